Context: an optimization exercise on an open-source flow, tuned for a short achievable clock period and few clock cycles. The choices shown serve that exercise and are no tape-out recipe.
RTL that was checked went through simulation tests only; none was proved equivalent to the original.
Runs are listed by start time; runs that overlapped did not see each other's results, and the first one shown may already differ from the original design.
Some runs may be left out. An edit can pass the tests and still lose a function that they never use.
The RTL of runs 3, 4, 6, 7 and 9 was laid out without a check of its function.
Power is estimated from default activity; no workload was simulated.

--- design/flow/config.mk ---
export PLATFORM = sky130hd
export DESIGN_NAME = mp3_core
export DESIGN_NICKNAME = mp3_core
export VERILOG_FILES = /design/flow/design.v
export SDC_FILE = /design/flow/constraint.sdc
export NUM_CORES = 4
export LEC_CHECK = 0
export CAP_MARGIN = 20
export CORE_MARGIN = 2
export CORE_UTILIZATION = 40
export SLEW_MARGIN = 20
--- design/flow/constraint.sdc ---
create_clock -name core_clock -period 12.0 [get_ports {clk}]
set_input_delay 2.4000 -clock core_clock [delete_from_list [all_inputs] [get_ports {clk}]]
set_output_delay 2.4000 -clock core_clock [all_outputs]
set_load 0.01 [all_outputs]
--- design/flow/design.v ---
package rv32i_types;
typedef enum bit [6:0] {
    op_lui   = 7'b0110111,  
    op_auipc = 7'b0010111,  
    op_jal   = 7'b1101111,  
    op_jalr  = 7'b1100111,  
    op_br    = 7'b1100011,  
    op_load  = 7'b0000011,  
    op_store = 7'b0100011,  
    op_imm   = 7'b0010011,  
    op_reg   = 7'b0110011,  
    op_csr   = 7'b1110011   
} rv32i_opcode;
typedef enum bit [2:0] {
    beq  = 3'b000,
    bne  = 3'b001,
    blt  = 3'b100,
    bge  = 3'b101,
    bltu = 3'b110,
    bgeu = 3'b111
} branch_funct3_t;
typedef enum bit [2:0] {
    lb  = 3'b000,
    lh  = 3'b001,
    lw  = 3'b010,
    lbu = 3'b100,
    lhu = 3'b101
} load_funct3_t;
typedef enum bit [2:0] {
    sb = 3'b000,
    sh = 3'b001,
    sw = 3'b010
} store_funct3_t;
typedef enum bit [2:0] {
    add  = 3'b000,  
    sll  = 3'b001,
    slt  = 3'b010,
    sltu = 3'b011,
    axor = 3'b100,
    sr   = 3'b101,  
    aor  = 3'b110,
    aand = 3'b111
} arith_funct3_t;
typedef enum bit [2:0] {
    alu_add = 3'b000,
    alu_sll = 3'b001,
    alu_sra = 3'b010,
    alu_sub = 3'b011,
    alu_xor = 3'b100,
    alu_srl = 3'b101,
    alu_or  = 3'b110,
    alu_and = 3'b111
} alu_ops;
typedef logic [31:0] rv32i_word;
typedef logic [4:0] rv32i_reg;
typedef logic [3:0] rv32i_mem_wmask;
 typedef struct packed {
	rv32i_opcode opcode;
	logic [1:0] pcadd_sel;
	logic [2:0] alumux_sel;
	logic alumux_sel_a;
	logic cmpmux_sel;
	logic pc_adder_arg;
	alu_ops aluop;
	branch_funct3_t cmpop;
} EX_struct;
typedef struct packed {
	rv32i_opcode opcode;
	logic [1:0] pcmux_if_sel;
	logic mem_read;
	logic mem_write;
	logic [3:0] mem_byte_enable;
	logic [2:0] mask_sel;
	logic load_predictor;
} MEM_struct;
typedef struct packed {
	rv32i_opcode opcode;
	logic [2:0] wbmux_sel;
	logic load_regfile;
} WB_struct;
endpackage : rv32i_types
module mux2 #(parameter width = 32)
(
	input sel,
	input [width-1:0] a, b,
	output logic [width-1:0] f
);
always_comb
begin
	if (sel == 0)
		f = a;
	else
		f = b;
end
endmodule : mux2
module mux4 #(parameter width = 32)
(
	input logic[1:0]sel,
	input [width-1:0] a, b, c, d,
	output logic [width-1:0] f
);
always_comb
begin
	if (sel == 2'b00)
		f = a;
	else if (sel == 2'b01)
		f = b;
	else if (sel == 2'b10)
		f = c;
	else 
		f = d;
end
endmodule : mux4
module mux8 #(parameter width = 32)
(
	input logic[2:0]sel,
	input [width-1:0] a, b, c, d, e, f, g, h,
	output logic [width-1:0] out
);
always_comb
begin
	case(sel)
		3'b000: out = a;
		3'b001: out = b;
		3'b010: out = c;
		3'b011: out = d;
		3'b100: out = e;
		3'b101: out = f;
		3'b110: out = g;
		3'b111: out = h;
	endcase
end
endmodule : mux8
module adder
(
	input logic [31:0] a, b,
	output logic [31:0] f
);
always_comb 
begin
	f = a + b;
end
endmodule
module register #(parameter width = 32)
(
    input clk,
    input rst,
    input load,
    input [width-1:0] in,
    output logic [width-1:0] out
);
logic [width-1:0] data;
always_ff @(posedge clk)
begin
    if (rst)
    begin
        data <= 1'b0;
    end
    else if (load)
    begin
        data <= in;
    end
end
always_comb
begin
    out = data;
end
endmodule : register
module pc_register #(parameter width = 32)
(
    input clk,
    input rst,
    input load,
    input [width-1:0] in,
    output logic [width-1:0] out
);
logic [width-1:0] data;
always_ff @(posedge clk)
begin
    if (rst)
    begin
        data <= 32'h00000060;
    end
    else if (load)
    begin
        data <= in;
    end
end
always_comb
begin
    out = data;
end
endmodule : pc_register
import rv32i_types::*;
module ir
(
    input clk,
    input rst,
    input load,
    input [31:0] in,
    output [2:0] funct3,
    output [6:0] funct7,
    output rv32i_types::rv32i_opcode opcode,
    output [31:0] i_imm,
    output [31:0] s_imm,
    output [31:0] b_imm,
    output [31:0] u_imm,
    output [31:0] j_imm,
    output [4:0] rs1,
    output [4:0] rs2,
    output [4:0] rd
);
logic [31:0] data;
assign funct3 = data[14:12];
assign funct7 = data[31:25];
assign opcode = rv32i_types::rv32i_opcode'(data[6:0]);
assign i_imm = {{21{data[31]}}, data[30:20]};
assign s_imm = {{21{data[31]}}, data[30:25], data[11:7]};
assign b_imm = {{20{data[31]}}, data[7], data[30:25], data[11:8], 1'b0};
assign u_imm = {data[31:12], 12'h000};
assign j_imm = {{12{data[31]}}, data[19:12], data[20], data[30:21], 1'b0};
assign rs1 = data[19:15];
assign rs2 = data[24:20];
assign rd = data[11:7];
always_ff @(posedge clk)
begin
    if (rst)
    begin
        data <= 32'h00000000;
    end
    else if (load == 1)
    begin
        data <= in;
    end
end
endmodule : ir
module regfile
(
    input clk,
    input load,
    input [31:0] in,
    input [4:0] src_a, src_b, dest,
    output logic [31:0] reg_a, reg_b
);
logic [31:0] data [32]  ;
always_ff @(posedge clk)
begin
    if (load && dest)
    begin
        data[dest] <= in;
    end
end
always_comb
begin
    reg_a = src_a ? data[src_a] : 0;
    reg_b = src_b ? data[src_b] : 0;
end
endmodule : regfile
import rv32i_types::*;
module control_memory
(
	input rv32i_types::rv32i_opcode opcode,
	input logic [2:0] funct3,
	input logic [6:0] funct7,
	output rv32i_types::EX_struct EX_struct_out,
	output rv32i_types::MEM_struct MEM_struct_out,
	output rv32i_types::WB_struct WB_struct_out
);
always_comb
begin
	EX_struct_out.opcode = opcode;
	EX_struct_out.pcadd_sel = 0;
	EX_struct_out.alumux_sel = 0;
	EX_struct_out.alumux_sel_a = 0;
	EX_struct_out.pc_adder_arg = 0;
	EX_struct_out.cmpmux_sel = 0;
	EX_struct_out.aluop = rv32i_types::alu_ops'(funct3);
	EX_struct_out.cmpop = rv32i_types::branch_funct3_t'(funct3);
	MEM_struct_out.opcode = opcode;
	MEM_struct_out.pcmux_if_sel = 0;
	MEM_struct_out.mem_read = 0;
	MEM_struct_out.mem_write = 0;
	MEM_struct_out.mem_byte_enable = 4'b1111;
	MEM_struct_out.mask_sel = 0;
	MEM_struct_out.load_predictor = 0;
	WB_struct_out.opcode = opcode;
	WB_struct_out.wbmux_sel = 0;
	WB_struct_out.load_regfile = 0;
	case (opcode)
		op_auipc: begin
			WB_struct_out.load_regfile=1;
			EX_struct_out.alumux_sel=1;
			EX_struct_out.aluop=alu_add;
			EX_struct_out.alumux_sel_a = 1;
		end
		op_lui: begin
			WB_struct_out.load_regfile=1;
			WB_struct_out.wbmux_sel=2;
		end
		op_store: begin
			case (funct3)
				sw: begin
					EX_struct_out.alumux_sel = 3;
					EX_struct_out.aluop = alu_add;
					MEM_struct_out.mem_write = 1;
					MEM_struct_out.mem_byte_enable = 4'b1111;
				end
				sh: begin
					EX_struct_out.alumux_sel = 3;
					EX_struct_out.aluop = alu_add;
					MEM_struct_out.mem_write = 1;
					MEM_struct_out.mem_byte_enable = 4'b0011;
				end
				sb: begin
					EX_struct_out.alumux_sel = 3;
					EX_struct_out.aluop = alu_add;
					MEM_struct_out.mem_write = 1;
					MEM_struct_out.mem_byte_enable = 4'b0001;
				end
				default :;
			endcase
		end
		op_load: begin
			case (funct3) 
				lw: begin
					EX_struct_out.aluop = alu_add;
					MEM_struct_out.mem_read = 1;
					MEM_struct_out.mask_sel = 0;
					WB_struct_out.wbmux_sel = 3;
					WB_struct_out.load_regfile = 1;
				end
				lh: begin
					EX_struct_out.aluop = alu_add;
					MEM_struct_out.mem_read = 1;
					MEM_struct_out.mask_sel = 1;
					WB_struct_out.wbmux_sel = 3;
					WB_struct_out.load_regfile = 1;
				end
				lhu: begin
					EX_struct_out.aluop = alu_add;
					MEM_struct_out.mem_read = 1;
					MEM_struct_out.mask_sel = 2;
					WB_struct_out.wbmux_sel = 3;
					WB_struct_out.load_regfile = 1;
				end
				lb: begin
					EX_struct_out.aluop = alu_add;
					MEM_struct_out.mem_read = 1;
					MEM_struct_out.mask_sel = 3;
					WB_struct_out.wbmux_sel = 3;
					WB_struct_out.load_regfile = 1;
				end
				lbu: begin
					EX_struct_out.aluop = alu_add;
					MEM_struct_out.mem_read = 1;
					MEM_struct_out.mask_sel = 4;
					WB_struct_out.wbmux_sel = 3;
					WB_struct_out.load_regfile = 1;
				end
				default :;
			endcase
		end
		op_br: begin
			MEM_struct_out.pcmux_if_sel = 1;
			MEM_struct_out.load_predictor = 1;
		end
		op_imm: begin
			case (funct3)
				slt: begin
					WB_struct_out.load_regfile = 1;
					EX_struct_out.cmpop = blt;
					WB_struct_out.wbmux_sel = 1;
					EX_struct_out.cmpmux_sel = 1;
				end
				sltu: begin
					WB_struct_out.load_regfile = 1;
					EX_struct_out.cmpop = bltu;
					WB_struct_out.wbmux_sel = 1;
					EX_struct_out.cmpmux_sel = 1;
				end
				sr: begin
					if (funct7 == 7'b0100000) begin
						WB_struct_out.load_regfile = 1;
						EX_struct_out.aluop = alu_sra;
					end
					else begin
						WB_struct_out.load_regfile = 1;
						EX_struct_out.aluop = rv32i_types::alu_ops'(funct3);
					end
				end
				default: begin
					WB_struct_out.load_regfile = 1;
					EX_struct_out.aluop = rv32i_types::alu_ops'(funct3);
				end
			endcase
		end
		op_reg: begin
			case (funct3)
				add: begin
					if (funct7 == 7'b0000000) begin
						WB_struct_out.load_regfile = 1;
						EX_struct_out.alumux_sel = 5;
						EX_struct_out.aluop = alu_add;
					end
					else begin
						WB_struct_out.load_regfile = 1;
						EX_struct_out.alumux_sel = 5;
						EX_struct_out.aluop = alu_sub;
					end
				end
				sll: begin
					WB_struct_out.load_regfile = 1;
					EX_struct_out.alumux_sel = 5;
					EX_struct_out.aluop = alu_sll;
				end
				axor: begin
					WB_struct_out.load_regfile = 1;
					EX_struct_out.alumux_sel = 5;
					EX_struct_out.aluop = alu_xor;
				end
				sr: begin
					if (funct7 == 7'b0000000) begin
						WB_struct_out.load_regfile = 1;
						EX_struct_out.alumux_sel = 5;
						EX_struct_out.aluop = alu_srl;
					end
					else begin
						WB_struct_out.load_regfile = 1;
						EX_struct_out.alumux_sel = 5;
						EX_struct_out.aluop = alu_sra;
					end
				end
				aor: begin
					WB_struct_out.load_regfile = 1;
					EX_struct_out.alumux_sel = 5;
					EX_struct_out.aluop = alu_or;
				end
				aand: begin
					WB_struct_out.load_regfile = 1;
					EX_struct_out.alumux_sel = 5;
					EX_struct_out.aluop = alu_and;
				end
				slt: begin
					WB_struct_out.load_regfile = 1;
					WB_struct_out.wbmux_sel = 1;
					EX_struct_out.cmpop = blt;
				end
				sltu: begin
					WB_struct_out.load_regfile = 1;
					WB_struct_out.wbmux_sel = 1;
					EX_struct_out.cmpop = bltu;
				end
				default: ;
			endcase
		end
		op_jal: begin
			EX_struct_out.pcadd_sel = 1;   
			WB_struct_out.wbmux_sel = 4;
			WB_struct_out.load_regfile = 1;
			MEM_struct_out.pcmux_if_sel = 2;
			MEM_struct_out.load_predictor = 1;
		end
		op_jalr: begin
			EX_struct_out.pcadd_sel = 2;   
			EX_struct_out.pc_adder_arg = 1;
			WB_struct_out.wbmux_sel = 4;
			WB_struct_out.load_regfile = 1;
			MEM_struct_out.pcmux_if_sel = 2;
			MEM_struct_out.load_predictor = 1;
		end
		default:;
	endcase
end 
endmodule : control_memory
import rv32i_types::*;
module alu
(
    input rv32i_types::alu_ops aluop,
    input [31:0] a, b,
    output logic [31:0] f
);
always_comb
begin
    case (aluop)
        alu_add:  f = a + b;
        alu_sll:  f = a << b[4:0];
        alu_sra:  f = $signed(a) >>> b[4:0];
        alu_sub:  f = a - b;
        alu_xor:  f = a ^ b;
        alu_srl:  f = a >> b[4:0];
        alu_or:   f = a | b;
        alu_and:  f = a & b;
    endcase
end
endmodule : alu
import rv32i_types::*;
module cmp
(
	input [31:0] a, b, 
	input rv32i_types::branch_funct3_t cmpop,
	output logic br_en
);
always_comb
begin
	br_en = 0;
	case(cmpop)
		beq: begin
			if (a==b)
				br_en = 1;
			else 
				br_en = 0;
		end
		bne: begin
			if (a!=b)
				br_en = 1;
			else 
				br_en = 0;
		end
		blt: begin
			if ($signed(a)<$signed(b))
				br_en = 1;
			else
				br_en = 0;
		end
		bge: begin
			if ($signed(a)>=$signed(b))
				br_en = 1;
			else 
				br_en = 0;
		end
		bltu: begin
			if (a<b)
				br_en = 1;
			else 
				br_en = 0;
		end
		bgeu: begin
			if (a>=b)
				br_en = 1;
			else 
				br_en = 0;
		end
	endcase	
end
endmodule : cmp
module forward
(
	input MEM_write,
	input WB_write,
	input EX_write,
	input [4:0] reg_MEM,
	input [4:0] reg_WB,
	input [4:0] reg_EX,
	input [4:0] curr_a,
	input [4:0] curr_b,
	output logic [1:0] sel_a,
	output logic [1:0] sel_b
);
always_comb
begin
	if((curr_a == reg_EX)&&(EX_write == 1)&&(curr_a!=0))
		sel_a = 1;
	else if((curr_a == reg_MEM)&&(MEM_write == 1)&&(curr_a!=0))
		sel_a = 2;
	else if((curr_a == reg_WB)&&(WB_write == 1)&&(curr_a!=0))
		sel_a = 3;
	else
		sel_a = 0;
	if((curr_b == reg_EX)&&(EX_write == 1)&&(curr_b!=0))
		sel_b = 1;
	else if((curr_b == reg_MEM)&&(MEM_write == 1)&&(curr_b!=0))
		sel_b = 2;
	else if((curr_b == reg_WB)&&(WB_write == 1)&&(curr_b!=0))
		sel_b = 3;
	else
		sel_b = 0;
end
endmodule : forward
module ex_forward_mod #(parameter width = 32)
(
	input logic[2:0]sel,
	input [width-1:0] a, b, c, d,
	output logic [width-1:0] f
);
always_comb
begin
	if (sel == 3'b00)
		f = a;
	else if (sel == 3'b01)
		f = b;
	else if (sel == 3'b10)
		f = c;
	else 
		f = d;
end
endmodule : ex_forward_mod
module mem_forward_mod #(parameter width = 32)
(
	input logic[2:0]sel,
	input [width-1:0] mem,old,
	output logic [width-1:0] out
);
always_comb
begin
	if (sel == 3)
		out = mem;
	else 
		out = old;
end
endmodule : mem_forward_mod
module mem_data_mask 
(
	input logic [31:0] in,
	input logic [2:0] sel,
	output logic [31:0] out
);
always_comb 
begin
	case (sel)
		3'b000: out = in;   
		3'b001: out = {{16{in[15]}}, in[15:0]};  
		3'b010: out = {16'd0, in[15:0]};  
		3'b011: out = {{24{in[7]}}, in[7:0]};  
		3'b100: out = {24'd0, in[7:0]};  
		default: out = in;
	endcase 
end
endmodule 
module new_pc_mod
(
    input [1:0] sel,
    input br,
	 input pc,
	 input cmp,
	 input BTB_found,
	 input predict_result,
	 output logic flush,
	 output logic[1:0] out
);
always_comb
begin
	flush = 0;
	out = 0;
	if (predict_result && BTB_found)
	begin
		out = 3;
	end
	if((!br)&&(((sel==1) && cmp)||(sel==2)))
	begin
		flush = 1;
		out = 2;
	end
	else if((sel==1) && (!pc) && (!cmp))
	begin
		flush = 1;
		out = 1;
	end
end
endmodule : new_pc_mod
import rv32i_types::*;
module datapath
(
	 input clk,
	 input rst,
    input logic resp_a,
    input logic [31:0] rdata_a,
    output read_a,
    output write_a,
    output [3:0] wmask_a,
    output [31:0] address_a,
    output [31:0] wdata_a,
    input logic resp_b,
    input logic [31:0] rdata_b,
    output read_b,
    output write_b,
    output [3:0] wmask_b,
    output [31:0] address_b,
    output [31:0] wdata_b
);
logic cmpmux_sel;
logic [1:0] pcadd_sel;
logic [2:0] alumux_sel,  wbmux_sel;
logic [31:0] pcmux_if_out;
logic [31:0] b_imm, j_imm, i_imm, u_imm, s_imm, b_imm_out, j_imm_out, i_imm_out, u_imm_out, s_imm_out,u_imm_mem;
logic [31:0] pcmux_ex_out, alumux_out, alumux_out_a, cmpmux_out;
logic [31:0] alu_out_mem,alu_out_wb, br_en_wb, br_en_mem, br_en_ex, u_imm_wb, mem_data_mask_wb,mem_data_mask_wb_pseudo; 
logic [31:0] instruction_raw;
logic [31:0] pc_reg_out_if, pcadder_out_if, pcadder_mux_out, pc_reg_out_id, pc_reg_out_ex,pc_reg_out_mem,pc_reg_out_wb,pc_new;
logic [31:0] mem_rdata_wb;
logic pc_reg_load;
logic [2:0] mask_sel;
rv32i_types::rv32i_opcode opcode;
logic [2:0] funct3;
logic [6:0] funct7;
rv32i_types::EX_struct EX_struct_ID,EX_struct_EX;
rv32i_types::MEM_struct MEM_struct_ID,MEM_struct_EX,MEM_struct_MEM;
rv32i_types::WB_struct WB_struct_ID,WB_struct_EX,WB_struct_MEM,WB_struct_WB;
logic load_regfile;
logic [31:0] reg_datain,alu_out,rs1_out, rs2_out, rs1_out_EX, rs2_out_EX, rs1_out_old, rs2_out_old, mem_forward,ex_forward,ex_forward_out;
logic [4:0] rs1, rs2, rd, rd_EX, rd_MEM, rd_WB;
logic alumux_sel_a;
logic [1:0] forward_sel_a;
logic [1:0] forward_sel_b;
rv32i_types::alu_ops aluop;
logic cmp_out;
rv32i_types::branch_funct3_t cmpop;
logic flush_IF_ID, flush_IF_ID_EX,flush_counter,flush_counter_EX,predictor_a_hit,predictor_b_hit;
logic br_counter_ld,br_ms_counter_ld,I_cache_hit_ld,D_cache_hit_ld,l2_cache_hit_ld,I_cache_miss_ld,D_cache_miss_ld,l2_cache_miss_ld,stall_counter_ld,predictor_a_ld,predictor_b_ld;
logic br_counter_sel, br_ms_counter_sel,I_cache_hit_sel,D_cache_hit_sel,l2_cache_hit_sel,I_cache_miss_sel,D_cache_miss_sel,l2_cache_miss_sel,stall_counter_sel,predictor_a_sel,predictor_b_sel;
logic [31:0] rdata;
logic [31:0] br_counter;
logic [31:0] br_ms_counter;
logic [31:0] I_cache_hit;
logic [31:0] D_cache_hit;
logic [31:0] l2_cache_hit;
logic [31:0] I_cache_miss;
logic [31:0] D_cache_miss;
logic [31:0] l2_cache_miss;
logic [31:0] stall_counter;
logic [31:0] predictor_a;
logic [31:0] predictor_b;
logic IF_ID_load;
logic ID_EX_load;
logic EX_MEM_load;
logic MEM_WB_load;
logic [9:0] PHT_idx;
logic [1:0] PHT_wdata_a, PHT_wdata_b, PHT_rdata,PHT_rdata_a,PHT_rdata_b,PHT_rdata_a_temp,PHT_rdata_b_temp,PHT_rdata_temp,tournament_sel_prev,tournament_sel,tournament_write;
logic BTB_load,BTB_found,BTB_found_ID,BTB_counter_ID;
logic [31:0] BTB_data;
logic [31:0] BTB_input;
logic [31:0] pc_input;
logic [1:0] ID_PC_sel;
logic flush;
logic [2:0] funct3_temp;
logic[6:0] funct7_temp;
logic[6:0] opcode_temp,opcode_out;
logic [31:0] i_imm_out_temp;
logic [31:0] s_imm_out_temp;
logic [31:0] b_imm_out_temp;
logic [31:0] u_imm_out_temp;
logic [31:0] j_imm_out_temp;
logic [4:0] rs1_temp;
logic [4:0] rs2_temp;
logic [4:0] rd_temp;
assign opcode = rv32i_types::rv32i_opcode' (opcode_out);
assign BTB_found = 1'b0;
assign BTB_data = 32'b0;
assign PHT_rdata = 2'b0;
assign instruction_raw = rdata_a;
assign address_a = pc_reg_out_if;
assign write_a = 1'b0;
assign wmask_a = 4'b0;
assign wdata_a = 32'b0;
assign read_a = 1;
assign pc_reg_load = (!(read_a||write_a)||resp_a)&&(!(read_b||write_b)||resp_b) &&(!((opcode == op_load)&& ((rd == instruction_raw[19:15])||(rd == instruction_raw[24:20]))));
assign IF_ID_load = (!(read_a||write_a)||resp_a)&&(!(read_b||write_b)||resp_b);
assign ID_EX_load = (!(read_a||write_a)||resp_a)&&(!(read_b||write_b)||resp_b);
assign EX_MEM_load = (!(read_a||write_a)||resp_a)&&(!(read_b||write_b)||resp_b);
assign MEM_WB_load = (!(read_a||write_a)||resp_a)&&(!(read_b||write_b)||resp_b);
assign flush_IF_ID = ((opcode == op_load)&& ((rd == instruction_raw[19:15])||(rd == instruction_raw[24:20]))) || flush;
assign read_b = MEM_struct_MEM.mem_read;
assign write_b = MEM_struct_MEM.mem_write;
assign wmask_b = MEM_struct_MEM.mem_byte_enable;
assign address_b = alu_out_mem;
assign pcadd_sel = EX_struct_ID.pcadd_sel;
assign alumux_sel = EX_struct_EX.alumux_sel;
assign alumux_sel_a = EX_struct_EX.alumux_sel_a;
assign aluop = EX_struct_EX.aluop;
assign cmpop = EX_struct_ID.cmpop;
assign cmpmux_sel = EX_struct_ID.cmpmux_sel;
assign load_regfile = WB_struct_WB.load_regfile;
assign mask_sel = MEM_struct_MEM.mask_sel;
assign wbmux_sel = WB_struct_WB.wbmux_sel; 
mux4 pcmux_if
(
	.sel(ID_PC_sel),
   .a(pcadder_out_if),
   .b(pc_reg_out_id+4),
	.c(pc_new),
	.d(BTB_data),
   .f(pc_input)
);
adder add_if
(
	.a(pc_reg_out_if),
	.b(32'd4),
	.f(pcadder_out_if)
);
pc_register pc_reg
(
	.clk(clk),
    .rst(rst),
   .load(pc_reg_load),
   .in(pc_input),
   .out(pc_reg_out_if)
);
register #(.width(1)) flush_ID_EX
(
    .clk,
    .rst(rst),
    .load(IF_ID_load),
    .in(flush_IF_ID),
    .out(flush_IF_ID_EX)
);
register #(.width(32)) pc_latch_IF_ID
(
    .clk,
    .rst(rst),
    .load(IF_ID_load),
    .in(pc_reg_out_if),
    .out(pc_reg_out_id)
);
ir ir
(
    .clk,
    .rst(rst),
    .load(IF_ID_load),
    .in(instruction_raw),
    .funct3(funct3_temp),
	 .funct7(funct7_temp),
    .opcode(opcode_temp),
    .i_imm(i_imm_out_temp),
	 .s_imm(s_imm_out_temp),
	 .b_imm(b_imm_out_temp),
	 .u_imm(u_imm_out_temp),
	 .j_imm(j_imm_out_temp),
	 .rs1(rs1_temp),
	 .rs2(rs2_temp),
	 .rd(rd_temp)
);
mux2 #(.width(5)) rs1_flush
(
	.sel(flush_IF_ID_EX),
	.a(rs1_temp),
	.b(5'b0),
	.f(rs1)
);
mux2 #(.width(5)) rs2_flush
(
	.sel(flush_IF_ID_EX),
	.a(rs2_temp),
	.b(5'b0),
	.f(rs2)
);
mux2 #(.width(5)) rd_flush
(
	.sel(flush_IF_ID_EX),
	.a(rd_temp),
	.b(5'b0),
	.f(rd)
);
mux2 s_imm_flush
(
	.sel(flush_IF_ID_EX),
	.a(s_imm_out_temp),
	.b(32'b0),
	.f(s_imm_out)
);
mux2 b_imm_flush
(
	.sel(flush_IF_ID_EX),
	.a(b_imm_out_temp),
	.b(32'b0),
	.f(b_imm_out)
);
mux2 u_imm_flush
(
	.sel(flush_IF_ID_EX),
	.a(u_imm_out_temp),
	.b(32'b0),
	.f(u_imm_out)
);
mux2 j_imm_flush
(
	.sel(flush_IF_ID_EX),
	.a(j_imm_out_temp),
	.b(32'b0),
	.f(j_imm_out)
);
mux2 i_imm_flush
(
	.sel(flush_IF_ID_EX),
	.a(i_imm_out_temp),
	.b(32'b0),
	.f(i_imm_out)
);
mux2 #(.width(3)) funct3_flush
(
	.sel(flush_IF_ID_EX),
	.a(funct3_temp),
	.b(3'b0),
	.f(funct3)
);
mux2 #(.width(7)) funct7_flush
(
	.sel(flush_IF_ID_EX),
	.a(funct7_temp),
	.b(7'b0),
	.f(funct7)
);
mux2 #(.width(7)) opcode_flush
(
	.sel(flush_IF_ID_EX),
	.a(opcode_temp),
	.b(7'b0110011),
	.f(opcode_out)
);
control_memory control_memory
(
	.opcode(opcode),
	.funct3(funct3),
	.funct7(funct7),
	.EX_struct_out(EX_struct_ID),
	.MEM_struct_out(MEM_struct_ID),
	.WB_struct_out(WB_struct_ID)
);
regfile regfile
(
	.clk(clk),
   .load(load_regfile),
   .in(reg_datain),
   .src_a(rs1),
	.src_b(rs2), 
	.dest(rd_WB),
   .reg_a(rs1_out), 
	.reg_b(rs2_out)
);
mux4 pcmux_ex
(
	.sel(pcadd_sel),
	.a(b_imm_out),
	.b(j_imm_out),
	.c(i_imm_out),
	.d(i_imm_out),
	.f(pcmux_ex_out)
);
mux2 pcadder_sel_mux
(
	.sel(EX_struct_ID.pc_adder_arg),
	.a(pc_reg_out_id+pcmux_ex_out),
	.b(rs1_out_old+pcmux_ex_out),
	.f(pc_new)
);
mux4 forward_mux_a
(
	.sel(forward_sel_a),
	.a(rs1_out),
	.b(ex_forward),
	.c(mem_forward),
	.d(reg_datain),
	.f(rs1_out_old)
);
mux4 forward_mux_b
(
	.sel(forward_sel_b),
	.a(rs2_out),
	.b(ex_forward),
	.c(mem_forward),
	.d(reg_datain),
	.f(rs2_out_old)
);
forward foward
(
	.MEM_write(WB_struct_MEM.load_regfile),
	.WB_write(WB_struct_WB.load_regfile),
	.EX_write(WB_struct_EX.load_regfile),
	.reg_MEM(rd_MEM),
	.reg_WB(rd_WB),
	.reg_EX(rd_EX),
	.sel_a(forward_sel_a),
	.sel_b(forward_sel_b),
	.curr_a(rs1),
	.curr_b(rs2)
);
mux2 cmpmux
(
	.sel(cmpmux_sel),
	.a(rs2_out_old),
	.b(i_imm_out),
	.f(cmpmux_out)
);
cmp cmp
(
	.a(rs1_out_old), 
	.b(cmpmux_out), 
	.cmpop(cmpop),
	.br_en(cmp_out)
);
new_pc_mod new_pc_mod
(
	.sel(MEM_struct_ID.pcmux_if_sel),
	.br(pc_new==pc_reg_out_if),
	.cmp(cmp_out),
	.pc((pc_reg_out_id+4)==pc_reg_out_if),
	.predict_result(PHT_rdata[1]),
	.BTB_found(BTB_found),
	.flush(flush),
	.out(ID_PC_sel)
);
register #(.width(32)) pc_latch_ID_EX
(
    .clk,
    .rst(rst),
    .load(ID_EX_load),
    .in(pc_reg_out_id),
    .out(pc_reg_out_ex)
);
register #(.width(21)) EX_struct_ID_EX
(
    .clk,
    .rst(rst),
    .load(ID_EX_load),
    .in(EX_struct_ID),
    .out(EX_struct_EX)
);
register #(.width(19)) MEM_struct_ID_EX
(
    .clk,
    .rst(rst),
    .load(ID_EX_load),
    .in(MEM_struct_ID),
    .out(MEM_struct_EX)
);
register #(.width(11)) WB_struct_ID_EX
(
    .clk,
    .rst(rst),
    .load(ID_EX_load),
    .in(WB_struct_ID),
    .out(WB_struct_EX)
);
register #(.width(32)) rs1_ID_EX
(
    .clk,
    .rst(rst),
    .load(ID_EX_load),
    .in(rs1_out_old),
    .out(rs1_out_EX)
);
register #(.width(32)) rs2_ID_EX
(
    .clk,
    .rst(rst),
    .load(ID_EX_load),
    .in(rs2_out_old),
    .out(rs2_out_EX)
);
register #(.width(5)) rd_ID_EX
(
    .clk,
    .rst(rst),
    .load(ID_EX_load),
    .in(rd),
    .out(rd_EX)
);
register #(.width(32)) br_en_ID_EX
(
    .clk,
    .rst(rst),
    .load(ID_EX_load),
    .in({31'b0,cmp_out}),
    .out(br_en_ex)
);
register #(.width(32)) b_imm_out_ID_EX
(
    .clk,
    .rst(rst),
    .load(ID_EX_load),
    .in(b_imm_out),
    .out(b_imm)
);
register #(.width(32)) j_imm_out_ID_EX
(
    .clk,
    .rst(rst),
    .load(ID_EX_load),
    .in(j_imm_out),
    .out(j_imm)
);
register #(.width(32)) i_imm_out_ID_EX
(
    .clk,
    .rst(rst),
    .load(ID_EX_load),
    .in(i_imm_out),
    .out(i_imm)
);
register #(.width(32)) u_imm_out_ID_EX
(
    .clk,
    .rst(rst),
    .load(ID_EX_load),
    .in(u_imm_out),
    .out(u_imm)
);
register #(.width(32)) s_imm_out_ID_EX
(
    .clk,
    .rst(rst),
    .load(ID_EX_load),
    .in(s_imm_out),
    .out(s_imm)
);
mux8 alumux
(
	.sel(alumux_sel),
	.a(i_imm),
	.b(u_imm),
	.c(b_imm),
	.d(s_imm),
	.e(j_imm),
	.f(rs2_out_EX),
	.g(32'd0),
	.h(32'd0),
	.out(alumux_out)
);
mux2 alumux_a
(
	.sel(alumux_sel_a),
	.a(rs1_out_EX),
	.b(pc_reg_out_ex),
	.f(alumux_out_a)
);
ex_forward_mod ex_forward_mod
(
	.sel(WB_struct_EX.wbmux_sel),
	.a(alu_out),
	.b(br_en_ex),
	.c(u_imm),
	.d(pc_reg_out_ex+4),
	.f(ex_forward)
);
alu alu
(
	.aluop(aluop),
   .a(alumux_out_a), 
	.b(alumux_out),
   .f(alu_out)
);
register #(.width(32)) pc_latch_EX_MEM
(
    .clk,
    .rst(rst),
    .load(EX_MEM_load),
    .in(pc_reg_out_ex),
    .out(pc_reg_out_mem)
);
register #(.width(19)) MEM_struct_EX_MEM
(
    .clk,
    .rst(rst),
    .load(EX_MEM_load),
    .in(MEM_struct_EX),
    .out(MEM_struct_MEM)
);
register #(.width(11)) WB_struct_EX_MEM
(
    .clk,
    .rst(rst),
    .load(EX_MEM_load),
    .in(WB_struct_EX),
    .out(WB_struct_MEM)
);
register #(.width(32)) alu_out_EX_MEM
(
    .clk,
    .rst(rst),
    .load(EX_MEM_load),
    .in(alu_out),
    .out(alu_out_mem)
);
register #(.width(32)) mem_data_out_EX_MEM
(
    .clk,
    .rst(rst),
    .load(EX_MEM_load),
    .in(rs2_out_EX),
    .out(wdata_b)
);
register #(.width(32)) br_en_EX_MEM
(
    .clk,
    .rst(rst),
    .load(EX_MEM_load),
    .in(br_en_ex),
    .out(br_en_mem)
);
register #(.width(5)) rd_EX_MEM
(
    .clk,
    .rst(rst),
    .load(EX_MEM_load),
    .in(rd_EX),
    .out(rd_MEM)
);
register #(.width(32)) u_imm_out_EX_MEM
(
    .clk,
    .rst(rst),
    .load(EX_MEM_load),
    .in(u_imm),
    .out(u_imm_mem)
);
register #(.width(32)) EX_MEM_forwarding
(
    .clk,
    .rst(rst),
    .load(EX_MEM_load),
    .in(ex_forward),
    .out(ex_forward_out)
);
mem_forward_mod mem_forward_mod
(
	.sel(WB_struct_MEM.wbmux_sel),
	.old(ex_forward_out),
	.mem(mem_data_mask_wb_pseudo),
	.out(mem_forward)
);
assign rdata = rdata_b;
mem_data_mask mem_data_mask_pse
(
	.in(rdata_b),
	.sel(mask_sel),
	.out(mem_data_mask_wb_pseudo)
);
mem_data_mask mem_data_mask
(
	.in(rdata),
	.sel(mask_sel),
	.out(mem_data_mask_wb)
);
register #(.width(32)) pc_latch_MEM_WB
(
    .clk,
    .rst(rst),
    .load(MEM_WB_load),
    .in(pc_reg_out_mem),
    .out(pc_reg_out_wb)
);
register #(.width(11)) WB_struct_MEM_WB
(
    .clk,
    .rst(rst),
    .load(MEM_WB_load),
    .in(WB_struct_MEM),
    .out(WB_struct_WB)
);
register #(.width(32)) alu_out_MEM_WB
(
    .clk,
    .rst(rst),
    .load(MEM_WB_load),
    .in(alu_out_mem),
    .out(alu_out_wb)
);
register #(.width(32)) mem_data_out_MEM_WB
(
    .clk,
    .rst(rst),
    .load(MEM_WB_load),
    .in(mem_data_mask_wb),
    .out(mem_rdata_wb)
);
register #(.width(32)) br_en_MEM_WB
(
    .clk,
    .rst(rst),
    .load(MEM_WB_load),
    .in(br_en_mem),
    .out(br_en_wb)
);
register #(.width(5)) rd_MEM_WB
(
    .clk,
    .rst(rst),
    .load(MEM_WB_load),
    .in(rd_MEM),
    .out(rd_WB)
);
register #(.width(32)) u_imm_out_MEM_WB
(
    .clk,
    .rst(rst),
    .load(MEM_WB_load),
    .in(u_imm_mem),
    .out(u_imm_wb)
);
mux8 wbmux
(
	.sel(wbmux_sel),
	.a(alu_out_wb),
	.b(br_en_wb),
	.c(u_imm_wb),
	.d(mem_rdata_wb),
	.e(pc_reg_out_wb+4),
	.f(32'd0),
	.g(32'd0),
	.h(32'd0),
	.out(reg_datain)
);
endmodule
module mp3_core
(
    input  logic        clk,
    input  logic        rst,
    output logic [31:0] imem_addr,
    input  logic        imem_resp,
    input  logic [31:0] imem_rdata,
    output logic        dmem_read,
    output logic        dmem_write,
    output logic [3:0]  dmem_wmask,
    output logic [31:0] dmem_addr,
    output logic [31:0] dmem_wdata,
    input  logic        dmem_resp,
    input  logic [31:0] dmem_rdata
);
logic        read_a, write_a;
logic [3:0]  wmask_a;
logic [31:0] wdata_a;
datapath datapath
(
    .clk(clk),
    .rst(rst),
    .resp_a(imem_resp),
    .rdata_a(imem_rdata),
    .read_a(read_a),
    .write_a(write_a),
    .wmask_a(wmask_a),
    .address_a(imem_addr),
    .wdata_a(wdata_a),
    .resp_b(dmem_resp),
    .rdata_b(dmem_rdata),
    .read_b(dmem_read),
    .write_b(dmem_write),
    .wmask_b(dmem_wmask),
    .address_b(dmem_addr),
    .wdata_b(dmem_wdata)
);
endmodule
--- design/flow/run.sh ---
#!/bin/bash
# synth_recipe.tcl (not shown) runs the flow's synth.tcl, then flattens the netlist and writes it again
# the make line also repeats each setting of config.mk as NAME=value (left out here)
make -C /OpenROAD-flow-scripts/flow DESIGN_CONFIG=/design/flow/config.mk WORK_HOME=/design/flow/orfs CLKGATE_MAP_FILE= SYNTH_SCRIPT=/design/flow/synth_recipe.tcl finish
==> results of run 1 <==
## cell usage after synthesis (all sizes together), types with 52 or more instances
cell and count:
o22ai 172, a21o 68, a221oi 181, a21oi 807, o21ai 350, buf 183
nor2b 73, dfxtp 530, nand2 1296, a221o 93, a31oi 159, a22oi 52
mux2i 750, xor2 88, nor2 839, nor3 168, nand3 196, clkbuf 635
o211ai 70, xnor2 157, a311oi 62, a2111oi 103, ha 162, inv 152
edfxtp 1024, a211oi 254
## critical path, delay by kind of cell (launching register included)
kind	cells	cell delay [ns]
AOI/OAI and AO/OA	18	4.19
muxes	2	0.53
buffers and inverters	4	0.86
DFF	1	0.48
and+or+nand+nor	11	4.08
xor gates and xnor gates	2	0.29
adders and majority gates	2	0.87
## through the flow
stage	total power, uW	utilization [%]	hold slack [ns]
after floorplan	7470	-	0.432
after global placement	8760	43.0	0.438
after detailed placement	8750	43.0	0.443
after CTS	14200	45.6	0.433
after global routing	14600	45.7	0.453
final	14300	45.7	0.424
## area by class of cell
type,instances,share of cell area [%]
diodes,12,0.0299
clock buffers,229,4.71
clock inverters,82,1.01
inverters,157,0.588
multi-input cells,6799,43.8
flip-flops and latches,1554,41.3
well taps,2871,3.58
repair buffers,570,5.01
## report_power, final
group	total [uW]	internal, uW	switching, uW
clock	5500	3140	2350
sequential	5930	5810	121
combinational	2850	862	1990
## cells by family (layout without fill, tap and decap cells)
group	Yosys count	after routing	synth area share, %
mux	803	803	9.43
fa+ha+maj	165	165	2.35
compound gates	2684	2684	20.5
buf+inv	975	1038	4.26
xor+xnor	247	247	2.52
other cells	1	44	0.00425
flops	1554	1554	46.9
simple gates	2868	2868	14.1
## per-layer routing
metal | wire (um) | global-route usage, %
met5 | 212 | 0
met4 | 28000 | 20.8
met3 | 49600 | 9.34
met2 | 180000 | 53.6
met1 | 169000 | 49.1
## layout by cell type, fill, tap and decap left out, drive strengths merged, types with 70 or more instances in the layout
master,n
xnor2,157
a221oi,181
nor2,839
nand3,196
xor2,88
ha,162
clkdlybuf4s50,168
a221o,93
o211ai,70
mux2i,750
clkbuf,229
a2111oi,103
o22ai,172
a211oi,254
inv,156
nand2,1296
dfxtp,530
nor3,168
a21oi,807
nor2b,73
a31oi,159
o21ai,350
buf,402
edfxtp,1024
## worst max path at each step
stage | start | to | depth (start not counted)
floorplan | datapath.s_imm_out_ID_EX.data[0] | datapath.pc_reg.data[17] | 45
finish | datapath.EX_struct_ID_EX.data[10] | datapath.pc_reg.data[19] | 39
global placement | datapath.EX_struct_ID_EX.data[9] | datapath.pc_reg.data[0] | 38
detailed placement | datapath.EX_struct_ID_EX.data[9] | datapath.pc_reg.data[20] | 39
global route | datapath.EX_struct_ID_EX.data[10] | datapath.pc_reg.data[20] | 40
CTS | datapath.EX_struct_ID_EX.data[10] | datapath.pc_reg.data[1] | 39
## timing repair
action | 4_1_cts | 5_1_grt
endpoints found under the setup margin | 0 | 32
buffers inserted | 0 | 1
resized for setup | 0 | 3
hold buffers | 0 | 0
==> summary.txt, run 1 <==
Reg clk slew, reported paths=0.06 ns; # clock sinks=1554; worst reg2reg setup slack=0.60 ns; Layout area overhead=13.7%; worst skew pair latency=0.87 ns; DRC viols=0; status=complete, no violations; largest area contributor in the netlist=edfxtp_1; non-filler cells, final=12.3k; first-pass GRT wire length=589 mm; Yosys reg bits=1554; Post-DP HPWL=286 mm; post-DR wirelength/cell=34.8 um; max-slew violations=0; gr usage total=36.7%; peak supply drop=0.154 mV; Pre-antenna DRT Iters=6; Critical Path Max Stage Delay=0.58 ns; worst slew pin tran=1.24 ns; cells after synthesis=9297; R2R depth=39; layout cells sized above 1=9.53%; TritonCTS clock tree=done; clock skew=0.0684 ns; WHS Path Cells=2; Placer Congestion=1.04; worst hold path startpoint=datapath.alu_out_EX_MEM.data[18]; Reg area=41400 sq um; Post-synth EDFFs=1024; setup TNS=0 ns; Final #Nets=9488; final setup violation count=0; Setup WS post-layout=0.601 ns; die height=474 um; Critical Path Start Type=flip-flop; Fin. Hold Viols=0; Rel. slew slack=16.5%; CP endpoint kind=flip-flop; chip width=474 um; P_leak=0.0348 uW; worst slack, placed=0.729 ns; Synth top area share=34.9%; Vias per Instance=6.68; Top FF cell, synth=edfxtp_1; min Tclk post-route=11.40 ns; slowest cell on the critical path=or4_1; top post-synthesis cells by area=edfxtp_1 35%, dfxtp_1 12%, mux2i_1 8.5%; critical-path maximum fanout=18; row cnt=172; power per cell area=142 nW/um^2; post-synth cell types=115; yosys warns=24; cts bufs inserted=174; post-synthesis sequential area ratio=46.9%; Worst R2R End=datapath.pc_reg.data[19]; max reg flops=1024; buffer depth of the longest clock path=3; Max Freq=87.7 MHz; filler cell count=20.8k; Max Cap Viol=0; Port-buffer cells=169; Async S/R FF share, synth=0%; origin of the critical flop-to-flop path=datapath.EX_struct_ID_EX.data[10]; # H-tree levels=4; dpl cell area=94400 sq um; Detailed Route WL=427 mm; ANT nets after route=0; Design Area, Final=100000 sq um; Worst Path Required=12.73 ns; I/O Pins=170; initial antenna violation count=32; grt ovf=0; area of the multi-input gates=43900 sq um; die area=224000 sq um; Placed Instances=11.9k; fin crit share=95.0%; Worst Hold Class=reg -> reg; RSZ-0062 raised after global routing=no; Initial Util=40.2%; Post-Syn Area=88200 sq um; First DRT Iteration DRCs=12.0k; critical path type=reg -> reg; root buffer cell=clkbuf_16; detailed-route via count=82.0k; WHS Endpoint=datapath.alu_out_MEM_WB.data[18]; CP arrival=12.13 ns; largest net degree at the start of global routing=167; number of global-route vias before repair=75.3k; largest reg by FF count=datapath.regfile.data; core area=220000 sq um; Synth Area per Inst=9.49 sq um
Testbench counts, summed over its fixed seeds: cycles 83,340.
==> run 2: changes to the inputs <==
==> design/flow/design.v (replaced) <==
module mp3_core
(
    input  logic        clk,
    input  logic        rst,
    output logic [31:0] imem_addr,
    input  logic        imem_resp,
    input  logic [31:0] imem_rdata,
    output logic        dmem_read,
    output logic        dmem_write,
    output logic [3:0]  dmem_wmask,
    output logic [31:0] dmem_addr,
    output logic [31:0] dmem_wdata,
    input  logic        dmem_resp,
    input  logic [31:0] dmem_rdata
);
logic [29:0] pc_f;
logic [31:0] bt_v;
logic [5:0]  bt_tag [32];
logic [29:0] bt_tgt [32];
logic [1:0]  bt_ctr [32];
logic        d_valid, d_miss;
logic [31:0] d_ir;
logic [29:0] d_pc, d_pnpc;
logic        d_hit;
logic [1:0]  d_ctr;
logic        e_valid;
logic [29:0] e_pc1, e_target, e_pnpc;
logic [10:0] e_pcl;
logic [31:0] e_a, e_b, e_sd, e_pass;
logic        e_mt, e_mnt;
logic        e_fam, e_fawa, e_fawl;
logic        e_fbm, e_fbwa, e_fbwl;
logic        e_fsm, e_fswa, e_fswl;
logic        e_sub;
logic        e_r_add, e_r_sll, e_r_srl, e_r_sra, e_r_xor, e_r_or, e_r_and, e_r_slt, e_r_sltu, e_r_pass;
logic        e_c_eq, e_c_ne, e_c_lt, e_c_ge, e_c_ltu, e_c_geu;
logic        e_br, e_jal, e_jalr, e_smis;
logic        e_we, e_ld, e_rdq, e_st;
logic [4:0]  e_rd;
logic        e_lw, e_lh, e_lhs, e_lbs;
logic [3:0]  e_mask;
logic        e_hit;
logic [1:0]  e_ctr;
logic        m_valid;
logic [29:0] m_pc1, m_pnpc;
logic [10:0] m_pcl;
logic [31:0] m_res, m_sd;
logic        m_we, m_ld, m_rdq, m_wrq;
logic [4:0]  m_rd;
logic        m_lw, m_lh, m_lhs, m_lbs;
logic [3:0]  m_mask;
logic        m_ctrl, m_jal, m_jalr, m_taken;
logic        m_hit;
logic [1:0]  m_ctr;
logic        replay_q;
logic        w_we, w_isld;
logic [4:0]  w_rd;
logic [31:0] w_alu, w_ld;
logic [31:0] rf [32];
assign imem_addr = {pc_f, 2'b00};
wire [4:0]  f_idx = pc_f[4:0];
wire        f_hit = bt_v[f_idx] && (bt_tag[f_idx] == pc_f[10:5]);
wire [1:0]  f_ctr = bt_ctr[f_idx];
wire [29:0] f_pc1 = pc_f + 30'd1;
wire [29:0] f_npc = (f_hit && f_ctr[1]) ? bt_tgt[f_idx] : f_pc1;
wire [6:0] d_op  = d_ir[6:0];
wire [4:0] d_rd  = d_ir[11:7];
wire [2:0] d_f3  = d_ir[14:12];
wire [4:0] d_rs1 = d_ir[19:15];
wire [4:0] d_rs2 = d_ir[24:20];
wire       d_b30 = d_ir[30];
wire d_is_lui   = (d_op == 7'b0110111);
wire d_is_auipc = (d_op == 7'b0010111);
wire d_is_jal   = (d_op == 7'b1101111);
wire d_is_jalr  = (d_op == 7'b1100111);
wire d_is_br    = (d_op == 7'b1100011);
wire d_is_ld    = (d_op == 7'b0000011);
wire d_is_st    = (d_op == 7'b0100011);
wire d_is_opi   = (d_op == 7'b0010011);
wire d_is_op    = (d_op == 7'b0110011);
wire d_ld_ok = d_is_ld && (d_f3 == 3'd0 || d_f3 == 3'd1 || d_f3 == 3'd2 || d_f3 == 3'd4 || d_f3 == 3'd5);
wire d_st_ok = d_is_st && (d_f3 == 3'd0 || d_f3 == 3'd1 || d_f3 == 3'd2);
wire d_use1 = d_is_jalr || d_is_br || d_is_ld || d_is_st || d_is_opi || d_is_op;
wire d_use2 = d_is_br || d_is_st || d_is_op;
wire d_wr   = d_is_lui || d_is_auipc || d_is_jal || d_is_jalr || d_ld_ok || d_is_opi || d_is_op;
wire d_we   = d_wr && (d_rd != 5'd0);
wire [31:0] d_i_imm = {{20{d_ir[31]}}, d_ir[31:20]};
wire [31:0] d_s_imm = {{20{d_ir[31]}}, d_ir[31:25], d_ir[11:7]};
wire [31:0] d_b_imm = {{19{d_ir[31]}}, d_ir[31], d_ir[7], d_ir[30:25], d_ir[11:8], 1'b0};
wire [31:0] d_u_imm = {d_ir[31:12], 12'h000};
wire [31:0] d_j_imm = {{11{d_ir[31]}}, d_ir[31], d_ir[19:12], d_ir[20], d_ir[30:21], 1'b0};
wire [31:0] d_t_imm = d_is_jal ? d_j_imm : (d_is_br ? d_b_imm : d_u_imm);
wire [31:0] d_tsum  = {d_pc, 2'b00} + d_t_imm;
wire [29:0] d_pc1   = d_pc + 30'd1;
wire        d_mt    = (d_tsum[31:2] == d_pnpc);
wire        d_mnt   = (d_pc1 == d_pnpc);
wire [31:0] w_wdata = w_isld ? w_ld : w_alu;
wire [31:0] d_rf1 = (d_rs1 == 5'd0) ? 32'd0 : ((w_we && w_rd == d_rs1) ? w_wdata : rf[d_rs1]);
wire [31:0] d_rf2 = (d_rs2 == 5'd0) ? 32'd0 : ((w_we && w_rd == d_rs2) ? w_wdata : rf[d_rs2]);
wire d_a_e = e_we && (e_rd == d_rs1);
wire d_b_e = e_we && (e_rd == d_rs2);
wire d_a_m = m_we && (m_rd == d_rs1);
wire d_b_m = m_we && (m_rd == d_rs2);
wire d_use_imm = d_is_opi || d_is_ld || d_is_st || d_is_jalr;
wire [31:0] d_b_imm_val = d_is_st ? d_s_imm : d_i_imm;
wire d_haz = e_ld && ((d_use1 && d_a_e) || (d_use2 && d_b_e));
wire d_alu_op  = d_is_op || d_is_opi;
wire d_f_add   = d_alu_op && d_f3 == 3'd0;
wire d_f_sub   = d_is_op && d_f3 == 3'd0 && d_b30;
wire d_f_slt   = d_alu_op && d_f3 == 3'd2;
wire d_f_sltu  = d_alu_op && d_f3 == 3'd3;
wire d_r_pass  = d_is_lui || d_is_auipc || d_is_jal || d_is_jalr;
wire [31:0] opA = ({32{e_fam}}  & m_res) | ({32{e_fawa}} & w_alu) | ({32{e_fawl}} & w_ld) |
                  ({32{!(e_fam | e_fawa | e_fawl)}} & e_a);
wire [31:0] opB = ({32{e_fbm}}  & m_res) | ({32{e_fbwa}} & w_alu) | ({32{e_fbwl}} & w_ld) |
                  ({32{!(e_fbm | e_fbwa | e_fbwl)}} & e_b);
wire [31:0] sdv = ({32{e_fsm}}  & m_res) | ({32{e_fswa}} & w_alu) | ({32{e_fswl}} & w_ld) |
                  ({32{!(e_fsm | e_fswa | e_fswl)}} & e_sd);
wire [31:0] opBx = opB ^ {32{e_sub}};
wire [33:0] addw = {opA, 1'b1} + {opBx, e_sub};
wire [31:0] sum  = addw[32:1];
wire        cout = addw[33];
wire        lt_u = !cout;
wire        lt_s = (opA[31] ^ opB[31]) ? opA[31] : sum[31];
wire        eq   = (opA == opB);
wire [31:0] sh_l  = opA << opB[4:0];
wire [31:0] sh_r  = opA >> opB[4:0];
wire [31:0] sh_ra = $signed(opA) >>> opB[4:0];
wire [31:0] e_res = ({32{e_r_add}}  & sum) |
                    ({32{e_r_sll}}  & sh_l) |
                    ({32{e_r_srl}}  & sh_r) |
                    ({32{e_r_sra}}  & sh_ra) |
                    ({32{e_r_xor}}  & (opA ^ opB)) |
                    ({32{e_r_or}}   & (opA | opB)) |
                    ({32{e_r_and}}  & (opA & opB)) |
                    {31'd0, (e_r_slt & lt_s) | (e_r_sltu & lt_u)} |
                    ({32{e_r_pass}} & e_pass);
wire cond = (e_c_eq & eq) | (e_c_ne & !eq) | (e_c_lt & lt_s) | (e_c_ge & !lt_s) |
            (e_c_ltu & lt_u) | (e_c_geu & !lt_u);
wire take_t = e_jal | (e_br & cond);
wire e_mis  = e_smis | (e_br & (cond ? !e_mt : !e_mnt));
wire [29:0] t_e = take_t ? e_target : e_pc1;
wire hold   = (m_rdq | m_wrq) & !dmem_resp;
wire r_jalr = m_valid & m_jalr & (m_sd[31:2] != m_pnpc);
wire r_m    = replay_q | r_jalr;
wire [29:0] t_m = replay_q ? m_pc1 : m_sd[31:2];
wire r_e    = e_valid & !r_m & e_mis;
wire r_d    = d_miss & !r_m & !r_e;
wire stall_d = d_valid & d_haz & !r_m & !r_e;
wire d_go   = d_valid & !stall_d & !r_m & !r_e;
wire e_go   = e_valid & !r_m;
always_ff @(posedge clk) begin
    if (rst)
        pc_f <= 30'h18;
    else if (r_m)
        pc_f <= t_m;
    else if (r_e)
        pc_f <= t_e;
    else if (r_d)
        pc_f <= d_pc;
    else if (!stall_d)
        pc_f <= f_npc;
end
always_ff @(posedge clk) begin
    if (rst || r_m || r_e || r_d) begin
        d_valid <= 1'b0;
        d_miss  <= 1'b0;
    end else if (!stall_d) begin
        d_valid <= imem_resp;
        d_miss  <= !imem_resp;
    end
    if (!stall_d) begin
        d_ir   <= imem_rdata;
        d_pc   <= pc_f;
        d_pnpc <= f_npc;
        d_hit  <= f_hit;
        d_ctr  <= f_ctr;
    end
end
always_ff @(posedge clk) begin
    if (rst) begin
        e_valid <= 1'b0;
        e_we <= 1'b0; e_ld <= 1'b0; e_rdq <= 1'b0; e_st <= 1'b0;
        e_br <= 1'b0; e_jal <= 1'b0; e_jalr <= 1'b0; e_smis <= 1'b0;
    end else begin
        e_valid <= d_go;
        e_we    <= d_go & d_we;
        e_ld    <= d_go & d_ld_ok & d_we;
        e_rdq   <= d_go & d_ld_ok;
        e_st    <= d_go & d_st_ok;
        e_br    <= d_go & d_is_br;
        e_jal   <= d_go & d_is_jal;
        e_jalr  <= d_go & d_is_jalr;
        e_smis  <= d_go & !d_is_br & !d_is_jalr & (d_is_jal ? !d_mt : !d_mnt);
    end
    e_pc1    <= d_pc1;
    e_pcl    <= d_pc[10:0];
    e_target <= d_tsum[31:2];
    e_pnpc   <= d_pnpc;
    e_mt     <= d_mt;
    e_mnt    <= d_mnt;
    e_a      <= d_rf1;
    e_b      <= d_use_imm ? d_b_imm_val : d_rf2;
    e_sd     <= d_rf2;
    e_pass   <= d_is_lui ? d_u_imm : (d_is_auipc ? d_tsum : {d_pc1, 2'b00});
    e_fam    <= d_use1 & d_a_e;
    e_fawa   <= d_use1 & !d_a_e & d_a_m & !m_ld;
    e_fawl   <= d_use1 & !d_a_e & d_a_m & m_ld;
    e_fbm    <= !d_use_imm & d_b_e;
    e_fbwa   <= !d_use_imm & !d_b_e & d_b_m & !m_ld;
    e_fbwl   <= !d_use_imm & !d_b_e & d_b_m & m_ld;
    e_fsm    <= d_b_e;
    e_fswa   <= !d_b_e & d_b_m & !m_ld;
    e_fswl   <= !d_b_e & d_b_m & m_ld;
    e_sub    <= d_f_sub | d_f_slt | d_f_sltu | d_is_br;
    e_r_add  <= d_f_add || d_is_ld || d_is_st;
    e_r_sll  <= d_alu_op && d_f3 == 3'd1;
    e_r_srl  <= d_alu_op && d_f3 == 3'd5 && !d_b30;
    e_r_sra  <= d_alu_op && d_f3 == 3'd5 && d_b30;
    e_r_xor  <= d_alu_op && d_f3 == 3'd4;
    e_r_or   <= d_alu_op && d_f3 == 3'd6;
    e_r_and  <= d_alu_op && d_f3 == 3'd7;
    e_r_slt  <= d_f_slt;
    e_r_sltu <= d_f_sltu;
    e_r_pass <= d_r_pass;
    e_c_eq   <= d_f3 == 3'd0;
    e_c_ne   <= d_f3 == 3'd1;
    e_c_lt   <= d_f3 == 3'd4;
    e_c_ge   <= d_f3 == 3'd5;
    e_c_ltu  <= d_f3 == 3'd6;
    e_c_geu  <= d_f3 == 3'd7;
    e_rd     <= d_rd;
    e_lw     <= d_f3 == 3'd2;
    e_lh     <= d_f3[0];
    e_lhs    <= d_f3 == 3'd1;
    e_lbs    <= d_f3 == 3'd0;
    e_mask   <= (d_f3 == 3'd0) ? 4'b0001 : ((d_f3 == 3'd1) ? 4'b0011 : 4'b1111);
    e_hit    <= d_hit;
    e_ctr    <= d_ctr;
end
always_ff @(posedge clk) begin
    if (rst) begin
        m_valid <= 1'b0;
        m_we <= 1'b0; m_ld <= 1'b0; m_rdq <= 1'b0; m_wrq <= 1'b0;
        m_ctrl <= 1'b0; m_jal <= 1'b0; m_jalr <= 1'b0;
    end else if (!hold) begin
        m_valid <= e_go;
        m_we    <= e_go & e_we;
        m_ld    <= e_go & e_ld;
        m_rdq   <= e_go & e_rdq;
        m_wrq   <= e_go & e_st;
        m_ctrl  <= e_go & (e_br | e_jal | e_jalr);
        m_jal   <= e_go & e_jal;
        m_jalr  <= e_go & e_jalr;
    end
    if (!hold) begin
        m_pc1   <= e_pc1;
        m_pcl   <= e_pcl;
        m_pnpc  <= e_pnpc;
        m_res   <= e_res;
        m_sd    <= e_jalr ? sum : ((e_br | e_jal) ? {e_target, 2'b00} : sdv);
        m_rd    <= e_rd;
        m_lw    <= e_lw;
        m_lh    <= e_lh;
        m_lhs   <= e_lhs;
        m_lbs   <= e_lbs;
        m_mask  <= e_mask;
        m_taken <= take_t | e_jalr;
        m_hit   <= e_hit;
        m_ctr   <= e_ctr;
    end
    replay_q <= !rst & hold;
end
assign dmem_read  = m_rdq;
assign dmem_write = m_wrq;
assign dmem_wmask = m_mask;
assign dmem_addr  = m_res;
assign dmem_wdata = m_sd;
wire [31:0] ld_ext;
assign ld_ext[7:0]   = dmem_rdata[7:0];
assign ld_ext[15:8]  = (m_lw | m_lh) ? dmem_rdata[15:8] : {8{m_lbs & dmem_rdata[7]}};
assign ld_ext[31:16] = m_lw ? dmem_rdata[31:16] :
                       {16{(m_lhs & dmem_rdata[15]) | (m_lbs & dmem_rdata[7])}};
always_ff @(posedge clk) begin
    w_we  <= !rst & m_we & !hold;
    w_rd  <= m_rd;
    w_isld <= m_ld;
    w_alu <= m_res;
    w_ld  <= ld_ext;
end
always_ff @(posedge clk) begin
    if (w_we)
        rf[w_rd] <= w_wdata;
end
wire [4:0] u_idx = m_pcl[4:0];
always_ff @(posedge clk) begin
    if (rst) begin
        bt_v <= 32'd0;
    end else if (m_valid) begin
        if (m_ctrl) begin
            if (m_taken) begin
                bt_v[u_idx]   <= 1'b1;
                bt_tag[u_idx] <= m_pcl[10:5];
                bt_tgt[u_idx] <= m_sd[31:2];
                bt_ctr[u_idx] <= (m_jal | m_jalr) ? 2'b11 :
                                 (m_hit ? ((m_ctr == 2'b11) ? 2'b11 : m_ctr + 2'b01) : 2'b10);
            end else if (m_hit) begin
                bt_ctr[u_idx] <= (m_ctr == 2'b00) ? 2'b00 : m_ctr - 2'b01;
            end
        end else if (m_hit && m_ctr[1]) begin
            bt_v[u_idx] <= 1'b0;
        end
    end
end
endmodule
==> run 2 against run 1 <==
Still clean on timing, DRC and antenna. Global-route usage decreased by 10 points. Non-clock buffer count is 184 lower. Sequential power is 91% higher. Clock skew grew 0.031 ns. Clock power grew 79%. Hold slack worse by 0.056 ns. Final cell count rose by 3.4%. Design area rose by 48%. Largest cell class is now registers. Largest power group unchanged.
==> summary.txt, run 2 <==
chip width=575 um (was 474 um); Final #Nets=8280 (was 9488); register share of total power=47.8% (was 41.5%); Yosys reg bits=2916 (was 1554); switch share=24.9% (was 31.3%); critical-path maximum fanout=51 (was 18); worst reg2reg setup slack=3.76 ns (was 0.60 ns); Detailed Route WL=447 mm (was 427 mm); most common cell in the synthesized netlist=edfxtp_1 (was nand2_1); top post-synthesis cells by area=edfxtp_1 57%, mux4_2 17%, dfxtp_1 6.6% (was edfxtp_1 35%, dfxtp_1 12%, mux2i_1 8.5%); non-filler cells, final=12.7k (was 12.3k); WHS Endpoint=e_ctr[0] (was datapath.alu_out_MEM_WB.data[18]); RSZ-0062 raised after global routing=no (unchanged); post-DR wirelength/cell=35.2 um (was 34.8 um); row cnt=209 (was 172); Synth top area share=57.2% (was 34.9%); CP arrival=8.98 ns (was 12.13 ns); P_leak=0.0497 uW (was 0.0348 uW); Max Cap Viol=0 (unchanged); Post-Syn Area=130000 sq um (was 88200 sq um); Port-buffer cells=166 (was 169); Fin. Hold Viols=0 (unchanged); Top FF cell, synth=edfxtp_1 (unchanged); Clock power frac=41.5% (was 38.5%); final setup violation count=0 (unchanged); Placed Instances=12.1k (was 11.9k); Worst Path Required=12.74 ns (was 12.73 ns); setup TNS=0 ns (unchanged); Max Freq=121 MHz (was 87.7 MHz); buffer depth of the longest clock path=4 (was 3); Async S/R FF share, synth=0% (unchanged); min Tclk post-route=8.24 ns (was 11.40 ns); max reg flops=1024 (unchanged); R2R depth=23 (was 39); die height=575 um (was 474 um); detailed-route via count=79.4k (was 82.0k); root buffer cell=clkbuf_16 (unchanged); Placer Congestion=0.973 (was 1.04); initial antenna violation count=30 (was 32); first-pass GRT wire length=615 mm (was 589 mm); origin of the critical flop-to-flop path=e_fbm (was datapath.EX_struct_ID_EX.data[10]); Reg clk slew, reported paths=0.06 ns (about the same); Vias per Instance=6.26 (was 6.68); yosys warns=1 (was 24); worst slew pin tran=1.25 ns (was 1.24 ns); Tot Pwr=23700 uW (was 14300 uW); commonest non-fill, non-tap cells in the layout=2485 x edfxtp_1, 973 x mux4_2, 512 x nand2_1, 416 x dfxtp_1, 330 x clkbuf_16 (was 1287 x nand2_1, 1024 x edfxtp_1, 801 x nor2_1, 801 x a21oi_1, 746 x mux2i_1); post-CTS sizing=0 (unchanged); largest area contributor in the netlist=edfxtp_1 (unchanged); simple-gate share of the synthesized area=5.01% (was 14.1%); die area=331000 sq um (was 224000 sq um); Post-DP HPWL=282 mm (was 286 mm); First DRT Iteration DRCs=11.4k (was 12.0k); power per cell area=160 nW/um^2 (was 142 nW/um^2); status=complete, no violations (unchanged); Synth Area per Inst=16.5 sq um (was 9.49 sq um); hold_buf cts=0 (unchanged); fin crit share=68.7% (was 95.0%); CP endpoint kind=flip-flop (unchanged); Synth Area in XOR/XNOR=1.85% (was 2.52%); post-synth cell types=95 (was 115); biggest regs=rf x1024, bt_tgt x960, bt_tag x192; Compound-Gate Fraction of Synth Area=6.40% (was 20.5%); Layout area overhead=13.7% (about the same); largest reg by FF count=rf (was datapath.regfile.data); ANT nets after route=0 (unchanged); Post-synth top cells=2485 x edfxtp_1, 973 x mux4_2, 516 x nand2_1, 431 x dfxtp_1, 383 x nor2_1 (was 1296 x nand2_1, 1024 x edfxtp_1, 837 x nor2_1, 806 x a21oi_1, 749 x mux2i_1); core area=324000 sq um (was 220000 sq um); layout cells sized above 1=22.2% (was 9.53%); critical path type=reg -> reg (unchanged); Rel. slew slack=16.4% (was 16.5%); # H-tree levels=5 (was 4); number of global-route vias before repair=77.5k (was 75.3k); TritonCTS clock tree=done (unchanged); Worst Hold Class=reg -> reg (unchanged); clock skew=0.0995 ns (was 0.0684 ns); commonest non-fill, non-tap cell in the layout=edfxtp_1 (was nand2_1); max-slew violations=0 (unchanged); largest family of logic cells by synthesized area=multiplexers (was compound AO/OA/AOI/OAI gates); P_int=17800 uW (was 9810 uW); Post-CTS Setup Inserts=0 (unchanged); grt ovf=0 (unchanged); largest net degree at the start of global routing=124 (was 167); Gate power share=10.7% (was 20.0%); DRC viols=0 (unchanged); I/O Pins=170 (unchanged); cts bufs inserted=320 (was 174); cells after synthesis=7903 (was 9297); post-synthesis sequential area ratio=63.8% (was 46.9%); worst hold path startpoint=d_ctr[0] (was datapath.alu_out_EX_MEM.data[18]); NetSw=5900 uW (was 4460 uW); # clock sinks=2916 (was 1554); post-synthesis mux area share=19.4% (was 9.43%); Pre-antenna DRT Iters=11 (was 6); filler cell count=27.8k (was 20.8k); worst skew pair latency=0.94 ns (was 0.87 ns); Adder-Cell Fraction of Synth Area=1.30% (was 2.35%); Post-synth EDFFs=2485 (was 1024); WHS Path Cells=0 (was 2); Initial Util=40.2% (about the same); peak supply drop=0.110 mV (was 0.154 mV); Critical Path Start Type=flip-flop (unchanged); gr usage total=26.4% (was 36.7%)
==> run 2: area by class of cell <==
class / count / area, sq um / share of cell area, %
inverters: 174 / 658 / 0.444
diodes: 15 / 37.5 / 0.0253
clock buffers: 412 / 8710 / 5.88
repair buffers: 386 / 3470 / 2.34
multi-input cells: 4279 / 45000 / 30.3
flip-flops and latches: 2916 / 83300 / 56.2
well taps: 4325 / 5410 / 3.65
clock inverters: 179 / 1680 / 1.13
==> run 2: layer usage <==
metal | wire length, um | track usage (%)
met5 | 60 | 0
met2 | 212000 | 42.7
met1 | 177000 | 35.9
met4 | 18500 | 9.27
met3 | 38400 | 4.81
==> run 2: kinds of logic after synthesis <==
| group | after synthesis |
|---|---|
| XOR/XNOR | 268 |
| buffers and inverters | 710 |
| flip-flops | 2916 |
| adder cells (fa/ha/maj) | 135 |
| AO/OA/AOI/OAI | 1184 |
| multiplexers | 1273 |
| other | 2 |
| AND/OR/NAND/NOR | 1415 |
==> run 2: how the worst max path moves through the flow <==
stage | start | endpoint | slack [ns] | cells past startpoint
after global routing | e_fbm | flip-flop | 3.51 | 23
final | e_fbm | flip-flop | 3.76 | 23
after CTS | e_fbm | flip-flop | 3.87 | 23
after global placement | e_fbm | flip-flop | 3.94 | 23
after detailed placement | e_fbm | flip-flop | 3.90 | 23
after floorplan | m_res[0] | flip-flop | 4.46 | 21
==> run 2: critical path: stages, from the launching register on <==
cell	delay (ns)
dfxtp_1	0.30
buf_4	0.27
nor3_4	0.64
buf_4	0.37
nand2_1	0.10
nand2_1	0.12
buf_4	0.45
inv_1	0.08
buf_4	0.30
xnor2_1	0.19
ha_1	0.40
a21oi_1	0.13
nor2b_1	0.19
a2111o_1	0.45
a21oi_1	0.32
a2111oi_2	0.15
o41a_1	0.47
a311oi_1	0.44
mux2_2	0.48
and2_1	0.19
buf_4	0.26
nand2_4	0.55
buf_4	0.65
mux2_2	0.40
==> run 2: power groups by stage <==
stage	Combinational (uW)	Sequential, uW	Clock, uW
final	2540	11300	9820
after global routing	2660	11300	10300
after CTS	2520	11300	9930
after detailed placement	2510	11500	0
after global placement	2500	11500	0
after floorplan	1510	11500	0
==> run 2: through the flow <==
stage | area [sq um] | hold slack, ns | worst slack (ns) | util, %
after global placement | 138000 | 0.344 | 3.94 | 42.5
after detailed placement | 138000 | 0.353 | 3.90 | 42.5
after global routing | 148000 | 0.380 | 3.51 | 45.7
after floorplan | 130000 | 0.323 | 4.46 | -
after CTS | 148000 | 0.367 | 3.87 | 45.7
final | 148000 | 0.368 | 3.76 | 45.7
Testbench counts for the RTL of run 2, summed over its fixed seeds: cycles 78,026.
==> run 3: changes to the inputs <==
--- a/design/flow/design.v
+++ b/design/flow/design.v
@@ -28,9 +28,9 @@
 logic [10:0] e_pcl;
 logic [31:0] e_a, e_b, e_sd, e_pass;
 logic        e_mt, e_mnt;
-logic        e_fam, e_fawa, e_fawl;
-logic        e_fbm, e_fbwa, e_fbwl;
-logic        e_fsm, e_fswa, e_fswl;
+logic        e_fam, e_fawa, e_fawl, e_far;
+logic        e_fbm, e_fbwa, e_fbwl, e_fbr;
+logic        e_fsm, e_fswa, e_fswl, e_fsr;
 logic        e_sub;
 logic        e_r_add, e_r_sll, e_r_srl, e_r_sra, e_r_xor, e_r_or, e_r_and, e_r_slt, e_r_sltu, e_r_pass;
 logic        e_c_eq, e_c_ne, e_c_lt, e_c_ge, e_c_ltu, e_c_geu;
@@ -42,14 +42,14 @@
 logic        e_hit;
 logic [1:0]  e_ctr;
 logic        m_valid;
-logic [29:0] m_pc1, m_pnpc;
+logic [29:0] m_tgt, m_pnpc, rp_pc;
 logic [10:0] m_pcl;
 logic [31:0] m_res, m_sd;
 logic        m_we, m_ld, m_rdq, m_wrq;
 logic [4:0]  m_rd;
 logic        m_lw, m_lh, m_lhs, m_lbs;
 logic [3:0]  m_mask;
-logic        m_ctrl, m_jal, m_jalr, m_taken;
+logic        m_ctrl, m_jal, m_jalr, m_taken, m_mis;
 logic        m_hit;
 logic [1:0]  m_ctr;
 logic        replay_q;
@@ -111,11 +111,11 @@
 wire d_f_sltu  = d_alu_op && d_f3 == 3'd3;
 wire d_r_pass  = d_is_lui || d_is_auipc || d_is_jal || d_is_jalr;
 wire [31:0] opA = ({32{e_fam}}  & m_res) | ({32{e_fawa}} & w_alu) | ({32{e_fawl}} & w_ld) |
-                  ({32{!(e_fam | e_fawa | e_fawl)}} & e_a);
+                  ({32{e_far}} & e_a);
 wire [31:0] opB = ({32{e_fbm}}  & m_res) | ({32{e_fbwa}} & w_alu) | ({32{e_fbwl}} & w_ld) |
-                  ({32{!(e_fbm | e_fbwa | e_fbwl)}} & e_b);
+                  ({32{e_fbr}} & e_b);
 wire [31:0] sdv = ({32{e_fsm}}  & m_res) | ({32{e_fswa}} & w_alu) | ({32{e_fswl}} & w_ld) |
-                  ({32{!(e_fsm | e_fswa | e_fswl)}} & e_sd);
+                  ({32{e_fsr}} & e_sd);
 wire [31:0] opBx = opB ^ {32{e_sub}};
 wire [33:0] addw = {opA, 1'b1} + {opBx, e_sub};
 wire [31:0] sum  = addw[32:1];
@@ -141,28 +141,26 @@
 wire e_mis  = e_smis | (e_br & (cond ? !e_mt : !e_mnt));
 wire [29:0] t_e = take_t ? e_target : e_pc1;
 wire hold   = (m_rdq | m_wrq) & !dmem_resp;
-wire r_jalr = m_valid & m_jalr & (m_sd[31:2] != m_pnpc);
-wire r_m    = replay_q | r_jalr;
-wire [29:0] t_m = replay_q ? m_pc1 : m_sd[31:2];
-wire r_e    = e_valid & !r_m & e_mis;
-wire r_d    = d_miss & !r_m & !r_e;
-wire stall_d = d_valid & d_haz & !r_m & !r_e;
-wire d_go   = d_valid & !stall_d & !r_m & !r_e;
+wire m_act  = m_valid & !replay_q;
+wire r_mis  = m_act & (m_mis | (m_jalr & (m_tgt != m_pnpc)));
+wire r_m    = replay_q | r_mis;
+wire [29:0] t_m = replay_q ? rp_pc : m_tgt;
+wire r_d    = d_miss & !r_m;
+wire stall_d = d_valid & d_haz;             
+wire d_go   = d_valid & !d_haz & !r_m;
 wire e_go   = e_valid & !r_m;
 always_ff @(posedge clk) begin
     if (rst)
         pc_f <= 30'h18;
     else if (r_m)
         pc_f <= t_m;
-    else if (r_e)
-        pc_f <= t_e;
     else if (r_d)
         pc_f <= d_pc;
     else if (!stall_d)
         pc_f <= f_npc;
 end
 always_ff @(posedge clk) begin
-    if (rst || r_m || r_e || r_d) begin
+    if (rst || r_m || r_d) begin
         d_valid <= 1'b0;
         d_miss  <= 1'b0;
     end else if (!stall_d) begin
@@ -206,12 +204,15 @@
     e_fam    <= d_use1 & d_a_e;
     e_fawa   <= d_use1 & !d_a_e & d_a_m & !m_ld;
     e_fawl   <= d_use1 & !d_a_e & d_a_m & m_ld;
+    e_far    <= !(d_use1 & (d_a_e | d_a_m));
     e_fbm    <= !d_use_imm & d_b_e;
     e_fbwa   <= !d_use_imm & !d_b_e & d_b_m & !m_ld;
     e_fbwl   <= !d_use_imm & !d_b_e & d_b_m & m_ld;
+    e_fbr    <= !(!d_use_imm & (d_b_e | d_b_m));
     e_fsm    <= d_b_e;
     e_fswa   <= !d_b_e & d_b_m & !m_ld;
     e_fswl   <= !d_b_e & d_b_m & m_ld;
+    e_fsr    <= !(d_b_e | d_b_m);
     e_sub    <= d_f_sub | d_f_slt | d_f_sltu | d_is_br;
     e_r_add  <= d_f_add || d_is_ld || d_is_st;
     e_r_sll  <= d_alu_op && d_f3 == 3'd1;
@@ -243,32 +244,37 @@
         m_valid <= 1'b0;
         m_we <= 1'b0; m_ld <= 1'b0; m_rdq <= 1'b0; m_wrq <= 1'b0;
         m_ctrl <= 1'b0; m_jal <= 1'b0; m_jalr <= 1'b0;
-    end else if (!hold) begin
-        m_valid <= e_go;
-        m_we    <= e_go & e_we;
-        m_ld    <= e_go & e_ld;
-        m_rdq   <= e_go & e_rdq;
-        m_wrq   <= e_go & e_st;
+    end else begin
+        if (!hold) begin
+            m_valid <= e_go;
+            m_we    <= e_go & e_we;
+            m_ld    <= e_go & e_ld;
+            m_rdq   <= e_go & e_rdq;
+            m_wrq   <= e_go & e_st;
+        end
         m_ctrl  <= e_go & (e_br | e_jal | e_jalr);
         m_jal   <= e_go & e_jal;
         m_jalr  <= e_go & e_jalr;
+        m_mis   <= e_go & e_mis;
     end
     if (!hold) begin
-        m_pc1   <= e_pc1;
-        m_pcl   <= e_pcl;
-        m_pnpc  <= e_pnpc;
         m_res   <= e_res;
-        m_sd    <= e_jalr ? sum : ((e_br | e_jal) ? {e_target, 2'b00} : sdv);
+        m_sd    <= sdv;
         m_rd    <= e_rd;
         m_lw    <= e_lw;
         m_lh    <= e_lh;
         m_lhs   <= e_lhs;
         m_lbs   <= e_lbs;
         m_mask  <= e_mask;
-        m_taken <= take_t | e_jalr;
-        m_hit   <= e_hit;
-        m_ctr   <= e_ctr;
     end
+    m_tgt   <= e_jalr ? sum[31:2] : t_e;
+    m_pcl   <= e_pcl;
+    m_pnpc  <= e_pnpc;
+    m_taken <= take_t | e_jalr;
+    m_hit   <= e_hit;
+    m_ctr   <= e_ctr;
+    if (!replay_q)
+        rp_pc <= m_tgt;              
     replay_q <= !rst & hold;
 end
 assign dmem_read  = m_rdq;
@@ -296,12 +302,12 @@
 always_ff @(posedge clk) begin
     if (rst) begin
         bt_v <= 32'd0;
-    end else if (m_valid) begin
+    end else if (m_act) begin
         if (m_ctrl) begin
             if (m_taken) begin
                 bt_v[u_idx]   <= 1'b1;
                 bt_tag[u_idx] <= m_pcl[10:5];
-                bt_tgt[u_idx] <= m_sd[31:2];
+                bt_tgt[u_idx] <= m_tgt;
                 bt_ctr[u_idx] <= (m_jal | m_jalr) ? 2'b11 :
                                  (m_hit ? ((m_ctr == 2'b11) ? 2'b11 : m_ctr + 2'b01) : 2'b10);
             end else if (m_hit) begin
==> design/flow/flow/run.sh (new file) <==
#!/bin/bash
set -euo pipefail
cd "$(dirname "$0")/.."
bash standard.sh SETUP_SLACK_MARGIN=9.0 finish > standard_flow.log 2>&1
==> design/flow/standard.sh (new file) <==
#!/bin/bash
# synth_recipe.tcl (not shown) runs the flow's synth.tcl, then flattens the netlist and writes it again
# the make line also repeats each setting of config.mk as NAME=value (left out here)
make -C /OpenROAD-flow-scripts/flow DESIGN_CONFIG=/design/flow/config.mk WORK_HOME=/design/flow/orfs CLKGATE_MAP_FILE= SYNTH_SCRIPT=/design/flow/synth_recipe.tcl "${@:-finish}"
removed: design/flow/run.sh
==> run 3 against run 2 <==
Now fails the layout checks on capacitance limit, slew limit. Final cell count increased by 8.7%. Sequential power about the same. Maximum frequency increased by 86%. Area after synthesis decreased by 0.18%. Setup slack improved by 3.8 ns. Design area increased by 18%. Largest cell class unchanged. Largest power group unchanged.
==> summary.txt, run 3 <==
die height=574 um (was 575 um); Design Area, Final=175000 sq um (was 148000 sq um); P_leak=0.0624 uW (was 0.0497 uW); Rel. slew slack=-4.42% (was 16.4%); commonest non-fill, non-tap cells in the layout=2411 x edfxtp_1, 1030 x mux4_2, 557 x buf_4, 481 x dfxtp_1, 365 x clkbuf_16 (was 2485 x edfxtp_1, 973 x mux4_2, 512 x nand2_1, 416 x dfxtp_1, 330 x clkbuf_16); yosys warns=1 (unchanged); fin crit share=36.9% (was 68.7%); R2R depth=18 (was 23); worst slack, placed=6.23 ns (was 3.90 ns); # H-tree levels=5 (unchanged); Worst Hold Class=reg -> reg (unchanged); Post-synth EDFFs=2411 (was 2485); Layout area overhead=34.7% (was 13.7%); number of global-route vias before repair=84.9k (was 77.5k); critical path type=reg -> reg (unchanged); biggest regs=rf x1024, bt_tgt x960, bt_tag x192 (unchanged); Synth Area per Inst=16.8 sq um (was 16.5 sq um); Initial Util=40.2% (about the same); Detailed Route WL=534 mm (was 447 mm); grt ovf=0 (unchanged); RSZ-0062 raised after global routing=yes (was no); worst skew pair latency=0.95 ns (was 0.94 ns); Post-synth top cells=2411 x edfxtp_1, 1030 x mux4_2, 539 x dfxtp_1, 444 x nand2_1, 371 x clkbuf_1 (was 2485 x edfxtp_1, 973 x mux4_2, 516 x nand2_1, 431 x dfxtp_1, 383 x nor2_1); most common cell in the synthesized netlist=edfxtp_1 (unchanged); buffer depth of the longest clock path=4 (unchanged); Setup WS post-layout=7.57 ns (was 3.76 ns); Max Cap Viol=1 (was 0); peak supply drop=0.116 mV (was 0.110 mV); Post-DP HPWL=266 mm (was 282 mm); largest net degree at the start of global routing=70 (was 124); Post-Syn Area=130000 sq um (about the same); layout cells sized above 1=44.2% (was 22.2%); final core utilization=54.1% (was 45.7%); CP arrival=4.96 ns (was 8.98 ns); Vias per Instance=6.41 (was 6.26); cts bufs inserted=316 (was 320); Final #Nets=9390 (was 8280); DRC viols=0 (unchanged); largest reg by FF count=rf (unchanged); top post-synthesis cells by area=edfxtp_1 56%, mux4_2 18%, dfxtp_1 8.3% (was edfxtp_1 57%, mux4_2 17%, dfxtp_1 6.6%); filler cell count=24.7k (was 27.8k); Yosys reg bits=2950 (was 2916); largest area contributor in the netlist=edfxtp_1 (unchanged); Reg clk slew, reported paths=0.07 ns (was 0.06 ns); Placer Congestion=0.951 (was 0.973); min Tclk post-route=4.43 ns (was 8.24 ns); Synth top area share=55.6% (was 57.2%); TritonCTS clock tree=done (unchanged); max-slew violations=5 (was 0); CP endpoint kind=flip-flop (unchanged); I/O Pins=170 (unchanged); dpl cell area=138000 sq um (about the same); Port-buffer cells=166 (unchanged); row cnt=209 (unchanged); hold_buf cts=0 (unchanged); commonest non-fill, non-tap cell in the layout=edfxtp_1 (unchanged); status=failed layout checks (was complete, no violations); die area=330000 sq um (was 331000 sq um); Layout Check Fails=capacitance limit, slew limit; clock skew=0.0944 ns (was 0.0995 ns); first-pass GRT wire length=707 mm (was 615 mm); Async S/R FF share, synth=0% (unchanged); setup TNS=0 ns (unchanged); critical-path maximum fanout=6 (was 51); detailed-route via count=88.4k (was 79.4k); cells after synthesis=7744 (was 7903); final setup violation count=0 (unchanged); max reg flops=1024 (unchanged); Worst Path Required=12.52 ns (was 12.74 ns); core area=324000 sq um (about the same); Placed Instances=11.9k (was 12.1k); ANT nets after route=0 (unchanged); # clock sinks=2950 (was 2916); post-DR wirelength/cell=38.7 um (was 35.2 um); post-synthesis sequential area ratio=63.9% (was 63.8%); non-filler cells, final=13.8k (was 12.7k); power per cell area=140 nW/um^2 (was 160 nW/um^2); worst slew pin tran=1.55 ns (was 1.25 ns); Pre-antenna DRT Iters=6 (was 11); Max Freq=226 MHz (was 121 MHz); Top FF cell, synth=edfxtp_1 (unchanged); root buffer cell=clkbuf_16 (unchanged); chip width=574 um (was 575 um); First DRT Iteration DRCs=12.8k (was 11.4k); Fin. Hold Viols=0 (unchanged); post-synth cell types=83 (was 95); WHS Path Cells=0 (unchanged); gr usage total=30.9% (was 26.4%); Critical Path Start Type=flip-flop (unchanged); initial antenna violation count=31 (was 30)
## run 3: cell count changes after synthesis, sizes merged, moves of 36 or more
cell,previous run,this run
a211oi,168,86
a221o,50,14
a222oi,111,0
a22oi,55,208
dfxtp,431,539
edfxtp,2485,2411
mux2,36,103
mux2i,255,337
mux4,982,1030
nand2,516,444
nor2b,89,39
o21ai,249,176
## run 3: stage by stage
stage | hold slack, ns | total power [uW]
after floorplan | 0.310 | 12900
after CTS | 0.291 | 24100
after global placement | 0.310 | 13800
after global routing | 0.296 | 25100
after detailed placement | 0.312 | 13800
final | 0.274 | 24600
## run 3: cell families (layout without fill, tap and decap cells)
kind of cell | after synthesis | after routing | synth area share, %
flops | 2950 | 2950 | 63.9
other cells | 2 | 33 | 0.00577
xor+xnor | 271 | 271 | 1.93
simple gates | 1238 | 1241 | 4.33
mux | 1470 | 1470 | 21.3
compound gates | 1013 | 1019 | 5.25
buf+inv | 665 | 2352 | 1.97
fa+ha+maj | 135 | 135 | 1.30
## run 3: layout make-up
class	instances	area, sq um	area share (%)
Antenna cell	29	72.6	0.0414
Clock buffer	404	8600	4.90
Clock inverter	169	1600	0.912
Inverter	157	689	0.393
Multi-Input combinational cell	4140	52100	29.7
Sequential cell	2950	83400	47.5
Tap cell	4325	5410	3.09
Timing Repair Buffer	1612	23500	13.4
Timing Repair inverter	10	50.0	0.0285
## run 3: worst paths after layout
kind	startpoint	end	slack (ns)
worst min register to register	e_pnpc[3]	m_pnpc[3]	0.27
worst min-delay path	e_pnpc[3]	m_pnpc[3]	0.27
worst max register to register	e_fbwl	m_res[25]	7.57
worst max-delay path	e_fbwl	m_res[25]	7.57
## run 3: routing by layer
metal	track usage, %	routed length, um	up-vias
met5	0	145	-
met3	7.64	61400	1540
met2	48.4	246000	6406
met4	17.0	37600	22
li1	-	-	34300
met1	39.5	189000	46100
## run 3: critical path, stage by stage (launching register included)
cell      delay (ns)
dfxtp_4         0.38
buf_16          0.15
buf_6           0.12
a22oi_2         0.17
nand2_2         0.14
xor2_2          0.19
ha_4            0.33
buf_4           0.11
buf_6           0.09
nand2_4         0.07
nor3_4          0.32
buf_6           0.15
a21oi_4         0.06
o31ai_4         0.34
o41a_1          0.23
a21oi_2         0.09
a21oi_2         0.17
xnor2_2         0.10
o211ai_1        0.85
## run 3: what timing repair did
item | CTS | global route
setup endpoints to repair | 2047 | 1966
buffers inserted | 666 | 268
cloned | 274 | 49
pin swaps | 302 | 272
gates resized for setup | 2187 | 544
## run 3: power breakdown
part | switching [uW] | internal (uW)
Combinational | 1970 | 1560
Sequential | 130 | 11100
Clock | 4270 | 5530
Total | 6370 | 18200
==> run 4: changes to the inputs <==
--- a/design/flow/design.v
+++ b/design/flow/design.v
@@ -14,10 +14,13 @@
     input  logic [31:0] dmem_rdata
 );
 logic [29:0] pc_f;
-logic [31:0] bt_v;
-logic [5:0]  bt_tag [32];
-logic [29:0] bt_tgt [32];
-logic [1:0]  bt_ctr [32];
+logic [31:0] f_oh;           
+localparam int IB = 5;            
+localparam int NB = 1 << IB;
+logic [NB-1:0] bt_v;
+logic [10-IB:0] bt_tag [NB];
+logic [29:0]   bt_tgt [NB];
+logic [1:0]    bt_ctr [NB];
 logic        d_valid, d_miss;
 logic [31:0] d_ir;
 logic [29:0] d_pc, d_pnpc;
@@ -42,9 +45,9 @@
 logic        e_hit;
 logic [1:0]  e_ctr;
 logic        m_valid;
-logic [29:0] m_tgt, m_pnpc, rp_pc;
+logic [29:0] m_tt, m_pc1, m_pnpc, rp_pc;
 logic [10:0] m_pcl;
-logic [31:0] m_res, m_sd;
+logic [31:0] m_res, m_addr, m_sd;      
 logic        m_we, m_ld, m_rdq, m_wrq;
 logic [4:0]  m_rd;
 logic        m_lw, m_lh, m_lhs, m_lbs;
@@ -58,11 +61,22 @@
 logic [31:0] w_alu, w_ld;
 logic [31:0] rf [32];
 assign imem_addr = {pc_f, 2'b00};
-wire [4:0]  f_idx = pc_f[4:0];
-wire        f_hit = bt_v[f_idx] && (bt_tag[f_idx] == pc_f[10:5]);
-wire [1:0]  f_ctr = bt_ctr[f_idx];
+logic          f_v;
+logic [10-IB:0] f_tag;
+logic [29:0]   f_tgt;
+logic [1:0]    f_ctr;
+always_comb begin
+    f_v = 1'b0; f_tag = '0; f_tgt = '0; f_ctr = '0;
+    for (int i = 0; i < NB; i++) begin
+        f_v   = f_v   | (f_oh[i] & bt_v[i]);
+        f_tag = f_tag | ({(11-IB){f_oh[i]}} & bt_tag[i]);
+        f_tgt = f_tgt | ({30{f_oh[i]}} & bt_tgt[i]);
+        f_ctr = f_ctr | ({2{f_oh[i]}} & bt_ctr[i]);
+    end
+end
+wire        f_hit = f_v && (f_tag == pc_f[10:IB]);
 wire [29:0] f_pc1 = pc_f + 30'd1;
-wire [29:0] f_npc = (f_hit && f_ctr[1]) ? bt_tgt[f_idx] : f_pc1;
+wire [29:0] f_npc = (f_hit && f_ctr[1]) ? f_tgt : f_pc1;
 wire [6:0] d_op  = d_ir[6:0];
 wire [4:0] d_rd  = d_ir[11:7];
 wire [2:0] d_f3  = d_ir[14:12];
@@ -92,8 +106,14 @@
 wire [31:0] d_t_imm = d_is_jal ? d_j_imm : (d_is_br ? d_b_imm : d_u_imm);
 wire [31:0] d_tsum  = {d_pc, 2'b00} + d_t_imm;
 wire [29:0] d_pc1   = d_pc + 30'd1;
-wire        d_mt    = (d_tsum[31:2] == d_pnpc);
-wire        d_mnt   = (d_pc1 == d_pnpc);
+wire [29:0] mt_x = d_pc;
+wire [29:0] mt_y = d_t_imm[31:2];    
+wire [29:0] mt_c = mt_x ^ mt_y ^ d_pnpc;
+wire [29:0] mt_o = (mt_x & mt_y) | (mt_c & (mt_x | mt_y));
+wire        d_mt  = !mt_c[0] && (mt_o[28:0] == mt_c[29:1]);
+wire [29:0] mn_c = d_pc ^ d_pnpc ^ 30'd1;
+wire [29:0] mn_o = (d_pc & 30'd1) | (mn_c & (d_pc | 30'd1));
+wire        d_mnt = !mn_c[0] && (mn_o[28:0] == mn_c[29:1]);
 wire [31:0] w_wdata = w_isld ? w_ld : w_alu;
 wire [31:0] d_rf1 = (d_rs1 == 5'd0) ? 32'd0 : ((w_we && w_rd == d_rs1) ? w_wdata : rf[d_rs1]);
 wire [31:0] d_rf2 = (d_rs2 == 5'd0) ? 32'd0 : ((w_we && w_rd == d_rs2) ? w_wdata : rf[d_rs2]);
@@ -139,28 +159,42 @@
             (e_c_ltu & lt_u) | (e_c_geu & !lt_u);
 wire take_t = e_jal | (e_br & cond);
 wire e_mis  = e_smis | (e_br & (cond ? !e_mt : !e_mnt));
-wire [29:0] t_e = take_t ? e_target : e_pc1;
 wire hold   = (m_rdq | m_wrq) & !dmem_resp;
 wire m_act  = m_valid & !replay_q;
-wire r_mis  = m_act & (m_mis | (m_jalr & (m_tgt != m_pnpc)));
+wire r_mis  = m_act & (m_mis | (m_jalr & (m_tt != m_pnpc)));
 wire r_m    = replay_q | r_mis;
-wire [29:0] t_m = replay_q ? rp_pc : m_tgt;
+wire [29:0] t_m = replay_q ? rp_pc : (m_taken ? m_tt : m_pc1);
 wire r_d    = d_miss & !r_m;
 wire stall_d = d_valid & d_haz;             
 wire d_go   = d_valid & !d_haz & !r_m;
+wire d_sjmp = d_is_jal | (d_is_br & d_ir[31]);
+wire r_dj   = d_go & d_sjmp & !d_mt;
 wire e_go   = e_valid & !r_m;
-always_ff @(posedge clk) begin
-    if (rst)
-        pc_f <= 30'h18;
-    else if (r_m)
-        pc_f <= t_m;
+logic [29:0] pc_alt;
+always_comb begin
+    if (r_m)
+        pc_alt = t_m;
     else if (r_d)
-        pc_f <= d_pc;
+        pc_alt = d_pc;
+    else if (r_dj)
+        pc_alt = d_tsum[31:2];
     else if (!stall_d)
-        pc_f <= f_npc;
+        pc_alt = f_pc1;
+    else
+        pc_alt = pc_f;
 end
+wire f_take = !r_m & !r_d & !r_dj & !stall_d & f_hit & f_ctr[1];
 always_ff @(posedge clk) begin
-    if (rst || r_m || r_d) begin
+    if (rst) begin
+        pc_f <= 30'h18;
+        f_oh <= 32'd1 << 5'h18;
+    end else begin
+        pc_f <= f_take ? f_tgt : pc_alt;
+        f_oh <= f_take ? (32'd1 << f_tgt[IB-1:0]) : (32'd1 << pc_alt[IB-1:0]);
+    end
+end
+always_ff @(posedge clk) begin
+    if (rst || r_m || r_d || r_dj) begin
         d_valid <= 1'b0;
         d_miss  <= 1'b0;
     end else if (!stall_d) begin
@@ -189,14 +223,14 @@
         e_br    <= d_go & d_is_br;
         e_jal   <= d_go & d_is_jal;
         e_jalr  <= d_go & d_is_jalr;
-        e_smis  <= d_go & !d_is_br & !d_is_jalr & (d_is_jal ? !d_mt : !d_mnt);
+        e_smis  <= d_go & !d_is_br & !d_is_jalr & (d_is_jal ? (!d_mt & !r_dj) : !d_mnt);
     end
     e_pc1    <= d_pc1;
     e_pcl    <= d_pc[10:0];
     e_target <= d_tsum[31:2];
-    e_pnpc   <= d_pnpc;
-    e_mt     <= d_mt;
-    e_mnt    <= d_mnt;
+    e_pnpc   <= r_dj ? d_tsum[31:2] : d_pnpc;
+    e_mt     <= d_mt | r_dj;
+    e_mnt    <= d_mnt & !r_dj;
     e_a      <= d_rf1;
     e_b      <= d_use_imm ? d_b_imm_val : d_rf2;
     e_sd     <= d_rf2;
@@ -258,7 +292,7 @@
         m_mis   <= e_go & e_mis;
     end
     if (!hold) begin
-        m_res   <= e_res;
+        m_addr  <= e_res;
         m_sd    <= sdv;
         m_rd    <= e_rd;
         m_lw    <= e_lw;
@@ -267,20 +301,22 @@
         m_lbs   <= e_lbs;
         m_mask  <= e_mask;
     end
-    m_tgt   <= e_jalr ? sum[31:2] : t_e;
+    m_res   <= e_res;
+    m_tt    <= e_jalr ? sum[31:2] : e_target;
+    m_pc1   <= e_pc1;
     m_pcl   <= e_pcl;
     m_pnpc  <= e_pnpc;
     m_taken <= take_t | e_jalr;
     m_hit   <= e_hit;
     m_ctr   <= e_ctr;
     if (!replay_q)
-        rp_pc <= m_tgt;              
+        rp_pc <= m_pc1;
     replay_q <= !rst & hold;
 end
 assign dmem_read  = m_rdq;
 assign dmem_write = m_wrq;
 assign dmem_wmask = m_mask;
-assign dmem_addr  = m_res;
+assign dmem_addr  = m_addr;
 assign dmem_wdata = m_sd;
 wire [31:0] ld_ext;
 assign ld_ext[7:0]   = dmem_rdata[7:0];
@@ -298,23 +334,24 @@
     if (w_we)
         rf[w_rd] <= w_wdata;
 end
-wire [4:0] u_idx = m_pcl[4:0];
+wire [IB-1:0] u_idx = m_pcl[IB-1:0];
 always_ff @(posedge clk) begin
-    if (rst) begin
-        bt_v <= 32'd0;
-    end else if (m_act) begin
-        if (m_ctrl) begin
-            if (m_taken) begin
-                bt_v[u_idx]   <= 1'b1;
-                bt_tag[u_idx] <= m_pcl[10:5];
-                bt_tgt[u_idx] <= m_tgt;
-                bt_ctr[u_idx] <= (m_jal | m_jalr) ? 2'b11 :
-                                 (m_hit ? ((m_ctr == 2'b11) ? 2'b11 : m_ctr + 2'b01) : 2'b10);
-            end else if (m_hit) begin
-                bt_ctr[u_idx] <= (m_ctr == 2'b00) ? 2'b00 : m_ctr - 2'b01;
-            end
-        end else if (m_hit && m_ctr[1]) begin
-            bt_v[u_idx] <= 1'b0;
+    if (rst)
+        bt_v <= '0;
+    else if (m_act && m_ctrl && m_taken)
+        bt_v[u_idx] <= 1'b1;
+    else if (m_act && !m_ctrl && m_hit && m_ctr[1])
+        bt_v[u_idx] <= 1'b0;
+end
+always_ff @(posedge clk) begin
+    if (m_act && m_ctrl) begin
+        if (m_taken) begin
+            bt_tag[u_idx] <= m_pcl[10:IB];
+            bt_tgt[u_idx] <= m_tt;
+            bt_ctr[u_idx] <= (m_jal | m_jalr) ? 2'b11 :
+                             (m_hit ? ((m_ctr == 2'b11) ? 2'b11 : m_ctr + 2'b01) : 2'b10);
+        end else if (m_hit) begin
+            bt_ctr[u_idx] <= (m_ctr == 2'b00) ? 2'b00 : m_ctr - 2'b01;
         end
     end
 end
==> design/flow/flow/run.sh (replaced) <==
#!/bin/bash
set -euo pipefail
cd "$(dirname "$0")/.."
bash standard.sh SETUP_SLACK_MARGIN=9.0 PRE_DETAIL_ROUTE_TCL="$PWD/flow/pre_drt.tcl" finish > standard_flow.log 2>&1
==> design/flow/flow/pre_drt.tcl (new file) <==
# Run before detailed routing (ORFS PRE_DETAIL_ROUTE_TCL hook): repair max slew and
# max capacitance with global-route parasitics, then legalize and re-route the
# changed nets incrementally.
if { [info exists ::env(DONT_USE_CELLS)] && $::env(DONT_USE_CELLS) ne "" } {
  set_dont_use $::env(DONT_USE_CELLS)
}
set_placement_padding -global \
  -left $::env(CELL_PAD_IN_SITES_DETAIL_PLACEMENT) \
  -right $::env(CELL_PAD_IN_SITES_DETAIL_PLACEMENT)
estimate_parasitics -global_routing
repair_design -slew_margin 30 -cap_margin 30 -verbose
global_route -start_incremental
detailed_placement
global_route -end_incremental
check_placement -verbose
==> run 4 against run 3 <==
Now clean on timing, DRC and antenna. Global-route usage is 0.71 points lower. Sequential power is 5% higher. Synthesized cell count is 12% higher. Wire length is 2.5% lower. Sequential share of layout area is 5.2 points higher. Clock-buffer cell count is 46 higher. Critical path depth is 1 higher. Total power is 2.8% higher. First-iteration DRC count is 16% higher. Setup slack worse by 0.54 ns. Design area is 7.5% lower. Via count is 3.5% higher.
==> summary.txt, run 4 <==
Tot Pwr=25200 uW (was 24600 uW); row cnt=210 (was 209); RSZ-0062 raised after global routing=yes (unchanged); Final #Nets=9790 (was 9390); Worst Path Required=12.82 ns (was 12.52 ns); Reg clk slew, reported paths=0.06 ns (was 0.07 ns); worst reg2reg setup slack=7.03 ns (was 7.57 ns); setup TNS=0 ns (unchanged); layout cells sized above 1=31.3% (was 44.2%); commonest non-fill, non-tap cell in the layout=edfxtp_1 (unchanged); Layout area overhead=23.8% (was 34.7%); post-DR wirelength/cell=36.8 um (was 38.7 um); fin crit share=41.4% (was 36.9%); worst skew pair latency=0.97 ns (was 0.95 ns); Synth Area per Inst=15.1 sq um (was 16.8 sq um); CP endpoint kind=flip-flop (unchanged); largest net degree at the start of global routing=71 (was 70); post-synthesis sequential area ratio=65.1% (was 63.9%); slowest cell on the critical path=fa_1 (was o211ai_1); initial antenna violation count=22 (was 31); most common cell in the synthesized netlist=edfxtp_1 (unchanged); worst slew pin tran=1.04 ns (was 1.55 ns); cts bufs inserted=325 (was 316); biggest regs=rf x1024, bt_tgt x960, bt_tag x192 (unchanged); largest area contributor in the netlist=edfxtp_1 (unchanged); First DRT Iteration DRCs=14.8k (was 12.8k); Post-DP HPWL=301 mm (was 266 mm); post-synth cell types=104 (was 83); Post-Syn Area=131000 sq um (was 130000 sq um); Worst Hold Class=reg -> reg (unchanged); final setup violation count=0 (unchanged); Post-synth top cells=2441 x edfxtp_1, 702 x a22oi_1, 598 x dfxtp_1, 566 x mux4_2, 490 x nand2_1 (was 2411 x edfxtp_1, 1030 x mux4_2, 539 x dfxtp_1, 444 x nand2_1, 371 x clkbuf_1); # H-tree levels=5 (unchanged); Max Cap Viol=0 (was 1); TritonCTS clock tree=done (unchanged); Detailed Route WL=520 mm (was 534 mm); commonest non-fill, non-tap cells in the layout=2441 x edfxtp_1, 654 x a22oi_1, 566 x mux4_2, 525 x buf_4, 506 x dfxtp_1 (was 2411 x edfxtp_1, 1030 x mux4_2, 557 x buf_4, 481 x dfxtp_1, 365 x clkbuf_16); Vias per Instance=6.48 (was 6.41); Async S/R FF share, synth=0% (unchanged); min Tclk post-route=4.97 ns (was 4.43 ns); first-pass GRT wire length=702 mm (was 707 mm); critical-path maximum fanout=8 (was 6); root buffer cell=clkbuf_16 (unchanged); Post-synth EDFFs=2441 (was 2411); Critical Path Start Type=flip-flop (unchanged); peak supply drop=0.115 mV (was 0.116 mV); Placer Congestion=0.949 (was 0.951); critical path type=reg -> reg (unchanged); DRC viols=0 (unchanged); power per cell area=156 nW/um^2 (was 140 nW/um^2); Critical Path Max Stage Delay=0.53 ns (was 0.85 ns); gr usage total=30.2% (was 30.9%); max reg flops=1024 (unchanged); Yosys reg bits=3039 (was 2950); CP arrival=5.79 ns (was 4.96 ns); die height=576 um (was 574 um); hold_buf cts=0 (unchanged); final core utilization=49.7% (was 54.1%); chip width=576 um (was 574 um); cells after synthesis=8666 (was 7744); P_leak=0.0560 uW (was 0.0624 uW); Initial Util=40.1% (was 40.2%); max-slew violations=0 (was 5); Synth top area share=56.0% (was 55.6%); Pre-antenna DRT Iters=7 (was 6); number of global-route vias before repair=87.2k (was 84.9k); Fin. Hold Viols=0 (unchanged); ANT nets after route=0 (unchanged); Max Freq=201 MHz (was 226 MHz); clock skew=0.119 ns (was 0.0944 ns); Rel. slew slack=30.8% (was -4.42%); Top FF cell, synth=edfxtp_1 (unchanged); cell-by-cell trace of the critical path=nand3b_4, or3_4, nand2_4, and2_4, a21o_1, inv_2, fa_1, xor2_2, nand2_1, or4_4, nor4_4, buf_6, buf_4, nor2_4, a211oi_4, a211oi_4, o31ai_4, nand2_1, nor3_2 (was buf_16, buf_6, a22oi_2, nand2_2, xor2_2, ha_4, buf_4, buf_6, nand2_4, nor3_4, buf_6, a21oi_4, o31ai_4, o41a_1, a21oi_2, a21oi_2, xnor2_2, o211ai_1); status=complete, no violations (was failed layout checks); detailed-route via count=91.5k (was 88.4k); largest reg by FF count=rf (unchanged); top post-synthesis cells by area=edfxtp_1 56%, mux4_2 9.7%, dfxtp_1 9.1% (was edfxtp_1 56%, mux4_2 18%, dfxtp_1 8.3%); I/O Pins=170 (unchanged); Port-buffer cells=166 (unchanged); core area=327000 sq um (was 324000 sq um); yosys warns=1 (unchanged); die area=332000 sq um (was 330000 sq um); grt ovf=0 (unchanged); # clock sinks=3039 (was 2950); buffer depth of the longest clock path=4 (unchanged)
-- run 4: cell count changes in the layout (fill, tap and decap cells not counted), sizes merged, moves of 77 or more --
cell and delta:
mux4 -464, nand4 +113, mux2i -77, a22oi +496, a221oi +96, buf -528
-- run 4: layout make-up --
type | count | area (sq um)
diodes | 11 | 27.5
clock buffers | 450 | 9090
clock inverters | 142 | 1340
fillers | 27100 | 164000
inverters | 217 | 886
multi-input cells | 4858 | 48200
flip-flops and latches | 3039 | 85500
well taps | 4346 | 5440
repair buffers | 1052 | 11700
repair inverters | 7 | 78.8
-- run 4: cell families after synthesis --
kind of cell,share of synthesized area (%)
compound gates,9.83
buf+inv,2.32
fa+ha+maj,2.29
simple gates,5.80
flops,65.1
xor+xnor,1.81
other cells,0.00573
mux,12.9
-- run 4: worst max-delay path: cells and delay by family (launching register included) --
kind	cells	cell delay [ns]
buf+inv	3	0.34
simple gates	10	2.36
compound gates	4	0.99
xor+xnor	1	0.21
fa+ha+maj	1	0.53
flops	1	0.42
-- run 4: path summary, 6_finish.rpt --
path,start,end,depth (start not counted)
hold reg to reg,e_pcl[0],m_pcl[0],0
hold / removal,e_pcl[0],m_pcl[0],0
setup reg to reg,d_ir[3],f_oh[19],19
setup / recovery,d_ir[3],f_oh[19],19
-- run 4: layer usage --
layer  up-vias  global-route usage, %  share of wire (%)
li1      36200                      -                  -
met4        10                   14.2                6.0
met5         -                      0              0.011
met2      6544                   46.6                 45
met3      1357                   6.20                 12
met1     47400                   40.9                 37
-- run 4: what timing repair did --
action                                  4_1_cts  5_1_grt
setup buffers                               418      154
resized for setup                          1553      410
endpoints found under the setup margin     2163     1738
pin swaps                                   272      188
gates cloned                                 52       14
-- run 4: metrics by stage --
step | hold WS, ns | cell area [sq um] | setup WS (ns) | cells
after floorplan | 0.310 | 132000 | 7.56 | 8668
after global placement | 0.311 | 139000 | 5.80 | 12900
after detailed placement | 0.312 | 139000 | 5.82 | 12900
after CTS | 0.317 | 159000 | 7.21 | 13900
after global routing | 0.326 | 162000 | 6.94 | 14100
final | 0.316 | 162000 | 7.03 | 14100
-- run 4: where the power goes --
| part | leakage (uW) | switching [uW] | internal [uW] |
|---|---|---|---|
| clock network | 0.00512 | 4250 | 5720 |
| logic | 0.0235 | 2030 | 1440 |
| registers | 0.0274 | 210 | 11600 |
==> run 5: changes to the inputs <==
--- a/design/flow/design.v
+++ b/design/flow/design.v
@@ -167,8 +167,6 @@
 wire r_d    = d_miss & !r_m;
 wire stall_d = d_valid & d_haz;             
 wire d_go   = d_valid & !d_haz & !r_m;
-wire d_sjmp = d_is_jal | (d_is_br & d_ir[31]);
-wire r_dj   = d_go & d_sjmp & !d_mt;
 wire e_go   = e_valid & !r_m;
 logic [29:0] pc_alt;
 always_comb begin
@@ -176,14 +174,12 @@
         pc_alt = t_m;
     else if (r_d)
         pc_alt = d_pc;
-    else if (r_dj)
-        pc_alt = d_tsum[31:2];
     else if (!stall_d)
         pc_alt = f_pc1;
     else
         pc_alt = pc_f;
 end
-wire f_take = !r_m & !r_d & !r_dj & !stall_d & f_hit & f_ctr[1];
+wire f_take = !r_m & !r_d & !stall_d & f_hit & f_ctr[1];
 always_ff @(posedge clk) begin
     if (rst) begin
         pc_f <= 30'h18;
@@ -194,7 +190,7 @@
     end
 end
 always_ff @(posedge clk) begin
-    if (rst || r_m || r_d || r_dj) begin
+    if (rst || r_m || r_d) begin
         d_valid <= 1'b0;
         d_miss  <= 1'b0;
     end else if (!stall_d) begin
@@ -223,14 +219,14 @@
         e_br    <= d_go & d_is_br;
         e_jal   <= d_go & d_is_jal;
         e_jalr  <= d_go & d_is_jalr;
-        e_smis  <= d_go & !d_is_br & !d_is_jalr & (d_is_jal ? (!d_mt & !r_dj) : !d_mnt);
+        e_smis  <= d_go & !d_is_br & !d_is_jalr & (d_is_jal ? !d_mt : !d_mnt);
     end
     e_pc1    <= d_pc1;
     e_pcl    <= d_pc[10:0];
     e_target <= d_tsum[31:2];
-    e_pnpc   <= r_dj ? d_tsum[31:2] : d_pnpc;
-    e_mt     <= d_mt | r_dj;
-    e_mnt    <= d_mnt & !r_dj;
+    e_pnpc   <= d_pnpc;
+    e_mt     <= d_mt;
+    e_mnt    <= d_mnt;
     e_a      <= d_rf1;
     e_b      <= d_use_imm ? d_b_imm_val : d_rf2;
     e_sd     <= d_rf2;
==> design/flow/flow/run.sh (replaced) <==
#!/bin/bash
set -euo pipefail
cd "$(dirname "$0")/.."
bash standard.sh SETUP_SLACK_MARGIN=9.0 finish > standard_flow.log 2>&1
removed: design/flow/flow/pre_drt.tcl
==> run 5 against run 4 <==
Flip-flop and latch count stayed put. Design area shrank 0.31%. Critical path type is now reg -> out. Die area is 0.59% lower. First-iteration DRC count shrank 3.2%. Largest cell class unchanged.
==> summary.txt, run 5 <==
status=complete, no violations (unchanged); # H-tree levels=5 (unchanged); biggest regs=rf x1024, bt_tgt x960, bt_tag x192 (unchanged); # clock sinks=3039 (unchanged); yosys warns=1 (unchanged); core area=324000 sq um (was 327000 sq um); row cnt=209 (was 210); Detailed Route WL=527 mm (was 520 mm); power per cell area=152 nW/um^2 (was 156 nW/um^2); cts bufs inserted=324 (was 325); Yosys reg bits=3039 (unchanged); min Tclk post-route=4.09 ns (was 4.97 ns); Synth Area per Inst=15.3 sq um (was 15.1 sq um); initial antenna violation count=28 (was 22); Post-synth top cells=2441 x edfxtp_1, 673 x a22oi_1, 598 x dfxtp_1, 560 x mux4_2, 483 x nand2_1 (was 2441 x edfxtp_1, 702 x a22oi_1, 598 x dfxtp_1, 566 x mux4_2, 490 x nand2_1); Reg area=85600 sq um (was 85500 sq um); largest area contributor in the netlist=edfxtp_1 (unchanged); Worst Hold Class=reg -> reg (unchanged); post-synth cell types=88 (was 104); Initial Util=40.2% (was 40.1%); most common cell in the synthesized netlist=edfxtp_1 (unchanged); critical-path maximum fanout=1 (was 8); instance count on the critical path=1 (was 19); number of global-route vias before repair=87.3k (was 87.2k); Compound-Gate Fraction of Synth Area=9.43% (was 9.83%); Post-DP HPWL=292 mm (was 301 mm); First DRT Iteration DRCs=14.3k (was 14.8k); Fin. Hold Viols=0 (unchanged); simple-gate share of the synthesized area=5.54% (was 5.80%); Post-synth EDFFs=2441 (unchanged); WHS Path Cells=0 (unchanged); top post-synthesis cells by area=edfxtp_1 56%, mux4_2 9.7%, dfxtp_1 9.2% (was edfxtp_1 56%, mux4_2 9.7%, dfxtp_1 9.1%); die height=575 um (was 576 um); Pre-antenna DRT Iters=8 (was 7); first-pass GRT wire length=709 mm (was 702 mm); root buffer cell=clkbuf_16 (unchanged); slowest cell on the critical path=edfxtp_1 (was fa_1); worst hold path startpoint=e_pnpc[18] (was e_pcl[0]); Placer Congestion=0.979 (was 0.949); largest family of logic cells by synthesized area=multiplexers (unchanged); DRC viols=0 (unchanged); Port-buffer cells=166 (unchanged); area of the multi-input gates=47600 sq um (was 48200 sq um); Async S/R FF share, synth=0% (unchanged); fin crit share=34.1% (was 41.4%); layout cells sized above 1=31.3% (about the same); worst reg2reg setup slack=7.94 ns (was 7.03 ns); grt ovf=0 (unchanged); Rel. slew slack=24.8% (was 30.8%); post-DR wirelength/cell=37.8 um (was 36.8 um); max reg flops=1024 (unchanged); CP arrival=1.69 ns (was 5.79 ns); Critical Path Start Type=flip-flop (unchanged); filler cell count=26.6k (was 27.1k); worst slew pin tran=1.13 ns (was 1.04 ns); largest reg by FF count=rf (unchanged); post-synthesis mux area share=13.2% (was 12.9%); chip width=575 um (was 576 um); Max Cap Viol=0 (unchanged); cell-by-cell trace of the critical path=buf_2 (was nand3b_4, or3_4, nand2_4, and2_4, a21o_1, inv_2, fa_1, xor2_2, nand2_1, or4_4, nor4_4, buf_6, buf_4, nor2_4, a211oi_4, a211oi_4, o31ai_4, nand2_1, nor3_2); RSZ-0062 raised after global routing=yes (unchanged); Reg clk slew, reported paths=0.06 ns (about the same); max-slew violations=0 (unchanged); worst skew pair latency=0.95 ns (was 0.97 ns); I/O Pins=170 (unchanged); Critical Path Max Stage Delay=0.57 ns (was 0.53 ns); Final #Nets=9637 (was 9790); CP endpoint kind=output pin (was flip-flop); cells after synthesis=8520 (was 8666); Top FF cell, synth=edfxtp_1 (unchanged); die area=330000 sq um (was 332000 sq um); Worst Path Required=9.60 ns (was 12.82 ns); P_leak=0.0557 uW (was 0.0560 uW); Post-Syn Area=130000 sq um (was 131000 sq um); Layout area overhead=24.2% (was 23.8%); Adder-Cell Fraction of Synth Area=2.31% (was 2.29%); ANT nets after route=0 (unchanged); origin of the critical flop-to-flop path=d_ir[4] (was d_ir[3]); hold_buf cts=0 (unchanged); Vias per Instance=6.48 (about the same); commonest non-fill, non-tap cells in the layout=2441 x edfxtp_1, 614 x a22oi_1, 560 x mux4_2, 519 x buf_4, 501 x dfxtp_1 (was 2441 x edfxtp_1, 654 x a22oi_1, 566 x mux4_2, 525 x buf_4, 506 x dfxtp_1); Worst R2R End=e_pass[29] (was f_oh[19]); TritonCTS clock tree=done (unchanged); final setup violation count=0 (unchanged); critical path type=reg -> out (was reg -> reg); Max Freq=244 MHz (was 201 MHz); peak supply drop=0.114 mV (was 0.115 mV); Tot Pwr=24700 uW (was 25200 uW); buffer depth of the longest clock path=4 (unchanged); Synth Area in XOR/XNOR=1.85% (was 1.81%); CP bufs+invs=1 (was 3); largest net degree at the start of global routing=67 (was 71); Synth top area share=56.3% (was 56.0%); detailed-route via count=90.5k (was 91.5k); post-synthesis sequential area ratio=65.5% (was 65.1%); kind of cell adding the most delay to the critical path=flip-flops (was simple AND/OR/NAND/NOR gates); R2R depth=17 (was 19); gr usage total=30.7% (was 30.2%); commonest non-fill, non-tap cell in the layout=edfxtp_1 (unchanged); clock skew=0.0585 ns (was 0.119 ns); WHS=0.321 ns (was 0.316 ns); setup TNS=0 ns (unchanged); WHS Endpoint=m_pnpc[18] (was m_pcl[0])
run 5: cell types whose count changed after synthesis, sizes merged, moves of 17 or more:
cell	delta
mux2i	+55
o21ai	-34
a21o	-17
nand3	-33
xor2	+21
nor4	+19
a22oi	-29
run 5: cells by family after synthesis:
logic type / Yosys count
muxes: 998
adders and majority gates: 222
DFF: 3039
buffers and inverters: 743
and+or+nand+nor: 1533
AOI/OAI and AO/OA: 1708
other: 2
xor gates and xnor gates: 275
run 5: metrics by stage:
stage	area (sq um)	setup WS (ns)	utilization (%)	instances
final	162000	7.91	49.9	14000
after global routing	162000	7.85	49.9	13900
after CTS	159000	7.90	48.9	13800
after detailed placement	138000	6.29	42.7	12700
after global placement	138000	6.39	42.7	12700
after floorplan	131000	7.97	-	8522
run 5: routing by layer:
| layer | vias up | wire [um] | track usage (%) |
|---|---|---|---|
| met5 | - | 46 | 0 |
| met4 | 8 | 40500 | 19.0 |
| met3 | 1498 | 61900 | 6.98 |
| met2 | 6780 | 237000 | 47.6 |
| met1 | 46500 | 188000 | 39.4 |
| li1 | 35700 | - | - |
run 5: timing repair:
action	in CTS	in global routing
buffers inserted	403	150
setup endpoints to repair	1808	805
gates resized for setup	1566	359
gates cloned	61	10
pin swaps	268	187
run 5: worst max-delay path by stage:
stage               startpoint      endpoint  slack (ns)
detailed placement      e_fbwl     m_addr[0]        6.29
floorplan            dmem_resp          w_we        7.97
CTS                    d_ir[4]    e_pass[31]        7.90
global placement        e_fbwl         m_mis        6.39
finish               m_addr[9]  dmem_addr[9]        7.91
global route           d_ir[5]    e_pass[29]        7.85
run 5: final cells by class:
class	instances	share of cell area (%)
Clock buffer	444	5.59
Timing Repair Buffer	1027	7.27
Sequential cell	3039	52.9
Multi-Input combinational cell	4742	29.4
Antenna cell	17	0.0263
Tap cell	4325	3.35
Timing Repair inverter	4	0.0302
Inverter	209	0.544
Clock inverter	150	0.888
run 5: power by group:
group	switching, uW	total [uW]	internal [uW]	leakage [uW]
logic	1770	3000	1230	0.0232
clock network	4280	10000	5750	0.00514
registers	169	11600	11500	0.0274
Testbench counts for the RTL of run 5, summed over its fixed seeds: cycles 81,070.
==> run 6: changes to the inputs <==
--- a/design/flow/design.v
+++ b/design/flow/design.v
@@ -15,6 +15,7 @@
 );
 logic [29:0] pc_f;
 logic [31:0] f_oh;           
+logic        rst_q;          
 localparam int IB = 5;            
 localparam int NB = 1 << IB;
 logic [NB-1:0] bt_v;
@@ -31,11 +32,12 @@
 logic [10:0] e_pcl;
 logic [31:0] e_a, e_b, e_sd, e_pass;
 logic        e_mt, e_mnt;
-logic        e_fam, e_fawa, e_fawl, e_far;
-logic        e_fbm, e_fbwa, e_fbwl, e_fbr;
-logic        e_fsm, e_fswa, e_fswl, e_fsr;
+logic        e_fas, e_fao, e_fal, e_far;    
+logic        e_fbs, e_fbo, e_fbl, e_fbr;
+logic        e_fss, e_fso, e_fsl, e_fsr;
+logic        e_ussum;                       
 logic        e_sub;
-logic        e_r_add, e_r_sll, e_r_srl, e_r_sra, e_r_xor, e_r_or, e_r_and, e_r_slt, e_r_sltu, e_r_pass;
+logic        e_r_sll, e_r_srl, e_r_sra, e_r_xor, e_r_or, e_r_and, e_r_slt, e_r_sltu, e_r_pass;
 logic        e_c_eq, e_c_ne, e_c_lt, e_c_ge, e_c_ltu, e_c_geu;
 logic        e_br, e_jal, e_jalr, e_smis;
 logic        e_we, e_ld, e_rdq, e_st;
@@ -47,12 +49,15 @@
 logic        m_valid;
 logic [29:0] m_tt, m_pc1, m_pnpc, rp_pc;
 logic [10:0] m_pcl;
-logic [31:0] m_res, m_addr, m_sd;      
+logic [31:0] m_sum, m_oth, m_addr, m_sd;  
+logic        m_ussum, m_eq, m_lts, m_ltu;
+logic        m_br, m_smis, m_mt, m_mnt;
+logic        m_c_eq, m_c_ne, m_c_lt, m_c_ge, m_c_ltu, m_c_geu;
 logic        m_we, m_ld, m_rdq, m_wrq;
 logic [4:0]  m_rd;
 logic        m_lw, m_lh, m_lhs, m_lbs;
 logic [3:0]  m_mask;
-logic        m_ctrl, m_jal, m_jalr, m_taken, m_mis;
+logic        m_ctrl, m_jal, m_jalr;
 logic        m_hit;
 logic [1:0]  m_ctr;
 logic        replay_q;
@@ -74,7 +79,7 @@
         f_ctr = f_ctr | ({2{f_oh[i]}} & bt_ctr[i]);
     end
 end
-wire        f_hit = f_v && (f_tag == pc_f[10:IB]);
+wire        f_hit = f_v && (f_tag == pc_f[10:IB]) && !rst_q;
 wire [29:0] f_pc1 = pc_f + 30'd1;
 wire [29:0] f_npc = (f_hit && f_ctr[1]) ? f_tgt : f_pc1;
 wire [6:0] d_op  = d_ir[6:0];
@@ -103,7 +108,7 @@
 wire [31:0] d_b_imm = {{19{d_ir[31]}}, d_ir[31], d_ir[7], d_ir[30:25], d_ir[11:8], 1'b0};
 wire [31:0] d_u_imm = {d_ir[31:12], 12'h000};
 wire [31:0] d_j_imm = {{11{d_ir[31]}}, d_ir[31], d_ir[19:12], d_ir[20], d_ir[30:21], 1'b0};
-wire [31:0] d_t_imm = d_is_jal ? d_j_imm : (d_is_br ? d_b_imm : d_u_imm);
+wire [31:0] d_t_imm = d_op[3] ? d_j_imm : (d_op[6] ? d_b_imm : d_u_imm);
 wire [31:0] d_tsum  = {d_pc, 2'b00} + d_t_imm;
 wire [29:0] d_pc1   = d_pc + 30'd1;
 wire [29:0] mt_x = d_pc;
@@ -114,13 +119,16 @@
 wire [29:0] mn_c = d_pc ^ d_pnpc ^ 30'd1;
 wire [29:0] mn_o = (d_pc & 30'd1) | (mn_c & (d_pc | 30'd1));
 wire        d_mnt = !mn_c[0] && (mn_o[28:0] == mn_c[29:1]);
-wire [31:0] w_wdata = w_isld ? w_ld : w_alu;
-wire [31:0] d_rf1 = (d_rs1 == 5'd0) ? 32'd0 : ((w_we && w_rd == d_rs1) ? w_wdata : rf[d_rs1]);
-wire [31:0] d_rf2 = (d_rs2 == 5'd0) ? 32'd0 : ((w_we && w_rd == d_rs2) ? w_wdata : rf[d_rs2]);
 wire d_a_e = e_we && (e_rd == d_rs1);
 wire d_b_e = e_we && (e_rd == d_rs2);
 wire d_a_m = m_we && (m_rd == d_rs1);
 wire d_b_m = m_we && (m_rd == d_rs2);
+wire [31:0] w_wdata = w_isld ? w_ld : w_alu;
+wire [31:0] m_val   = m_ussum ? m_sum : m_oth;
+wire [31:0] d_rf1 = (d_rs1 == 5'd0) ? 32'd0 :
+                    ((d_a_m && !m_ld) ? m_val : ((w_we && w_rd == d_rs1) ? w_wdata : rf[d_rs1]));
+wire [31:0] d_rf2 = (d_rs2 == 5'd0) ? 32'd0 :
+                    ((d_b_m && !m_ld) ? m_val : ((w_we && w_rd == d_rs2) ? w_wdata : rf[d_rs2]));
 wire d_use_imm = d_is_opi || d_is_ld || d_is_st || d_is_jalr;
 wire [31:0] d_b_imm_val = d_is_st ? d_s_imm : d_i_imm;
 wire d_haz = e_ld && ((d_use1 && d_a_e) || (d_use2 && d_b_e));
@@ -130,11 +138,12 @@
 wire d_f_slt   = d_alu_op && d_f3 == 3'd2;
 wire d_f_sltu  = d_alu_op && d_f3 == 3'd3;
 wire d_r_pass  = d_is_lui || d_is_auipc || d_is_jal || d_is_jalr;
-wire [31:0] opA = ({32{e_fam}}  & m_res) | ({32{e_fawa}} & w_alu) | ({32{e_fawl}} & w_ld) |
+wire d_ussum   = d_f_add;
+wire [31:0] opA = ({32{e_fas}} & m_sum) | ({32{e_fao}} & m_oth) | ({32{e_fal}} & w_ld) |
                   ({32{e_far}} & e_a);
-wire [31:0] opB = ({32{e_fbm}}  & m_res) | ({32{e_fbwa}} & w_alu) | ({32{e_fbwl}} & w_ld) |
+wire [31:0] opB = ({32{e_fbs}} & m_sum) | ({32{e_fbo}} & m_oth) | ({32{e_fbl}} & w_ld) |
                   ({32{e_fbr}} & e_b);
-wire [31:0] sdv = ({32{e_fsm}}  & m_res) | ({32{e_fswa}} & w_alu) | ({32{e_fswl}} & w_ld) |
+wire [31:0] sdv = ({32{e_fss}} & m_sum) | ({32{e_fso}} & m_oth) | ({32{e_fsl}} & w_ld) |
                   ({32{e_fsr}} & e_sd);
 wire [31:0] opBx = opB ^ {32{e_sub}};
 wire [33:0] addw = {opA, 1'b1} + {opBx, e_sub};
@@ -146,8 +155,7 @@
 wire [31:0] sh_l  = opA << opB[4:0];
 wire [31:0] sh_r  = opA >> opB[4:0];
 wire [31:0] sh_ra = $signed(opA) >>> opB[4:0];
-wire [31:0] e_res = ({32{e_r_add}}  & sum) |
-                    ({32{e_r_sll}}  & sh_l) |
+wire [31:0] e_oth = ({32{e_r_sll}}  & sh_l) |
                     ({32{e_r_srl}}  & sh_r) |
                     ({32{e_r_sra}}  & sh_ra) |
                     ({32{e_r_xor}}  & (opA ^ opB)) |
@@ -155,42 +163,51 @@
                     ({32{e_r_and}}  & (opA & opB)) |
                     {31'd0, (e_r_slt & lt_s) | (e_r_sltu & lt_u)} |
                     ({32{e_r_pass}} & e_pass);
-wire cond = (e_c_eq & eq) | (e_c_ne & !eq) | (e_c_lt & lt_s) | (e_c_ge & !lt_s) |
-            (e_c_ltu & lt_u) | (e_c_geu & !lt_u);
-wire take_t = e_jal | (e_br & cond);
-wire e_mis  = e_smis | (e_br & (cond ? !e_mt : !e_mnt));
 wire hold   = (m_rdq | m_wrq) & !dmem_resp;
 wire m_act  = m_valid & !replay_q;
-wire r_mis  = m_act & (m_mis | (m_jalr & (m_tt != m_pnpc)));
+wire m_cond = (m_c_eq & m_eq) | (m_c_ne & !m_eq) | (m_c_lt & m_lts) | (m_c_ge & !m_lts) |
+              (m_c_ltu & m_ltu) | (m_c_geu & !m_ltu);
+wire m_taken = m_jal | m_jalr | (m_br & m_cond);
+wire [29:0] m_tgt = m_jalr ? m_sum[31:2] : m_tt;
+wire r_mis  = m_act & (m_smis | (m_br & (m_cond ? !m_mt : !m_mnt)) |
+                       (m_jalr & (m_sum[31:2] != m_pnpc)));
 wire r_m    = replay_q | r_mis;
-wire [29:0] t_m = replay_q ? rp_pc : (m_taken ? m_tt : m_pc1);
+wire [29:0] t_m = replay_q ? rp_pc : (m_taken ? m_tgt : m_pc1);
 wire r_d    = d_miss & !r_m;
 wire stall_d = d_valid & d_haz;             
 wire d_go   = d_valid & !d_haz & !r_m;
+wire d_sjmp = d_is_jal | (d_is_br & d_ir[31]);
+wire r_dj   = d_go & d_sjmp & !d_mt;
 wire e_go   = e_valid & !r_m;
-logic [29:0] pc_alt;
-always_comb begin
-    if (r_m)
-        pc_alt = t_m;
-    else if (r_d)
-        pc_alt = d_pc;
-    else if (!stall_d)
-        pc_alt = f_pc1;
-    else
-        pc_alt = pc_f;
-end
-wire f_take = !r_m & !r_d & !stall_d & f_hit & f_ctr[1];
+wire s_m    = r_m;
+wire s_d    = !r_m & r_d;
+wire s_dj   = !r_m & !r_d & r_dj;
+wire s_hold = !r_m & !r_d & !r_dj & stall_d;
+wire s_f    = !r_m & !r_d & !r_dj & !stall_d;
+wire f_take = s_f & f_hit & f_ctr[1];
+wire s_inc  = s_f & !(f_hit & f_ctr[1]);
+wire [29:0] pc_nx = ({30{s_m}}    & t_m) |
+                    ({30{s_d}}    & d_pc) |
+                    ({30{s_dj}}   & d_tsum[31:2]) |
+                    ({30{s_hold}} & pc_f) |
+                    ({30{s_inc}}  & f_pc1) |
+                    ({30{f_take}} & f_tgt);
+wire [31:0] oh_nx = ({32{s_m}}    & (32'd1 << t_m[4:0])) |
+                    ({32{s_d}}    & (32'd1 << d_pc[4:0])) |
+                    ({32{s_dj}}   & (32'd1 << d_tsum[6:2])) |
+                    ({32{s_hold}} & f_oh) |
+                    ({32{s_inc}}  & {f_oh[30:0], f_oh[31]}) |
+                    ({32{f_take}} & (32'd1 << f_tgt[4:0]));
 always_ff @(posedge clk) begin
-    if (rst) begin
+    if (rst)
         pc_f <= 30'h18;
-        f_oh <= 32'd1 << 5'h18;
-    end else begin
-        pc_f <= f_take ? f_tgt : pc_alt;
-        f_oh <= f_take ? (32'd1 << f_tgt[IB-1:0]) : (32'd1 << pc_alt[IB-1:0]);
-    end
+    else
+        pc_f <= pc_nx;
+    f_oh <= rst_q ? (32'd1 << 25) : oh_nx;
+    rst_q <= rst;
 end
 always_ff @(posedge clk) begin
-    if (rst || r_m || r_d) begin
+    if (rst || r_m || r_d || r_dj) begin
         d_valid <= 1'b0;
         d_miss  <= 1'b0;
     end else if (!stall_d) begin
@@ -219,32 +236,32 @@
         e_br    <= d_go & d_is_br;
         e_jal   <= d_go & d_is_jal;
         e_jalr  <= d_go & d_is_jalr;
-        e_smis  <= d_go & !d_is_br & !d_is_jalr & (d_is_jal ? !d_mt : !d_mnt);
+        e_smis  <= d_go & !d_is_br & !d_is_jalr & (d_is_jal ? (!d_mt & !r_dj) : !d_mnt);
     end
     e_pc1    <= d_pc1;
     e_pcl    <= d_pc[10:0];
     e_target <= d_tsum[31:2];
-    e_pnpc   <= d_pnpc;
-    e_mt     <= d_mt;
-    e_mnt    <= d_mnt;
+    e_pnpc   <= r_dj ? d_tsum[31:2] : d_pnpc;
+    e_mt     <= d_mt | r_dj;
+    e_mnt    <= d_mnt & !r_dj;
     e_a      <= d_rf1;
     e_b      <= d_use_imm ? d_b_imm_val : d_rf2;
     e_sd     <= d_rf2;
-    e_pass   <= d_is_lui ? d_u_imm : (d_is_auipc ? d_tsum : {d_pc1, 2'b00});
-    e_fam    <= d_use1 & d_a_e;
-    e_fawa   <= d_use1 & !d_a_e & d_a_m & !m_ld;
-    e_fawl   <= d_use1 & !d_a_e & d_a_m & m_ld;
-    e_far    <= !(d_use1 & (d_a_e | d_a_m));
-    e_fbm    <= !d_use_imm & d_b_e;
-    e_fbwa   <= !d_use_imm & !d_b_e & d_b_m & !m_ld;
-    e_fbwl   <= !d_use_imm & !d_b_e & d_b_m & m_ld;
-    e_fbr    <= !(!d_use_imm & (d_b_e | d_b_m));
-    e_fsm    <= d_b_e;
-    e_fswa   <= !d_b_e & d_b_m & !m_ld;
-    e_fswl   <= !d_b_e & d_b_m & m_ld;
-    e_fsr    <= !(d_b_e | d_b_m);
+    e_pass   <= d_op[6] ? {d_pc1, 2'b00} : (d_op[5] ? d_u_imm : d_tsum);
+    e_fas    <= d_use1 & d_a_e & e_ussum;
+    e_fao    <= d_use1 & d_a_e & !e_ussum;
+    e_fal    <= d_use1 & !d_a_e & d_a_m & m_ld;
+    e_far    <= !(d_use1 & (d_a_e | (d_a_m & m_ld)));
+    e_fbs    <= !d_use_imm & d_b_e & e_ussum;
+    e_fbo    <= !d_use_imm & d_b_e & !e_ussum;
+    e_fbl    <= !d_use_imm & !d_b_e & d_b_m & m_ld;
+    e_fbr    <= !(!d_use_imm & (d_b_e | (d_b_m & m_ld)));
+    e_fss    <= d_b_e & e_ussum;
+    e_fso    <= d_b_e & !e_ussum;
+    e_fsl    <= !d_b_e & d_b_m & m_ld;
+    e_fsr    <= !(d_b_e | (d_b_m & m_ld));
+    e_ussum  <= d_ussum;
     e_sub    <= d_f_sub | d_f_slt | d_f_sltu | d_is_br;
-    e_r_add  <= d_f_add || d_is_ld || d_is_st;
     e_r_sll  <= d_alu_op && d_f3 == 3'd1;
     e_r_srl  <= d_alu_op && d_f3 == 3'd5 && !d_b30;
     e_r_sra  <= d_alu_op && d_f3 == 3'd5 && d_b30;
@@ -273,7 +290,7 @@
     if (rst) begin
         m_valid <= 1'b0;
         m_we <= 1'b0; m_ld <= 1'b0; m_rdq <= 1'b0; m_wrq <= 1'b0;
-        m_ctrl <= 1'b0; m_jal <= 1'b0; m_jalr <= 1'b0;
+        m_ctrl <= 1'b0; m_jal <= 1'b0; m_jalr <= 1'b0; m_br <= 1'b0; m_smis <= 1'b0;
     end else begin
         if (!hold) begin
             m_valid <= e_go;
@@ -285,10 +302,11 @@
         m_ctrl  <= e_go & (e_br | e_jal | e_jalr);
         m_jal   <= e_go & e_jal;
         m_jalr  <= e_go & e_jalr;
-        m_mis   <= e_go & e_mis;
+        m_br    <= e_go & e_br;
+        m_smis  <= e_go & e_smis;
     end
     if (!hold) begin
-        m_addr  <= e_res;
+        m_addr  <= sum;
         m_sd    <= sdv;
         m_rd    <= e_rd;
         m_lw    <= e_lw;
@@ -297,12 +315,24 @@
         m_lbs   <= e_lbs;
         m_mask  <= e_mask;
     end
-    m_res   <= e_res;
-    m_tt    <= e_jalr ? sum[31:2] : e_target;
+    m_sum   <= sum;
+    m_oth   <= e_oth;
+    m_ussum <= e_ussum;
+    m_eq    <= eq;
+    m_lts   <= lt_s;
+    m_ltu   <= lt_u;
+    m_mt    <= e_mt;
+    m_mnt   <= e_mnt;
+    m_c_eq  <= e_c_eq;
+    m_c_ne  <= e_c_ne;
+    m_c_lt  <= e_c_lt;
+    m_c_ge  <= e_c_ge;
+    m_c_ltu <= e_c_ltu;
+    m_c_geu <= e_c_geu;
+    m_tt    <= e_target;
     m_pc1   <= e_pc1;
     m_pcl   <= e_pcl;
     m_pnpc  <= e_pnpc;
-    m_taken <= take_t | e_jalr;
     m_hit   <= e_hit;
     m_ctr   <= e_ctr;
     if (!replay_q)
@@ -323,7 +353,7 @@
     w_we  <= !rst & m_we & !hold;
     w_rd  <= m_rd;
     w_isld <= m_ld;
-    w_alu <= m_res;
+    w_alu <= m_val;
     w_ld  <= ld_ext;
 end
 always_ff @(posedge clk) begin
@@ -332,7 +362,7 @@
 end
 wire [IB-1:0] u_idx = m_pcl[IB-1:0];
 always_ff @(posedge clk) begin
-    if (rst)
+    if (rst_q)
         bt_v <= '0;
     else if (m_act && m_ctrl && m_taken)
         bt_v[u_idx] <= 1'b1;
@@ -343,7 +373,7 @@
     if (m_act && m_ctrl) begin
         if (m_taken) begin
             bt_tag[u_idx] <= m_pcl[10:IB];
-            bt_tgt[u_idx] <= m_tt;
+            bt_tgt[u_idx] <= m_tgt;
             bt_ctr[u_idx] <= (m_jal | m_jalr) ? 2'b11 :
                              (m_hit ? ((m_ctr == 2'b11) ? 2'b11 : m_ctr + 2'b01) : 2'b10);
         end else if (m_hit) begin
==> design/flow/flow/run.sh (replaced) <==
#!/bin/bash
set -euo pipefail
cd "$(dirname "$0")/.."
bash standard.sh SETUP_SLACK_MARGIN=9.0 PRE_DETAIL_ROUTE_TCL="$PWD/flow/pre_drt.tcl" \
  "BUFFER_PORTS_ARGS=-buffer_cell sky130_fd_sc_hd__buf_4" finish > standard_flow.log 2>&1
==> design/flow/flow/pre_drt.tcl (new file) <==
# Run before detailed routing (ORFS PRE_DETAIL_ROUTE_TCL hook): repair max slew and
# max capacitance with global-route parasitics, then legalize and re-route the
# changed nets incrementally.
if { [info exists ::env(DONT_USE_CELLS)] && $::env(DONT_USE_CELLS) ne "" } {
  set_dont_use $::env(DONT_USE_CELLS)
}
set_placement_padding -global \
  -left $::env(CELL_PAD_IN_SITES_DETAIL_PLACEMENT) \
  -right $::env(CELL_PAD_IN_SITES_DETAIL_PLACEMENT)
estimate_parasitics -global_routing
repair_design -slew_margin 30 -cap_margin 30 -verbose
global_route -start_incremental
detailed_placement
global_route -end_incremental
check_placement -verbose
==> run 6 against run 5 <==
Area after synthesis is 2.6% higher. Hold slack got worse by 0.019 ns. Flip-flop and latch count up 50. Setup slack lost 0.36 ns. Utilization grew 0.71 points. Total power increased by 3.0%. Maximum frequency shrank 8.0%. Design area rose by 4.2%. Largest power group unchanged.
==> summary.txt, run 6 <==
yosys warns=1 (unchanged); top post-synthesis cells by area=edfxtp_1 55%, mux4_2 11%, dfxtp_1 9.7% (was edfxtp_1 56%, mux4_2 9.7%, dfxtp_1 9.2%); post-synthesis sequential area ratio=64.6% (was 65.5%); Layout area overhead=26.1% (was 24.2%); origin of the critical flop-to-flop path=d_ir[31] (was d_ir[4]); min Tclk post-route=4.45 ns (was 4.09 ns); Post-synth EDFFs=2440 (was 2441); Critical Path Max Stage Delay=0.84 ns (was 0.57 ns); WHS Path Cells=0 (unchanged); Vias per Instance=6.57 (was 6.48); cells after synthesis=8773 (was 8520); Top FF cell, synth=edfxtp_1 (unchanged); chip width=582 um (was 575 um); first-pass GRT wire length=726 mm (was 709 mm); R2R depth=15 (was 17); commonest non-fill, non-tap cell in the layout=edfxtp_1 (unchanged); First DRT Iteration DRCs=14.8k (was 14.3k); Worst R2R End=f_oh[18] (was e_pass[29]); row cnt=212 (was 209); WHS Endpoint=m_tt[6] (was m_pnpc[18]); ANT nets after route=0 (unchanged); most used cell, CP=nor4_4; final core utilization=50.6% (was 49.9%); grt ovf=0 (unchanged); largest area contributor in the netlist=edfxtp_1 (unchanged); Max Freq=225 MHz (was 244 MHz); Yosys reg bits=3089 (was 3039); cell-by-cell trace of the critical path=and2_4, a21oi_4, inv_2, fa_1, xnor2_2, nor4_4, nand4_1, or4_4, nand4_4, nor4_4, buf_6, nor3b_4, a221o_1, a31oi_1, o22ai_1 (was buf_2); Detailed Route WL=538 mm (was 527 mm); critical path type=reg -> reg (was reg -> out); Synth top area share=54.8% (was 56.3%); largest reg by FF count=rf (unchanged); CP arrival=5.26 ns (was 1.69 ns); power per cell area=151 nW/um^2 (was 152 nW/um^2); # clock sinks=3089 (was 3039); peak supply drop=0.122 mV (was 0.114 mV); worst reg2reg setup slack=7.55 ns (was 7.94 ns); root buffer cell=clkbuf_16 (unchanged); Final #Nets=9990 (was 9637); core area=333000 sq um (was 324000 sq um); status=complete, no violations (unchanged); Worst Path Required=12.81 ns (was 9.60 ns); Post-Syn Area=134000 sq um (was 130000 sq um); Critical Path Start Type=flip-flop (unchanged); setup TNS=0 ns (unchanged); Max Cap Viol=0 (unchanged); post-DR wirelength/cell=37.4 um (was 37.8 um); layout cells sized above 1=35.1% (was 31.3%); P_leak=0.0575 uW (was 0.0557 uW); Synth Area per Inst=15.2 sq um (was 15.3 sq um); worst slew pin tran=1.10 ns (was 1.13 ns); fin crit share=37.1% (was 34.1%); max reg flops=1024 (unchanged); gr usage total=30.5% (was 30.7%); Post-synth top cells=2440 x edfxtp_1, 649 x dfxtp_1, 640 x mux4_2, 618 x a22oi_1, 574 x nand2_1 (was 2441 x edfxtp_1, 673 x a22oi_1, 598 x dfxtp_1, 560 x mux4_2, 483 x nand2_1); clock skew=0.111 ns (was 0.0585 ns); CP endpoint kind=flip-flop (was output pin); DRC viols=0 (unchanged); Worst Hold Class=reg -> reg (unchanged); initial antenna violation count=35 (was 28); RSZ-0062 raised after global routing=yes (unchanged); TritonCTS clock tree=done (unchanged); buffer depth of the longest clock path=4 (unchanged); post-synth cell types=105 (was 88); Rel. slew slack=26.6% (was 24.8%); Port-buffer cells=166 (unchanged); max-slew violations=0 (unchanged); commonest non-fill, non-tap cells in the layout=2440 x edfxtp_1, 640 x mux4_2, 596 x buf_4, 573 x a22oi_1, 531 x dfxtp_1 (was 2441 x edfxtp_1, 614 x a22oi_1, 560 x mux4_2, 519 x buf_4, 501 x dfxtp_1); Reg clk slew, reported paths=0.06 ns (about the same); Pre-antenna DRT Iters=8 (unchanged); critical-path maximum fanout=8 (was 1); worst skew pair latency=0.98 ns (was 0.95 ns); largest net degree at the start of global routing=67 (unchanged); die area=339000 sq um (was 330000 sq um); Initial Util=40.1% (was 40.2%); Fin. Hold Viols=0 (unchanged); biggest regs=rf x1024, bt_tgt x960, bt_tag x192 (unchanged); final setup violation count=0 (unchanged); number of global-route vias before repair=90.3k (was 87.3k); Async S/R FF share, synth=0% (unchanged); worst hold path startpoint=e_target[6] (was e_pnpc[18]); slowest cell on the critical path=edfxtp_1 (unchanged); Post-DP HPWL=301 mm (was 292 mm); I/O Pins=170 (unchanged); detailed-route via count=94.3k (was 90.5k); # H-tree levels=5 (unchanged); cts bufs inserted=325 (was 324); most common cell in the synthesized netlist=edfxtp_1 (unchanged); die height=582 um (was 575 um); Placer Congestion=0.965 (was 0.979); hold_buf cts=0 (unchanged)
[run 6: changes by cell type after synthesis, sizes merged, moves of 56 or more]
cell / delta
a221oi: +61
nand2: +90
nor2: -68
mux4: +80
nor2b: +56
a22oi: -57
a211oi: +60
mux2i: -98
[run 6: what timing repair did]
action                                  CTS  global route
setup buffers                           424           215
endpoints found under the hold margin     0             0
resized for setup                      1354           565
pin swaps                               301           283
cloned                                   89            24
setup endpoints to repair              2109           815
[run 6: how the worst max path moves through the flow]
stage / start / endpoint / slack (ns) / depth (start not counted)
after floorplan: dmem_resp / m_addr[0] / 8.01 / 2
after global placement: e_fbl / m_addr[29] / 6.76 / 17
after detailed placement: e_fbl / m_addr[29] / 6.64 / 17
after CTS: d_ir[6] / f_oh[12] / 7.72 / 18
after global routing: d_ir[6] / f_oh[22] / 7.49 / 17
final: d_ir[31] / f_oh[18] / 7.55 / 15
[run 6: where the power goes]
group | total [uW] | leakage, uW | switching (uW) | internal [uW]
clock network | 10200 | 0.00516 | 4380 | 5790
logic | 3120 | 0.0249 | 1830 | 1290
registers | 12100 | 0.0275 | 328 | 11800
total | 25400 | 0.0575 | 6540 | 18900
[run 6: cells by family after synthesis]
group	share of synthesized area (%)
compound gates	10.1
xor+xnor	1.79
fa+ha+maj	2.29
buf+inv	2.41
flops	64.6
mux	13.0
other cells	0.00562
simple gates	5.80
[run 6: final cells by class]
cell class | count | area [sq um]
well taps | 4387 | 5490
inverters | 229 | 906
multi-input cells | 4874 | 50300
diodes | 15 | 37.5
fillers | 27000 | 164000
clock inverters | 159 | 1570
clock buffers | 434 | 9030
repair buffers | 1176 | 14700
flip-flops and latches | 3089 | 86600
[run 6: metrics by stage]
step | instance area, sq um | cells | power [uW] | setup slack, ns | hold slack [ns]
after CTS | 164000 | 14100 | 25000 | 7.72 | 0.304
final | 169000 | 14400 | 25400 | 7.55 | 0.301
after floorplan | 135000 | 8774 | 13400 | 8.01 | 0.310
after global placement | 141000 | 13000 | 14500 | 6.76 | 0.310
after detailed placement | 141000 | 13000 | 14500 | 6.64 | 0.312
after global routing | 168000 | 14400 | 25900 | 7.49 | 0.317
[run 6: critical path, delay by kind of cell (launching register included)]
family                   cells  cell delay (ns)
AO/OA/AOI/OAI                4             0.64
XOR/XNOR                     1             0.18
adder cells (fa/ha/maj)      1             0.45
buffers and inverters        2             0.26
flip-flops                   1             0.84
AND/OR/NAND/NOR              7             1.95
[run 6: per-layer routing]
metal / share of wire, % / wire length [um] / track usage, % / up-vias
li1: - / - / - / 36900
met1: 37 / 198000 / 41.4 / 48700
met2: 44 / 235000 / 45.0 / 7148
met3: 13 / 68700 / 7.15 / 1498
met4: 6.7 / 35900 / 17.2 / 12
met5: 0.014 / 77 / 0 / -
==> run 7: changes to the inputs <==
--- a/design/flow/design.v
+++ b/design/flow/design.v
@@ -39,7 +39,7 @@
 logic        e_sub;
 logic        e_r_sll, e_r_srl, e_r_sra, e_r_xor, e_r_or, e_r_and, e_r_slt, e_r_sltu, e_r_pass;
 logic        e_c_eq, e_c_ne, e_c_lt, e_c_ge, e_c_ltu, e_c_geu;
-logic        e_br, e_jal, e_jalr, e_smis;
+logic        e_br, e_jal, e_jalr, e_rt, e_rp, e_beqne;
 logic        e_we, e_ld, e_rdq, e_st;
 logic [4:0]  e_rd;
 logic        e_lw, e_lh, e_lhs, e_lbs;
@@ -51,7 +51,7 @@
 logic [10:0] m_pcl;
 logic [31:0] m_sum, m_oth, m_addr, m_sd;  
 logic        m_ussum, m_eq, m_lts, m_ltu;
-logic        m_br, m_smis, m_mt, m_mnt;
+logic        m_br, m_mt, m_mnt, m_jrok, m_redone;
 logic        m_c_eq, m_c_ne, m_c_lt, m_c_ge, m_c_ltu, m_c_geu;
 logic        m_we, m_ld, m_rdq, m_wrq;
 logic [4:0]  m_rd;
@@ -108,14 +108,27 @@
 wire [31:0] d_b_imm = {{19{d_ir[31]}}, d_ir[31], d_ir[7], d_ir[30:25], d_ir[11:8], 1'b0};
 wire [31:0] d_u_imm = {d_ir[31:12], 12'h000};
 wire [31:0] d_j_imm = {{11{d_ir[31]}}, d_ir[31], d_ir[19:12], d_ir[20], d_ir[30:21], 1'b0};
-wire [31:0] d_t_imm = d_op[3] ? d_j_imm : (d_op[6] ? d_b_imm : d_u_imm);
-wire [31:0] d_tsum  = {d_pc, 2'b00} + d_t_imm;
+wire [31:0] d_pcx   = {d_pc, 2'b00};
+wire [31:0] d_tsu   = d_pcx + d_u_imm;
+wire [11:0] tb_lo = {1'b0, d_pc[10:0]} + {1'b0, d_b_imm[12:2]};
+wire [18:0] tb_p1 = d_pc[29:11] + 19'd1;
+wire [18:0] tb_m1 = d_pc[29:11] - 19'd1;
+wire [18:0] tb_hi = (tb_lo[11] == d_ir[31]) ? d_pc[29:11] : (tb_lo[11] ? tb_p1 : tb_m1);
+wire [19:0] tj_lo = {1'b0, d_pc[18:0]} + {1'b0, d_j_imm[20:2]};
+wire [10:0] tj_p1 = d_pc[29:19] + 11'd1;
+wire [10:0] tj_m1 = d_pc[29:19] - 11'd1;
+wire [10:0] tj_hi = (tj_lo[19] == d_ir[31]) ? d_pc[29:19] : (tj_lo[19] ? tj_p1 : tj_m1);
+wire [29:0] d_tsb = {tb_hi, tb_lo[10:0]};
+wire [29:0] d_tsj = {tj_hi, tj_lo[18:0]};
+wire [29:0] d_tgt = ({30{d_op[3]}} & d_tsj) | ({30{!d_op[3]}} & d_tsb);    
 wire [29:0] d_pc1   = d_pc + 30'd1;
-wire [29:0] mt_x = d_pc;
-wire [29:0] mt_y = d_t_imm[31:2];    
-wire [29:0] mt_c = mt_x ^ mt_y ^ d_pnpc;
-wire [29:0] mt_o = (mt_x & mt_y) | (mt_c & (mt_x | mt_y));
-wire        d_mt  = !mt_c[0] && (mt_o[28:0] == mt_c[29:1]);
+wire [29:0] mj_c = d_pc ^ d_j_imm[31:2] ^ d_pnpc;
+wire [29:0] mj_o = (d_pc & d_j_imm[31:2]) | (mj_c & (d_pc | d_j_imm[31:2]));
+wire [29:0] mb_c = d_pc ^ d_b_imm[31:2] ^ d_pnpc;
+wire [29:0] mb_o = (d_pc & d_b_imm[31:2]) | (mb_c & (d_pc | d_b_imm[31:2]));
+wire        d_mtj = !mj_c[0] && (mj_o[28:0] == mj_c[29:1]);
+wire        d_mtb = !mb_c[0] && (mb_o[28:0] == mb_c[29:1]);
+wire        d_mt  = d_op[3] ? d_mtj : d_mtb;
 wire [29:0] mn_c = d_pc ^ d_pnpc ^ 30'd1;
 wire [29:0] mn_o = (d_pc & 30'd1) | (mn_c & (d_pc | 30'd1));
 wire        d_mnt = !mn_c[0] && (mn_o[28:0] == mn_c[29:1]);
@@ -145,13 +158,19 @@
                   ({32{e_fbr}} & e_b);
 wire [31:0] sdv = ({32{e_fss}} & m_sum) | ({32{e_fso}} & m_oth) | ({32{e_fsl}} & w_ld) |
                   ({32{e_fsr}} & e_sd);
-wire [31:0] opBx = opB ^ {32{e_sub}};
+wire [31:0] subm = {32{e_sub}};
+wire [31:0] opBx = ({32{e_fbs}} & (m_sum ^ subm)) | ({32{e_fbo}} & (m_oth ^ subm)) |
+                   ({32{e_fbl}} & (w_ld ^ subm)) | ({32{e_fbr}} & (e_b ^ subm));
 wire [33:0] addw = {opA, 1'b1} + {opBx, e_sub};
 wire [31:0] sum  = addw[32:1];
 wire        cout = addw[33];
 wire        lt_u = !cout;
 wire        lt_s = (opA[31] ^ opB[31]) ? opA[31] : sum[31];
 wire        eq   = (opA == opB);
+wire [29:0] jr_c  = opA[31:2] ^ e_b[31:2] ^ e_pnpc;
+wire [29:0] jr_o  = (opA[31:2] & e_b[31:2]) | (jr_c & (opA[31:2] | e_b[31:2]));
+wire        jr_ci = (opA[1] & e_b[1]) | ((opA[1] | e_b[1]) & opA[0] & e_b[0]);
+wire        e_jrok = (jr_c[0] == jr_ci) && (jr_o[28:0] == jr_c[29:1]);
 wire [31:0] sh_l  = opA << opB[4:0];
 wire [31:0] sh_r  = opA >> opB[4:0];
 wire [31:0] sh_ra = $signed(opA) >>> opB[4:0];
@@ -169,35 +188,41 @@
               (m_c_ltu & m_ltu) | (m_c_geu & !m_ltu);
 wire m_taken = m_jal | m_jalr | (m_br & m_cond);
 wire [29:0] m_tgt = m_jalr ? m_sum[31:2] : m_tt;
-wire r_mis  = m_act & (m_smis | (m_br & (m_cond ? !m_mt : !m_mnt)) |
-                       (m_jalr & (m_sum[31:2] != m_pnpc)));
+wire r_mis  = m_act & !m_redone & ((m_br & (m_cond ? !m_mt : !m_mnt)) | (m_jalr & !m_jrok));
 wire r_m    = replay_q | r_mis;
 wire [29:0] t_m = replay_q ? rp_pc : (m_taken ? m_tgt : m_pc1);
+wire e_eqt  = e_c_eq ? eq : !eq;            
+wire e_tt   = e_rt | (e_beqne & e_eqt);     
+wire r_e    = !r_m & (e_rt | e_rp | (e_beqne & (e_eqt ? !e_mt : !e_mnt)));
+wire [29:0] t_e = e_tt ? e_target : e_pc1;
 wire r_d    = d_miss & !r_m;
 wire stall_d = d_valid & d_haz;             
-wire d_go   = d_valid & !d_haz & !r_m;
+wire d_adv  = d_valid & !d_haz & !r_m;      
+wire d_go   = d_adv & !r_e;
 wire d_sjmp = d_is_jal | (d_is_br & d_ir[31]);
-wire r_dj   = d_go & d_sjmp & !d_mt;
+wire d_pt   = d_hit & d_ctr[1];            
+wire d_beqne = d_is_br & (d_f3 == 3'd0 || d_f3 == 3'd1);
+wire d_rt   = (d_is_jal | (d_is_br & d_ir[31] & !d_beqne)) & !d_mt;
+wire d_rp   = !d_is_br & !d_is_jal & !d_is_jalr & !d_mnt;   
 wire e_go   = e_valid & !r_m;
 wire s_m    = r_m;
 wire s_d    = !r_m & r_d;
-wire s_dj   = !r_m & !r_d & r_dj;
-wire s_hold = !r_m & !r_d & !r_dj & stall_d;
-wire s_f    = !r_m & !r_d & !r_dj & !stall_d;
+wire s_hold = !r_m & !r_d & stall_d;
+wire s_f    = !r_m & !r_d & !stall_d;
 wire f_take = s_f & f_hit & f_ctr[1];
 wire s_inc  = s_f & !(f_hit & f_ctr[1]);
-wire [29:0] pc_nx = ({30{s_m}}    & t_m) |
+wire [29:0] pc_rs = ({30{s_m}}    & t_m) |
                     ({30{s_d}}    & d_pc) |
-                    ({30{s_dj}}   & d_tsum[31:2]) |
                     ({30{s_hold}} & pc_f) |
                     ({30{s_inc}}  & f_pc1) |
                     ({30{f_take}} & f_tgt);
-wire [31:0] oh_nx = ({32{s_m}}    & (32'd1 << t_m[4:0])) |
+wire [31:0] oh_rs = ({32{s_m}}    & (32'd1 << t_m[4:0])) |
                     ({32{s_d}}    & (32'd1 << d_pc[4:0])) |
-                    ({32{s_dj}}   & (32'd1 << d_tsum[6:2])) |
                     ({32{s_hold}} & f_oh) |
                     ({32{s_inc}}  & {f_oh[30:0], f_oh[31]}) |
                     ({32{f_take}} & (32'd1 << f_tgt[4:0]));
+wire [29:0] pc_nx = r_e ? t_e : pc_rs;
+wire [31:0] oh_nx = r_e ? (e_tt ? (32'd1 << e_target[4:0]) : (32'd1 << e_pc1[4:0])) : oh_rs;
 always_ff @(posedge clk) begin
     if (rst)
         pc_f <= 30'h18;
@@ -207,7 +232,7 @@
     rst_q <= rst;
 end
 always_ff @(posedge clk) begin
-    if (rst || r_m || r_d || r_dj) begin
+    if (rst || r_m || r_e || r_d) begin
         d_valid <= 1'b0;
         d_miss  <= 1'b0;
     end else if (!stall_d) begin
@@ -226,7 +251,7 @@
     if (rst) begin
         e_valid <= 1'b0;
         e_we <= 1'b0; e_ld <= 1'b0; e_rdq <= 1'b0; e_st <= 1'b0;
-        e_br <= 1'b0; e_jal <= 1'b0; e_jalr <= 1'b0; e_smis <= 1'b0;
+        e_br <= 1'b0; e_jal <= 1'b0; e_jalr <= 1'b0; e_rt <= 1'b0; e_rp <= 1'b0; e_beqne <= 1'b0;
     end else begin
         e_valid <= d_go;
         e_we    <= d_go & d_we;
@@ -234,20 +259,22 @@
         e_rdq   <= d_go & d_ld_ok;
         e_st    <= d_go & d_st_ok;
         e_br    <= d_go & d_is_br;
+        e_beqne <= d_go & d_beqne;
         e_jal   <= d_go & d_is_jal;
         e_jalr  <= d_go & d_is_jalr;
-        e_smis  <= d_go & !d_is_br & !d_is_jalr & (d_is_jal ? (!d_mt & !r_dj) : !d_mnt);
+        e_rt    <= d_go & d_rt;
+        e_rp    <= d_go & d_rp;
     end
     e_pc1    <= d_pc1;
     e_pcl    <= d_pc[10:0];
-    e_target <= d_tsum[31:2];
-    e_pnpc   <= r_dj ? d_tsum[31:2] : d_pnpc;
-    e_mt     <= d_mt | r_dj;
-    e_mnt    <= d_mnt & !r_dj;
+    e_target <= d_tgt;
+    e_pnpc   <= d_pnpc;
+    e_mt     <= d_mt;
+    e_mnt    <= d_mnt;
     e_a      <= d_rf1;
     e_b      <= d_use_imm ? d_b_imm_val : d_rf2;
     e_sd     <= d_rf2;
-    e_pass   <= d_op[6] ? {d_pc1, 2'b00} : (d_op[5] ? d_u_imm : d_tsum);
+    e_pass   <= d_op[6] ? {d_pc1, 2'b00} : (d_op[5] ? d_u_imm : d_tsu);
     e_fas    <= d_use1 & d_a_e & e_ussum;
     e_fao    <= d_use1 & d_a_e & !e_ussum;
     e_fal    <= d_use1 & !d_a_e & d_a_m & m_ld;
@@ -290,7 +317,8 @@
     if (rst) begin
         m_valid <= 1'b0;
         m_we <= 1'b0; m_ld <= 1'b0; m_rdq <= 1'b0; m_wrq <= 1'b0;
-        m_ctrl <= 1'b0; m_jal <= 1'b0; m_jalr <= 1'b0; m_br <= 1'b0; m_smis <= 1'b0;
+        m_ctrl <= 1'b0; m_jal <= 1'b0; m_jalr <= 1'b0; m_br <= 1'b0;
+        m_redone <= 1'b0;
     end else begin
         if (!hold) begin
             m_valid <= e_go;
@@ -303,7 +331,7 @@
         m_jal   <= e_go & e_jal;
         m_jalr  <= e_go & e_jalr;
         m_br    <= e_go & e_br;
-        m_smis  <= e_go & e_smis;
+        m_redone <= e_go & e_beqne;        
     end
     if (!hold) begin
         m_addr  <= sum;
@@ -321,8 +349,9 @@
     m_eq    <= eq;
     m_lts   <= lt_s;
     m_ltu   <= lt_u;
-    m_mt    <= e_mt;
-    m_mnt   <= e_mnt;
+    m_mt    <= e_mt | e_rt;                
+    m_jrok  <= e_jrok;
+    m_mnt   <= e_mnt & !e_rt;
     m_c_eq  <= e_c_eq;
     m_c_ne  <= e_c_ne;
     m_c_lt  <= e_c_lt;
--- a/design/flow/config.mk
+++ b/design/flow/config.mk
@@ -7,5 +7,8 @@
 export LEC_CHECK = 0
 export CAP_MARGIN = 20
 export CORE_MARGIN = 2
-export CORE_UTILIZATION = 40
+export CORE_UTILIZATION = 60
+export CTS_CLUSTER_DIAMETER = 100
+export CTS_CLUSTER_SIZE = 20
+export PLACE_DENSITY = 0.75
 export SLEW_MARGIN = 20
==> run 7 against run 6 <==
Total power is 9.1% lower. Via count is 11% higher. Sequential share of layout area is 0.30 points lower. Design area hardly changed. Clock skew is 0.018 ns lower. Sequential power hardly changed. Flip-flop and latch count is 28 lower. Critical path depth is 6 higher. Wire length is 10% higher. Global-route usage is 18 points higher. Critical endpoint is now e_target[23]. First-iteration DRC count is 45% higher. Non-clock buffer count is 131 higher.
==> summary.txt, run 7 <==
Fin. Hold Viols=0 (unchanged); number of global-route vias before repair=97.0k (was 90.3k); Compound-Gate Fraction of Synth Area=10.6% (was 10.1%); root buffer cell=clkbuf_16 (unchanged); Rel. slew slack=24.9% (was 26.6%); buffer depth of the longest clock path=3 (was 4); Initial Util=60.2% (was 40.1%); First DRT Iteration DRCs=21.4k (was 14.8k); max reg flops=1024 (unchanged); first-pass GRT wire length=772 mm (was 726 mm); post-DR wirelength/cell=44.9 um (was 37.4 um); Post-synth EDFFs=2440 (unchanged); Synth Area in XOR/XNOR=1.81% (was 1.79%); Final #Nets=10.4k (was 9990); Design Area, Final=168000 sq um (was 169000 sq um); Vias per Instance=7.93 (was 6.57); worst slack, placed=5.55 ns (was 6.64 ns); P_leak=0.0572 uW (was 0.0575 uW); clock skew=0.0931 ns (was 0.111 ns); Pre-antenna DRT Iters=7 (was 8); Post-DP HPWL=314 mm (was 301 mm); cells after synthesis=9179 (was 8773); largest net degree at the start of global routing=66 (was 67); min Tclk post-route=4.26 ns (was 4.45 ns); DRC viols=0 (unchanged); power per cell area=137 nW/um^2 (was 151 nW/um^2); Worst Path Required=12.82 ns (was 12.81 ns); simple-gate share of the synthesized area=5.69% (was 5.80%); largest family of logic cells by synthesized area=multiplexers (unchanged); critical-path maximum fanout=8 (unchanged); largest reg by FF count=rf (unchanged); ANT nets after route=0 (unchanged); Worst Hold Class=reg -> reg (unchanged); yosys warns=1 (unchanged); largest area contributor in the netlist=edfxtp_1 (unchanged); fin crit share=35.5% (was 37.1%); initial antenna violation count=35 (unchanged); hold_buf cts=0 (unchanged); commonest non-fill, non-tap cells in the layout=2440 x edfxtp_1, 662 x buf_4, 641 x mux4_2, 552 x a22oi_1, 507 x dfxtp_1 (was 2440 x edfxtp_1, 640 x mux4_2, 596 x buf_4, 573 x a22oi_1, 531 x dfxtp_1); Top FF cell, synth=edfxtp_1 (unchanged); worst slew pin tran=1.10 ns (about the same); Critical Path Start Type=flip-flop (unchanged); cell-by-cell trace of the critical path=inv_2, ha_4, a21oi_2, o211ai_1, buf_4, o21bai_4, a21oi_4, o21ai_4, buf_12, inv_16, buf_6, ha_4, o21a_1, o31a_1, o2111a_1, or3_1, a21o_1, a21o_1, a21oi_2, xor2_1, a221oi_2 (was and2_4, a21oi_4, inv_2, fa_1, xnor2_2, nor4_4, nand4_1, or4_4, nand4_4, nor4_4, buf_6, nor3b_4, a221o_1, a31oi_1, o22ai_1); # clock sinks=3061 (was 3089); post-synth cell types=93 (was 105); Layout area overhead=23.3% (was 26.1%); dpl cell area=143000 sq um (was 141000 sq um); biggest regs=rf x1024, bt_tgt x960, bt_tag x192 (unchanged); die height=481 um (was 582 um); post-synthesis mux area share=13.5% (was 13.0%); Synth Area per Inst=14.9 sq um (was 15.2 sq um); CP arrival=5.08 ns (was 5.26 ns); RSZ-0062 raised after global routing=yes (unchanged); post-synthesis sequential area ratio=62.8% (was 64.6%); gr usage total=48.4% (was 30.5%); Synth top area share=53.6% (was 54.8%); CP endpoint kind=flip-flop (unchanged); top post-synthesis cells by area=edfxtp_1 54%, mux4_2 11%, dfxtp_1 9.1% (was edfxtp_1 55%, mux4_2 11%, dfxtp_1 9.7%); setup TNS=0 ns (unchanged); Adder-Cell Fraction of Synth Area=3.17% (was 2.29%); cts bufs inserted=174 (was 325); most common cell in the synthesized netlist=edfxtp_1 (unchanged); die area=231000 sq um (was 339000 sq um); commonest non-fill, non-tap cell in the layout=edfxtp_1 (unchanged); Yosys reg bits=3061 (was 3089); filler cell count=13.2k (was 27.0k); chip width=481 um (was 582 um); core area=227000 sq um (was 333000 sq um); Async S/R FF share, synth=0% (unchanged); critical path type=reg -> reg (unchanged); row cnt=175 (was 212); Port-buffer cells=166 (unchanged); Post-synth top cells=2440 x edfxtp_1, 641 x mux4_2, 621 x dfxtp_1, 579 x a22oi_1, 431 x nand2_1 (was 2440 x edfxtp_1, 649 x dfxtp_1, 640 x mux4_2, 618 x a22oi_1, 574 x nand2_1); Max Freq=235 MHz (was 225 MHz); worst skew pair latency=0.94 ns (was 0.98 ns); grt ovf=0 (unchanged); Setup WS post-layout=7.74 ns (was 7.55 ns); I/O Pins=170 (unchanged); Detailed Route WL=592 mm (was 538 mm); TritonCTS clock tree=done (unchanged); Post-Syn Area=137000 sq um (was 134000 sq um); Max Cap Viol=0 (unchanged); layout cells sized above 1=34.9% (was 35.1%); final setup violation count=0 (unchanged); slowest cell on the critical path=edfxtp_1 (unchanged); max-slew violations=0 (unchanged); detailed-route via count=105k (was 94.3k); # H-tree levels=4 (was 5); Reg clk slew, reported paths=0.09 ns (was 0.06 ns); Critical Path Max Stage Delay=0.59 ns (was 0.84 ns); peak supply drop=0.170 mV (was 0.122 mV); Placer Congestion=1.04 (was 0.965); status=complete, no violations (unchanged)
==> run 7: power by group <==
group,switching (uW),internal (uW)
sequential,515,11900
combinational,2490,1750
clock,3670,2770
==> run 7: metal layers <==
metal | part of all wire (%) | global-route usage (%) | up-vias | wire length (um)
met2 | 41 | 67.5 | 11900 | 243000
met1 | 32 | 63.8 | 51300 | 188000
met3 | 18 | 18.8 | 3101 | 106000
met4 | 9.3 | 30.8 | 20 | 55000
li1 | - | - | 38300 | -
met5 | 0.067 | 0 | - | 395
==> run 7: logic make-up after synthesis <==
kind of cell             count (synthesis)
XOR/XNOR                               282
multiplexers                          1022
other                                    2
buffers and inverters                  877
adder cells (fa/ha/maj)                300
AO/OA/AOI/OAI                         2023
AND/OR/NAND/NOR                       1612
flip-flops                            3061
==> run 7: final timing paths <==
path,startpoint,endpoint,slack (ns),depth (start not counted)
worst max-delay path,d_pc[4],e_target[23],7.74,21
worst min-delay path,e_c_lt,m_c_lt,0.33,0
worst max register to register,d_pc[4],e_target[23],7.74,21
worst min register to register,e_c_lt,m_c_lt,0.33,0
==> run 7: through the flow <==
| step | util, % | hold WS, ns | cells | power (uW) |
|---|---|---|---|---|
| after global routing | 74.2 | 0.335 | 13200 | 23400 |
| after CTS | 71.3 | 0.331 | 12900 | 22400 |
| after detailed placement | 62.8 | 0.312 | 12000 | 15400 |
| final | 74.2 | 0.335 | 13200 | 23100 |
| after global placement | 62.8 | 0.312 | 12000 | 15400 |
| after floorplan | - | 0.310 | 9180 | 14100 |
==> run 7: area by class of cell <==
| type | instances | area (sq um) | share of cell area, % |
|---|---|---|---|
| repair buffers | 1307 | 16300 | 9.70 |
| clock inverters | 22 | 459 | 0.273 |
| clock buffers | 251 | 4690 | 2.78 |
| inverters | 265 | 1150 | 0.682 |
| multi-input cells | 5248 | 56000 | 33.2 |
| diodes | 20 | 50.0 | 0.0297 |
| well taps | 3009 | 3760 | 2.24 |
| flip-flops and latches | 3061 | 86000 | 51.1 |
==> run 7: critical path, delay by kind of cell (launching register included) <==
family | cells | cell delay (ns)
xor+xnor | 1 | 0.09
compound gates | 12 | 2.04
flops | 1 | 0.59
fa+ha+maj | 2 | 0.53
buf+inv | 5 | 0.59
simple gates | 1 | 0.32
==> run 7: what timing repair did <==
item	in CTS	in global routing
setup endpoints to repair	1891	618
pin swaps	319	342
setup buffers	502	268
cloned	88	29
gates resized for setup	1626	694
==> run 8: changes to the inputs <==
--- a/design/flow/design.v
+++ b/design/flow/design.v
@@ -39,7 +39,7 @@
 logic        e_sub;
 logic        e_r_sll, e_r_srl, e_r_sra, e_r_xor, e_r_or, e_r_and, e_r_slt, e_r_sltu, e_r_pass;
 logic        e_c_eq, e_c_ne, e_c_lt, e_c_ge, e_c_ltu, e_c_geu;
-logic        e_br, e_jal, e_jalr, e_rt, e_rp, e_beqne;
+logic        e_br, e_jal, e_jalr, e_smis;
 logic        e_we, e_ld, e_rdq, e_st;
 logic [4:0]  e_rd;
 logic        e_lw, e_lh, e_lhs, e_lbs;
@@ -51,7 +51,7 @@
 logic [10:0] m_pcl;
 logic [31:0] m_sum, m_oth, m_addr, m_sd;  
 logic        m_ussum, m_eq, m_lts, m_ltu;
-logic        m_br, m_mt, m_mnt, m_jrok, m_redone;
+logic        m_br, m_smis, m_mt, m_mnt, m_jrok;
 logic        m_c_eq, m_c_ne, m_c_lt, m_c_ge, m_c_ltu, m_c_geu;
 logic        m_we, m_ld, m_rdq, m_wrq;
 logic [4:0]  m_rd;
@@ -109,18 +109,10 @@
 wire [31:0] d_u_imm = {d_ir[31:12], 12'h000};
 wire [31:0] d_j_imm = {{11{d_ir[31]}}, d_ir[31], d_ir[19:12], d_ir[20], d_ir[30:21], 1'b0};
 wire [31:0] d_pcx   = {d_pc, 2'b00};
+wire [31:0] d_tsj   = d_pcx + d_j_imm;
+wire [31:0] d_tsb   = d_pcx + d_b_imm;
 wire [31:0] d_tsu   = d_pcx + d_u_imm;
-wire [11:0] tb_lo = {1'b0, d_pc[10:0]} + {1'b0, d_b_imm[12:2]};
-wire [18:0] tb_p1 = d_pc[29:11] + 19'd1;
-wire [18:0] tb_m1 = d_pc[29:11] - 19'd1;
-wire [18:0] tb_hi = (tb_lo[11] == d_ir[31]) ? d_pc[29:11] : (tb_lo[11] ? tb_p1 : tb_m1);
-wire [19:0] tj_lo = {1'b0, d_pc[18:0]} + {1'b0, d_j_imm[20:2]};
-wire [10:0] tj_p1 = d_pc[29:19] + 11'd1;
-wire [10:0] tj_m1 = d_pc[29:19] - 11'd1;
-wire [10:0] tj_hi = (tj_lo[19] == d_ir[31]) ? d_pc[29:19] : (tj_lo[19] ? tj_p1 : tj_m1);
-wire [29:0] d_tsb = {tb_hi, tb_lo[10:0]};
-wire [29:0] d_tsj = {tj_hi, tj_lo[18:0]};
-wire [29:0] d_tgt = ({30{d_op[3]}} & d_tsj) | ({30{!d_op[3]}} & d_tsb);    
+wire [29:0] d_tgt   = d_op[3] ? d_tsj[31:2] : d_tsb[31:2];    
 wire [29:0] d_pc1   = d_pc + 30'd1;
 wire [29:0] mj_c = d_pc ^ d_j_imm[31:2] ^ d_pnpc;
 wire [29:0] mj_o = (d_pc & d_j_imm[31:2]) | (mj_c & (d_pc | d_j_imm[31:2]));
@@ -188,41 +180,36 @@
               (m_c_ltu & m_ltu) | (m_c_geu & !m_ltu);
 wire m_taken = m_jal | m_jalr | (m_br & m_cond);
 wire [29:0] m_tgt = m_jalr ? m_sum[31:2] : m_tt;
-wire r_mis  = m_act & !m_redone & ((m_br & (m_cond ? !m_mt : !m_mnt)) | (m_jalr & !m_jrok));
+wire r_mis  = m_act & (m_smis | (m_br & (m_cond ? !m_mt : !m_mnt)) |
+                       (m_jalr & !m_jrok));
 wire r_m    = replay_q | r_mis;
 wire [29:0] t_m = replay_q ? rp_pc : (m_taken ? m_tgt : m_pc1);
-wire e_eqt  = e_c_eq ? eq : !eq;            
-wire e_tt   = e_rt | (e_beqne & e_eqt);     
-wire r_e    = !r_m & (e_rt | e_rp | (e_beqne & (e_eqt ? !e_mt : !e_mnt)));
-wire [29:0] t_e = e_tt ? e_target : e_pc1;
 wire r_d    = d_miss & !r_m;
 wire stall_d = d_valid & d_haz;             
-wire d_adv  = d_valid & !d_haz & !r_m;      
-wire d_go   = d_adv & !r_e;
+wire d_go   = d_valid & !d_haz & !r_m;
 wire d_sjmp = d_is_jal | (d_is_br & d_ir[31]);
 wire d_pt   = d_hit & d_ctr[1];            
-wire d_beqne = d_is_br & (d_f3 == 3'd0 || d_f3 == 3'd1);
-wire d_rt   = (d_is_jal | (d_is_br & d_ir[31] & !d_beqne)) & !d_mt;
-wire d_rp   = !d_is_br & !d_is_jal & !d_is_jalr & !d_mnt;   
+wire r_dj   = d_go & d_sjmp & !d_pt;
 wire e_go   = e_valid & !r_m;
 wire s_m    = r_m;
 wire s_d    = !r_m & r_d;
-wire s_hold = !r_m & !r_d & stall_d;
-wire s_f    = !r_m & !r_d & !stall_d;
+wire s_dj   = !r_m & !r_d & r_dj;
+wire s_hold = !r_m & !r_d & !r_dj & stall_d;
+wire s_f    = !r_m & !r_d & !r_dj & !stall_d;
 wire f_take = s_f & f_hit & f_ctr[1];
 wire s_inc  = s_f & !(f_hit & f_ctr[1]);
-wire [29:0] pc_rs = ({30{s_m}}    & t_m) |
+wire [29:0] pc_nx = ({30{s_m}}    & t_m) |
                     ({30{s_d}}    & d_pc) |
+                    ({30{s_dj}}   & d_tgt) |
                     ({30{s_hold}} & pc_f) |
                     ({30{s_inc}}  & f_pc1) |
                     ({30{f_take}} & f_tgt);
-wire [31:0] oh_rs = ({32{s_m}}    & (32'd1 << t_m[4:0])) |
+wire [31:0] oh_nx = ({32{s_m}}    & (32'd1 << t_m[4:0])) |
                     ({32{s_d}}    & (32'd1 << d_pc[4:0])) |
+                    ({32{s_dj}}   & (32'd1 << d_tgt[4:0])) |
                     ({32{s_hold}} & f_oh) |
                     ({32{s_inc}}  & {f_oh[30:0], f_oh[31]}) |
                     ({32{f_take}} & (32'd1 << f_tgt[4:0]));
-wire [29:0] pc_nx = r_e ? t_e : pc_rs;
-wire [31:0] oh_nx = r_e ? (e_tt ? (32'd1 << e_target[4:0]) : (32'd1 << e_pc1[4:0])) : oh_rs;
 always_ff @(posedge clk) begin
     if (rst)
         pc_f <= 30'h18;
@@ -232,7 +219,7 @@
     rst_q <= rst;
 end
 always_ff @(posedge clk) begin
-    if (rst || r_m || r_e || r_d) begin
+    if (rst || r_m || r_d || r_dj) begin
         d_valid <= 1'b0;
         d_miss  <= 1'b0;
     end else if (!stall_d) begin
@@ -251,7 +238,7 @@
     if (rst) begin
         e_valid <= 1'b0;
         e_we <= 1'b0; e_ld <= 1'b0; e_rdq <= 1'b0; e_st <= 1'b0;
-        e_br <= 1'b0; e_jal <= 1'b0; e_jalr <= 1'b0; e_rt <= 1'b0; e_rp <= 1'b0; e_beqne <= 1'b0;
+        e_br <= 1'b0; e_jal <= 1'b0; e_jalr <= 1'b0; e_smis <= 1'b0;
     end else begin
         e_valid <= d_go;
         e_we    <= d_go & d_we;
@@ -259,18 +246,16 @@
         e_rdq   <= d_go & d_ld_ok;
         e_st    <= d_go & d_st_ok;
         e_br    <= d_go & d_is_br;
-        e_beqne <= d_go & d_beqne;
         e_jal   <= d_go & d_is_jal;
         e_jalr  <= d_go & d_is_jalr;
-        e_rt    <= d_go & d_rt;
-        e_rp    <= d_go & d_rp;
+        e_smis  <= d_go & !d_is_br & !d_is_jalr & (d_is_jal ? (!d_mt & !r_dj) : !d_mnt);
     end
     e_pc1    <= d_pc1;
     e_pcl    <= d_pc[10:0];
     e_target <= d_tgt;
-    e_pnpc   <= d_pnpc;
-    e_mt     <= d_mt;
-    e_mnt    <= d_mnt;
+    e_pnpc   <= r_dj ? d_tgt : d_pnpc;
+    e_mt     <= d_mt | r_dj;
+    e_mnt    <= d_mnt & !r_dj;
     e_a      <= d_rf1;
     e_b      <= d_use_imm ? d_b_imm_val : d_rf2;
     e_sd     <= d_rf2;
@@ -317,8 +302,7 @@
     if (rst) begin
         m_valid <= 1'b0;
         m_we <= 1'b0; m_ld <= 1'b0; m_rdq <= 1'b0; m_wrq <= 1'b0;
-        m_ctrl <= 1'b0; m_jal <= 1'b0; m_jalr <= 1'b0; m_br <= 1'b0;
-        m_redone <= 1'b0;
+        m_ctrl <= 1'b0; m_jal <= 1'b0; m_jalr <= 1'b0; m_br <= 1'b0; m_smis <= 1'b0;
     end else begin
         if (!hold) begin
             m_valid <= e_go;
@@ -331,7 +315,7 @@
         m_jal   <= e_go & e_jal;
         m_jalr  <= e_go & e_jalr;
         m_br    <= e_go & e_br;
-        m_redone <= e_go & e_beqne;        
+        m_smis  <= e_go & e_smis;
     end
     if (!hold) begin
         m_addr  <= sum;
@@ -349,9 +333,9 @@
     m_eq    <= eq;
     m_lts   <= lt_s;
     m_ltu   <= lt_u;
-    m_mt    <= e_mt | e_rt;                
+    m_mt    <= e_mt;
     m_jrok  <= e_jrok;
-    m_mnt   <= e_mnt & !e_rt;
+    m_mnt   <= e_mnt;
     m_c_eq  <= e_c_eq;
     m_c_ne  <= e_c_ne;
     m_c_lt  <= e_c_lt;
--- a/design/flow/config.mk
+++ b/design/flow/config.mk
@@ -7,8 +7,5 @@
 export LEC_CHECK = 0
 export CAP_MARGIN = 20
 export CORE_MARGIN = 2
-export CORE_UTILIZATION = 60
-export CTS_CLUSTER_DIAMETER = 100
-export CTS_CLUSTER_SIZE = 20
-export PLACE_DENSITY = 0.75
+export CORE_UTILIZATION = 40
 export SLEW_MARGIN = 20
==> run 8 against run 7 <==
Design area rose by 0.98%. Utilization decreased by 24 points. Clock power grew 54%. Critical path depth down 20. Still clean on timing, DRC and antenna. Register-to-register slack improved by 0.34 ns. Die area rose by 48%. Flip-flop and latch count shrank 2. Highest routed layer unchanged. Non-clock buffer count decreased by 195. Final cell count rose by 11%. Maximum frequency rose by 4.5%. Clock-buffer cell count up 178.
==> summary.txt, run 8 <==
status=complete, no violations (unchanged); Gate power share=11.9% (was 18.4%); Pre-antenna DRT Iters=6 (was 7); Critical Path Max Stage Delay=0.54 ns (was 0.59 ns); First DRT Iteration DRCs=15.3k (was 21.4k); commonest non-fill, non-tap cells in the layout=2440 x edfxtp_1, 641 x mux4_2, 595 x buf_4, 523 x a22oi_1, 475 x dfxtp_1 (was 2440 x edfxtp_1, 662 x buf_4, 641 x mux4_2, 552 x a22oi_1, 507 x dfxtp_1); P_int=18500 uW (was 16400 uW); root buffer cell=clkbuf_16 (unchanged); Placer Congestion=0.974 (was 1.04); ANT nets after route=0 (unchanged); most common cell in the synthesized netlist=edfxtp_1 (unchanged); max reg flops=1024 (unchanged); core area=337000 sq um (was 227000 sq um); min Tclk post-route=4.07 ns (was 4.26 ns); cell-by-cell trace of the critical path=buf_6 (was inv_2, ha_4, a21oi_2, o211ai_1, buf_4, o21bai_4, a21oi_4, o21ai_4, buf_12, inv_16, buf_6, ha_4, o21a_1, o31a_1, o2111a_1, or3_1, a21o_1, a21o_1, a21oi_2, xor2_1, a221oi_2); Rel. slew slack=28.9% (was 24.9%); Setup WS post-layout=7.93 ns (was 7.74 ns); initial antenna violation count=26 (was 35); # clock sinks=3059 (was 3061); Critical Path Start Type=flip-flop (unchanged); RSZ-0062 raised after global routing=yes (unchanged); Synth Area per Inst=15.0 sq um (was 14.9 sq um); Top FF cell, synth=edfxtp_1 (unchanged); first-pass GRT wire length=755 mm (was 772 mm); top post-synthesis cells by area=edfxtp_1 54%, mux4_2 11%, dfxtp_1 9.1% (unchanged); largest reg by FF count=rf (unchanged); buffer depth of the longest clock path=4 (was 3); biggest regs=rf x1024, bt_tgt x960, bt_tag x192 (unchanged); # H-tree levels=5 (was 4); cells after synthesis=9016 (was 9179); CP endpoint kind=output pin (was flip-flop); critical path type=reg -> out (was reg -> reg); power per cell area=147 nW/um^2 (was 137 nW/um^2); post-DR wirelength/cell=38.6 um (was 44.9 um); DRC viols=0 (unchanged); Async S/R FF share, synth=0% (unchanged); yosys warns=1 (unchanged); Post-synth EDFFs=2440 (unchanged); Initial Util=40.2% (was 60.2%); Fin. Hold Viols=0 (unchanged); fin crit share=33.9% (was 35.5%); worst slack, placed=6.98 ns (was 5.55 ns); slowest cell on the critical path=edfxtp_1 (unchanged); Vias per Instance=6.60 (was 7.93); number of global-route vias before repair=91.8k (was 97.0k); largest net degree at the start of global routing=67 (was 66); Max Freq=246 MHz (was 235 MHz); row cnt=213 (was 175); NetSw=6540 uW (was 6680 uW); Post-DP HPWL=323 mm (was 314 mm); final setup violation count=0 (unchanged); Max Cap Viol=0 (unchanged); detailed-route via count=96.8k (was 105k); Worst Path Required=9.60 ns (was 12.82 ns); setup TNS=0 ns (unchanged); post-synth cell types=99 (was 93); Synth top area share=54.1% (was 53.6%); layout cells sized above 1=34.4% (was 34.9%); WHS Path Cells=0 (unchanged); critical-path maximum fanout=1 (was 8); chip width=586 um (was 481 um); Worst Hold Class=reg -> reg (unchanged); I/O Pins=170 (unchanged); switch share=26.1% (was 28.9%); largest area contributor in the netlist=edfxtp_1 (unchanged); die height=586 um (was 481 um); die area=343000 sq um (was 231000 sq um); worst skew pair latency=0.97 ns (was 0.94 ns); Tot Pwr=25100 uW (was 23100 uW); Post-synth top cells=2440 x edfxtp_1, 641 x mux4_2, 619 x dfxtp_1, 564 x a22oi_1, 477 x nand2_1 (was 2440 x edfxtp_1, 641 x mux4_2, 621 x dfxtp_1, 579 x a22oi_1, 431 x nand2_1); clock skew=0.112 ns (was 0.0931 ns); cts bufs inserted=327 (was 174); WHS=0.279 ns (was 0.335 ns); final core utilization=50.5% (was 74.2%); CP bufs+invs=1 (was 5); R2R depth=14 (was 21); kind of cell adding the most delay to the critical path=flip-flops (was compound AO/OA/AOI/OAI gates); Post-Syn Area=135000 sq um (was 137000 sq um); register share of total power=48.5% (was 53.8%); CP arrival=1.67 ns (was 5.08 ns); TritonCTS clock tree=done (unchanged); Yosys reg bits=3059 (was 3061); max-slew violations=0 (unchanged); gr usage total=31.7% (was 48.4%); Reg clk slew, reported paths=0.06 ns (was 0.09 ns); grt ovf=0 (unchanged); Final #Nets=10.2k (was 10.4k); commonest non-fill, non-tap cell in the layout=edfxtp_1 (unchanged); instance count on the critical path=1 (was 21); peak supply drop=0.117 mV (was 0.170 mV); Layout area overhead=25.6% (was 23.3%); P_leak=0.0573 uW (was 0.0572 uW); Detailed Route WL=566 mm (was 592 mm); Port-buffer cells=166 (unchanged); post-synthesis sequential area ratio=63.2% (was 62.8%); worst slew pin tran=1.07 ns (was 1.10 ns); Clock power frac=39.6% (was 27.9%)
## run 8: cell count changes after synthesis, moves of 28 or more
cell,before,now
buf_2,57,93
nand2_1,431,477
buf_1,129,97
nand3_1,132,104
clkbuf_1,420,376
a21oi_1,290,257
xnor2_1,165,136
o21ai_0,191,232
## run 8: area by class of cell
type / count / area, sq um
repair inverters: 3 / 57.6
diodes: 17 / 42.5
flip-flops and latches: 3059 / 86000
fillers: 27800 / 167000
clock buffers: 429 / 8780
well taps: 4515 / 5650
clock inverters: 153 / 1470
multi-input cells: 5123 / 53600
inverters: 256 / 1050
repair buffers: 1112 / 13400
## run 8: repair_timing
item,in CTS,in global routing
endpoints found under the setup margin,1929,1616
pin swaps,274,271
setup buffers,384,203
hold buffers,0,0
resized for setup,1370,716
gates cloned,77,30
## run 8: final timing paths
path	from	slack, ns	to
setup / recovery	m_addr[31]	7.93	dmem_addr[31]
hold / removal	e_pc1[20]	0.28	m_pc1[20]
hold reg to reg	e_pc1[20]	0.28	m_pc1[20]
setup reg to reg	d_ir[3]	8.08	pc_f[22]
## run 8: power groups by stage
| stage | clock network, uW | logic [uW] | registers, uW |
|---|---|---|---|
| 6_report | 9920 | 2990 | 12100 |
| 2_1_floorplan | 0 | 1240 | 12000 |
| 3_5_place_dp | 0 | 2120 | 12300 |
| 5_1_grt | 10400 | 3080 | 12100 |
| 3_3_place_gp | 0 | 2120 | 12300 |
| 4_1_cts | 9960 | 2640 | 12100 |
## run 8: stage by stage
stage / instances / instance area, sq um
final: 14700 / 170000
after floorplan: 9017 / 136000
after CTS: 14400 / 164000
after detailed placement: 13400 / 143000
after global routing: 14700 / 170000
after global placement: 13400 / 143000
## run 8: routing by layer
metal / routed length, um / GRT usage [%]
met5: 75 / 0
met4: 36600 / 16.8
met3: 72300 / 7.98
met2: 247000 / 46.8
met1: 211000 / 43.1
## run 8: logic make-up (layout without fill, tap and decap cells)
group | after synthesis | count (layout) | synth area share [%]
other | 2 | 20 | 0.00554
xor gates and xnor gates | 262 | 262 | 1.69
buffers and inverters | 843 | 1953 | 2.49
AOI/OAI and AO/OA | 1951 | 1951 | 10.3
DFF | 3059 | 3059 | 63.2
muxes | 1031 | 1031 | 13.6
adders and majority gates | 286 | 286 | 3.04
and+or+nand+nor | 1582 | 1590 | 5.64
Testbench counts for the RTL of run 8, summed over its fixed seeds: cycles 78,612.
==> run 9: changes to the inputs <==
--- a/design/flow/design.v
+++ b/design/flow/design.v
@@ -39,7 +39,7 @@
 logic        e_sub;
 logic        e_r_sll, e_r_srl, e_r_sra, e_r_xor, e_r_or, e_r_and, e_r_slt, e_r_sltu, e_r_pass;
 logic        e_c_eq, e_c_ne, e_c_lt, e_c_ge, e_c_ltu, e_c_geu;
-logic        e_br, e_jal, e_jalr, e_smis;
+logic        e_br, e_jal, e_jalr, e_smis, e_beqne;
 logic        e_we, e_ld, e_rdq, e_st;
 logic [4:0]  e_rd;
 logic        e_lw, e_lh, e_lhs, e_lbs;
@@ -51,7 +51,7 @@
 logic [10:0] m_pcl;
 logic [31:0] m_sum, m_oth, m_addr, m_sd;  
 logic        m_ussum, m_eq, m_lts, m_ltu;
-logic        m_br, m_smis, m_mt, m_mnt, m_jrok;
+logic        m_br, m_smis, m_mt, m_mnt, m_jrok, m_redone;
 logic        m_c_eq, m_c_ne, m_c_lt, m_c_ge, m_c_ltu, m_c_geu;
 logic        m_we, m_ld, m_rdq, m_wrq;
 logic [4:0]  m_rd;
@@ -109,10 +109,18 @@
 wire [31:0] d_u_imm = {d_ir[31:12], 12'h000};
 wire [31:0] d_j_imm = {{11{d_ir[31]}}, d_ir[31], d_ir[19:12], d_ir[20], d_ir[30:21], 1'b0};
 wire [31:0] d_pcx   = {d_pc, 2'b00};
-wire [31:0] d_tsj   = d_pcx + d_j_imm;
-wire [31:0] d_tsb   = d_pcx + d_b_imm;
 wire [31:0] d_tsu   = d_pcx + d_u_imm;
-wire [29:0] d_tgt   = d_op[3] ? d_tsj[31:2] : d_tsb[31:2];    
+wire [11:0] tb_lo = {1'b0, d_pc[10:0]} + {1'b0, d_b_imm[12:2]};
+wire [18:0] tb_p1 = d_pc[29:11] + 19'd1;
+wire [18:0] tb_m1 = d_pc[29:11] - 19'd1;
+wire [18:0] tb_hi = (tb_lo[11] == d_ir[31]) ? d_pc[29:11] : (tb_lo[11] ? tb_p1 : tb_m1);
+wire [19:0] tj_lo = {1'b0, d_pc[18:0]} + {1'b0, d_j_imm[20:2]};
+wire [10:0] tj_p1 = d_pc[29:19] + 11'd1;
+wire [10:0] tj_m1 = d_pc[29:19] - 11'd1;
+wire [10:0] tj_hi = (tj_lo[19] == d_ir[31]) ? d_pc[29:19] : (tj_lo[19] ? tj_p1 : tj_m1);
+wire [29:0] d_tsb = {tb_hi, tb_lo[10:0]};
+wire [29:0] d_tsj = {tj_hi, tj_lo[18:0]};
+wire [29:0] d_tgt = ({30{d_op[3]}} & d_tsj) | ({30{!d_op[3]}} & d_tsb);    
 wire [29:0] d_pc1   = d_pc + 30'd1;
 wire [29:0] mj_c = d_pc ^ d_j_imm[31:2] ^ d_pnpc;
 wire [29:0] mj_o = (d_pc & d_j_imm[31:2]) | (mj_c & (d_pc | d_j_imm[31:2]));
@@ -180,16 +188,20 @@
               (m_c_ltu & m_ltu) | (m_c_geu & !m_ltu);
 wire m_taken = m_jal | m_jalr | (m_br & m_cond);
 wire [29:0] m_tgt = m_jalr ? m_sum[31:2] : m_tt;
-wire r_mis  = m_act & (m_smis | (m_br & (m_cond ? !m_mt : !m_mnt)) |
-                       (m_jalr & !m_jrok));
+wire r_mis  = m_act & !m_redone & (m_smis | (m_br & (m_cond ? !m_mt : !m_mnt)) |
+                                   (m_jalr & !m_jrok));
 wire r_m    = replay_q | r_mis;
 wire [29:0] t_m = replay_q ? rp_pc : (m_taken ? m_tgt : m_pc1);
+wire e_eqt  = e_c_eq ? eq : !eq;            
+wire r_e    = e_beqne & !r_m & (e_eqt ? !e_mt : !e_mnt);
+wire [29:0] t_e = e_eqt ? e_target : e_pc1;
 wire r_d    = d_miss & !r_m;
 wire stall_d = d_valid & d_haz;             
-wire d_go   = d_valid & !d_haz & !r_m;
+wire d_adv  = d_valid & !d_haz & !r_m;      
+wire d_go   = d_adv & !r_e;
 wire d_sjmp = d_is_jal | (d_is_br & d_ir[31]);
 wire d_pt   = d_hit & d_ctr[1];            
-wire r_dj   = d_go & d_sjmp & !d_pt;
+wire r_dj   = d_adv & d_sjmp & !d_pt;       
 wire e_go   = e_valid & !r_m;
 wire s_m    = r_m;
 wire s_d    = !r_m & r_d;
@@ -198,18 +210,20 @@
 wire s_f    = !r_m & !r_d & !r_dj & !stall_d;
 wire f_take = s_f & f_hit & f_ctr[1];
 wire s_inc  = s_f & !(f_hit & f_ctr[1]);
-wire [29:0] pc_nx = ({30{s_m}}    & t_m) |
+wire [29:0] pc_rs = ({30{s_m}}    & t_m) |
                     ({30{s_d}}    & d_pc) |
                     ({30{s_dj}}   & d_tgt) |
                     ({30{s_hold}} & pc_f) |
                     ({30{s_inc}}  & f_pc1) |
                     ({30{f_take}} & f_tgt);
-wire [31:0] oh_nx = ({32{s_m}}    & (32'd1 << t_m[4:0])) |
+wire [31:0] oh_rs = ({32{s_m}}    & (32'd1 << t_m[4:0])) |
                     ({32{s_d}}    & (32'd1 << d_pc[4:0])) |
                     ({32{s_dj}}   & (32'd1 << d_tgt[4:0])) |
                     ({32{s_hold}} & f_oh) |
                     ({32{s_inc}}  & {f_oh[30:0], f_oh[31]}) |
                     ({32{f_take}} & (32'd1 << f_tgt[4:0]));
+wire [29:0] pc_nx = r_e ? t_e : pc_rs;
+wire [31:0] oh_nx = r_e ? (e_eqt ? (32'd1 << e_target[4:0]) : (32'd1 << e_pc1[4:0])) : oh_rs;
 always_ff @(posedge clk) begin
     if (rst)
         pc_f <= 30'h18;
@@ -219,7 +233,7 @@
     rst_q <= rst;
 end
 always_ff @(posedge clk) begin
-    if (rst || r_m || r_d || r_dj) begin
+    if (rst || r_m || r_e || r_d || r_dj) begin
         d_valid <= 1'b0;
         d_miss  <= 1'b0;
     end else if (!stall_d) begin
@@ -238,7 +252,7 @@
     if (rst) begin
         e_valid <= 1'b0;
         e_we <= 1'b0; e_ld <= 1'b0; e_rdq <= 1'b0; e_st <= 1'b0;
-        e_br <= 1'b0; e_jal <= 1'b0; e_jalr <= 1'b0; e_smis <= 1'b0;
+        e_br <= 1'b0; e_jal <= 1'b0; e_jalr <= 1'b0; e_smis <= 1'b0; e_beqne <= 1'b0;
     end else begin
         e_valid <= d_go;
         e_we    <= d_go & d_we;
@@ -246,6 +260,7 @@
         e_rdq   <= d_go & d_ld_ok;
         e_st    <= d_go & d_st_ok;
         e_br    <= d_go & d_is_br;
+        e_beqne <= d_go & d_is_br & (d_f3 == 3'd0 || d_f3 == 3'd1);
         e_jal   <= d_go & d_is_jal;
         e_jalr  <= d_go & d_is_jalr;
         e_smis  <= d_go & !d_is_br & !d_is_jalr & (d_is_jal ? (!d_mt & !r_dj) : !d_mnt);
@@ -303,6 +318,7 @@
         m_valid <= 1'b0;
         m_we <= 1'b0; m_ld <= 1'b0; m_rdq <= 1'b0; m_wrq <= 1'b0;
         m_ctrl <= 1'b0; m_jal <= 1'b0; m_jalr <= 1'b0; m_br <= 1'b0; m_smis <= 1'b0;
+        m_redone <= 1'b0;
     end else begin
         if (!hold) begin
             m_valid <= e_go;
@@ -316,6 +332,7 @@
         m_jalr  <= e_go & e_jalr;
         m_br    <= e_go & e_br;
         m_smis  <= e_go & e_smis;
+        m_redone <= e_go & r_e;
     end
     if (!hold) begin
         m_addr  <= sum;
==> run 9 against run 8 <==
Synthesized cell count up 4.5%. Final cell count grew 5.4%. Clock power is 5% higher. Flip-flop and latch count up 2. Sequential power barely moved. Highest routed layer unchanged. Hold slack better by 0.022 ns. Still clean on timing, DRC and antenna.
==> summary.txt, run 9 <==
status=complete, no violations (unchanged); max reg flops=1024 (unchanged); commonest non-fill, non-tap cell in the layout=edfxtp_1 (unchanged); setup TNS=0 ns (unchanged); Detailed Route WL=620 mm (was 566 mm); Critical Path Max Stage Delay=0.49 ns (was 0.54 ns); detailed-route via count=103k (was 96.8k); register share of total power=46.3% (was 48.5%); Worst Hold Class=reg -> reg (unchanged); kind of cell adding the most delay to the critical path=compound AO/OA/AOI/OAI gates (was flip-flops); layout cells sized above 1=37.1% (was 34.4%); core area=343000 sq um (was 337000 sq um); ANT nets after route=0 (unchanged); peak supply drop=0.122 mV (was 0.117 mV); cell-by-cell trace of the critical path=inv_2, ha_4, a21o_1, a21oi_2, o21bai_4, a311o_2, clkinvlp_4, buf_12, buf_12, ha_2, nor2b_1, or3_4, o31a_1, nor3_2, nor3_2, nor3b_4, xnor2_2, mux2_4 (was buf_6); Yosys reg bits=3061 (was 3059); Gate power share=13.8% (was 11.9%); I/O Pins=170 (unchanged); TritonCTS clock tree=done (unchanged); CP endpoint kind=flip-flop (was output pin); Synth top area share=53.1% (was 54.1%); Post-synth top cells=2440 x edfxtp_1, 640 x mux4_2, 621 x dfxtp_1, 590 x a22oi_1, 501 x nand2_1 (was 2440 x edfxtp_1, 641 x mux4_2, 619 x dfxtp_1, 564 x a22oi_1, 477 x nand2_1); DRC viols=0 (unchanged); RSZ-0062 raised after global routing=yes (unchanged); first-pass GRT wire length=821 mm (was 755 mm); P_leak=0.0614 uW (was 0.0573 uW); Post-DP HPWL=362 mm (was 323 mm); Port-buffer cells=166 (unchanged); Design Area, Final=179000 sq um (was 170000 sq um); CP bufs+invs=4 (was 1); NetSw=6940 uW (was 6540 uW); Layout area overhead=29.7% (was 25.6%); worst slew pin tran=1.19 ns (was 1.07 ns); Vias per Instance=6.69 (was 6.60); chip width=591 um (was 586 um); slowest cell on the critical path=edfxtp_1 (unchanged); biggest regs=rf x1024, bt_tgt x960, bt_tag x192 (unchanged); Initial Util=40.2% (about the same); post-synthesis sequential area ratio=62.2% (was 63.2%); gr usage total=34.1% (was 31.7%); row cnt=215 (was 213); post-synth cell types=91 (was 99); buffer depth of the longest clock path=4 (unchanged); die height=591 um (was 586 um); worst skew pair latency=0.98 ns (was 0.97 ns); Placer Congestion=1.01 (was 0.974); filler cell count=27.8k (about the same); Max Freq=224 MHz (was 246 MHz); # clock sinks=3061 (was 3059); Post-Syn Area=138000 sq um (was 135000 sq um); clock skew=0.0840 ns (was 0.112 ns); switch share=26.6% (was 26.1%); Post-synth EDFFs=2440 (unchanged); dpl cell area=146000 sq um (was 143000 sq um); largest area contributor in the netlist=edfxtp_1 (unchanged); Fin. Hold Viols=0 (unchanged); cells after synthesis=9418 (was 9016); grt ovf=0 (unchanged); commonest non-fill, non-tap cells in the layout=2440 x edfxtp_1, 794 x buf_4, 640 x mux4_2, 555 x a22oi_1, 505 x dfxtp_1 (was 2440 x edfxtp_1, 641 x mux4_2, 595 x buf_4, 523 x a22oi_1, 475 x dfxtp_1); yosys warns=1 (unchanged); critical path type=reg -> reg (was reg -> out); max-slew violations=0 (unchanged); initial antenna violation count=40 (was 26); Top FF cell, synth=edfxtp_1 (unchanged); min Tclk post-route=4.46 ns (was 4.07 ns); top post-synthesis cells by area=edfxtp_1 53%, mux4_2 10%, dfxtp_1 9.0% (was edfxtp_1 54%, mux4_2 11%, dfxtp_1 9.1%); Clock power frac=39.9% (was 39.6%); Critical Path Start Type=flip-flop (unchanged); post-DR wirelength/cell=40.1 um (was 38.6 um); root buffer cell=clkbuf_16 (unchanged); First DRT Iteration DRCs=17.2k (was 15.3k); # H-tree levels=5 (unchanged); Final #Nets=11.0k (was 10.2k); P_int=19100 uW (was 18500 uW); Reg clk slew, reported paths=0.07 ns (was 0.06 ns); Async S/R FF share, synth=0% (unchanged); most common cell in the synthesized netlist=edfxtp_1 (unchanged); power per cell area=146 nW/um^2 (was 147 nW/um^2); largest net degree at the start of global routing=65 (was 67); Synth Area per Inst=14.6 sq um (was 15.0 sq um); WHS=0.301 ns (was 0.279 ns); critical-path maximum fanout=5 (was 1); cts bufs inserted=333 (was 327); CP arrival=5.30 ns (was 1.67 ns); fin crit share=37.2% (was 33.9%); final setup violation count=0 (unchanged); number of global-route vias before repair=97.0k (was 91.8k); die area=349000 sq um (was 343000 sq um); Max Cap Viol=0 (unchanged); Worst Path Required=12.84 ns (was 9.60 ns); largest reg by FF count=rf (unchanged); Pre-antenna DRT Iters=8 (was 6); Rel. slew slack=20.3% (was 28.9%)
## run 9: cell count changes after synthesis, sizes merged, moves of 23 or more
cell,delta
nor2,+73
clkbuf,+67
buf,-39
xnor2,+35
nand3,+32
a22oi,+29
o21ai,-24
a21oi,+23
nand2,+23
## run 9: timing repair
action                                   CTS  global route
buffers inserted                         583           328
hold buffers                               0             0
endpoints found under the setup margin  2412           881
gates cloned                              75            26
gates resized for setup                 1625           844
pin swaps                                291           412
## run 9: area by class of cell
cell class | instances | area [sq um] | area share (%)
Inverter | 267 | 1130 | 0.633
Clock inverter | 178 | 1850 | 1.04
Antenna cell | 25 | 62.6 | 0.0350
Tap cell | 4557 | 5700 | 3.19
Clock buffer | 427 | 9020 | 5.04
Timing Repair Buffer | 1463 | 17500 | 9.77
Multi-Input combinational cell | 5481 | 57500 | 32.2
Timing Repair inverter | 2 | 23.8 | 0.0133
Sequential cell | 3061 | 86000 | 48.1
## run 9: worst paths after layout
check	to	depth (start not counted)	slack [ns]	start
max	e_pnpc[29]	18	7.54	d_pc[1]
min	m_tt[11]	0	0.30	e_target[11]
max reg2reg	e_pnpc[29]	18	7.54	d_pc[1]
min reg2reg	m_tt[11]	0	0.30	e_target[11]
## run 9: logic make-up (layout without fill, tap and decap cells)
family / Yosys count / in the layout / synth area share [%]
other cells: 2 / 28 / 0.00545
compound gates: 2120 / 2120 / 11.0
simple gates: 1740 / 1745 / 6.01
buf+inv: 882 / 2337 / 2.48
flops: 3061 / 3061 / 62.2
xor+xnor: 287 / 287 / 1.82
mux: 1026 / 1026 / 13.3
fa+ha+maj: 300 / 300 / 3.14
## run 9: metrics by stage
stage | setup WS [ns] | instances | power [uW] | utilization [%]
after CTS | 7.55 | 15100 | 25600 | 50.0
after detailed placement | 5.60 | 13800 | 14700 | 42.6
after floorplan | 7.47 | 9419 | 13400 | -
after global placement | 5.62 | 13800 | 14700 | 42.5
final | 7.54 | 15500 | 26100 | 52.1
after global routing | 7.44 | 15400 | 26600 | 52.1
## run 9: power groups by stage
| stage | sequential (uW) | combinational (uW) | clock, uW |
|---|---|---|---|
| after global routing | 12100 | 3680 | 10800 |
| after detailed placement | 12300 | 2380 | 0 |
| after floorplan | 12100 | 1370 | 0 |
| final | 12100 | 3600 | 10400 |
| after global placement | 12300 | 2380 | 0 |
| after CTS | 12100 | 3100 | 10400 |
## run 9: routing by layer
metal / global-route usage, % / vias to the layer above / share of wire (%)
li1: - / 40100 / -
met1: 46.6 / 53200 / 37
met2: 49.5 / 8457 / 43
met3: 8.61 / 1665 / 13
met4: 19.0 / 8 / 6.9
met5: 0 / - / 0.0093
==> run 10: changes to the inputs <==
==> design/flow/design.v: back to that of run 8 <==
--- a/design/flow/config.mk
+++ b/design/flow/config.mk
@@ -7,5 +7,8 @@
 export LEC_CHECK = 0
 export CAP_MARGIN = 20
 export CORE_MARGIN = 2
-export CORE_UTILIZATION = 40
+export CORE_UTILIZATION = 60
+export CTS_CLUSTER_DIAMETER = 100
+export CTS_CLUSTER_SIZE = 20
+export PLACE_DENSITY = 0.75
 export SLEW_MARGIN = 20
==> run 10 against run 9 <==
Final cell count fell by 16%. Sequential power barely moved. Design area fell by 8.8%. Critical path type is now reg -> out. Critical path depth fell by 17. First-iteration DRC count rose by 20%. Wire length fell by 10%.
==> summary.txt, run 10 <==
status=complete, no violations (unchanged); Initial Util=60.3% (was 40.2%); largest area contributor in the netlist=edfxtp_1 (unchanged); die area=230000 sq um (was 349000 sq um); max reg flops=1024 (unchanged); WHS Endpoint=m_tt[2] (was m_tt[11]); commonest non-fill, non-tap cells in the layout=2440 x edfxtp_1, 642 x buf_4, 641 x mux4_2, 522 x a22oi_1, 506 x dfxtp_1 (was 2440 x edfxtp_1, 794 x buf_4, 640 x mux4_2, 555 x a22oi_1, 505 x dfxtp_1); Clock power frac=30.0% (was 39.9%); Worst Path Required=9.60 ns (was 12.84 ns); cell-by-cell trace of the critical path=buf_6 (was inv_2, ha_4, a21o_1, a21oi_2, o21bai_4, a311o_2, clkinvlp_4, buf_12, buf_12, ha_2, nor2b_1, or3_4, o31a_1, nor3_2, nor3_2, nor3b_4, xnor2_2, mux2_4); worst slew pin tran=1.07 ns (was 1.19 ns); worst hold path startpoint=e_target[2] (was e_target[11]); non-filler cells, final=12.9k (was 15.5k); layout cells sized above 1=32.2% (was 37.1%); I/O Pins=170 (unchanged); Fin. Hold Viols=0 (unchanged); Reg clk slew, reported paths=0.10 ns (was 0.07 ns); post-DR wirelength/cell=43.1 um (was 40.1 um); Post-synth EDFFs=2440 (unchanged); setup TNS=0 ns (unchanged); Pre-antenna DRT Iters=9 (was 8); Post-Syn Area=135000 sq um (was 138000 sq um); worst skew pair latency=0.94 ns (was 0.98 ns); Post-DP HPWL=296 mm (was 362 mm); Worst Hold Class=reg -> reg (unchanged); die height=479 um (was 591 um); Critical Path Start Type=flip-flop (unchanged); TritonCTS clock tree=done (unchanged); number of global-route vias before repair=95.2k (was 97.0k); Synth top area share=54.1% (was 53.1%); Max Cap Viol=0 (unchanged); first-pass GRT wire length=732 mm (was 821 mm); kind of cell adding the most delay to the critical path=flip-flops (was compound AO/OA/AOI/OAI gates); cts bufs inserted=175 (was 333); Final #Nets=10.1k (was 11.0k); grt ovf=0 (unchanged); Layout area overhead=20.4% (was 29.7%); Detailed Route WL=557 mm (was 620 mm); Critical Path Max Stage Delay=0.44 ns (was 0.49 ns); largest reg by FF count=rf (unchanged); slowest cell on the critical path=edfxtp_1 (unchanged); power per cell area=132 nW/um^2 (was 146 nW/um^2); commonest non-fill, non-tap cell in the layout=edfxtp_1 (unchanged); DR top layer=met5 (unchanged); biggest regs=rf x1024, bt_tgt x960, bt_tag x192 (unchanged); Vias per Instance=7.87 (was 6.69); max-slew violations=0 (unchanged); yosys warns=1 (unchanged); switch share=27.1% (was 26.6%); critical-path maximum fanout=1 (was 5); NetSw=5840 uW (was 6940 uW); Synth Area per Inst=15.0 sq um (was 14.6 sq um); First DRT Iteration DRCs=20.7k (was 17.2k); most common cell in the synthesized netlist=edfxtp_1 (unchanged); Post-synth top cells=2440 x edfxtp_1, 641 x mux4_2, 619 x dfxtp_1, 564 x a22oi_1, 477 x nand2_1 (was 2440 x edfxtp_1, 640 x mux4_2, 621 x dfxtp_1, 590 x a22oi_1, 501 x nand2_1); root buffer cell=clkbuf_16 (unchanged); row cnt=174 (was 215); P_leak=0.0552 uW (was 0.0614 uW); initial antenna violation count=37 (was 40); largest net degree at the start of global routing=71 (was 65); CP arrival=1.54 ns (was 5.30 ns); peak supply drop=0.163 mV (was 0.122 mV); routed length on met1=174 mm (was 229 mm); R2R depth=14 (was 18); Rel. slew slack=28.8% (was 20.3%); post-synth cell types=99 (was 91); # clock sinks=3059 (was 3061); Worst R2R End=e_pnpc[28] (was e_pnpc[29]); Placer Congestion=1.05 (was 1.01); clock skew=0.0510 ns (was 0.0840 ns); Placed Instances=11.8k (was 13.8k); post-synthesis sequential area ratio=63.2% (was 62.2%); register share of total power=56.0% (was 46.3%); chip width=479 um (was 591 um); Yosys reg bits=3059 (was 3061); critical path type=reg -> out (was reg -> reg); Top FF cell, synth=edfxtp_1 (unchanged); detailed-route via count=102k (was 103k); metal2 WL=230 mm (was 265 mm); top post-synthesis cells by area=edfxtp_1 54%, mux4_2 11%, dfxtp_1 9.1% (was edfxtp_1 53%, mux4_2 10%, dfxtp_1 9.0%); CP endpoint kind=output pin (was flip-flop); hold_buf cts=0 (unchanged); ANT nets after route=0 (unchanged); Max Freq=254 MHz (was 224 MHz); fin crit share=32.8% (was 37.2%); origin of the critical flop-to-flop path=d_ir[3] (was d_pc[1]); DRC viols=0 (unchanged); Port-buffer cells=166 (unchanged); CP bufs+invs=1 (was 4); metal3 WL=101 mm (was 83.3 mm); Gate power share=14.0% (was 13.8%); WHS Path Cells=0 (unchanged); final setup violation count=0 (unchanged); cells after synthesis=9016 (was 9418); core area=225000 sq um (was 343000 sq um); min Tclk post-route=3.94 ns (was 4.46 ns); worst reg2reg setup slack=8.09 ns (was 7.54 ns); Async S/R FF share, synth=0% (unchanged); RSZ-0062 raised after global routing=yes (unchanged); gr usage total=45.8% (was 34.1%); buffer depth of the longest clock path=3 (was 4); # H-tree levels=4 (was 5); P_int=15700 uW (was 19100 uW)
run 10: cell count changes after synthesis, moves of 21 or more:
cell      delta
nand4_1     +22
nand2_1     -24
buf_1       -32
a211oi_1    -21
a21oi_1     -23
nor2_1      -73
clkbuf_1    -67
nor3_1      -21
buf_2       +62
xnor2_1     -35
a22oi_1     -26
nand3_1     -32
run 10: cell families (layout without fill, tap and decap cells):
family          Yosys count  after routing  synth area share, %
simple gates           1582           1594                 5.64
mux                    1031           1031                 13.6
xor+xnor                262            262                 1.69
other cells               2             20              0.00554
fa+ha+maj               286            286                 3.04
flops                  3059           3059                 63.2
compound gates         1951           1951                 10.3
buf+inv                 843           1727                 2.49
run 10: final cells by class:
cell class	count	area [sq um]
sequential	3059	86000
fill	13300	61700
multi-input combinational	5127	52900
timing repair buffer	1161	14000
clock buffer	283	4840
tap	2992	3740
inverter	256	1040
clock inverter	22	369
timing repair inverter	5	72.6
antenna	17	42.5
run 10: worst max path at each step:
stage,from,to,depth (start not counted)
after floorplan,e_fbs,m_addr[30],18
after global placement,e_fbr,m_addr[28],15
after detailed placement,e_fbr,m_addr[28],15
after CTS,m_addr[21],dmem_addr[21],1
after global routing,m_addr[21],dmem_addr[21],1
final,m_addr[21],dmem_addr[21],1
run 10: per-layer routing:
layer,GRT usage [%],up-vias
met5,0.559,-
met4,29.7,30
met3,17.7,2947
met2,64.3,11500
met1,59.8,49700
li1,-,37400
run 10: stage by stage:
step,hold WS [ns],setup slack (ns),cell area [sq um],power (uW),utilization (%)
floorplan,0.310,8.36,136000,13300,-
global placement,0.310,7.07,141000,14300,62.7
detailed placement,0.312,7.06,141000,14300,62.7
CTS,0.308,8.06,157000,20900,69.9
global route,0.305,8.04,163000,21800,72.5
finish,0.292,8.06,163000,21500,72.6
run 10: what timing repair did:
| action | in CTS | in global routing |
|---|---|---|
| buffers inserted | 410 | 242 |
| resized for setup | 1232 | 707 |
| setup endpoints to repair | 1964 | 1888 |
| hold endpoints to repair | 0 | 0 |
| pin swaps | 227 | 283 |
| cloned | 86 | 25 |
run 10: power by group through the flow:
stage	sequential (uW)	combinational, uW	clock [uW]
finish	12100	3010	6460
detailed placement	12300	2070	0
global route	12000	3050	6740
CTS	12000	2570	6350
floorplan	12000	1240	0
global placement	12300	2050	0
Testbench counts for the RTL of run 10, summed over its fixed seeds: cycles 78,612.

separate check: timing with driven ports:
The results above use ideal ports. As a check the final layouts listed here were re-extracted and re-timed, cells and wires unchanged.
Step 1 (the two cells are an assumption about what drives the block):
set clk [get_ports {clk}]
set_driving_cell -lib_cell sky130_fd_sc_hd__clkbuf_16 $clk
set_driving_cell -lib_cell sky130_fd_sc_hd__buf_2 [delete_from_list [all_inputs] $clk]
Step 2, shift: input delay + t, output delay - t, t = (earliest + latest rising clock arrival at the registers) / 2. This alone moves slack from input paths to output paths.
Slacks: ideal / step 1 / step 2; pairs: ideal / step 1.
run | shift t [ns] | setup slack, ns | hold slack, ns | worst setup path after step 2
run 1 | 0.927 | 0.601 / 0.601 / 0.601 | 0.424 / 0.424 / 0.424 | register to register
run 2 | 0.988 | 3.760 / 3.760 / 3.760 | 0.368 / 0.368 / 0.368 | register to register
run 3 | 1.002 | 7.569 / 7.569 / 7.164 | 0.274 / 0.274 / 0.274 | input to register
run 4 | 1.002 | 7.031 / 7.031 / 7.031 | 0.316 / 0.316 / 0.316 | register to register
run 5 | 1.032 | 7.905 / 7.797 / 7.936 | 0.321 / 0.321 / 0.321 | register to register
run 6 | 1.048 | 7.547 / 7.547 / 7.547 | 0.301 / 0.301 / 0.301 | register to register
run 7 | 1.005 | 7.745 / 7.745 / 7.745 | 0.335 / 0.335 / 0.335 | register to register
run 8 | 1.014 | 7.928 / 7.830 / 8.061 | 0.279 / 0.279 / 0.279 | input to register
run 9 | 1.032 | 7.540 / 7.540 / 7.540 | 0.301 / 0.301 / 0.301 | register to register
run 10 | 1.031 | 8.060 / 7.949 / 8.076 | 0.292 / 0.292 / 0.292 | input to register
For run 3, which loses most, drivers alone change the setup slack by 0.000 ns; drivers and shift together by -0.405 ns.
